Source: an optimization exercise on an open RTL-to-GDS flow (aim: small area, a short achievable clock period and few clock cycles). Production flows keep margins and buffers that such runs may drop.
At most, simulation tests tie the RTL to the original design; equivalence was not proved.
Runs are listed by start time; runs that overlapped did not see each other's results, and the first one shown may already differ from the original design.
Not every run is shown, and edits may drop behaviour that the tests do not exercise.
No functional check of the RTL was part of runs 4, 5, 10, 13 and 19.
Power is estimated from default activity; no workload was simulated.

==> design/flow/design.v <==
`timescale 1ns/1ps
module rdma_hdr_validator #(
    parameter [47:0] LOCAL_MAC  = 48'h000A35010203,
    parameter [15:0] LOCAL_PORT = 16'd5005
)(
    input  wire        clk,
    input  wire        rst_n,       
    input  wire [47:0] i_dst_mac,
    input  wire [47:0] i_src_mac,
    input  wire [15:0] i_ethertype,
    input  wire [3:0]  i_ip_version,
    input  wire [3:0]  i_ip_ihl,
    input  wire [7:0]  i_ip_protocol,
    input  wire [15:0] i_ip_total_len,
    input  wire [15:0] i_ip_checksum,
    input  wire [31:0] i_src_ip,
    input  wire [31:0] i_dst_ip,
    input  wire [15:0] i_src_port,
    input  wire [15:0] i_dst_port,
    input  wire [15:0] i_udp_len,
    input  wire [31:0] i_checksum_accum,   
    input  wire        i_hdr_valid,        
    output reg         o_hdr_ready,        
    output reg  [31:0] o_src_ip,
    output reg  [31:0] o_dst_ip,
    output reg  [15:0] o_src_port,
    output reg  [15:0] o_dst_port,
    output reg  [15:0] o_payload_len,
    output reg         o_valid,            
    input  wire        i_ready,            
    output reg         o_error,
    output reg  [3:0]  o_error_code
);
    wire rst = ~rst_n;
    localparam [3:0] ERR_NONE           = 4'd0,
                     ERR_MAC_MISMATCH   = 4'd1,
                     ERR_NOT_IPV4       = 4'd2,
                     ERR_IP_VERSION     = 4'd3,
                     ERR_IP_OPTIONS     = 4'd4,
                     ERR_IP_CHECKSUM    = 4'd5,
                     ERR_NOT_UDP        = 4'd6,
                     ERR_PORT_MISMATCH  = 4'd7,
                     ERR_LENGTH         = 4'd8,
                     ERR_FRAME_ERROR    = 4'd9;
    localparam [1:0] IDLE     = 2'b00,
                     VALIDATE = 2'b01,
                     FORWARD  = 2'b10,
                     ERROR_ST = 2'b11;
    reg [1:0] state;
    reg [47:0] lat_dst_mac;
    reg [47:0] lat_src_mac;
    reg [15:0] lat_ethertype;
    reg [3:0]  lat_ip_version;
    reg [3:0]  lat_ip_ihl;
    reg [7:0]  lat_ip_protocol;
    reg [15:0] lat_ip_total_len;
    reg [31:0] lat_checksum_accum;
    reg [31:0] lat_src_ip;
    reg [31:0] lat_dst_ip;
    reg [15:0] lat_src_port;
    reg [15:0] lat_dst_port;
    reg [15:0] lat_udp_len;
    wire mac_match      = (lat_dst_mac == LOCAL_MAC) || (lat_dst_mac == 48'hFFFFFFFFFFFF);
    wire ethertype_ok   = (lat_ethertype == 16'h0800);
    wire ip_version_ok  = (lat_ip_version == 4'd4);
    wire ip_ihl_ok      = (lat_ip_ihl == 4'd5);
    wire ip_protocol_ok = (lat_ip_protocol == 8'h11);   
    wire udp_port_ok    = (lat_dst_port == LOCAL_PORT);
    wire length_ok      = (lat_ip_total_len >= 16'd28);   
    wire [31:0] cksum_fold1 = lat_checksum_accum[15:0] + lat_checksum_accum[31:16];
    wire [15:0] cksum_final = cksum_fold1[15:0] + cksum_fold1[16];
    wire cksum_valid = (cksum_final == 16'hFFFF);
    wire all_valid = mac_match && ethertype_ok && ip_version_ok && ip_ihl_ok &&
                     ip_protocol_ok && cksum_valid && udp_port_ok && length_ok;
    wire [15:0] payload_len = lat_udp_len - 16'd8;
    function [3:0] get_error_code;
        input mac_ok, etype_ok, ipver_ok, ihl_ok, proto_ok, cksum_ok, port_ok, len_ok;
        begin
            if (!mac_ok)        get_error_code = ERR_MAC_MISMATCH;
            else if (!etype_ok) get_error_code = ERR_NOT_IPV4;
            else if (!ipver_ok) get_error_code = ERR_IP_VERSION;
            else if (!ihl_ok)   get_error_code = ERR_IP_OPTIONS;
            else if (!cksum_ok) get_error_code = ERR_IP_CHECKSUM;
            else if (!proto_ok) get_error_code = ERR_NOT_UDP;
            else if (!port_ok)  get_error_code = ERR_PORT_MISMATCH;
            else if (!len_ok)   get_error_code = ERR_LENGTH;
            else                get_error_code = ERR_NONE;
        end
    endfunction
    always @(posedge clk) begin
        if (rst) begin
            state           <= IDLE;
            o_hdr_ready     <= 1'b0;
            o_valid         <= 1'b0;
            o_error         <= 1'b0;
            o_error_code    <= ERR_NONE;
            o_src_ip        <= 32'd0;
            o_dst_ip        <= 32'd0;
            o_src_port      <= 16'd0;
            o_dst_port      <= 16'd0;
            o_payload_len   <= 16'd0;
            lat_dst_mac     <= 48'd0;
            lat_src_mac     <= 48'd0;
            lat_ethertype   <= 16'd0;
            lat_ip_version  <= 4'd0;
            lat_ip_ihl      <= 4'd0;
            lat_ip_protocol <= 8'd0;
            lat_ip_total_len <= 16'd0;
            lat_checksum_accum <= 32'd0;
            lat_src_ip      <= 32'd0;
            lat_dst_ip      <= 32'd0;
            lat_src_port    <= 16'd0;
            lat_dst_port    <= 16'd0;
            lat_udp_len     <= 16'd0;
        end else begin
            case (state)
                IDLE: begin
                    o_hdr_ready  <= 1'b1;
                    o_valid      <= 1'b0;
                    o_error      <= 1'b0;
                    o_error_code <= ERR_NONE;
                    if (i_hdr_valid && o_hdr_ready) begin
                        lat_dst_mac     <= i_dst_mac;
                        lat_src_mac     <= i_src_mac;
                        lat_ethertype   <= i_ethertype;
                        lat_ip_version  <= i_ip_version;
                        lat_ip_ihl      <= i_ip_ihl;
                        lat_ip_protocol <= i_ip_protocol;
                        lat_ip_total_len <= i_ip_total_len;
                        lat_checksum_accum <= i_checksum_accum;
                        lat_src_ip      <= i_src_ip;
                        lat_dst_ip      <= i_dst_ip;
                        lat_src_port    <= i_src_port;
                        lat_dst_port    <= i_dst_port;
                        lat_udp_len     <= i_udp_len;
                        o_hdr_ready <= 1'b0;
                        state <= VALIDATE;
                    end
                end
                VALIDATE: begin
                    if (all_valid) begin
                        o_src_ip      <= lat_src_ip;
                        o_dst_ip      <= lat_dst_ip;
                        o_src_port    <= lat_src_port;
                        o_dst_port    <= lat_dst_port;
                        o_payload_len <= payload_len;
                        o_valid       <= 1'b1;
                        state         <= FORWARD;
                    end else begin
                        o_error      <= 1'b1;
                        o_error_code <= get_error_code(mac_match, ethertype_ok, ip_version_ok,
                                                       ip_ihl_ok, ip_protocol_ok, cksum_valid,
                                                       udp_port_ok, length_ok);
                        state        <= ERROR_ST;
                    end
                end
                FORWARD: begin
                    if (i_ready && o_valid) begin
                        o_valid <= 1'b0;
                        state   <= IDLE;
                    end
                end
                ERROR_ST: begin
                    o_error <= 1'b0;
                    state   <= IDLE;
                end
                default: state <= IDLE;
            endcase
        end
    end
endmodule
`timescale 1ns/1ps
module ip_eth_rx_64_rdma (
    input  wire        iClk,
    input  wire        iRst,         
    input  wire [31:0] s_eth_tdata,
    input  wire [3:0]  s_eth_tkeep,
    input  wire        s_eth_tvalid,
    output wire        s_eth_tready,
    input  wire        s_eth_tlast,
    input  wire        s_eth_tuser,   
    output wire [31:0] m_payload_tdata,
    output wire [3:0]  m_payload_tkeep,
    output wire        m_payload_tvalid,
    input  wire        m_payload_tready,
    output wire        m_payload_tlast,
    output wire        m_payload_tuser,   
    output wire [47:0] m_hdr_dst_mac,
    output wire [47:0] m_hdr_src_mac,
    output wire [15:0] m_hdr_ethertype,
    output wire [3:0]  m_hdr_ip_version,
    output wire [3:0]  m_hdr_ip_ihl,
    output wire [7:0]  m_hdr_ip_protocol,
    output wire [15:0] m_hdr_ip_total_len,
    output wire [31:0] m_hdr_src_ip,
    output wire [31:0] m_hdr_dst_ip,
    output wire [15:0] m_hdr_src_port,
    output wire [15:0] m_hdr_dst_port,
    output wire [15:0] m_hdr_udp_len,
    output wire [31:0] m_hdr_checksum_accum,   
    output wire [15:0] m_hdr_payload_len,
    output wire        m_hdr_valid,            
    input  wire        m_hdr_ready,            
    input  wire        i_packet_accept,   
    input  wire        i_packet_drop,     
    output wire        busy,
    output wire [2:0]  o_debug_state,
    output wire        stat_pkt_received,    
    output wire        stat_pkt_dropped      
);
localparam [3:0]
    ST_IDLE       = 4'd0,    
    ST_HDR_0      = 4'd1,    
    ST_HDR_1      = 4'd2,    
    ST_HDR_2      = 4'd3,    
    ST_HDR_3      = 4'd4,    
    ST_HDR_4      = 4'd5,    
    ST_HDR_5      = 4'd6,    
    ST_HDR_6      = 4'd7,    
    ST_HDR_7      = 4'd8,    
    ST_HDR_8      = 4'd9,    
    ST_HDR_9      = 4'd10,   
    ST_TRANSITION = 4'd11,   
    ST_PAYLOAD    = 4'd12;   
reg [3:0] state_reg;
reg drop_mode;
reg waiting_validator;   
reg [31:0] hdr_beat0, hdr_beat1, hdr_beat2, hdr_beat3, hdr_beat4;
reg [31:0] hdr_beat5, hdr_beat6, hdr_beat7, hdr_beat8, hdr_beat9;
wire [47:0] rx_dst_mac_w = {hdr_beat0[7:0],   hdr_beat0[15:8],  hdr_beat0[23:16],
                            hdr_beat0[31:24], hdr_beat1[7:0],   hdr_beat1[15:8]};
wire [47:0] rx_src_mac_w = {hdr_beat1[23:16], hdr_beat1[31:24], hdr_beat2[7:0],
                            hdr_beat2[15:8],  hdr_beat2[23:16], hdr_beat2[31:24]};
wire [15:0] rx_ethertype = {hdr_beat3[7:0], hdr_beat3[15:8]};
wire [7:0]  rx_ip_ver_ihl = hdr_beat3[23:16];
wire [3:0]  rx_ip_version = rx_ip_ver_ihl[7:4];
wire [3:0]  rx_ip_ihl     = rx_ip_ver_ihl[3:0];
wire [7:0]  rx_ip_dscp_ecn = hdr_beat3[31:24];
wire [15:0] rx_ip_total_len = {hdr_beat4[7:0], hdr_beat4[15:8]};
wire [15:0] rx_ip_id = {hdr_beat4[23:16], hdr_beat4[31:24]};
wire [15:0] rx_ip_flags_frag = {hdr_beat5[7:0], hdr_beat5[15:8]};
wire [7:0]  rx_ip_ttl = hdr_beat5[23:16];
wire [7:0]  rx_ip_protocol = hdr_beat5[31:24];
wire [15:0] rx_ip_checksum = {hdr_beat6[7:0], hdr_beat6[15:8]};
wire [31:0] rx_src_ip = {hdr_beat6[23:16], hdr_beat6[31:24],
                         hdr_beat7[7:0],   hdr_beat7[15:8]};
wire [31:0] rx_dst_ip = {hdr_beat7[23:16], hdr_beat7[31:24],
                         hdr_beat8[7:0],   hdr_beat8[15:8]};
wire [15:0] rx_udp_src_port = {hdr_beat8[23:16], hdr_beat8[31:24]};
wire [15:0] rx_udp_dst_port = {hdr_beat9[7:0], hdr_beat9[15:8]};
wire [15:0] rx_udp_len = {hdr_beat9[23:16], hdr_beat9[31:24]};
wire [15:0] rx_payload_len = rx_udp_len - 16'd8;   
wire [31:0] checksum_accum =
    {rx_ip_ver_ihl, rx_ip_dscp_ecn} +      
    rx_ip_total_len +                       
    rx_ip_id +                              
    rx_ip_flags_frag +                      
    {rx_ip_ttl, rx_ip_protocol} +           
    rx_ip_checksum +                        
    rx_src_ip[31:16] + rx_src_ip[15:0] +    
    rx_dst_ip[31:16] + rx_dst_ip[15:0];     
reg [15:0] shift_reg;        
reg [2:0]  shift_count;      
reg        last_pending;     
reg        last_tuser;       
reg [31:0] m_payload_tdata_reg;
reg [3:0]  m_payload_tkeep_reg;
reg        m_payload_tvalid_reg;
reg        m_payload_tlast_reg;
reg        m_payload_tuser_reg;
reg        s_eth_tready_reg;
reg        busy_reg;
reg [47:0] hdr_dst_mac_reg;
reg [47:0] hdr_src_mac_reg;
reg [15:0] hdr_ethertype_reg;
reg [3:0]  hdr_ip_version_reg;
reg [3:0]  hdr_ip_ihl_reg;
reg [7:0]  hdr_ip_protocol_reg;
reg [15:0] hdr_ip_total_len_reg;
reg [31:0] hdr_src_ip_reg;
reg [31:0] hdr_dst_ip_reg;
reg [15:0] hdr_src_port_reg;
reg [15:0] hdr_dst_port_reg;
reg [15:0] hdr_udp_len_reg;
reg [31:0] hdr_checksum_accum_reg;
reg [15:0] hdr_payload_len_reg;
reg        hdr_valid_reg;
reg        stat_received_reg;
reg        stat_dropped_reg;
assign m_payload_tdata  = m_payload_tdata_reg;
assign m_payload_tkeep  = m_payload_tkeep_reg;
assign m_payload_tvalid = m_payload_tvalid_reg;
assign m_payload_tlast  = m_payload_tlast_reg;
assign m_payload_tuser  = m_payload_tuser_reg;
assign s_eth_tready = (state_reg == ST_PAYLOAD && !drop_mode && !last_pending) ?
                      (!m_payload_tvalid_reg || m_payload_tready) : s_eth_tready_reg;
assign busy         = busy_reg;
assign m_hdr_dst_mac        = hdr_dst_mac_reg;
assign m_hdr_src_mac        = hdr_src_mac_reg;
assign m_hdr_ethertype      = hdr_ethertype_reg;
assign m_hdr_ip_version     = hdr_ip_version_reg;
assign m_hdr_ip_ihl         = hdr_ip_ihl_reg;
assign m_hdr_ip_protocol    = hdr_ip_protocol_reg;
assign m_hdr_ip_total_len   = hdr_ip_total_len_reg;
assign m_hdr_src_ip         = hdr_src_ip_reg;
assign m_hdr_dst_ip         = hdr_dst_ip_reg;
assign m_hdr_src_port       = hdr_src_port_reg;
assign m_hdr_dst_port       = hdr_dst_port_reg;
assign m_hdr_udp_len        = hdr_udp_len_reg;
assign m_hdr_checksum_accum = hdr_checksum_accum_reg;
assign m_hdr_payload_len    = hdr_payload_len_reg;
assign m_hdr_valid          = hdr_valid_reg;
assign o_debug_state     = state_reg[2:0];   
assign stat_pkt_received = stat_received_reg;
assign stat_pkt_dropped  = stat_dropped_reg;
function [2:0] count_ones;
    input [3:0] keep;
    begin
        count_ones = keep[0] + keep[1] + keep[2] + keep[3];
    end
endfunction
always @(posedge iClk) begin
    if (!iRst) begin
        state_reg <= ST_IDLE;
        drop_mode <= 1'b0;
        waiting_validator <= 1'b0;
        hdr_beat0 <= 32'd0;
        hdr_beat1 <= 32'd0;
        hdr_beat2 <= 32'd0;
        hdr_beat3 <= 32'd0;
        hdr_beat4 <= 32'd0;
        hdr_beat5 <= 32'd0;
        hdr_beat6 <= 32'd0;
        hdr_beat7 <= 32'd0;
        hdr_beat8 <= 32'd0;
        hdr_beat9 <= 32'd0;
        m_payload_tdata_reg  <= 32'd0;
        m_payload_tkeep_reg  <= 4'd0;
        m_payload_tvalid_reg <= 1'b0;
        m_payload_tlast_reg  <= 1'b0;
        m_payload_tuser_reg  <= 1'b0;
        s_eth_tready_reg <= 1'b0;
        busy_reg         <= 1'b0;
        hdr_dst_mac_reg        <= 48'd0;
        hdr_src_mac_reg        <= 48'd0;
        hdr_ethertype_reg      <= 16'd0;
        hdr_ip_version_reg     <= 4'd0;
        hdr_ip_ihl_reg         <= 4'd0;
        hdr_ip_protocol_reg    <= 8'd0;
        hdr_ip_total_len_reg   <= 16'd0;
        hdr_src_ip_reg         <= 32'd0;
        hdr_dst_ip_reg         <= 32'd0;
        hdr_src_port_reg       <= 16'd0;
        hdr_dst_port_reg       <= 16'd0;
        hdr_udp_len_reg        <= 16'd0;
        hdr_checksum_accum_reg <= 32'd0;
        hdr_payload_len_reg    <= 16'd0;
        hdr_valid_reg          <= 1'b0;
        stat_received_reg <= 1'b0;
        stat_dropped_reg  <= 1'b0;
        shift_reg    <= 16'd0;
        shift_count  <= 3'd0;
        last_pending <= 1'b0;
        last_tuser   <= 1'b0;
    end else begin
        hdr_valid_reg     <= 1'b0;
        stat_received_reg <= 1'b0;
        stat_dropped_reg  <= 1'b0;
        if (m_payload_tvalid_reg && m_payload_tready) begin
            m_payload_tvalid_reg <= 1'b0;
            m_payload_tlast_reg  <= 1'b0;
        end
        case (state_reg)
            ST_IDLE: begin
                s_eth_tready_reg <= 1'b1;
                busy_reg         <= 1'b0;
                drop_mode        <= 1'b0;
                last_pending     <= 1'b0;
                waiting_validator <= 1'b0;
                if (s_eth_tvalid && s_eth_tready_reg) begin
                    busy_reg <= 1'b1;
                    if (s_eth_tuser) begin
                        stat_dropped_reg <= 1'b1;
                        if (s_eth_tlast) begin
                            state_reg <= ST_IDLE;
                        end else begin
                            drop_mode <= 1'b1;
                            state_reg <= ST_PAYLOAD;
                        end
                    end else if (s_eth_tlast) begin
                        stat_dropped_reg <= 1'b1;
                        state_reg        <= ST_IDLE;
                    end else begin
                        hdr_beat0 <= s_eth_tdata;
                        state_reg <= ST_HDR_0;
                    end
                end
            end
            ST_HDR_0: begin
                if (s_eth_tvalid && s_eth_tready_reg) begin
                    hdr_beat1 <= s_eth_tdata;
                    if (s_eth_tlast || s_eth_tuser) begin
                        stat_dropped_reg <= 1'b1;
                        if (s_eth_tlast) begin
                            state_reg <= ST_IDLE;
                        end else begin
                            drop_mode <= 1'b1;
                            state_reg <= ST_PAYLOAD;
                        end
                    end else begin
                        state_reg <= ST_HDR_1;
                    end
                end
            end
            ST_HDR_1: begin
                if (s_eth_tvalid && s_eth_tready_reg) begin
                    hdr_beat2 <= s_eth_tdata;
                    if (s_eth_tlast || s_eth_tuser) begin
                        stat_dropped_reg <= 1'b1;
                        if (s_eth_tlast) begin
                            state_reg <= ST_IDLE;
                        end else begin
                            drop_mode <= 1'b1;
                            state_reg <= ST_PAYLOAD;
                        end
                    end else begin
                        state_reg <= ST_HDR_2;
                    end
                end
            end
            ST_HDR_2: begin
                if (s_eth_tvalid && s_eth_tready_reg) begin
                    hdr_beat3 <= s_eth_tdata;
                    if (s_eth_tlast || s_eth_tuser) begin
                        stat_dropped_reg <= 1'b1;
                        if (s_eth_tlast) begin
                            state_reg <= ST_IDLE;
                        end else begin
                            drop_mode <= 1'b1;
                            state_reg <= ST_PAYLOAD;
                        end
                    end else begin
                        state_reg <= ST_HDR_3;
                    end
                end
            end
            ST_HDR_3: begin
                if (s_eth_tvalid && s_eth_tready_reg) begin
                    hdr_beat4 <= s_eth_tdata;
                    if (s_eth_tlast || s_eth_tuser) begin
                        stat_dropped_reg <= 1'b1;
                        if (s_eth_tlast) begin
                            state_reg <= ST_IDLE;
                        end else begin
                            drop_mode <= 1'b1;
                            state_reg <= ST_PAYLOAD;
                        end
                    end else begin
                        state_reg <= ST_HDR_4;
                    end
                end
            end
            ST_HDR_4: begin
                if (s_eth_tvalid && s_eth_tready_reg) begin
                    hdr_beat5 <= s_eth_tdata;
                    if (s_eth_tlast || s_eth_tuser) begin
                        stat_dropped_reg <= 1'b1;
                        if (s_eth_tlast) begin
                            state_reg <= ST_IDLE;
                        end else begin
                            drop_mode <= 1'b1;
                            state_reg <= ST_PAYLOAD;
                        end
                    end else begin
                        state_reg <= ST_HDR_5;
                    end
                end
            end
            ST_HDR_5: begin
                if (s_eth_tvalid && s_eth_tready_reg) begin
                    hdr_beat6 <= s_eth_tdata;
                    if (s_eth_tlast || s_eth_tuser) begin
                        stat_dropped_reg <= 1'b1;
                        if (s_eth_tlast) begin
                            state_reg <= ST_IDLE;
                        end else begin
                            drop_mode <= 1'b1;
                            state_reg <= ST_PAYLOAD;
                        end
                    end else begin
                        state_reg <= ST_HDR_6;
                    end
                end
            end
            ST_HDR_6: begin
                if (s_eth_tvalid && s_eth_tready_reg) begin
                    hdr_beat7 <= s_eth_tdata;
                    if (s_eth_tlast || s_eth_tuser) begin
                        stat_dropped_reg <= 1'b1;
                        if (s_eth_tlast) begin
                            state_reg <= ST_IDLE;
                        end else begin
                            drop_mode <= 1'b1;
                            state_reg <= ST_PAYLOAD;
                        end
                    end else begin
                        state_reg <= ST_HDR_7;
                    end
                end
            end
            ST_HDR_7: begin
                if (s_eth_tvalid && s_eth_tready_reg) begin
                    hdr_beat8 <= s_eth_tdata;
                    if (s_eth_tlast || s_eth_tuser) begin
                        stat_dropped_reg <= 1'b1;
                        if (s_eth_tlast) begin
                            state_reg <= ST_IDLE;
                        end else begin
                            drop_mode <= 1'b1;
                            state_reg <= ST_PAYLOAD;
                        end
                    end else begin
                        state_reg <= ST_HDR_8;
                    end
                end
            end
            ST_HDR_8: begin
                if (s_eth_tvalid && s_eth_tready_reg) begin
                    hdr_beat9 <= s_eth_tdata;
                    if (s_eth_tlast || s_eth_tuser) begin
                        stat_dropped_reg <= 1'b1;
                        if (s_eth_tlast) begin
                            state_reg <= ST_IDLE;
                        end else begin
                            drop_mode <= 1'b1;
                            state_reg <= ST_PAYLOAD;
                        end
                    end else begin
                        s_eth_tready_reg <= 1'b0;
                        state_reg <= ST_HDR_9;
                    end
                end
            end
            ST_HDR_9: begin
                if (!waiting_validator) begin
                    hdr_dst_mac_reg        <= rx_dst_mac_w;
                    hdr_src_mac_reg        <= rx_src_mac_w;
                    hdr_ethertype_reg      <= rx_ethertype;
                    hdr_ip_version_reg     <= rx_ip_version;
                    hdr_ip_ihl_reg         <= rx_ip_ihl;
                    hdr_ip_protocol_reg    <= rx_ip_protocol;
                    hdr_ip_total_len_reg   <= rx_ip_total_len;
                    hdr_src_ip_reg         <= rx_src_ip;
                    hdr_dst_ip_reg         <= rx_dst_ip;
                    hdr_src_port_reg       <= rx_udp_src_port;
                    hdr_dst_port_reg       <= rx_udp_dst_port;
                    hdr_udp_len_reg        <= rx_udp_len;
                    hdr_checksum_accum_reg <= checksum_accum;
                    hdr_payload_len_reg    <= rx_payload_len;
                    hdr_valid_reg          <= 1'b1;
                    waiting_validator      <= 1'b1;
                end else begin
                    if (i_packet_accept) begin
                        s_eth_tready_reg  <= 1'b1;
                        drop_mode         <= 1'b0;
                        waiting_validator <= 1'b0;
                        state_reg         <= ST_TRANSITION;
                    end else if (i_packet_drop) begin
                        s_eth_tready_reg  <= 1'b1;
                        drop_mode         <= 1'b1;
                        waiting_validator <= 1'b0;
                        stat_dropped_reg  <= 1'b1;
                        state_reg         <= ST_TRANSITION;
                    end
                end
            end
            ST_TRANSITION: begin
                if (s_eth_tvalid && s_eth_tready_reg) begin
                    if (drop_mode) begin
                        if (s_eth_tlast) begin
                            drop_mode <= 1'b0;
                            state_reg <= ST_IDLE;
                        end else begin
                            state_reg <= ST_PAYLOAD;
                        end
                    end else begin
                        shift_reg <= s_eth_tdata[31:16];
                        if (s_eth_tlast) begin
                            s_eth_tready_reg <= 1'b0;   
                            if (!m_payload_tvalid_reg || m_payload_tready) begin
                                m_payload_tdata_reg  <= {16'd0, s_eth_tdata[31:16]};
                                m_payload_tkeep_reg  <= {2'b00, s_eth_tkeep[3:2]};
                                m_payload_tvalid_reg <= (s_eth_tkeep[3:2] != 2'd0);
                                m_payload_tlast_reg  <= 1'b1;
                                m_payload_tuser_reg  <= s_eth_tuser;
                                stat_received_reg    <= 1'b1;
                                state_reg            <= ST_IDLE;
                            end else begin
                                last_pending <= 1'b1;
                                last_tuser   <= s_eth_tuser;
                                shift_count  <= {2'b00, s_eth_tkeep[3]} + {2'b00, s_eth_tkeep[2]};
                                state_reg    <= ST_PAYLOAD;
                            end
                        end else begin
                            state_reg <= ST_PAYLOAD;
                        end
                    end
                end
            end
            ST_PAYLOAD: begin
                if (drop_mode) begin
                    s_eth_tready_reg <= 1'b1;   
                    if (s_eth_tvalid && s_eth_tready_reg) begin
                        if (s_eth_tlast) begin
                            drop_mode <= 1'b0;
                            state_reg <= ST_IDLE;
                        end
                    end
                end else begin
                    s_eth_tready_reg <= !m_payload_tvalid_reg || m_payload_tready;
                    if (!m_payload_tvalid_reg || m_payload_tready) begin
                        if (last_pending) begin
                            if (shift_count > 3'd0) begin
                                m_payload_tdata_reg  <= {16'd0, shift_reg};
                                m_payload_tkeep_reg  <= (4'hF >> (3'd4 - shift_count));
                                m_payload_tvalid_reg <= 1'b1;
                                m_payload_tlast_reg  <= 1'b1;
                                m_payload_tuser_reg  <= last_tuser;
                            end
                            stat_received_reg    <= 1'b1;
                            last_pending         <= 1'b0;
                            state_reg            <= ST_IDLE;
                        end else if (s_eth_tvalid) begin
                            m_payload_tdata_reg  <= {s_eth_tdata[15:0], shift_reg};
                            m_payload_tkeep_reg  <= 4'hF;
                            m_payload_tvalid_reg <= 1'b1;
                            m_payload_tlast_reg  <= 1'b0;
                            shift_reg <= s_eth_tdata[31:16];
                            if (s_eth_tlast) begin
                                s_eth_tready_reg <= 1'b0;
                                if (count_ones(s_eth_tkeep) <= 3'd2) begin
                                    m_payload_tkeep_reg <= {s_eth_tkeep[1:0], 2'b11};
                                    m_payload_tlast_reg <= 1'b1;
                                    m_payload_tuser_reg <= s_eth_tuser;
                                    stat_received_reg   <= 1'b1;
                                    state_reg           <= ST_IDLE;
                                end else begin
                                    last_pending <= 1'b1;
                                    last_tuser   <= s_eth_tuser;
                                    shift_count  <= count_ones(s_eth_tkeep) - 3'd2;
                                end
                            end
                        end
                    end   
                end   
            end   
            default: state_reg <= ST_IDLE;
        endcase
    end
end
endmodule
`timescale 1ns/1ps
module rdma_ip_decap_integrated #(
    parameter [47:0] LOCAL_MAC  = 48'h000A35010203,
    parameter [15:0] LOCAL_PORT = 16'd5005
)(
    input  wire        iClk,
    input  wire        iRst,         
    input  wire [31:0] i_eth_axis_tdata,
    input  wire [3:0]  i_eth_axis_tkeep,
    input  wire        i_eth_axis_tvalid,
    output wire        o_eth_axis_tready,
    input  wire        i_eth_axis_tlast,
    input  wire        i_eth_axis_tuser,
    output wire [31:0] o_payload_axis_tdata,
    output wire [3:0]  o_payload_axis_tkeep,
    output wire        o_payload_axis_tvalid,
    input  wire        i_payload_axis_tready,
    output wire        o_payload_axis_tlast,
    output wire        o_payload_axis_tuser,
    output wire [31:0] o_hdr_src_ip,
    output wire [31:0] o_hdr_dst_ip,
    output wire [15:0] o_hdr_src_port,
    output wire [15:0] o_hdr_dst_port,
    output wire [15:0] o_hdr_payload_len,
    output wire        o_hdr_valid,
    output wire        o_busy,
    output wire        o_error,
    output wire [3:0]  o_error_code,
    output wire        o_stat_pkt_received,
    output wire        o_stat_pkt_dropped,
    output wire [2:0]  o_debug_state
);
wire [47:0] w_raw_dst_mac;
wire [47:0] w_raw_src_mac;
wire [15:0] w_raw_ethertype;
wire [3:0]  w_raw_ip_version;
wire [3:0]  w_raw_ip_ihl;
wire [7:0]  w_raw_ip_protocol;
wire [15:0] w_raw_ip_total_len;
wire [31:0] w_raw_src_ip;
wire [31:0] w_raw_dst_ip;
wire [15:0] w_raw_src_port;
wire [15:0] w_raw_dst_port;
wire [15:0] w_raw_udp_len;
wire [31:0] w_raw_checksum_accum;
wire [15:0] w_raw_payload_len;
wire        w_raw_hdr_valid;
wire        w_raw_hdr_ready;
wire        w_packet_accept;
wire        w_packet_drop;
wire [31:0] w_val_src_ip;
wire [31:0] w_val_dst_ip;
wire [15:0] w_val_src_port;
wire [15:0] w_val_dst_port;
wire [15:0] w_val_payload_len;
wire        w_val_valid;
wire        w_val_error;
wire [3:0]  w_val_error_code;
ip_eth_rx_64_rdma u_streaming_rx (
    .iClk(iClk),
    .iRst(iRst),
    .s_eth_tdata(i_eth_axis_tdata),
    .s_eth_tkeep(i_eth_axis_tkeep),
    .s_eth_tvalid(i_eth_axis_tvalid),
    .s_eth_tready(o_eth_axis_tready),
    .s_eth_tlast(i_eth_axis_tlast),
    .s_eth_tuser(i_eth_axis_tuser),
    .m_payload_tdata(o_payload_axis_tdata),
    .m_payload_tkeep(o_payload_axis_tkeep),
    .m_payload_tvalid(o_payload_axis_tvalid),
    .m_payload_tready(i_payload_axis_tready),
    .m_payload_tlast(o_payload_axis_tlast),
    .m_payload_tuser(o_payload_axis_tuser),
    .m_hdr_dst_mac(w_raw_dst_mac),
    .m_hdr_src_mac(w_raw_src_mac),
    .m_hdr_ethertype(w_raw_ethertype),
    .m_hdr_ip_version(w_raw_ip_version),
    .m_hdr_ip_ihl(w_raw_ip_ihl),
    .m_hdr_ip_protocol(w_raw_ip_protocol),
    .m_hdr_ip_total_len(w_raw_ip_total_len),
    .m_hdr_src_ip(w_raw_src_ip),
    .m_hdr_dst_ip(w_raw_dst_ip),
    .m_hdr_src_port(w_raw_src_port),
    .m_hdr_dst_port(w_raw_dst_port),
    .m_hdr_udp_len(w_raw_udp_len),
    .m_hdr_checksum_accum(w_raw_checksum_accum),
    .m_hdr_payload_len(w_raw_payload_len),
    .m_hdr_valid(w_raw_hdr_valid),
    .m_hdr_ready(w_raw_hdr_ready),
    .i_packet_accept(w_packet_accept),
    .i_packet_drop(w_packet_drop),
    .busy(o_busy),
    .o_debug_state(),
    .stat_pkt_received(o_stat_pkt_received),
    .stat_pkt_dropped(o_stat_pkt_dropped)
);
rdma_hdr_validator #(
    .LOCAL_MAC(LOCAL_MAC),
    .LOCAL_PORT(LOCAL_PORT)
) u_validator (
    .clk(iClk),
    .rst_n(iRst),
    .i_dst_mac(w_raw_dst_mac),
    .i_src_mac(w_raw_src_mac),
    .i_ethertype(w_raw_ethertype),
    .i_ip_version(w_raw_ip_version),
    .i_ip_ihl(w_raw_ip_ihl),
    .i_ip_protocol(w_raw_ip_protocol),
    .i_ip_total_len(w_raw_ip_total_len),
    .i_ip_checksum(16'd0),   
    .i_src_ip(w_raw_src_ip),
    .i_dst_ip(w_raw_dst_ip),
    .i_src_port(w_raw_src_port),
    .i_dst_port(w_raw_dst_port),
    .i_udp_len(w_raw_udp_len),
    .i_checksum_accum(w_raw_checksum_accum),
    .i_hdr_valid(w_raw_hdr_valid),
    .o_hdr_ready(w_raw_hdr_ready),
    .o_src_ip(w_val_src_ip),
    .o_dst_ip(w_val_dst_ip),
    .o_src_port(w_val_src_port),
    .o_dst_port(w_val_dst_port),
    .o_payload_len(w_val_payload_len),
    .o_valid(w_val_valid),
    .i_ready(1'b1),   
    .o_error(w_val_error),
    .o_error_code(w_val_error_code)
);
assign w_packet_accept = w_val_valid;
assign w_packet_drop   = w_val_error;
assign o_debug_state = 3'b000;
assign o_hdr_src_ip      = w_val_src_ip;
assign o_hdr_dst_ip      = w_val_dst_ip;
assign o_hdr_src_port    = w_val_src_port;
assign o_hdr_dst_port    = w_val_dst_port;
assign o_hdr_payload_len = w_val_payload_len;
assign o_hdr_valid       = w_val_valid;
assign o_error      = w_val_error;
assign o_error_code = w_val_error_code;
endmodule
==> design/flow/run.sh <==
#!/bin/bash
# synth_recipe.tcl (not shown) runs the flow's synth.tcl, then flattens the netlist and writes it again
# the make line also repeats each setting of config.mk as NAME=value (left out here)
make -C /OpenROAD-flow-scripts/flow DESIGN_CONFIG=/design/flow/config.mk WORK_HOME=/design/flow/orfs CLKGATE_MAP_FILE= SYNTH_SCRIPT=/design/flow/synth_recipe.tcl finish
==> design/flow/config.mk <==
export PLATFORM = sky130hd
export DESIGN_NAME = rdma_ip_decap_integrated
export DESIGN_NICKNAME = rdma_ip_decap_integrated
export VERILOG_FILES = /design/flow/design.v
export SDC_FILE = /design/flow/constraint.sdc
export NUM_CORES = 4
export LEC_CHECK = 0
export CAP_MARGIN = 20
export CORE_MARGIN = 2
export CORE_UTILIZATION = 40
export SLEW_MARGIN = 20
==> design/flow/constraint.sdc <==
create_clock -name core_clock -period 9.0 [get_ports {iClk}]
set_input_delay 1.8000 -clock core_clock [delete_from_list [all_inputs] [get_ports {iClk}]]
set_output_delay 1.8000 -clock core_clock [all_outputs]
set_load 0.01 [all_outputs]
==> impl_metrics.prom, run 1 <==
# TYPE chip_impl_metric gauge
chip_impl_info{name="run_status",value="complete, no violations"} 1
chip_impl_metric{name="clock_tree.htree_level_count",unit=""} 3
chip_impl_info{name="family_with_the_most_delay_on_the_worst_path",value="adder cells"} 1
chip_impl_metric{name="cts_max_path_buffers",unit=""} 3
chip_impl_metric{name="finalClockSkew",unit="ns"} 0.0408
chip_impl_metric{name="synth_cell_type_count",unit=""} 73
chip_impl_metric{name="globalRouteOverflowTotal",unit=""} 0
chip_impl_metric{name="synthesis.area",unit="sq mm"} 0.0381
chip_impl_info{name="path_class",value="reg2reg"} 1
chip_impl_metric{name="critical_path_peak_fanout",unit=""} 5
chip_impl_info{name="start_kind",value="flip-flop"} 1
chip_impl_metric{name="clkSinkCount",unit=""} 916
chip_impl_metric{name="sequential_fraction_of_the_synthesis_area",unit="%"} 48.1
chip_impl_info{name="most_common_cell_after_layout_fill_and_taps_aside",value="sky130_fd_sc_hd__nand2_1"} 1
chip_impl_metric{name="globalRouteTotalUtil",unit="%"} 22.4
chip_impl_metric{name="number_of_enable_flip_flop_cells_after_synthesis",unit=""} 0
chip_impl_metric{name="grt_max_degree",unit=""} 206
chip_impl_metric{name="placeableCoreArea",unit="sq mm"} 0.0947
chip_impl_metric{name="post-cts-setup-buffers",unit=""} 0
chip_impl_metric{name="critPathArrivalTime",unit="ns"} 6.89
chip_impl_metric{name="die_area",unit="sq mm"} 0.0977
chip_impl_metric{name="num_antenna_cells",unit=""} 0
chip_impl_metric{name="setup_violations",unit=""} 0
chip_impl_metric{name="cts_bufs_inserted",unit=""} 98
chip_impl_info{name="setup.worst_path.end_class",value="flip-flop"} 1
chip_impl_metric{name="design.portCount",unit=""} 206
chip_impl_metric{name="synth.ff_latch_count",unit=""} 916
chip_impl_metric{name="drt-pass1-iter-count",unit=""} 5
chip_impl_metric{name="grt_first_pass_wirelength",unit="um"} 173000
chip_impl_metric{name="final.min_clock_period",unit="ns"} 6.31
chip_impl_metric{name="post_cts.resized_instances",unit=""} 0
chip_impl_metric{name="share_of_flip_flops_with_an_asynchronous_set_or_reset",unit="%"} 0
chip_impl_metric{name="fillers",unit=""} 9473
chip_impl_info{name="synth_area_leader_cell",value="sky130_fd_sc_hd__dfxtp_1"} 1
chip_impl_metric{name="antenna_found_initial",unit=""} 2
chip_impl_info{name="dominantRegCellSynth",value="sky130_fd_sc_hd__dfxtp_1"} 1
chip_impl_metric{name="synthToLayoutAreaGrowth",unit="%"} 15.7
chip_impl_metric{name="slew-limit-headroom",unit="%"} 17.4
chip_impl_info{name="layout_common_cells",value="1713 x sky130_fd_sc_hd__nand2_1, 916 x sky130_fd_sc_hd__dfxtp_1, 825 x sky130_fd_sc_hd__a21oi_1, 201 x sky130_fd_sc_hd__clkdlybuf4s50_1, 143 x sky130_fd_sc_hd__inv_1"} 1
chip_impl_metric{name="totalNegativeSetupSlack",unit="ns"} 0
chip_impl_info{name="min-delay-path-class",value="reg2reg"} 1
chip_impl_metric{name="die_x",unit="um"} 313
chip_impl_metric{name="footprint_of_the_multi_input_gates",unit="sq mm"} 0.0179
chip_impl_metric{name="io_buffer_count",unit=""} 202
chip_impl_metric{name="peakVddDrop",unit="mV"} 0.164
chip_impl_metric{name="timing_worst_slew_pin_value",unit="ns"} 1.23
chip_impl_info{name="netlist_top_cells_area",value="sky130_fd_sc_hd__dfxtp_1 48%, sky130_fd_sc_hd__nand2_1 17%, sky130_fd_sc_hd__a21oi_1 11%"} 1
chip_impl_metric{name="clkSlewWorstSetupHoldPaths",unit="ns"} 0.06
chip_impl_metric{name="max_freq",unit="MHz"} 159
chip_impl_metric{name="synthesis.instances",unit=""} 4774
chip_impl_metric{name="synth_largest_type_area_fraction",unit="%"} 48.1
chip_impl_info{name="crit_path_top_delay_cell",value="sky130_fd_sc_hd__fa_1"} 1
chip_impl_metric{name="final-seq-area",unit="sq mm"} 0.0183
chip_impl_metric{name="drc",unit=""} 0
chip_impl_metric{name="routedWlPerCell",unit="um"} 18.2
chip_impl_metric{name="gpl.final_weighted_congestion",unit=""} 0.906
chip_impl_metric{name="cts.hold.buffers_added",unit=""} 0
chip_impl_metric{name="antenna_violating_nets_post_route",unit=""} 0
chip_impl_metric{name="final_core_utilization",unit="%"} 46.5
chip_impl_metric{name="number_of_design_rule_violations_left_by_the_first_detailed_router_iteration",unit=""} 2722
chip_impl_info{name="critPathMostFrequentCell",value="sky130_fd_sc_hd__o21ai_0"} 1
chip_impl_metric{name="post_route_cells_drive_above_1_share",unit="%"} 5.71
chip_impl_metric{name="cp.required",unit="ns"} 9.59
chip_impl_metric{name="crit_buf_inv",unit=""} 3
chip_impl_metric{name="worst_r2r_path_depth",unit=""} 24
chip_impl_metric{name="num_rows",unit=""} 113
chip_impl_metric{name="starting_density_of_the_core",unit="%"} 40.2
chip_impl_metric{name="worst_path_largest_cell_delay",unit="ns"} 0.54
chip_impl_metric{name="avgSynthCellArea",unit="sq um"} 7.98
chip_impl_metric{name="die_h",unit="um"} 313
chip_impl_metric{name="post_drt_via_cell_ratio",unit=""} 5.15
chip_impl_metric{name="cap_viol_max_count",unit=""} 0
chip_impl_metric{name="post-route-period-util",unit="%"} 70.1
chip_impl_metric{name="finish.net_count",unit=""} 4979
chip_impl_metric{name="power",unit="mW"} 8.47
chip_impl_metric{name="dp_slack",unit="ns"} 2.67
chip_impl_metric{name="hold_viol",unit=""} 0
chip_impl_metric{name="drt_wl_total",unit="um"} 111000
chip_impl_metric{name="cp.depth",unit=""} 24
chip_impl_metric{name="dr_total_vias",unit=""} 31432
chip_impl_metric{name="power.density_cell_area",unit="mW/mm^2"} 192
chip_impl_info{name="tritoncts",value="built"} 1
chip_impl_metric{name="setup_slack",unit="ns"} 2.69
chip_impl_metric{name="clk-insertion-delay-late",unit="ns"} 0.68
chip_impl_info{name="worstPathCellList",value="ha_1, inv_1, fa_1, nor2b_1, o21ai_0, a21oi_1, o21ai_0, a211oi_1, nor3_1, xnor2_1, fa_1, inv_1, fa_1, fa_1, fa_1, inv_1, ha_1, o21ai_0, o21ai_0, o41ai_1, o21a_1, o21ai_0, xnor2_1, o21ai_0"} 1
chip_impl_metric{name="min_delay_path_depth",unit=""} 2
chip_impl_metric{name="vias_in_the_first_global_route",unit=""} 29335
chip_impl_metric{name="yosysWarningCount",unit=""} 2
chip_impl_metric{name="p_leak",unit="nW"} 14.8
chip_impl_info{name="ctsRootBufferMaster",value="sky130_fd_sc_hd__clkbuf_16"} 1
chip_impl_metric{name="hpwl",unit="um"} 70600
chip_impl_metric{name="finalMaxSlewViolations",unit=""} 0
chip_impl_info{name="rsz_0062_raised_after_global_routing",value="false"} 1
[where the power goes]
group | internal (mW) | leakage [nW] | switching, mW
registers | 4.07 | 7.38 | 0.0185
logic | 0.0730 | 5.84 | 0.212
clock network | 2.40 | 1.60 | 1.69
[routing by layer]
metal	up-vias	GRT usage, %	wire length, um
li1	15543	-	-
met1	14920	32.9	53700
met2	842	33.7	47600
met3	127	3.84	7270
met4	0	6.13	2610
met5	-	0	0
[path summary, 6_finish.rpt]
check | from | to | slack (ns)
setup reg to reg | u_streaming_rx.hdr_beat3[24] | u_streaming_rx.hdr_checksum_accum_reg[17] | 2.69
hold reg to reg | u_streaming_rx.hdr_dst_port_reg[9] | u_validator.lat_dst_port[9] | 0.44
setup / recovery | u_streaming_rx.hdr_beat3[24] | u_streaming_rx.hdr_checksum_accum_reg[17] | 2.69
hold / removal | u_streaming_rx.hdr_dst_port_reg[9] | u_validator.lat_dst_port[9] | 0.44
[synth_stat cells (all sizes together), types with 10 or more instances]
library cell	number
a211oi	23
a21oi	875
a311oi	18
a31oi	17
and2	10
and3	20
buf	29
clkbuf	328
dfxtp	916
fa	114
ha	58
inv	144
mux2i	22
nand2	1715
nand3	45
nand4	21
nor2	132
nor2b	11
nor3	37
nor4	24
o21ai	42
or3	20
xnor2	35
xor2	15
[tightest hold or removal path, cell delays in order (launching register included)]
cell	delay, ns
sky130_fd_sc_hd__dfxtp_1	0.31
sky130_fd_sc_hd__nand2_1	0.05
sky130_fd_sc_hd__a21oi_1	0.05
[through the flow]
stage               area (sq um)  cells  hold WS, ns
CTS                        44100   6102        0.431
finish                     44100   6102        0.436
global route               44100   6102        0.443
global placement           40800   5930        0.436
floorplan                  38100   4776        0.431
detailed placement         40800   5930        0.441
[cell type report]
cell class | instances | area share [%]
clock buffers | 136 | 6.32
clock inverters | 36 | 1.10
inverters | 144 | 1.24
multi-input cells | 3359 | 40.6
flip-flops and latches | 916 | 41.6
well taps | 1265 | 3.59
repair buffers | 246 | 5.50
[cell families after synthesis]
logic type	synth area share, %
adder cells (fa/ha/maj)	7.90
multiplexers	0.578
flip-flops	48.1
XOR/XNOR	1.15
other	0.00984
AO/OA/AOI/OAI	15.3
AND/OR/NAND/NOR	21.8
buffers and inverters	5.16
Testbench counts, summed over its fixed seeds: cycles 49,527.
==> run 2, diff against run 1 <==
==> design/flow/design.v (replaced) <==
`timescale 1ns/1ps
module rdma_ip_decap_integrated #(
    parameter [47:0] LOCAL_MAC  = 48'h000A35010203,
    parameter [15:0] LOCAL_PORT = 16'd5005
)(
    input  wire        iClk,
    input  wire        iRst,
    input  wire [31:0] i_eth_axis_tdata,
    input  wire [3:0]  i_eth_axis_tkeep,
    input  wire        i_eth_axis_tvalid,
    output wire        o_eth_axis_tready,
    input  wire        i_eth_axis_tlast,
    input  wire        i_eth_axis_tuser,
    output wire [31:0] o_payload_axis_tdata,
    output wire [3:0]  o_payload_axis_tkeep,
    output wire        o_payload_axis_tvalid,
    input  wire        i_payload_axis_tready,
    output wire        o_payload_axis_tlast,
    output wire        o_payload_axis_tuser,
    output wire [31:0] o_hdr_src_ip,
    output wire [31:0] o_hdr_dst_ip,
    output wire [15:0] o_hdr_src_port,
    output wire [15:0] o_hdr_dst_port,
    output wire [15:0] o_hdr_payload_len,
    output wire        o_hdr_valid,
    output wire        o_busy,
    output wire        o_error,
    output wire [3:0]  o_error_code,
    output wire        o_stat_pkt_received,
    output wire        o_stat_pkt_dropped,
    output wire [2:0]  o_debug_state
);
wire [31:0] d    = i_eth_axis_tdata;
wire [3:0]  k    = i_eth_axis_tkeep;
wire        tl   = i_eth_axis_tlast;
wire        tu   = i_eth_axis_tuser;
reg  [3:0] bc;       
reg        drop;     
reg        pay;      
reg        v1;       
reg        pend;     
reg        pk3;      
reg        pu;       
wire hdr_mode = !drop && !pay;
wire b10      = hdr_mode && (bc == 4'd10);
reg [31:0] o_data; reg [3:0] o_keep; reg o_last, o_user, o_valid;
reg [31:0] q_data; reg [3:0] q_keep; reg q_last, q_user, q_valid;
wire tready = (hdr_mode && bc != 4'd10) || drop || (!pend && !q_valid);
wire hs     = i_eth_axis_tvalid && tready;
reg        ml, mb;           
reg        mac_bad, et_bad, ver_bad, ihl_bad, len_bad, pr_bad, port_bad;
reg [15:0] ca, cb;           
reg [31:0] src_ip, dst_ip;
reg [15:0] src_port, plen;
reg [15:0] s_reg;            
reg        hv_r, er_r, rc_r, dr_r;
reg [3:0]  code_r;
wire [15:0] cx = (bc == 4'd3) ? 16'd0 : d[15:0];
wire [15:0] ya = (bc == 4'd3) ? 16'd0 : ca;
wire [15:0] yb = (bc == 4'd3) ? 16'd0 : cb;
wire [15:0] cw2 = (bc == 4'd8) ? 16'd0 : d[31:16];
wire [15:0] s1 = ya ^ yb ^ cx;
wire [15:0] c1 = (ya & yb) | (ya & cx) | (yb & cx);
wire [15:0] c1r = {c1[14:0], c1[15]};
wire [15:0] s2 = s1 ^ c1r ^ cw2;
wire [15:0] c2 = (s1 & c1r) | (s1 & cw2) | (c1r & cw2);
wire [15:0] c2r = {c2[14:0], c2[15]};
wire ck_ok = (ca == ~cb) || ((ca == 16'h0000) && (cb == 16'h0000)) ||
             ((ca == 16'hFFFF) && (cb == 16'hFFFF));
wire good  = !mac_bad && !et_bad && !ver_bad && !ihl_bad && ck_ok &&
             !pr_bad && !port_bad && !len_bad;
wire [3:0] code = mac_bad  ? 4'd1 : et_bad ? 4'd2 : ver_bad ? 4'd3 :
                  ihl_bad  ? 4'd4 : !ck_ok ? 4'd5 : pr_bad  ? 4'd6 :
                  port_bad ? 4'd7 : 4'd8;
wire drop_eff = drop || (v1 && !good);
wire [15:0] w_lo = {d[7:0],   d[15:8]};     
wire [15:0] w_hi = {d[23:16], d[31:24]};    
always @(posedge iClk) begin
    if (hdr_mode) begin
        case (bc)
            4'd0: begin
                ml <= (d == {LOCAL_MAC[23:16], LOCAL_MAC[31:24], LOCAL_MAC[39:32], LOCAL_MAC[47:40]});
                mb <= (d == 32'hFFFFFFFF);
            end
            4'd1: mac_bad <= !((ml && w_lo == LOCAL_MAC[15:0]) || (mb && w_lo == 16'hFFFF));
            4'd3: begin
                et_bad  <= (w_lo != 16'h0800);
                ver_bad <= (d[23:20] != 4'd4);
                ihl_bad <= (d[19:16] != 4'd5);
            end
            4'd4: len_bad  <= (w_lo < 16'd28);
            4'd5: pr_bad   <= (d[31:24] != 8'h11);
            4'd6: src_ip[31:16] <= w_hi;
            4'd7: begin
                src_ip[15:0]   <= w_lo;
                dst_ip[31:16]  <= w_hi;
            end
            4'd8: begin
                dst_ip[15:0] <= w_lo;
                src_port     <= w_hi;
            end
            4'd9: begin
                port_bad <= (w_lo != LOCAL_PORT);
            end
            default: ;
        endcase
    end
    if (hdr_mode && bc == 4'd9)
        plen <= w_hi;
    else if (v1)
        plen <= plen - 16'd8;
    if (hs && hdr_mode && bc >= 4'd3 && bc <= 4'd8) begin
        ca <= s2;
        cb <= c2r;
    end
    if (hs && (pay || (b10 && !drop_eff)))
        s_reg <= d[31:16];
end
wire push_in = hs && pay;
wire push_fl = pend && !q_valid;
wire push    = push_in || push_fl;
wire pop     = o_valid && i_payload_axis_tready;
wire [31:0] w_data = push_in ? {d[15:0], s_reg} : {16'd0, s_reg};
wire        w_last = push_in ? (tl && !k[2]) : 1'b1;
wire [3:0]  w_keep = push_in ? (w_last ? {k[1:0], 2'b11} : 4'hF) : {2'b00, pk3, 1'b1};
wire        w_user = push_in ? tu : pu;
always @(posedge iClk) begin
    if (!iRst) begin
        bc <= 4'd0; drop <= 1'b0; pay <= 1'b0; v1 <= 1'b0;
        pend <= 1'b0; o_valid <= 1'b0; q_valid <= 1'b0;
        hv_r <= 1'b0; er_r <= 1'b0; rc_r <= 1'b0; dr_r <= 1'b0;
    end else begin
        hv_r <= 1'b0; er_r <= 1'b0; rc_r <= 1'b0; dr_r <= 1'b0;
        v1 <= 1'b0;
        if (v1) begin
            if (good) begin
                hv_r <= 1'b1;
            end else begin
                er_r <= 1'b1;
                dr_r <= 1'b1;
                drop <= 1'b1;
                bc   <= 4'd0;
            end
        end
        if (push_fl) pend <= 1'b0;
        if (hs) begin
            if (drop_eff) begin
                if (tl) begin drop <= 1'b0; bc <= 4'd0; end
            end else if (pay) begin
                if (tl) begin
                    pay  <= 1'b0;
                    rc_r <= 1'b1;
                    if (k[2]) begin pend <= 1'b1; pk3 <= k[3]; pu <= tu; end
                end
            end else if (bc == 4'd10) begin
                bc <= 4'd0;
                if (tl) begin
                    rc_r <= 1'b1;
                    if (k[2]) begin pend <= 1'b1; pk3 <= k[3]; pu <= tu; end
                end else begin
                    pay <= 1'b1;
                end
            end else if (tl || tu) begin
                dr_r <= 1'b1;
                bc   <= 4'd0;
                if (!tl) drop <= 1'b1;
            end else begin
                bc <= bc + 4'd1;
                if (bc == 4'd9) v1 <= 1'b1;
            end
        end
        if (q_valid) begin
            if (pop) begin
                o_valid <= 1'b1;
                q_valid <= 1'b0;
            end
        end else if (push) begin
            if (!o_valid || pop) o_valid <= 1'b1;
            else                 q_valid <= 1'b1;
        end else if (pop) begin
            o_valid <= 1'b0;
        end
    end
end
always @(posedge iClk) begin
    if (v1) code_r <= code;
    if (q_valid) begin
        if (pop) begin
            o_data <= q_data; o_keep <= q_keep; o_last <= q_last; o_user <= q_user;
        end
    end else if (push) begin
        if (!o_valid || pop) begin
            o_data <= w_data; o_keep <= w_keep; o_last <= w_last; o_user <= w_user;
        end else begin
            q_data <= w_data; q_keep <= w_keep; q_last <= w_last; q_user <= w_user;
        end
    end
end
assign o_eth_axis_tready     = tready;
assign o_payload_axis_tdata  = o_data;
assign o_payload_axis_tkeep  = o_keep;
assign o_payload_axis_tvalid = o_valid;
assign o_payload_axis_tlast  = o_last;
assign o_payload_axis_tuser  = o_user;
assign o_hdr_src_ip      = src_ip;
assign o_hdr_dst_ip      = dst_ip;
assign o_hdr_src_port    = src_port;
assign o_hdr_dst_port    = LOCAL_PORT;    
assign o_hdr_payload_len = plen;
assign o_hdr_valid       = hv_r;
assign o_busy       = drop || pay || (bc != 4'd0);
assign o_error      = er_r;
assign o_error_code = code_r;
assign o_stat_pkt_received = rc_r;
assign o_stat_pkt_dropped  = dr_r;
assign o_debug_state       = 3'b000;
endmodule
==> run 2 against run 1 <==
Still clean on timing, DRC and antenna. Highest routed layer unchanged. Global-route usage is 3.6 points lower. Setup slack improved by 2.0 ns. Via count fell by 79%. Clock skew fell by 0.020 ns. Critical endpoint is now q_data[5]. Maximum frequency increased by 45%.
==> impl_metrics.prom, run 2 <==
# TYPE chip_impl_metric gauge
chip_impl_metric{name="post_route_cells_drive_above_1_share",unit="%"} 10.0
chip_impl_metric{name="max_freq",unit="MHz"} 230
chip_impl_metric{name="vias_in_the_first_global_route",unit=""} 6425
chip_impl_metric{name="grt_first_pass_wirelength",unit="um"} 40100
chip_impl_metric{name="cts_max_path_buffers",unit=""} 3
chip_impl_metric{name="routedWlPerCell",unit="um"} 21.1
chip_impl_info{name="r2r_end",value="q_data[5]"} 1
chip_impl_metric{name="setup_slack",unit="ns"} 4.66
chip_impl_metric{name="cap_viol_max_count",unit=""} 0
chip_impl_metric{name="totalNegativeSetupSlack",unit="ns"} 0
chip_impl_metric{name="design.portCount",unit=""} 206
chip_impl_info{name="layout_common_cells",value="233 x sky130_fd_sc_hd__edfxtp_1, 185 x sky130_fd_sc_hd__clkdlybuf4s50_1, 68 x sky130_fd_sc_hd__and2_1, 38 x sky130_fd_sc_hd__nand2_1, 36 x sky130_fd_sc_hd__mux2_2"} 1
chip_impl_metric{name="post-cts-setup-buffers",unit=""} 0
chip_impl_info{name="ctsRootBufferMaster",value="sky130_fd_sc_hd__clkbuf_16"} 1
chip_impl_metric{name="globalRouteOverflowTotal",unit=""} 0
chip_impl_metric{name="die_area",unit="sq mm"} 0.0279
chip_impl_metric{name="worst_r2r_path_depth",unit=""} 8
chip_impl_metric{name="die_x",unit="um"} 167
chip_impl_metric{name="antenna_found_initial",unit=""} 1
chip_impl_metric{name="drc",unit=""} 0
chip_impl_info{name="most_used_standard_cells_in_the_synthesized_netlist",value="233 x sky130_fd_sc_hd__edfxtp_1, 69 x sky130_fd_sc_hd__and2_1, 39 x sky130_fd_sc_hd__nand2_1"} 1
chip_impl_metric{name="yosysWarningCount",unit=""} 1
chip_impl_metric{name="number_of_design_rule_violations_left_by_the_first_detailed_router_iteration",unit=""} 442
chip_impl_info{name="setup.worst_path.end_class",value="flip-flop"} 1
chip_impl_metric{name="post_drt_via_cell_ratio",unit=""} 5.24
chip_impl_metric{name="dr_total_vias",unit=""} 6566
chip_impl_info{name="path_class",value="in2reg"} 1
chip_impl_metric{name="final.min_clock_period",unit="ns"} 4.34
chip_impl_metric{name="finalMaxSlewViolations",unit=""} 0
chip_impl_metric{name="globalRouteTotalUtil",unit="%"} 18.7
chip_impl_info{name="synth_area_leader_cell",value="sky130_fd_sc_hd__edfxtp_1"} 1
chip_impl_metric{name="post_cts.resized_instances",unit=""} 0
chip_impl_metric{name="clk-insertion-delay-late",unit="ns"} 0.53
chip_impl_metric{name="num_rows",unit=""} 59
chip_impl_metric{name="critPathArrivalTime",unit="ns"} 4.53
chip_impl_metric{name="dp_slack",unit="ns"} 4.11
chip_impl_metric{name="num_antenna_cells",unit=""} 0
chip_impl_metric{name="share_of_flip_flops_with_an_asynchronous_set_or_reset",unit="%"} 0
chip_impl_info{name="tritoncts",value="built"} 1
chip_impl_metric{name="synthToLayoutAreaGrowth",unit="%"} 28.2
chip_impl_metric{name="cp.required",unit="ns"} 9.19
chip_impl_metric{name="sequential_fraction_of_the_synthesis_area",unit="%"} 68.4
chip_impl_metric{name="avgSynthCellArea",unit="sq um"} 15.1
chip_impl_info{name="ff_to_ff_start",value="bc[0]"} 1
chip_impl_metric{name="power.density_cell_area",unit="mW/mm^2"} 175
chip_impl_metric{name="timing.reg2reg.setup_slack",unit="ns"} 5.42
chip_impl_metric{name="timing_worst_slew_pin_value",unit="ns"} 0.952
chip_impl_metric{name="placeableCoreArea",unit="sq mm"} 0.0261
chip_impl_info{name="synth.most_common_cell",value="sky130_fd_sc_hd__edfxtp_1"} 1
chip_impl_metric{name="die_h",unit="um"} 167
chip_impl_metric{name="antenna_violating_nets_post_route",unit=""} 0
chip_impl_metric{name="cts.hold.buffers_added",unit=""} 0
chip_impl_info{name="most_common_cell_after_layout_fill_and_taps_aside",value="sky130_fd_sc_hd__edfxtp_1"} 1
chip_impl_metric{name="setup_violations",unit=""} 0
chip_impl_metric{name="synth_largest_type_area_fraction",unit="%"} 65.7
chip_impl_metric{name="gpl.final_weighted_congestion",unit=""} 0.865
chip_impl_metric{name="finish.net_count",unit=""} 978
chip_impl_metric{name="clock_tree.htree_level_count",unit=""} 1
chip_impl_metric{name="hpwl",unit="um"} 18300
chip_impl_info{name="min-delay-path-class",value="reg2reg"} 1
chip_impl_metric{name="io_buffer_count",unit=""} 185
chip_impl_metric{name="p_leak",unit="nW"} 4.72
chip_impl_metric{name="post-route-period-util",unit="%"} 48.2
chip_impl_metric{name="drt-pass1-iter-count",unit=""} 5
chip_impl_metric{name="synth.ff_latch_count",unit=""} 247
chip_impl_metric{name="drt_wl_total",unit="um"} 26400
chip_impl_metric{name="synthesis.instances",unit=""} 704
chip_impl_metric{name="min_delay_path_depth",unit=""} 0
chip_impl_metric{name="starting_density_of_the_core",unit="%"} 40.8
chip_impl_metric{name="clkSinkCount",unit=""} 247
chip_impl_info{name="dominantRegCellSynth",value="sky130_fd_sc_hd__edfxtp_1"} 1
chip_impl_metric{name="synth_cell_type_count",unit=""} 52
chip_impl_metric{name="final_core_utilization",unit="%"} 52.4
chip_impl_metric{name="cts_bufs_inserted",unit=""} 26
chip_impl_metric{name="synthesis.area",unit="sq mm"} 0.0106
chip_impl_metric{name="number_of_enable_flip_flop_cells_after_synthesis",unit=""} 233
chip_impl_metric{name="peakVddDrop",unit="mV"} 0.134
chip_impl_info{name="whs_endpoint",value="q_data[4]"} 1
chip_impl_metric{name="critical_path_peak_fanout",unit=""} 21
chip_impl_info{name="run_status",value="complete, no violations"} 1
chip_impl_metric{name="slew-limit-headroom",unit="%"} 36.6
chip_impl_metric{name="clkSlewWorstSetupHoldPaths",unit="ns"} 0.06
chip_impl_metric{name="grt_max_degree",unit=""} 50
chip_impl_metric{name="finalClockSkew",unit="ns"} 0.0213
chip_impl_metric{name="hold_viol",unit=""} 0
chip_impl_metric{name="power",unit="mW"} 2.38
chip_impl_info{name="rsz_0062_raised_after_global_routing",value="false"} 1
chip_impl_info{name="start_kind",value="primary input"} 1
chip_impl_info{name="netlist_top_cells_area",value="sky130_fd_sc_hd__edfxtp_1 66%, sky130_fd_sc_hd__fa_1 6.0%, sky130_fd_sc_hd__and2_1 4.1%"} 1
chip_impl_info{name="worstHoldStart",value="s_reg[4]"} 1
==> run 2: changes by cell type in the layout (fill, tap and decap cells not counted), sizes merged, moves of 116 or more <==
cell / change
nor2: -116
inv: -133
a21oi: -862
nand2: -1676
edfxtp: +233
dfxtp: -902
==> run 2: power by group <==
| part | leakage, nW | total (mW) | internal (mW) | switching (mW) |
|---|---|---|---|---|
| sequential | 2.31 | 1.25 | 1.25 | 0.00171 |
| combinational | 2.01 | 0.0868 | 0.0327 | 0.0541 |
| clock | 0.391 | 1.04 | 0.616 | 0.428 |
| total | 4.72 | 2.38 | 1.90 | 0.484 |
==> run 2: layout make-up <==
class,instances,area (sq um)
Inverter,15,56.3
Timing Repair Buffer,192,1900
Sequential cell,247,7280
Clock inverter,15,164
Fill cell,2171,12400
Tap cell,335,419
Multi-Input combinational cell,417,3160
Clock buffer,31,669
==> run 2: how the worst max path moves through the flow <==
stage / cells past startpoint / startpoint / endpoint
3_5_place_dp: 6 / i_eth_axis_tvalid / q_data[2]
3_3_place_gp: 6 / i_eth_axis_tvalid / q_data[2]
6_report: 6 / i_eth_axis_tvalid / q_data[5]
4_1_cts: 6 / i_eth_axis_tvalid / q_data[3]
5_1_grt: 6 / i_eth_axis_tvalid / q_data[5]
2_1_floorplan: 5 / i_eth_axis_tvalid / q_data[0]
==> run 2: logic make-up (layout without fill, tap and decap cells) <==
logic type	after synthesis	count (layout)	share of synthesized area, %
AND/OR/NAND/NOR	241	241	12.9
other	2	20	0.0706
multiplexers	39	39	4.19
buffers and inverters	58	253	2.86
XOR/XNOR	15	15	1.23
AO/OA/AOI/OAI	65	65	3.80
flip-flops	247	247	68.4
adder cells (fa/ha/maj)	37	37	6.61
==> run 2: critical path, cell delays in order <==
cell and delay (ns):
sky130_fd_sc_hd__clkdlybuf4s50_1 0.50, sky130_fd_sc_hd__o31a_1 0.58, sky130_fd_sc_hd__and2_1 0.37, sky130_fd_sc_hd__o21ai_0 0.22, sky130_fd_sc_hd__nor3b_2 0.64, sky130_fd_sc_hd__buf_4 0.41
==> run 2: per-layer routing <==
layer  up-vias  track usage, %  part of all wire, %
met5         -               0                    0
met4         0            4.80                  1.9
met3        38            2.69                  6.0
met2       249            30.9                   49
met1      3304            26.3                   43
li1       2975               -                    -
==> run 2: through the flow <==
| step | cells | area [sq um] | hold slack (ns) |
|---|---|---|---|
| floorplan | 722 | 10700 | 0.417 |
| global placement | 1206 | 12800 | 0.434 |
| detailed placement | 1206 | 12800 | 0.437 |
| CTS | 1252 | 13600 | 0.451 |
| global route | 1252 | 13600 | 0.466 |
| finish | 1252 | 13600 | 0.448 |
Testbench counts for the RTL of run 2, summed over its fixed seeds: cycles 43,647.
==> run 3, diff against run 2 <==
==> design/flow/design.v (replaced) <==
`timescale 1ns/1ps
module rdma_ip_decap_integrated #(
    parameter [47:0] LOCAL_MAC  = 48'h000A35010203,
    parameter [15:0] LOCAL_PORT = 16'd5005
)(
    input  wire        iClk,
    input  wire        iRst,
    input  wire [31:0] i_eth_axis_tdata,
    input  wire [3:0]  i_eth_axis_tkeep,
    input  wire        i_eth_axis_tvalid,
    output wire        o_eth_axis_tready,
    input  wire        i_eth_axis_tlast,
    input  wire        i_eth_axis_tuser,
    output wire [31:0] o_payload_axis_tdata,
    output wire [3:0]  o_payload_axis_tkeep,
    output wire        o_payload_axis_tvalid,
    input  wire        i_payload_axis_tready,
    output wire        o_payload_axis_tlast,
    output wire        o_payload_axis_tuser,
    output wire [31:0] o_hdr_src_ip,
    output wire [31:0] o_hdr_dst_ip,
    output wire [15:0] o_hdr_src_port,
    output wire [15:0] o_hdr_dst_port,
    output wire [15:0] o_hdr_payload_len,
    output wire        o_hdr_valid,
    output wire        o_busy,
    output wire        o_error,
    output wire [3:0]  o_error_code,
    output wire        o_stat_pkt_received,
    output wire        o_stat_pkt_dropped,
    output wire [2:0]  o_debug_state
);
wire [31:0] d    = i_eth_axis_tdata;
wire [3:0]  k    = i_eth_axis_tkeep;
wire        tl   = i_eth_axis_tlast;
wire        tu   = i_eth_axis_tuser;
reg  [3:0] bc;       
reg        drop;     
reg        pay;      
reg        pend;     
reg        pk3;      
reg        pu;       
wire hdr_mode = !drop && !pay;
reg [31:0] o_data; reg [3:0] o_keep; reg o_last, o_user, o_valid;
reg [31:0] q_data; reg [3:0] q_keep; reg q_last, q_user, q_valid;
wire out_idle = !pend && !o_valid && !q_valid;
wire tready = drop || (pay ? !q_valid : (!(bc == 4'd6 || bc == 4'd7) || out_idle));
wire hs     = i_eth_axis_tvalid && tready;
wire hh     = hs && hdr_mode;      
reg [3:0]  ec;               
reg [15:0] ca, cb;           
reg [15:0] s_reg;            
reg        hv_r, er_r, rc_r, dr_r;
wire [15:0] cw2 = (bc == 4'd8) ? 16'd0 : d[31:16];
wire [15:0] s1  = ca ^ cb ^ d[15:0];
wire [15:0] c1  = (ca & cb) | (ca & d[15:0]) | (cb & d[15:0]);
wire [15:0] c1r = {c1[14:0], c1[15]};
wire [15:0] s2  = s1 ^ c1r ^ cw2;
wire [15:0] c2  = (s1 & c1r) | (s1 & cw2) | (c1r & cw2);
wire [15:0] c2r = {c2[14:0], c2[15]};
wire ck_ok = (ca == ~cb) || ((ca == 16'h0000) && (cb == 16'h0000)) ||
             ((ca == 16'hFFFF) && (cb == 16'hFFFF));
wire [15:0] w_lo = {d[7:0],   d[15:8]};     
wire [15:0] w_hi = {d[23:16], d[31:24]};    
wire mac_ok = (ec[1] && w_lo == LOCAL_MAC[15:0]) || (ec[0] && w_lo == 16'hFFFF);
wire [3:0] ec3 = (w_lo != 16'h0800)  ? 4'd2 : (d[23:20] != 4'd4) ? 4'd3 :
                 (d[19:16] != 4'd5)  ? 4'd4 : 4'd0;
wire [3:0] ec9 = (ec != 4'd0 && ec < 4'd5) ? ec :
                 !ck_ok               ? 4'd5 :
                 (ec == 4'd6)         ? 4'd6 :
                 (w_lo != LOCAL_PORT) ? 4'd7 : ec;
wire       good9 = (ec9 == 4'd0);
wire       hfail = tl || tu;            
always @(posedge iClk) begin
    if (hh) begin
        case (bc)
            4'd0: ec <= {2'b00,
                         d == {LOCAL_MAC[23:16], LOCAL_MAC[31:24], LOCAL_MAC[39:32], LOCAL_MAC[47:40]},
                         d == 32'hFFFFFFFF};
            4'd1: ec <= mac_ok ? 4'd0 : 4'd1;
            4'd3: if (ec == 4'd0) ec <= ec3;
            4'd4: if (ec == 4'd0 && w_lo < 16'd28) ec <= 4'd8;
            4'd5: if ((ec == 4'd0 || ec == 4'd8) && d[31:24] != 8'h11) ec <= 4'd6;
            4'd9: ec <= ec9;
            default: ;
        endcase
        if (bc == 4'd3) begin
            ca <= d[31:16];
            cb <= 16'd0;
        end else if (bc >= 4'd4 && bc <= 4'd8) begin
            ca <= s2;
            cb <= c2r;
        end else if (bc == 4'd9) begin
            ca <= {w_hi[15:3] - 13'd1, w_hi[2:0]};
        end
    end
    if (hs && (pay || (hdr_mode && (bc == 4'd6 || bc == 4'd7 || bc == 4'd8 || bc == 4'd10))))
        s_reg <= d[31:16];
end
wire push_in = hs && pay;
wire push_fl = pend && !q_valid;
wire push    = push_in || push_fl;
wire pop     = o_valid && i_payload_axis_tready;
wire [31:0] w_data = {d[15:0], s_reg};
wire        w_last = push_in ? (tl && !k[2]) : 1'b1;
wire [3:0]  w_keep = push_in ? (w_last ? {k[1:0], 2'b11} : 4'hF) : {2'b00, pk3, 1'b1};
wire        w_user = push_in ? tu : pu;
always @(posedge iClk) begin
    if (!iRst) begin
        bc <= 4'd0; drop <= 1'b0; pay <= 1'b0;
        pend <= 1'b0; o_valid <= 1'b0; q_valid <= 1'b0;
        hv_r <= 1'b0; er_r <= 1'b0; rc_r <= 1'b0; dr_r <= 1'b0;
    end else begin
        hv_r <= 1'b0; er_r <= 1'b0; rc_r <= 1'b0; dr_r <= 1'b0;
        if (push_fl) pend <= 1'b0;
        if (hs) begin
            if (drop) begin
                if (tl) drop <= 1'b0;
            end else if (pay) begin
                if (tl) begin
                    pay  <= 1'b0;
                    rc_r <= 1'b1;
                    if (k[2]) begin pend <= 1'b1; pk3 <= k[3]; pu <= tu; end
                end
            end else if (bc == 4'd10) begin
                bc <= 4'd0;
                if (tl) begin
                    rc_r <= 1'b1;
                    if (k[2]) begin pend <= 1'b1; pk3 <= k[3]; pu <= tu; end
                end else begin
                    pay <= 1'b1;
                end
            end else if (hfail) begin
                dr_r <= 1'b1;
                bc   <= 4'd0;
                if (!tl) drop <= 1'b1;
            end else if (bc == 4'd9) begin
                if (good9) begin
                    hv_r <= 1'b1;
                    bc   <= 4'd10;
                end else begin
                    er_r <= 1'b1;
                    dr_r <= 1'b1;
                    drop <= 1'b1;
                    bc   <= 4'd0;
                end
            end else begin
                bc <= bc + 4'd1;
            end
        end
        if (q_valid) begin
            if (pop) begin
                o_valid <= 1'b1;
                q_valid <= 1'b0;
            end
        end else if (push) begin
            if (!o_valid || pop) o_valid <= 1'b1;
            else                 q_valid <= 1'b1;
        end else if (pop) begin
            o_valid <= 1'b0;
        end
    end
end
wire hdr7 = hh && bc == 4'd7;
wire hdr8 = hh && bc == 4'd8;
always @(posedge iClk) begin
    if (q_valid) begin
        if (pop) begin
            o_data <= q_data; o_keep <= q_keep; o_last <= q_last; o_user <= q_user;
        end
    end else if (push) begin
        if (!o_valid || pop) begin
            o_data <= w_data; o_keep <= w_keep; o_last <= w_last; o_user <= w_user;
        end else begin
            q_data <= w_data; q_keep <= w_keep; q_last <= w_last; q_user <= w_user;
        end
    end else begin
        if (hdr7) o_data <= w_data;
        if (hdr8) q_data <= w_data;
    end
end
assign o_eth_axis_tready     = tready;
assign o_payload_axis_tdata  = o_data;
assign o_payload_axis_tkeep  = o_keep;
assign o_payload_axis_tvalid = o_valid;
assign o_payload_axis_tlast  = o_last;
assign o_payload_axis_tuser  = o_user;
assign o_hdr_src_ip      = {o_data[7:0], o_data[15:8], o_data[23:16], o_data[31:24]};
assign o_hdr_dst_ip      = {q_data[7:0], q_data[15:8], q_data[23:16], q_data[31:24]};
assign o_hdr_src_port    = {s_reg[7:0], s_reg[15:8]};
assign o_hdr_dst_port    = LOCAL_PORT;    
assign o_hdr_payload_len = ca;
assign o_hdr_valid       = hv_r;
assign o_busy       = drop || pay || (bc != 4'd0);
assign o_error      = er_r;
assign o_error_code = ec;
assign o_stat_pkt_received = rc_r;
assign o_stat_pkt_dropped  = dr_r;
assign o_debug_state       = 3'b000;
endmodule
==> run 3 against run 2 <==
Setup slack better by 0.19 ns. Worst hold slack improved by 0.041 ns. Synthesized area decreased by 27%. Utilization rose by 0.71 points. Combinational power is 23% higher. Via count fell by 11%. Critical path depth rose by 1. Clock skew down 0.012 ns. Non-clock buffer count shrank 5.
==> impl_metrics.prom, run 3 <==
# TYPE chip_impl_metric gauge
chip_impl_info{name="run_status",value="complete, no violations"} 1
chip_impl_metric{name="globalRouteOverflowTotal",unit=""} 0
chip_impl_metric{name="cap_viol_max_count",unit=""} 0
chip_impl_metric{name="min_delay_path_depth",unit=""} 0
chip_impl_metric{name="critical_path_peak_fanout",unit=""} 4
chip_impl_metric{name="clkSinkCount",unit=""} 141
chip_impl_metric{name="post_drt_via_cell_ratio",unit=""} 5.38
chip_impl_metric{name="clock_tree.htree_level_count",unit=""} 4
chip_impl_metric{name="hpwl",unit="um"} 16900
chip_impl_info{name="layout_common_cells",value="185 x sky130_fd_sc_hd__clkdlybuf4s50_1, 128 x sky130_fd_sc_hd__edfxtp_1, 44 x sky130_fd_sc_hd__nand2_1, 36 x sky130_fd_sc_hd__inv_1, 36 x sky130_fd_sc_hd__and2_1"} 1
chip_impl_info{name="rsz_0062_raised_after_global_routing",value="false"} 1
chip_impl_metric{name="yosysWarningCount",unit=""} 1
chip_impl_metric{name="fillers",unit=""} 1687
chip_impl_metric{name="design.portCount",unit=""} 206
chip_impl_metric{name="power_switching",unit="uW"} 358
chip_impl_metric{name="post-route-period-util",unit="%"} 46.1
chip_impl_metric{name="power.switching_fraction",unit="%"} 23.4
chip_impl_metric{name="post_route_cells_drive_above_1_share",unit="%"} 9.67
chip_impl_info{name="path_class",value="reg2out"} 1
chip_impl_info{name="setup.worst_path.end_class",value="output pin"} 1
chip_impl_metric{name="finish.net_count",unit=""} 899
chip_impl_metric{name="cts_max_path_buffers",unit=""} 2
chip_impl_metric{name="hold_viol",unit=""} 0
chip_impl_metric{name="synthesis.instances",unit=""} 652
chip_impl_metric{name="dr_total_vias",unit=""} 5830
chip_impl_metric{name="dpl-instance-area",unit="sq mm"} 0.00963
chip_impl_metric{name="avgSynthCellArea",unit="sq um"} 12.0
chip_impl_metric{name="peakVddDrop",unit="mV"} 0.131
chip_impl_metric{name="clk-insertion-delay-late",unit="ns"} 0.43
chip_impl_metric{name="placeableCoreArea",unit="sq mm"} 0.0193
chip_impl_info{name="dominantRegCellSynth",value="sky130_fd_sc_hd__edfxtp_1"} 1
chip_impl_metric{name="drc",unit=""} 0
chip_impl_metric{name="timing_worst_slew_pin_value",unit="ns"} 1.09
chip_impl_metric{name="share_of_flip_flops_with_an_asynchronous_set_or_reset",unit="%"} 0
chip_impl_metric{name="critPathArrivalTime",unit="ns"} 2.35
chip_impl_metric{name="slew-limit-headroom",unit="%"} 27.2
chip_impl_metric{name="synth.ff_latch_count",unit=""} 141
chip_impl_metric{name="worst_r2r_path_depth",unit=""} 5
chip_impl_metric{name="finalMaxSlewViolations",unit=""} 0
chip_impl_metric{name="internal_power",unit="mW"} 1.17
chip_impl_metric{name="post-cts-setup-buffers",unit=""} 0
chip_impl_metric{name="cts_bufs_inserted",unit=""} 17
chip_impl_metric{name="finalClockSkew",unit="ns"} 0.00901
chip_impl_metric{name="sequential_fraction_of_the_synthesis_area",unit="%"} 52.6
chip_impl_metric{name="cts.hold.buffers_added",unit=""} 0
chip_impl_metric{name="p_leak",unit="nW"} 3.60
chip_impl_info{name="synth.most_common_cell",value="sky130_fd_sc_hd__edfxtp_1"} 1
chip_impl_metric{name="number_of_enable_flip_flop_cells_after_synthesis",unit=""} 128
chip_impl_metric{name="cp.required",unit="ns"} 7.20
chip_impl_info{name="most_used_standard_cells_in_the_synthesized_netlist",value="128 x sky130_fd_sc_hd__edfxtp_1, 52 x sky130_fd_sc_hd__buf_4, 44 x sky130_fd_sc_hd__nand2_1"} 1
chip_impl_metric{name="post_cts.resized_instances",unit=""} 0
chip_impl_metric{name="totalNegativeSetupSlack",unit="ns"} 0
chip_impl_metric{name="routedWlPerCell",unit="um"} 20.9
chip_impl_metric{name="final.min_clock_period",unit="ns"} 4.15
chip_impl_metric{name="synthToLayoutAreaGrowth",unit="%"} 31.1
chip_impl_info{name="most_common_cell_after_layout_fill_and_taps_aside",value="sky130_fd_sc_hd__clkdlybuf4s50_1"} 1
chip_impl_metric{name="starting_density_of_the_core",unit="%"} 40.5
chip_impl_metric{name="setup_violations",unit=""} 0
chip_impl_metric{name="drt_wl_total",unit="um"} 22600
chip_impl_metric{name="synthesis.area",unit="sq mm"} 0.00780
chip_impl_metric{name="die_x",unit="um"} 144
chip_impl_metric{name="synth_largest_type_area_fraction",unit="%"} 49.3
chip_impl_metric{name="drt-pass1-iter-count",unit=""} 5
chip_impl_metric{name="combinationalPowerShare",unit="%"} 7.0
chip_impl_metric{name="max_freq",unit="MHz"} 241
chip_impl_info{name="min-delay-path-class",value="reg2reg"} 1
chip_impl_metric{name="power.density_cell_area",unit="mW/mm^2"} 149
chip_impl_metric{name="final_cell_area",unit="sq mm"} 0.0102
chip_impl_metric{name="antenna_violating_nets_post_route",unit=""} 0
chip_impl_metric{name="globalRouteTotalUtil",unit="%"} 22.3
chip_impl_info{name="start_kind",value="flip-flop"} 1
chip_impl_metric{name="vias_in_the_first_global_route",unit=""} 5566
chip_impl_metric{name="io_buffer_count",unit=""} 185
chip_impl_metric{name="die_area",unit="sq mm"} 0.0206
chip_impl_metric{name="grt_max_degree",unit=""} 53
chip_impl_info{name="synth_area_leader_cell",value="sky130_fd_sc_hd__edfxtp_1"} 1
chip_impl_metric{name="sequentialPowerShare",unit="%"} 46.8
chip_impl_info{name="ctsRootBufferMaster",value="sky130_fd_sc_hd__clkbuf_16"} 1
chip_impl_metric{name="synth_cell_type_count",unit=""} 59
chip_impl_info{name="netlist_top_cells_area",value="sky130_fd_sc_hd__edfxtp_1 49%, sky130_fd_sc_hd__fa_1 8.2%, sky130_fd_sc_hd__buf_4 5.0%"} 1
chip_impl_metric{name="die_h",unit="um"} 144
chip_impl_metric{name="clkSlewWorstSetupHoldPaths",unit="ns"} 0.06
chip_impl_metric{name="num_rows",unit=""} 51
chip_impl_metric{name="antenna_found_initial",unit=""} 0
chip_impl_metric{name="power_frac_clock",unit="%"} 46.2
chip_impl_info{name="tritoncts",value="built"} 1
chip_impl_metric{name="number_of_design_rule_violations_left_by_the_first_detailed_router_iteration",unit=""} 528
chip_impl_metric{name="grt_first_pass_wirelength",unit="um"} 34100
chip_impl_metric{name="gpl.final_weighted_congestion",unit=""} 0.970
## run 3: worst max-delay path, stage by stage, from the launching register on
cell and delay, ns:
sky130_fd_sc_hd__dfxtp_1 0.38, sky130_fd_sc_hd__inv_1 0.10, sky130_fd_sc_hd__ha_1 0.25, sky130_fd_sc_hd__nor2_1 0.22
sky130_fd_sc_hd__nor2_1 0.10, sky130_fd_sc_hd__o22ai_1 0.21, sky130_fd_sc_hd__nand2b_1 0.14, sky130_fd_sc_hd__clkdlybuf4s50_1 0.54
## run 3: cell families (layout without fill, tap and decap cells)
logic type      after synthesis  after routing  share of synthesized area (%)
simple gates                210            210                           14.3
flops                       141            141                           52.6
buf+inv                     108            255                           7.70
compound gates               93             93                           7.65
fa+ha+maj                    53             53                           11.6
mux                          34             34                           4.84
xor+xnor                     11             11                           1.23
other cells                   2             21                         0.0963
## run 3: power by group through the flow
stage	registers [mW]	clock network, mW	logic [mW]
global placement	0.729	0	0.103
floorplan	0.729	0	0.0560
CTS	0.715	0.714	0.106
finish	0.715	0.706	0.107
global route	0.715	0.749	0.117
detailed placement	0.729	0	0.105
## run 3: cell type report
class | count | area [sq um] | share of cell area (%)
Antenna cell | 1 | 2.50 | 0.0245
Clock buffer | 17 | 425 | 4.16
Clock inverter | 15 | 164 | 1.60
Inverter | 36 | 135 | 1.32
Multi-Input combinational cell | 421 | 3200 | 31.2
Sequential cell | 141 | 4110 | 40.2
Tap cell | 265 | 332 | 3.24
Timing Repair Buffer | 187 | 1870 | 18.3
## run 3: per-stage QoR
step	utilization (%)	cells	total power, mW	setup WS (ns)	hold slack (ns)
3_3_place_gp	50.0	1050	0.833	4.75	0.468
6_report	53.1	1083	1.53	4.85	0.489
2_1_floorplan	-	670	0.785	4.66	0.496
3_5_place_dp	50.0	1050	0.834	4.65	0.475
4_1_cts	53.1	1082	1.54	4.81	0.491
5_1_grt	53.1	1082	1.58	4.67	0.514
## run 3: path summary, 6_finish.rpt
check | from | end | slack, ns
min | s_reg[7] | q_data[7] | 0.49
min reg2reg | s_reg[7] | q_data[7] | 0.49
max | bc[0] | o_eth_axis_tready | 4.85
max reg2reg | bc[3] | q_data[22] | 5.78
## run 3: routing by layer
metal	vias to the layer above	GRT usage [%]	share of wire (%)
met5	-	0	0
met4	0	6.97	2.0
met3	35	5.00	7.6
met2	342	36.0	47
met1	2858	30.2	43
li1	2595	-	-
Testbench counts for the RTL of run 3, summed over its fixed seeds: cycles 43,647.
==> run 4, diff against run 3 <==
--- a/design/flow/design.v
+++ b/design/flow/design.v
@@ -42,8 +42,8 @@
 reg        pu;       
 wire hdr_mode = !drop && !pay;
-reg [31:0] o_data; reg [3:0] o_keep; reg o_last, o_user, o_valid;
-reg [31:0] q_data; reg [3:0] q_keep; reg q_last, q_user, q_valid;
-wire out_idle = !pend && !o_valid && !q_valid;
-wire tready = drop || (pay ? !q_valid : (!(bc == 4'd6 || bc == 4'd7) || out_idle));
+reg [31:0] o_data; reg [3:1] o_keep; reg o_last, o_user, o_valid;
+reg [31:0] q_data; reg [3:1] q_keep; reg q_last, q_user, q_valid;
+reg  tready;          
+reg  busy_r;
 wire hs     = i_eth_axis_tvalid && tready;
 wire hh     = hs && hdr_mode;      
@@ -104,6 +104,61 @@
 wire [31:0] w_data = {d[15:0], s_reg};
 wire        w_last = push_in ? (tl && !k[2]) : 1'b1;
-wire [3:0]  w_keep = push_in ? (w_last ? {k[1:0], 2'b11} : 4'hF) : {2'b00, pk3, 1'b1};
+wire [3:1]  w_keep = push_in ? (w_last ? {k[1], 2'b11} : 3'b111) : {2'b00, pk3};
 wire        w_user = push_in ? tu : pu;
+reg  [3:0] bc_n;
+reg        drop_n, pay_n, pend_n, o_valid_n, q_valid_n;
+reg        hv_n, er_n, rc_n, dr_n, set_pend;
+always @* begin
+    bc_n = bc; drop_n = drop; pay_n = pay;
+    hv_n = 1'b0; er_n = 1'b0; rc_n = 1'b0; dr_n = 1'b0; set_pend = 1'b0;
+    if (hs) begin
+        if (drop) begin
+            if (tl) drop_n = 1'b0;
+        end else if (pay) begin
+            if (tl) begin
+                pay_n    = 1'b0;
+                rc_n     = 1'b1;
+                set_pend = k[2];
+            end
+        end else if (bc == 4'd10) begin
+            bc_n = 4'd0;
+            if (tl) begin
+                rc_n     = 1'b1;
+                set_pend = k[2];
+            end else begin
+                pay_n = 1'b1;
+            end
+        end else if (hfail) begin
+            dr_n = 1'b1;
+            bc_n = 4'd0;
+            if (!tl) drop_n = 1'b1;
+        end else if (bc == 4'd9) begin
+            if (good9) begin
+                hv_n = 1'b1;
+                bc_n = 4'd10;
+            end else begin
+                er_n   = 1'b1;
+                dr_n   = 1'b1;
+                drop_n = 1'b1;
+                bc_n   = 4'd0;
+            end
+        end else begin
+            bc_n = bc + 4'd1;
+        end
+    end
+    pend_n = set_pend || (pend && !push_fl);
+    o_valid_n = o_valid; q_valid_n = q_valid;
+    if (q_valid) begin
+        if (pop) q_valid_n = 1'b0;
+    end else if (push) begin
+        if (!o_valid || pop) o_valid_n = 1'b1;
+        else                 q_valid_n = 1'b1;
+    end else if (pop) begin
+        o_valid_n = 1'b0;
+    end
+end
+wire tready_n = drop_n ||
+                (pay_n ? !q_valid_n
+                       : !(bc_n == 4'd6 && (pend_n || o_valid_n || q_valid_n)));
 always @(posedge iClk) begin
     if (!iRst) begin
@@ -111,53 +166,17 @@
         pend <= 1'b0; o_valid <= 1'b0; q_valid <= 1'b0;
         hv_r <= 1'b0; er_r <= 1'b0; rc_r <= 1'b0; dr_r <= 1'b0;
+        tready <= 1'b1; busy_r <= 1'b0;
     end else begin
-        hv_r <= 1'b0; er_r <= 1'b0; rc_r <= 1'b0; dr_r <= 1'b0;
-        if (push_fl) pend <= 1'b0;
-        if (hs) begin
-            if (drop) begin
-                if (tl) drop <= 1'b0;
-            end else if (pay) begin
-                if (tl) begin
-                    pay  <= 1'b0;
-                    rc_r <= 1'b1;
-                    if (k[2]) begin pend <= 1'b1; pk3 <= k[3]; pu <= tu; end
-                end
-            end else if (bc == 4'd10) begin
-                bc <= 4'd0;
-                if (tl) begin
-                    rc_r <= 1'b1;
-                    if (k[2]) begin pend <= 1'b1; pk3 <= k[3]; pu <= tu; end
-                end else begin
-                    pay <= 1'b1;
-                end
-            end else if (hfail) begin
-                dr_r <= 1'b1;
-                bc   <= 4'd0;
-                if (!tl) drop <= 1'b1;
-            end else if (bc == 4'd9) begin
-                if (good9) begin
-                    hv_r <= 1'b1;
-                    bc   <= 4'd10;
-                end else begin
-                    er_r <= 1'b1;
-                    dr_r <= 1'b1;
-                    drop <= 1'b1;
-                    bc   <= 4'd0;
-                end
-            end else begin
-                bc <= bc + 4'd1;
-            end
-        end
-        if (q_valid) begin
-            if (pop) begin
-                o_valid <= 1'b1;
-                q_valid <= 1'b0;
-            end
-        end else if (push) begin
-            if (!o_valid || pop) o_valid <= 1'b1;
-            else                 q_valid <= 1'b1;
-        end else if (pop) begin
-            o_valid <= 1'b0;
-        end
+        bc <= bc_n; drop <= drop_n; pay <= pay_n;
+        pend <= pend_n; o_valid <= o_valid_n; q_valid <= q_valid_n;
+        hv_r <= hv_n; er_r <= er_n; rc_r <= rc_n; dr_r <= dr_n;
+        tready <= tready_n;
+        busy_r <= drop_n || pay_n || (bc_n != 4'd0);
+    end
+end
+always @(posedge iClk) begin
+    if (set_pend) begin
+        pk3 <= k[3];
+        pu  <= tu;
     end
 end
@@ -182,5 +201,5 @@
 assign o_eth_axis_tready     = tready;
 assign o_payload_axis_tdata  = o_data;
-assign o_payload_axis_tkeep  = o_keep;
+assign o_payload_axis_tkeep  = {o_keep, 1'b1};    
 assign o_payload_axis_tvalid = o_valid;
 assign o_payload_axis_tlast  = o_last;
@@ -192,5 +211,5 @@
 assign o_hdr_payload_len = ca;
 assign o_hdr_valid       = hv_r;
-assign o_busy       = drop || pay || (bc != 4'd0);
+assign o_busy       = busy_r;
 assign o_error      = er_r;
 assign o_error_code = ec;
==> design/flow/flow/run.sh (new file) <==
#!/bin/bash
# The standard layout, except that the port buffers inserted before global
# placement are plain buf_1 cells instead of the default delay-cell choice.
set -euo pipefail
export BUFFER_PORTS_ARGS="-buffer_cell sky130_fd_sc_hd__buf_1"
bash standard.sh > standard_flow.log 2>&1
==> design/flow/standard.sh (new file) <==
#!/bin/bash
# synth_recipe.tcl (not shown) runs the flow's synth.tcl, then flattens the netlist and writes it again
# the make line also repeats each setting of config.mk as NAME=value (left out here)
make -C /OpenROAD-flow-scripts/flow DESIGN_CONFIG=/design/flow/config.mk WORK_HOME=/design/flow/orfs CLKGATE_MAP_FILE= SYNTH_SCRIPT=/design/flow/synth_recipe.tcl "${@:-finish}"
--- a/design/flow/config.mk
+++ b/design/flow/config.mk
@@ -6,6 +6,8 @@
 export NUM_CORES = 4
 export LEC_CHECK = 0
+export ABC_CLOCK_PERIOD_IN_PS = 2500
 export CAP_MARGIN = 20
 export CORE_MARGIN = 2
 export CORE_UTILIZATION = 40
+export SETUP_SLACK_MARGIN = 5
 export SLEW_MARGIN = 20
removed: design/flow/run.sh
==> run 4 against run 3 <==
Die area rose by 1.1%. Routed wire length fell by 6.8%. Critical endpoint is now o_data[26]. First-iteration DRC count fell by 34%. Still clean on timing, DRC and antenna.
==> impl_metrics.prom, run 4 <==
# TYPE chip_impl_metric gauge
chip_impl_metric{name="finalMaxSlewViolations",unit=""} 0
chip_impl_metric{name="gpl.final_weighted_congestion",unit=""} 0.887
chip_impl_info{name="netlist_top_cells_area",value="sky130_fd_sc_hd__edfxtp_1 49%, sky130_fd_sc_hd__fa_1 8.1%, sky130_fd_sc_hd__buf_4 4.9%"} 1
chip_impl_metric{name="post_drt_via_cell_ratio",unit=""} 5.18
chip_impl_metric{name="synth_cell_type_count",unit=""} 58
chip_impl_metric{name="routedWlPerCell",unit="um"} 19.3
chip_impl_info{name="run_status",value="complete, no violations"} 1
chip_impl_metric{name="placeableCoreArea",unit="sq mm"} 0.0194
chip_impl_metric{name="synthesis.area",unit="sq mm"} 0.00789
chip_impl_metric{name="setup_violations",unit=""} 0
chip_impl_info{name="min-delay-path-class",value="reg2reg"} 1
chip_impl_info{name="dominantRegCellSynth",value="sky130_fd_sc_hd__edfxtp_1"} 1
chip_impl_info{name="start_kind",value="primary input"} 1
chip_impl_info{name="most_common_cell_after_layout_fill_and_taps_aside",value="sky130_fd_sc_hd__buf_1"} 1
chip_impl_metric{name="p_leak",unit="nW"} 3.12
chip_impl_metric{name="power.density_cell_area",unit="mW/mm^2"} 168
chip_impl_info{name="r2r_end",value="cb[0]"} 1
chip_impl_metric{name="globalRouteTotalUtil",unit="%"} 20.4
chip_impl_metric{name="post-cts-setup-buffers",unit=""} 0
chip_impl_info{name="synth.most_common_cell",value="sky130_fd_sc_hd__edfxtp_1"} 1
chip_impl_metric{name="timing.reg2reg.setup_slack",unit="ns"} 6.20
chip_impl_metric{name="sequential_fraction_of_the_synthesis_area",unit="%"} 52.5
chip_impl_metric{name="totalNegativeSetupSlack",unit="ns"} 0
chip_impl_metric{name="final_cell_area",unit="sq mm"} 0.00922
chip_impl_metric{name="synthesis.instances",unit=""} 658
chip_impl_metric{name="die_area",unit="sq mm"} 0.0209
chip_impl_metric{name="die_x",unit="um"} 144
chip_impl_metric{name="final_core_utilization",unit="%"} 47.5
chip_impl_metric{name="grt_max_degree",unit=""} 52
chip_impl_metric{name="timing_worst_slew_pin_value",unit="ns"} 1.05
chip_impl_metric{name="critical_path_peak_fanout",unit=""} 16
chip_impl_info{name="ctsRootBufferMaster",value="sky130_fd_sc_hd__clkbuf_16"} 1
chip_impl_metric{name="antenna_violating_nets_post_route",unit=""} 0
chip_impl_metric{name="final.min_clock_period",unit="ns"} 3.85
chip_impl_metric{name="starting_density_of_the_core",unit="%"} 40.7
chip_impl_metric{name="hpwl",unit="um"} 15500
chip_impl_metric{name="fillers",unit=""} 1807
chip_impl_metric{name="final-seq-area",unit="sq mm"} 0.00415
chip_impl_metric{name="io_buffer_count",unit=""} 184
chip_impl_metric{name="grt_first_pass_wirelength",unit="um"} 31200
chip_impl_metric{name="design.portCount",unit=""} 206
chip_impl_metric{name="globalRouteOverflowTotal",unit=""} 0
chip_impl_metric{name="clkSinkCount",unit=""} 143
chip_impl_metric{name="worst_r2r_path_depth",unit=""} 3
chip_impl_metric{name="post_route_cells_drive_above_1_share",unit="%"} 10.4
chip_impl_metric{name="num_antenna_cells",unit=""} 0
chip_impl_metric{name="vias_in_the_first_global_route",unit=""} 5332
chip_impl_metric{name="clkSlewWorstSetupHoldPaths",unit="ns"} 0.06
chip_impl_metric{name="cts_bufs_inserted",unit=""} 17
chip_impl_metric{name="drc",unit=""} 0
chip_impl_metric{name="number_of_enable_flip_flop_cells_after_synthesis",unit=""} 128
chip_impl_metric{name="antenna_found_initial",unit=""} 0
chip_impl_metric{name="dpl-instance-area",unit="sq mm"} 0.00856
chip_impl_metric{name="avgSynthCellArea",unit="sq um"} 12.0
chip_impl_metric{name="min_delay_path_depth",unit=""} 0
chip_impl_metric{name="non_filler_instances",unit=""} 1091
chip_impl_info{name="path_class",value="in2reg"} 1
chip_impl_metric{name="synthToLayoutAreaGrowth",unit="%"} 16.8
chip_impl_metric{name="cts_max_path_buffers",unit=""} 2
chip_impl_metric{name="number_of_design_rule_violations_left_by_the_first_detailed_router_iteration",unit=""} 350
chip_impl_info{name="tritoncts",value="built"} 1
chip_impl_metric{name="critPathArrivalTime",unit="ns"} 3.90
chip_impl_metric{name="synth_largest_type_area_fraction",unit="%"} 48.7
chip_impl_metric{name="cp.required",unit="ns"} 9.05
chip_impl_metric{name="share_of_flip_flops_with_an_asynchronous_set_or_reset",unit="%"} 0
chip_impl_info{name="rsz_0062_raised_after_global_routing",value="true"} 1
chip_impl_metric{name="clk-insertion-delay-late",unit="ns"} 0.43
chip_impl_info{name="layout_common_cells",value="184 x sky130_fd_sc_hd__buf_1, 128 x sky130_fd_sc_hd__edfxtp_1, 57 x sky130_fd_sc_hd__nand2_1, 35 x sky130_fd_sc_hd__nor2_1, 34 x sky130_fd_sc_hd__and2_1"} 1
chip_impl_metric{name="max_freq",unit="MHz"} 260
chip_impl_metric{name="finish.net_count",unit=""} 908
chip_impl_metric{name="drt_wl_total",unit="um"} 21100
chip_impl_metric{name="hold_viol",unit=""} 0
chip_impl_metric{name="synth.ff_latch_count",unit=""} 143
chip_impl_info{name="most_used_standard_cells_in_the_synthesized_netlist",value="128 x sky130_fd_sc_hd__edfxtp_1, 57 x sky130_fd_sc_hd__nand2_1, 52 x sky130_fd_sc_hd__buf_4"} 1
chip_impl_info{name="synth_area_leader_cell",value="sky130_fd_sc_hd__edfxtp_1"} 1
chip_impl_metric{name="num_rows",unit=""} 51
chip_impl_metric{name="die_h",unit="um"} 144
chip_impl_metric{name="dr_total_vias",unit=""} 5656
chip_impl_info{name="ff_to_ff_start",value="bc[0]"} 1
chip_impl_info{name="setup.worst_path.start",value="i_eth_axis_tvalid"} 1
chip_impl_metric{name="cap_viol_max_count",unit=""} 0
chip_impl_metric{name="post-route-period-util",unit="%"} 42.7
chip_impl_metric{name="drt-pass1-iter-count",unit=""} 5
chip_impl_metric{name="clock_tree.htree_level_count",unit=""} 4
chip_impl_metric{name="peakVddDrop",unit="mV"} 0.104
chip_impl_metric{name="finalClockSkew",unit="ns"} 0.0104
chip_impl_metric{name="yosysWarningCount",unit=""} 1
chip_impl_metric{name="slew-limit-headroom",unit="%"} 30.1
chip_impl_info{name="setup.worst_path.end_class",value="flip-flop"} 1
chip_impl_metric{name="placed_cells",unit=""} 1057
chip_impl_info{name="worst_setup_path_endpoint",value="o_data[26]"} 1
chip_impl_metric{name="footprint_of_the_multi_input_gates",unit="sq mm"} 0.00328
run 4: changes by cell type in the layout (fill, tap and decap cells not counted), moves of 4 or more:
cell                              previous run  this run
sky130_fd_sc_hd__inv_1                      36        27
sky130_fd_sc_hd__nor3_1                     18        10
sky130_fd_sc_hd__o21ai_1                     1        11
sky130_fd_sc_hd__o21ai_0                    35        30
sky130_fd_sc_hd__nand4_1                    20        24
sky130_fd_sc_hd__buf_1                       0       184
sky130_fd_sc_hd__a21oi_1                    17        11
sky130_fd_sc_hd__nand2_1                    44        57
sky130_fd_sc_hd__clkdlybuf4s50_1           185         0
run 4: area by class of cell:
| class | instances | share of cell area, % |
|---|---|---|
| clock buffer | 17 | 4.61 |
| clock inverter | 15 | 2.01 |
| inverter | 29 | 1.18 |
| multi-input combinational | 434 | 35.6 |
| sequential | 143 | 45.0 |
| tap | 265 | 3.60 |
| timing repair buffer | 188 | 8.03 |
run 4: logic make-up after synthesis:
family / synth area share [%]
other: 0.0952
AND/OR/NAND/NOR: 15.8
adder cells (fa/ha/maj): 11.4
buffers and inverters: 7.43
flip-flops: 52.5
AO/OA/AOI/OAI: 6.72
XOR/XNOR: 1.11
multiplexers: 4.93
run 4: through the flow:
stage | worst slack, ns | power, mW | hold WS, ns
after global placement | 4.61 | 0.828 | 0.465
after floorplan | 5.08 | 0.795 | 0.490
final | 5.15 | 1.55 | 0.483
after CTS | 5.06 | 1.56 | 0.481
after detailed placement | 4.60 | 0.829 | 0.465
after global routing | 4.97 | 1.59 | 0.504
run 4: worst max-delay path, cell delays in order:
cell                      delay, ns
sky130_fd_sc_hd__buf_1         0.11
sky130_fd_sc_hd__nand2_1       0.22
sky130_fd_sc_hd__nor3_1        0.63
sky130_fd_sc_hd__nand3_1       0.44
sky130_fd_sc_hd__a21oi_4       0.67
run 4: worst min-delay path by stage:
stage | startpoint | end | slack (ns)
after floorplan | pend | pend | 0.49
after global placement | s_reg[8] | q_data[8] | 0.46
after detailed placement | s_reg[8] | q_data[8] | 0.46
after CTS | s_reg[8] | q_data[8] | 0.48
after global routing | s_reg[13] | q_data[13] | 0.50
final | s_reg[8] | q_data[8] | 0.48
run 4: power breakdown:
group          switching, mW  internal (mW)  leakage, nW
logic                 0.0603         0.0305         1.55
clock network          0.290          0.440        0.297
registers            0.00278          0.722         1.28
run 4: timing repair:
action,in CTS,in global routing
resized for setup,0,1
endpoints found under the setup margin,0,32
hold buffers,0,0
run 4: layer usage:
metal	global-route usage (%)	wire [um]	vias to the layer above
li1	-	-	2633
met4	7.20	358	0
met3	3.34	1400	25
met5	0	0	-
met2	33.0	10100	252
met1	28.0	9220	2746
==> run 5, diff against run 4 <==
==> design/flow/run.sh (new file) <==
#!/bin/bash
# synth_recipe.tcl (not shown) runs the flow's synth.tcl, then flattens the netlist and writes it again
# the make line also repeats each setting of config.mk as NAME=value (left out here)
make -C /OpenROAD-flow-scripts/flow DESIGN_CONFIG=/design/flow/config.mk WORK_HOME=/design/flow/orfs CLKGATE_MAP_FILE= SYNTH_SCRIPT=/design/flow/synth_recipe.tcl finish
removed: design/flow/flow/run.sh
removed: design/flow/standard.sh
==> run 5 against run 4 <==
Clock-buffer cell count up 1. Synthesized cell count is the same. Sequential power about the same. Total power rose by 3.2%. Global-route usage is 1.6 points higher. Sequential share of layout area fell by 5.6 points. Still clean. Combinational power grew 17%. Final area is 14% higher. Highest routed layer unchanged. Critical path type unchanged. Non-clock buffer count rose by 6. Worst hold slack about the same. Maximum frequency decreased by 1.2%.
==> impl_metrics.prom, run 5 <==
# TYPE chip_impl_metric gauge
chip_impl_info{name="dominantRegCellSynth",value="sky130_fd_sc_hd__edfxtp_1"} 1
chip_impl_metric{name="clock_tree.htree_level_count",unit=""} 4
chip_impl_metric{name="clkSinkCount",unit=""} 143
chip_impl_info{name="start_kind",value="primary input"} 1
chip_impl_metric{name="peakVddDrop",unit="mV"} 0.128
chip_impl_metric{name="cp.required",unit="ns"} 9.30
chip_impl_metric{name="finalClockSkew",unit="ns"} 0.0132
chip_impl_metric{name="grt_first_pass_wirelength",unit="um"} 34000
chip_impl_info{name="ctsRootBufferMaster",value="sky130_fd_sc_hd__clkbuf_16"} 1
chip_impl_metric{name="die_area",unit="sq mm"} 0.0209
chip_impl_metric{name="post-route-period-util",unit="%"} 43.3
chip_impl_info{name="setup.worst_path.end_class",value="flip-flop"} 1
chip_impl_metric{name="yosysWarningCount",unit=""} 1
chip_impl_metric{name="drt-pass1-iter-count",unit=""} 5
chip_impl_metric{name="timing_worst_slew_pin_value",unit="ns"} 1.08
chip_impl_metric{name="design.portCount",unit=""} 206
chip_impl_metric{name="synth_largest_type_area_fraction",unit="%"} 48.7
chip_impl_metric{name="totalNegativeSetupSlack",unit="ns"} 0
chip_impl_metric{name="synthToLayoutAreaGrowth",unit="%"} 33.5
chip_impl_info{name="synth.most_common_cell",value="sky130_fd_sc_hd__edfxtp_1"} 1
chip_impl_metric{name="die_x",unit="um"} 144
chip_impl_info{name="crit_path_top_delay_cell",value="sky130_fd_sc_hd__clkdlybuf4s50_1"} 1
chip_impl_metric{name="synthesis.instances",unit=""} 658
chip_impl_metric{name="drc",unit=""} 0
chip_impl_metric{name="hpwl",unit="um"} 16500
chip_impl_metric{name="finalMaxSlewViolations",unit=""} 0
chip_impl_info{name="synth_area_leader_cell",value="sky130_fd_sc_hd__edfxtp_1"} 1
chip_impl_metric{name="clkSlewWorstSetupHoldPaths",unit="ns"} 0.06
chip_impl_info{name="run_status",value="complete, no violations"} 1
chip_impl_metric{name="power.density_cell_area",unit="mW/mm^2"} 151
chip_impl_info{name="critPathMostFrequentCell",value="sky130_fd_sc_hd__a2111o_1"} 1
chip_impl_metric{name="vias_in_the_first_global_route",unit=""} 5656
chip_impl_metric{name="setup_slack",unit="ns"} 5.11
chip_impl_info{name="min-delay-path-class",value="reg2reg"} 1
chip_impl_info{name="path_class",value="in2reg"} 1
chip_impl_metric{name="cts_max_path_buffers",unit=""} 2
chip_impl_metric{name="final.min_clock_period",unit="ns"} 3.89
chip_impl_metric{name="setup_violations",unit=""} 0
chip_impl_metric{name="routedWlPerCell",unit="um"} 20.7
chip_impl_metric{name="number_of_enable_flip_flop_cells_after_synthesis",unit=""} 128
chip_impl_info{name="tritoncts",value="built"} 1
chip_impl_metric{name="dpl-instance-area",unit="sq mm"} 0.00970
chip_impl_metric{name="share_of_flip_flops_with_an_asynchronous_set_or_reset",unit="%"} 0
chip_impl_metric{name="sequential_fraction_of_the_synthesis_area",unit="%"} 52.5
chip_impl_metric{name="critical_path_peak_fanout",unit=""} 5
chip_impl_metric{name="antenna_found_initial",unit=""} 0
chip_impl_metric{name="max_freq",unit="MHz"} 257
chip_impl_metric{name="hold_viol",unit=""} 0
chip_impl_metric{name="cap_viol_max_count",unit=""} 0
chip_impl_metric{name="number_of_design_rule_violations_left_by_the_first_detailed_router_iteration",unit=""} 478
chip_impl_metric{name="io_buffer_count",unit=""} 184
chip_impl_metric{name="globalRouteTotalUtil",unit="%"} 22.1
chip_impl_metric{name="globalRouteOverflowTotal",unit=""} 0
chip_impl_metric{name="antenna_violating_nets_post_route",unit=""} 0
chip_impl_metric{name="synth.ff_latch_count",unit=""} 143
chip_impl_metric{name="num_rows",unit=""} 51
chip_impl_metric{name="die_h",unit="um"} 144
chip_impl_metric{name="cts_bufs_inserted",unit=""} 17
chip_impl_metric{name="fillers",unit=""} 1708
chip_impl_metric{name="p_leak",unit="nW"} 3.78
chip_impl_info{name="worstPathCellList",value="clkdlybuf4s50_1, and3_1, nand3_1, nor3_4, and4_1, a211oi_1, a2111o_1, a2111o_1"} 1
chip_impl_metric{name="synthesis.area",unit="sq mm"} 0.00789
chip_impl_metric{name="cts.hold.buffers_added",unit=""} 0
chip_impl_metric{name="synth_cell_type_count",unit=""} 58
chip_impl_metric{name="drt_wl_total",unit="um"} 22700
chip_impl_info{name="most_common_cell_after_layout_fill_and_taps_aside",value="sky130_fd_sc_hd__clkdlybuf4s50_1"} 1
chip_impl_info{name="rsz_0062_raised_after_global_routing",value="false"} 1
chip_impl_metric{name="num_antenna_cells",unit=""} 0
chip_impl_metric{name="clk-insertion-delay-late",unit="ns"} 0.43
chip_impl_metric{name="slew-limit-headroom",unit="%"} 28.1
chip_impl_metric{name="dr_total_vias",unit=""} 5843
chip_impl_metric{name="critPathArrivalTime",unit="ns"} 4.20
chip_impl_info{name="layout_common_cells",value="174 x sky130_fd_sc_hd__clkdlybuf4s50_1, 128 x sky130_fd_sc_hd__edfxtp_1, 57 x sky130_fd_sc_hd__nand2_1, 35 x sky130_fd_sc_hd__nor2_1, 34 x sky130_fd_sc_hd__and2_1"} 1
chip_impl_metric{name="gpl.final_weighted_congestion",unit=""} 0.913
chip_impl_info{name="netlist_top_cells_area",value="sky130_fd_sc_hd__edfxtp_1 49%, sky130_fd_sc_hd__fa_1 8.1%, sky130_fd_sc_hd__buf_4 4.9%"} 1
chip_impl_metric{name="post_route_cells_drive_above_1_share",unit="%"} 11.9
chip_impl_metric{name="avgSynthCellArea",unit="sq um"} 12.0
chip_impl_metric{name="finish.net_count",unit=""} 915
chip_impl_metric{name="post_drt_via_cell_ratio",unit=""} 5.32
chip_impl_info{name="most_used_standard_cells_in_the_synthesized_netlist",value="128 x sky130_fd_sc_hd__edfxtp_1, 57 x sky130_fd_sc_hd__nand2_1, 52 x sky130_fd_sc_hd__buf_4"} 1
chip_impl_metric{name="placeableCoreArea",unit="sq mm"} 0.0194
chip_impl_metric{name="dp_slack",unit="ns"} 4.20
chip_impl_metric{name="grt_max_degree",unit=""} 53
chip_impl_metric{name="worst_path_largest_cell_delay",unit="ns"} 0.62
chip_impl_metric{name="final_cell_area",unit="sq mm"} 0.0105
chip_impl_metric{name="starting_density_of_the_core",unit="%"} 40.7
-- run 5: cell counts after synthesis --
No cell type changed its count.
-- run 5: layout make-up --
class / count / area, sq um / area share (%)
clock buffer: 18 / 429 / 4.07
clock inverter: 14 / 208 / 1.97
inverter: 29 / 109 / 1.03
multi-input combinational: 435 / 3330 / 31.6
sequential: 143 / 4150 / 39.4
tap: 265 / 332 / 3.15
timing repair buffer: 194 / 1980 / 18.8
-- run 5: worst paths after layout --
path	depth (start not counted)	slack (ns)	to	from
max	8	5.11	tready	i_eth_axis_tdata[0]
min	0	0.48	q_data[7]	s_reg[7]
max reg2reg	3	6.22	cb[11]	bc[0]
min reg2reg	0	0.48	q_data[7]	s_reg[7]
-- run 5: report_power, final --
part	leakage, nW	total [mW]	internal, mW	switching (mW)
logic	2.20	0.106	0.0441	0.0620
registers	1.28	0.724	0.721	0.00288
clock network	0.311	0.765	0.471	0.295
-- run 5: stage by stage --
step,cells,utilization (%),hold slack [ns],total power [mW]
floorplan,676,-,0.490,0.795
detailed placement,1056,50.0,0.471,0.842
CTS,1097,54.0,0.484,1.60
global route,1098,54.3,0.505,1.64
finish,1098,54.3,0.483,1.60
global placement,1056,50.0,0.471,0.841
-- run 5: cell families (layout without fill, tap and decap cells) --
group	after synthesis	in the layout	synth area share [%]
XOR/XNOR	10	10	1.11
other	2	20	0.0952
multiplexers	35	35	4.93
AO/OA/AOI/OAI	87	89	6.72
AND/OR/NAND/NOR	228	228	15.8
adder cells (fa/ha/maj)	53	53	11.4
buffers and inverters	100	255	7.43
flip-flops	143	143	52.5
-- run 5: layer usage --
| metal | vias up | wire [um] | global-route usage [%] |
|---|---|---|---|
| li1 | 2641 | - | - |
| met5 | - | 0 | 0 |
| met1 | 2869 | 9440 | 28.9 |
| met4 | 0 | 401 | 6.90 |
| met3 | 29 | 1820 | 4.97 |
| met2 | 304 | 11100 | 36.6 |
-- run 5: worst max-delay path, delay by kind of cell --
kind	cells	cell delay [ns]
AOI/OAI and AO/OA	3	0.82
and+or+nand+nor	4	0.95
buffers and inverters	1	0.62
-- run 5: timing repair --
| action | CTS | global route |
|---|---|---|
| pin swaps | 3 | 2 |
| endpoints found under the setup margin | 71 | 22 |
| buffers inserted | 7 | 1 |
| cloned | 2 | 0 |
| gates resized for setup | 7 | 12 |
==> run 6, diff against run 5 <==
--- a/design/flow/design.v
+++ b/design/flow/design.v
@@ -52,7 +52,10 @@
 reg [15:0] s_reg;            
 reg        hv_r, er_r, rc_r, dr_r;
+wire        b3  = (bc == 4'd3);
+wire [15:0] ya  = b3 ? 16'hFFF7 : ca;
+wire [15:0] yb  = b3 ? 16'h0000 : cb;
 wire [15:0] cw2 = (bc == 4'd8) ? 16'd0 : d[31:16];
-wire [15:0] s1  = ca ^ cb ^ d[15:0];
-wire [15:0] c1  = (ca & cb) | (ca & d[15:0]) | (cb & d[15:0]);
+wire [15:0] s1  = ya ^ yb ^ d[15:0];
+wire [15:0] c1  = (ya & yb) | (ya & d[15:0]) | (yb & d[15:0]);
 wire [15:0] c1r = {c1[14:0], c1[15]};
 wire [15:0] s2  = s1 ^ c1r ^ cw2;
@@ -85,8 +88,5 @@
             default: ;
         endcase
-        if (bc == 4'd3) begin
-            ca <= d[31:16];
-            cb <= 16'd0;
-        end else if (bc >= 4'd4 && bc <= 4'd8) begin
+        if (bc >= 4'd3 && bc <= 4'd8) begin
             ca <= s2;
             cb <= c2r;
@@ -181,20 +181,17 @@
     end
 end
-wire hdr7 = hh && bc == 4'd7;
-wire hdr8 = hh && bc == 4'd8;
-always @(posedge iClk) begin
-    if (q_valid) begin
-        if (pop) begin
+wire hold_o = hdr_mode && (bc == 4'd8 || bc == 4'd9 || bc == 4'd10);
+wire o_load = q_valid ? pop : ((!o_valid || pop) && !hold_o);
+wire q_load = !q_valid && ((o_valid && !pop) || (hdr_mode && bc == 4'd8));
+always @(posedge iClk) begin
+    if (o_load) begin
+        if (q_valid) begin
             o_data <= q_data; o_keep <= q_keep; o_last <= q_last; o_user <= q_user;
+        end else begin
+            o_data <= w_data; o_keep <= w_keep; o_last <= w_last; o_user <= w_user;
         end
-    end else if (push) begin
-        if (!o_valid || pop) begin
-            o_data <= w_data; o_keep <= w_keep; o_last <= w_last; o_user <= w_user;
-        end else begin
-            q_data <= w_data; q_keep <= w_keep; q_last <= w_last; q_user <= w_user;
-        end
-    end else begin
-        if (hdr7) o_data <= w_data;
-        if (hdr8) q_data <= w_data;
+    end
+    if (q_load) begin
+        q_data <= w_data; q_keep <= w_keep; q_last <= w_last; q_user <= w_user;
     end
 end
==> design/flow/flow/run.sh (new file) <==
#!/bin/bash
# The standard layout (standard.sh), with two changes: the port buffers
# inserted before global placement are plain buf_1 cells instead of the
# default delay-cell choice, and timing repair aims for a setup slack of
# 6.0 ns at the 9 ns clock, i.e. a period well under the constraint.
set -euo pipefail
export BUFFER_PORTS_ARGS="-buffer_cell sky130_fd_sc_hd__buf_1"
bash standard.sh SETUP_SLACK_MARGIN=6.0 finish > standard_flow.log 2>&1
==> design/flow/standard.sh (new file) <==
#!/bin/bash
# synth_recipe.tcl (not shown) runs the flow's synth.tcl, then flattens the netlist and writes it again
# the make line also repeats each setting of config.mk as NAME=value (left out here)
make -C /OpenROAD-flow-scripts/flow DESIGN_CONFIG=/design/flow/config.mk WORK_HOME=/design/flow/orfs CLKGATE_MAP_FILE= SYNTH_SCRIPT=/design/flow/synth_recipe.tcl "${@:-finish}"
--- a/design/flow/config.mk
+++ b/design/flow/config.mk
@@ -10,4 +10,3 @@
 export CORE_MARGIN = 2
 export CORE_UTILIZATION = 40
-export SETUP_SLACK_MARGIN = 5
 export SLEW_MARGIN = 20
removed: design/flow/run.sh
==> run 6 against run 5 <==
Still clean. Register-to-register slack worse by 0.04 ns. Setup slack improved by 0.87 ns. Clock-buffer cell count is 1 lower. Utilization fell by 4.7 points. Total power increased by 2.5%. Critical path type unchanged.
==> impl_metrics.prom, run 6 <==
# TYPE chip_impl_metric gauge
chip_impl_info{name="netlist_top_cells_area",value="sky130_fd_sc_hd__edfxtp_1 49%, sky130_fd_sc_hd__fa_1 8.1%, sky130_fd_sc_hd__buf_4 5.0%"} 1
chip_impl_metric{name="vias_in_the_first_global_route",unit=""} 5546
chip_impl_info{name="rsz_0062_raised_after_global_routing",value="true"} 1
chip_impl_metric{name="number_of_design_rule_violations_left_by_the_first_detailed_router_iteration",unit=""} 384
chip_impl_metric{name="synth-compound-area-share",unit="%"} 7.13
chip_impl_metric{name="finish.net_count",unit=""} 933
chip_impl_info{name="path_class",value="in2reg"} 1
chip_impl_metric{name="timing_worst_slew_pin_value",unit="ns"} 0.757
chip_impl_metric{name="avgSynthCellArea",unit="sq um"} 11.4
chip_impl_metric{name="drt_wl_total",unit="um"} 21600
chip_impl_metric{name="cts_bufs_inserted",unit=""} 17
chip_impl_info{name="synth_area_leader_cell",value="sky130_fd_sc_hd__edfxtp_1"} 1
chip_impl_metric{name="post_route_cells_drive_above_1_share",unit="%"} 17.6
chip_impl_metric{name="design.portCount",unit=""} 206
chip_impl_metric{name="worst_path_largest_cell_delay",unit="ns"} 0.57
chip_impl_metric{name="crit_buf_inv",unit=""} 1
chip_impl_metric{name="cts_max_path_buffers",unit=""} 2
chip_impl_metric{name="io_buffer_count",unit=""} 184
chip_impl_metric{name="cap_viol_max_count",unit=""} 0
chip_impl_metric{name="hold_viol",unit=""} 0
chip_impl_metric{name="num_antenna_cells",unit=""} 0
chip_impl_info{name="ctsRootBufferMaster",value="sky130_fd_sc_hd__clkbuf_16"} 1
chip_impl_metric{name="synth_cell_type_count",unit=""} 60
chip_impl_metric{name="num_rows",unit=""} 51
chip_impl_metric{name="dr_total_vias",unit=""} 5852
chip_impl_metric{name="placeableCoreArea",unit="sq mm"} 0.0194
chip_impl_metric{name="antenna_violating_nets_post_route",unit=""} 0
chip_impl_metric{name="gpl.final_weighted_congestion",unit=""} 0.919
chip_impl_info{name="highest_layer",value="met4"} 1
chip_impl_metric{name="synth_simple_gate_area_share",unit="%"} 16.1
chip_impl_info{name="worstPathCellList",value="buf_1, or4bb_4, a32oi_1, o31ai_2, a211o_1, o31a_1"} 1
chip_impl_metric{name="globalRouteOverflowTotal",unit=""} 0
chip_impl_metric{name="yosysWarningCount",unit=""} 1
chip_impl_metric{name="clk-insertion-delay-late",unit="ns"} 0.43
chip_impl_metric{name="critical_path_peak_fanout",unit=""} 7
chip_impl_info{name="synth_top_family_by_area",value="simple AND/OR/NAND/NOR gates"} 1
chip_impl_metric{name="antenna_found_initial",unit=""} 0
chip_impl_metric{name="grt_first_pass_wirelength",unit="um"} 32500
chip_impl_metric{name="synth_fa_ha_area_share",unit="%"} 8.92
chip_impl_metric{name="die_x",unit="um"} 144
chip_impl_info{name="tritoncts",value="built"} 1
chip_impl_metric{name="synthesis.area",unit="sq mm"} 0.00788
chip_impl_metric{name="globalRouteTotalUtil",unit="%"} 21.1
chip_impl_metric{name="finalClockSkew",unit="ns"} 0.0139
chip_impl_metric{name="clkSlewWorstSetupHoldPaths",unit="ns"} 0.07
chip_impl_metric{name="clock_tree.htree_level_count",unit=""} 4
chip_impl_metric{name="routedWlPerCell",unit="um"} 19.1
chip_impl_metric{name="power.density_cell_area",unit="mW/mm^2"} 170
chip_impl_info{name="family_with_the_most_delay_on_the_worst_path",value="compound AO/OA/AOI/OAI gates"} 1
chip_impl_info{name="setup.worst_path.start",value="i_eth_axis_tvalid"} 1
chip_impl_metric{name="timing.reg2reg.setup_slack",unit="ns"} 6.18
chip_impl_metric{name="final_core_utilization",unit="%"} 49.6
chip_impl_info{name="start_kind",value="primary input"} 1
chip_impl_metric{name="finalMaxSlewViolations",unit=""} 0
chip_impl_metric{name="share_of_flip_flops_with_an_asynchronous_set_or_reset",unit="%"} 0
chip_impl_metric{name="synth.ff_latch_count",unit=""} 143
chip_impl_info{name="layout_common_cells",value="159 x sky130_fd_sc_hd__buf_1, 128 x sky130_fd_sc_hd__edfxtp_1, 74 x sky130_fd_sc_hd__nand2_1, 40 x sky130_fd_sc_hd__nor2_1, 33 x sky130_fd_sc_hd__inv_1"} 1
chip_impl_metric{name="peakVddDrop",unit="mV"} 0.130
chip_impl_metric{name="grt_max_degree",unit=""} 53
chip_impl_metric{name="critPathArrivalTime",unit="ns"} 3.33
chip_impl_metric{name="synth_mux_area_share",unit="%"} 3.41
chip_impl_metric{name="fillers",unit=""} 1782
chip_impl_metric{name="synthToLayoutAreaGrowth",unit="%"} 22.2
chip_impl_info{name="ff_to_ff_start",value="bc[0]"} 1
chip_impl_metric{name="post-route-period-util",unit="%"} 33.5
chip_impl_metric{name="post_drt_via_cell_ratio",unit=""} 5.17
chip_impl_info{name="min-delay-path-class",value="reg2reg"} 1
chip_impl_metric{name="cts.hold.buffers_added",unit=""} 0
chip_impl_metric{name="sequential_fraction_of_the_synthesis_area",unit="%"} 52.6
chip_impl_info{name="dominantRegCellSynth",value="sky130_fd_sc_hd__edfxtp_1"} 1
chip_impl_metric{name="synthesis.instances",unit=""} 693
chip_impl_metric{name="dr_wl_met3",unit="um"} 1590
chip_impl_info{name="setup.worst_path.end_class",value="flip-flop"} 1
chip_impl_metric{name="m1WireLength",unit="um"} 9620
chip_impl_metric{name="die_h",unit="um"} 144
chip_impl_metric{name="drc",unit=""} 0
chip_impl_metric{name="final.min_clock_period",unit="ns"} 3.02
chip_impl_info{name="run_status",value="complete, no violations"} 1
chip_impl_metric{name="hpwl",unit="um"} 16100
chip_impl_metric{name="max_freq",unit="MHz"} 331
chip_impl_metric{name="slew-limit-headroom",unit="%"} 49.4
chip_impl_metric{name="clkSinkCount",unit=""} 143
chip_impl_metric{name="drt-pass1-iter-count",unit=""} 5
chip_impl_metric{name="setup_violations",unit=""} 0
chip_impl_info{name="crit_path_top_delay_cell",value="sky130_fd_sc_hd__or4bb_4"} 1
chip_impl_metric{name="synth_largest_type_area_fraction",unit="%"} 48.8
chip_impl_metric{name="synthXorXnorAreaFrac",unit="%"} 3.33
chip_impl_metric{name="number_of_enable_flip_flop_cells_after_synthesis",unit=""} 128
chip_impl_info{name="most_common_cell_after_layout_fill_and_taps_aside",value="sky130_fd_sc_hd__buf_1"} 1
chip_impl_metric{name="die_area",unit="sq mm"} 0.0208
chip_impl_metric{name="p_leak",unit="nW"} 3.43
chip_impl_metric{name="cp.required",unit="ns"} 9.31
chip_impl_metric{name="totalNegativeSetupSlack",unit="ns"} 0
chip_impl_info{name="worstHoldStart",value="s_reg[14]"} 1
chip_impl_metric{name="starting_density_of_the_core",unit="%"} 40.6
chip_impl_info{name="synth.most_common_cell",value="sky130_fd_sc_hd__edfxtp_1"} 1
chip_impl_metric{name="power",unit="mW"} 1.64
chip_impl_info{name="most_used_standard_cells_in_the_synthesized_netlist",value="128 x sky130_fd_sc_hd__edfxtp_1, 76 x sky130_fd_sc_hd__nand2_1, 52 x sky130_fd_sc_hd__buf_4"} 1
chip_impl_metric{name="wl_met2",unit="um"} 10100
## run 6: cell type report
| cell class | count | area, sq um | area share, % |
|---|---|---|---|
| Clock buffer | 17 | 425 | 4.42 |
| Timing Repair Buffer | 202 | 900 | 9.35 |
| Clock inverter | 15 | 234 | 2.43 |
| Tap cell | 265 | 332 | 3.44 |
| Sequential cell | 143 | 4150 | 43.1 |
| Inverter | 46 | 248 | 2.57 |
| Multi-Input combinational cell | 444 | 3340 | 34.7 |
## run 6: final timing paths
check	cells past startpoint	to
worst max-delay path	6	busy_r
worst min register to register	0	q_data[14]
worst max register to register	7	ca[15]
worst min-delay path	0	q_data[14]
## run 6: report_power, final
group / internal [mW] / switching, mW
Sequential: 0.725 / 0.00477
Combinational: 0.0396 / 0.0713
Clock: 0.480 / 0.315
## run 6: logic make-up after synthesis
group,Yosys count
and+or+nand+nor,245
DFF,143
buffers and inverters,124
AOI/OAI and AO/OA,88
adders and majority gates,37
xor gates and xnor gates,30
muxes,24
other,2
## run 6: routing by layer
layer  vias up  track usage [%]
met5         -                0
li1       2730                -
met4         0             5.47
met3        26             4.87
met1      2830             29.6
met2       266             33.3
## run 6: timing repair
item / 4_1_cts / 5_1_grt
pin swaps: 5 / 11
resized for setup: 27 / 38
buffers inserted: 10 / 4
endpoints found under the setup margin: 63 / 27
## run 6: worst register-to-register path, stage by stage (launching register included)
cell and delay (ns):
sky130_fd_sc_hd__dfxtp_1 0.43, sky130_fd_sc_hd__ha_1 0.34, sky130_fd_sc_hd__nand2_2 0.32, sky130_fd_sc_hd__and2_1 0.31, sky130_fd_sc_hd__fa_1 0.57, sky130_fd_sc_hd__fa_1 0.43
sky130_fd_sc_hd__nand2_1 0.06, sky130_fd_sc_hd__o21ai_0 0.09
## run 6: per-stage QoR
stage | instances | area (sq um) | worst slack [ns] | hold slack [ns]
5_1_grt | 1132 | 9630 | 5.91 | 0.502
3_5_place_dp | 1086 | 8720 | 5.21 | 0.468
4_1_cts | 1128 | 9500 | 5.90 | 0.484
3_3_place_gp | 1086 | 8720 | 5.25 | 0.463
6_report | 1132 | 9630 | 5.98 | 0.490
2_1_floorplan | 711 | 8170 | 5.80 | 0.477
Testbench counts for the RTL of run 6, summed over its fixed seeds: cycles 43,647.
==> run 7, diff against run 6 <==
==> design/flow/flow/run.sh (replaced) <==
#!/bin/bash
# The standard layout (standard.sh), with two changes: the port buffers
# inserted before global placement are plain buf_1 cells instead of the
# default delay-cell choice, and timing repair aims for a setup slack of
# 6.5 ns at the 9 ns clock, i.e. a period well under the constraint.
set -euo pipefail
export BUFFER_PORTS_ARGS="-buffer_cell sky130_fd_sc_hd__buf_1"
bash standard.sh SETUP_SLACK_MARGIN=6.5 finish > standard_flow.log 2>&1
==> run 7 against run 6 <==
Final area is 15% higher. Utilization increased by 7.3 points. Synthesized area unchanged. Via count up 7.8%. Flip-flop and latch count is the same. Clock power shrank 3.3%. Register-to-register slack improved by 0.13 ns. Maximum frequency up 0.86%. Routed wire length rose by 13%. Total power up 0.72%. Die area is the same. Non-clock buffer count is 71 higher. Critical path type unchanged. Critical endpoint is now ca[9]. Largest power group unchanged.
==> impl_metrics.prom, run 7 <==
# TYPE chip_impl_metric gauge
chip_impl_metric{name="setup_violations",unit=""} 0
chip_impl_metric{name="clkSinkCount",unit=""} 143
chip_impl_metric{name="cts_bufs_inserted",unit=""} 17
chip_impl_info{name="tritoncts",value="built"} 1
chip_impl_metric{name="routedWlPerCell",unit="um"} 20.2
chip_impl_metric{name="globalRouteTotalUtil",unit="%"} 23.2
chip_impl_metric{name="finish.net_count",unit=""} 1004
chip_impl_metric{name="share_of_flip_flops_with_an_asynchronous_set_or_reset",unit="%"} 0
chip_impl_metric{name="finalClockSkew",unit="ns"} 0.0175
chip_impl_metric{name="min_delay_path_depth",unit=""} 0
chip_impl_metric{name="number_of_design_rule_violations_left_by_the_first_detailed_router_iteration",unit=""} 400
chip_impl_metric{name="grt_first_pass_wirelength",unit="um"} 35300
chip_impl_metric{name="final_core_utilization",unit="%"} 57.0
chip_impl_metric{name="drt-pass1-iter-count",unit=""} 6
chip_impl_metric{name="hold_viol",unit=""} 0
chip_impl_info{name="worstHoldStart",value="s_reg[13]"} 1
chip_impl_info{name="dominantRegCellSynth",value="sky130_fd_sc_hd__edfxtp_1"} 1
chip_impl_metric{name="max_freq",unit="MHz"} 334
chip_impl_metric{name="num_antenna_cells",unit=""} 0
chip_impl_info{name="path_class",value="in2reg"} 1
chip_impl_metric{name="finalMaxSlewViolations",unit=""} 0
chip_impl_metric{name="vias_in_the_first_global_route",unit=""} 6005
chip_impl_metric{name="sequential_fraction_of_the_synthesis_area",unit="%"} 52.6
chip_impl_metric{name="post_drt_via_cell_ratio",unit=""} 5.24
chip_impl_metric{name="slew-limit-headroom",unit="%"} 47.4
chip_impl_info{name="whs_endpoint",value="q_data[13]"} 1
chip_impl_metric{name="synth.ff_latch_count",unit=""} 143
chip_impl_metric{name="antenna_found_initial",unit=""} 0
chip_impl_info{name="netlist_top_cells_area",value="sky130_fd_sc_hd__edfxtp_1 49%, sky130_fd_sc_hd__fa_1 8.1%, sky130_fd_sc_hd__buf_4 5.0%"} 1
chip_impl_metric{name="gpl.final_weighted_congestion",unit=""} 0.886
chip_impl_info{name="ctsRootBufferMaster",value="sky130_fd_sc_hd__clkbuf_16"} 1
chip_impl_info{name="ff_to_ff_start",value="bc[0]"} 1
chip_impl_info{name="rsz_0062_raised_after_global_routing",value="true"} 1
chip_impl_metric{name="clkSlewWorstSetupHoldPaths",unit="ns"} 0.07
chip_impl_metric{name="synth_largest_type_area_fraction",unit="%"} 48.8
chip_impl_metric{name="die_area",unit="sq mm"} 0.0208
chip_impl_info{name="start_kind",value="primary input"} 1
chip_impl_metric{name="drt_wl_total",unit="um"} 24300
chip_impl_metric{name="totalNegativeSetupSlack",unit="ns"} 0
chip_impl_metric{name="die_x",unit="um"} 144
chip_impl_metric{name="design.portCount",unit=""} 206
chip_impl_metric{name="cp.required",unit="ns"} 9.18
chip_impl_metric{name="synthToLayoutAreaGrowth",unit="%"} 40.2
chip_impl_metric{name="dr_total_vias",unit=""} 6309
chip_impl_metric{name="timing.reg2reg.setup_slack",unit="ns"} 6.31
chip_impl_metric{name="power.density_cell_area",unit="mW/mm^2"} 149
chip_impl_metric{name="io_buffer_count",unit=""} 184
chip_impl_metric{name="critPathArrivalTime",unit="ns"} 3.17
chip_impl_info{name="r2r_end",value="ca[3]"} 1
chip_impl_info{name="run_status",value="complete, no violations"} 1
chip_impl_metric{name="synth_cell_type_count",unit=""} 60
chip_impl_metric{name="worst_r2r_path_depth",unit=""} 7
chip_impl_metric{name="starting_density_of_the_core",unit="%"} 40.6
chip_impl_metric{name="die_h",unit="um"} 144
chip_impl_metric{name="p_leak",unit="nW"} 4.35
chip_impl_metric{name="drc",unit=""} 0
chip_impl_info{name="most_used_standard_cells_in_the_synthesized_netlist",value="128 x sky130_fd_sc_hd__edfxtp_1, 76 x sky130_fd_sc_hd__nand2_1, 52 x sky130_fd_sc_hd__buf_4"} 1
chip_impl_info{name="synth_area_leader_cell",value="sky130_fd_sc_hd__edfxtp_1"} 1
chip_impl_metric{name="globalRouteOverflowTotal",unit=""} 0
chip_impl_metric{name="peakVddDrop",unit="mV"} 0.121
chip_impl_info{name="most_common_cell_after_layout_fill_and_taps_aside",value="sky130_fd_sc_hd__edfxtp_1"} 1
chip_impl_metric{name="hpwl",unit="um"} 16300
chip_impl_info{name="min-delay-path-class",value="reg2reg"} 1
chip_impl_info{name="synth.most_common_cell",value="sky130_fd_sc_hd__edfxtp_1"} 1
chip_impl_metric{name="avgSynthCellArea",unit="sq um"} 11.4
chip_impl_info{name="setup.worst_path.end_class",value="flip-flop"} 1
chip_impl_metric{name="num_rows",unit=""} 51
chip_impl_metric{name="synthesis.instances",unit=""} 693
chip_impl_metric{name="post_route_cells_drive_above_1_share",unit="%"} 44.8
chip_impl_metric{name="timing_worst_slew_pin_value",unit="ns"} 0.783
chip_impl_metric{name="grt_max_degree",unit=""} 53
chip_impl_metric{name="number_of_enable_flip_flop_cells_after_synthesis",unit=""} 128
chip_impl_metric{name="clock_tree.htree_level_count",unit=""} 4
chip_impl_metric{name="placeableCoreArea",unit="sq mm"} 0.0194
chip_impl_metric{name="critical_path_peak_fanout",unit=""} 3
chip_impl_metric{name="antenna_violating_nets_post_route",unit=""} 0
chip_impl_metric{name="synthesis.area",unit="sq mm"} 0.00788
chip_impl_metric{name="cts.hold.buffers_added",unit=""} 0
chip_impl_metric{name="post-route-period-util",unit="%"} 33.3
chip_impl_metric{name="final.min_clock_period",unit="ns"} 2.99
chip_impl_metric{name="cts_max_path_buffers",unit=""} 2
chip_impl_metric{name="clk-insertion-delay-late",unit="ns"} 0.43
chip_impl_info{name="layout_common_cells",value="128 x sky130_fd_sc_hd__edfxtp_1, 105 x sky130_fd_sc_hd__clkbuf_2, 77 x sky130_fd_sc_hd__buf_4, 70 x sky130_fd_sc_hd__nand2_1, 38 x sky130_fd_sc_hd__nor2_1"} 1
chip_impl_metric{name="cap_viol_max_count",unit=""} 0
chip_impl_metric{name="yosysWarningCount",unit=""} 1
[run 7: cell count changes in the layout (fill, tap and decap cells not counted), sizes merged]
cell / change
buf: -26
bufinv: -1
inv: -3
clkinv: +4
clkbuf: +97
[run 7: logic make-up after synthesis]
kind of cell	Yosys count	synth area share, %
simple gates	245	16.1
compound gates	88	7.13
mux	24	3.41
buf+inv	124	8.38
other cells	2	0.0953
flops	143	52.6
fa+ha+maj	37	8.92
xor+xnor	30	3.34
[run 7: what timing repair did]
| item | in CTS | in global routing |
|---|---|---|
| setup buffers | 63 | 21 |
| pin swaps | 27 | 13 |
| endpoints found under the setup margin | 319 | 268 |
| gates cloned | 1 | 0 |
| gates resized for setup | 196 | 145 |
[run 7: final cells by class]
type	count	area, sq um
fillers	1634	8350
flip-flops and latches	143	4150
multi-input cells	444	3610
repair buffers	273	2060
clock buffers	17	425
well taps	265	332
inverters	46	255
clock inverters	15	219
[run 7: worst max-delay path by stage]
stage | from | to | depth (start not counted)
floorplan | i_eth_axis_tdata[11] | ca[11] | 6
global placement | i_eth_axis_tdata[0] | busy_r | 7
detailed placement | i_eth_axis_tvalid | ca[8] | 3
CTS | i_eth_axis_tdata[2] | busy_r | 8
global route | i_eth_axis_tdata[9] | ca[9] | 7
finish | i_eth_axis_tdata[9] | ca[9] | 7
[run 7: metal layers]
layer / share of wire (%) / track usage, % / up-vias
li1: - / - / 2868
met1: 43 / 31.9 / 3109
met2: 48 / 37.2 / 306
met3: 7.4 / 5.40 / 26
met4: 1.5 / 6.29 / 0
met5: 0 / 0 / -
[run 7: worst max-delay path: stages]
cell and delay [ns]:
sky130_fd_sc_hd__buf_8 0.09, sky130_fd_sc_hd__clkinvlp_4 0.15, sky130_fd_sc_hd__fa_2 0.57, sky130_fd_sc_hd__inv_2 0.04, sky130_fd_sc_hd__fa_2 0.41, sky130_fd_sc_hd__nand2_1 0.06
sky130_fd_sc_hd__o21ai_1 0.06
[run 7: power breakdown]
group          switching [mW]  internal [mW]
clock network           0.318          0.451
logic                  0.0823         0.0665
registers             0.00465          0.725
total                   0.405           1.24
[run 7: through the flow]
stage                     worst slack [ns]  power (mW)  hold WS, ns  std cells  area, sq um
after floorplan                       5.80       0.817        0.477        711         8310
after global placement                5.23       0.850        0.462       1086         8840
after detailed placement              5.24       0.850        0.467       1086         8840
after CTS                             5.99        1.65        0.480       1182        10600
after global routing                  5.98        1.70        0.504       1203        11000
final                                 6.01        1.65        0.482       1203        11000
==> run 8, diff against run 7 <==
==> design/flow/flow/run.sh (replaced) <==
#!/bin/bash
# The standard layout (standard.sh) with these changes: the port buffers
# inserted before global placement are plain buf_1 cells instead of the
# default delay-cell choice, and timing repair aims for a setup slack of
# 6.0 ns at the 9 ns clock, i.e. a period well under the constraint.
set -euo pipefail
export BUFFER_PORTS_ARGS="-buffer_cell sky130_fd_sc_hd__buf_1"
# Clock tree without dummy balancing loads.
export CTS_ARGS="-sink_clustering_enable -repair_clock_nets -dont_use_dummy_load"
bash standard.sh SETUP_SLACK_MARGIN=6.0 finish > standard_flow.log 2>&1
==> run 8 against run 7 <==
Clock skew grew 0.015 ns. Final area fell by 15%. Register-to-register slack worse by 0.08 ns. Global-route usage is 2.2 points lower. Sequential power barely moved. Still clean. Synthesized cell count did not move. Routed wire length is 11% lower. Total power is 15% lower. Critical path type unchanged. Critical path depth grew 1. Setup slack got worse by 0.059 ns. Via count fell by 8.0%.
==> impl_metrics.prom, run 8 <==
# TYPE chip_impl_metric gauge
chip_impl_metric{name="power_frac_clock",unit="%"} 40.0
chip_impl_metric{name="antenna_violating_nets_post_route",unit=""} 0
chip_impl_metric{name="footprint_of_the_multi_input_gates",unit="sq mm"} 0.00335
chip_impl_metric{name="post_route_cells_drive_above_1_share",unit="%"} 15.8
chip_impl_info{name="worstHoldStart",value="s_reg[8]"} 1
chip_impl_info{name="path_class",value="in2reg"} 1
chip_impl_metric{name="io_buffer_count",unit=""} 184
chip_impl_metric{name="setup_violations",unit=""} 0
chip_impl_metric{name="totalNegativeSetupSlack",unit="ns"} 0
chip_impl_metric{name="timing_worst_slew_pin_value",unit="ns"} 0.748
chip_impl_metric{name="slew-limit-headroom",unit="%"} 50.0
chip_impl_metric{name="cts_max_path_buffers",unit=""} 2
chip_impl_info{name="synth_area_leader_cell",value="sky130_fd_sc_hd__edfxtp_1"} 1
chip_impl_metric{name="design.portCount",unit=""} 206
chip_impl_info{name="whs_endpoint",value="q_data[8]"} 1
chip_impl_metric{name="num_rows",unit=""} 51
chip_impl_metric{name="synth_cell_type_count",unit=""} 60
chip_impl_metric{name="starting_density_of_the_core",unit="%"} 40.6
chip_impl_metric{name="finalClockSkew",unit="ns"} 0.0328
chip_impl_metric{name="synth.ff_latch_count",unit=""} 143
chip_impl_metric{name="finalMaxSlewViolations",unit=""} 0
chip_impl_metric{name="gpl.final_weighted_congestion",unit=""} 0.919
chip_impl_info{name="netlist_top_cells_area",value="sky130_fd_sc_hd__edfxtp_1 49%, sky130_fd_sc_hd__fa_1 8.1%, sky130_fd_sc_hd__buf_4 5.0%"} 1
chip_impl_metric{name="hold_viol",unit=""} 0
chip_impl_info{name="dominantRegCellSynth",value="sky130_fd_sc_hd__edfxtp_1"} 1
chip_impl_metric{name="clk-insertion-delay-late",unit="ns"} 0.42
chip_impl_info{name="r2r_end",value="ca[15]"} 1
chip_impl_info{name="min-delay-path-class",value="reg2reg"} 1
chip_impl_metric{name="power.switching_fraction",unit="%"} 22.2
chip_impl_metric{name="synthToLayoutAreaGrowth",unit="%"} 19.3
chip_impl_metric{name="cp.required",unit="ns"} 9.29
chip_impl_info{name="setup.worst_path.end_class",value="flip-flop"} 1
chip_impl_info{name="synth.most_common_cell",value="sky130_fd_sc_hd__edfxtp_1"} 1
chip_impl_metric{name="peakVddDrop",unit="mV"} 0.128
chip_impl_info{name="family_with_the_most_delay_on_the_worst_path",value="compound AO/OA/AOI/OAI gates"} 1
chip_impl_metric{name="worst_path_largest_cell_delay",unit="ns"} 0.28
chip_impl_info{name="ctsRootBufferMaster",value="sky130_fd_sc_hd__clkbuf_16"} 1
chip_impl_metric{name="synth_largest_type_area_fraction",unit="%"} 48.8
chip_impl_metric{name="worst_r2r_path_depth",unit=""} 7
chip_impl_info{name="most_common_cell_after_layout_fill_and_taps_aside",value="sky130_fd_sc_hd__buf_1"} 1
chip_impl_metric{name="timing.reg2reg.setup_slack",unit="ns"} 6.23
chip_impl_metric{name="die_h",unit="um"} 144
chip_impl_info{name="run_status",value="complete, no violations"} 1
chip_impl_metric{name="clock_tree.htree_level_count",unit=""} 4
chip_impl_metric{name="vias_in_the_first_global_route",unit=""} 5519
chip_impl_info{name="tritoncts",value="built"} 1
chip_impl_metric{name="placeableCoreArea",unit="sq mm"} 0.0194
chip_impl_metric{name="fillers",unit=""} 1805
chip_impl_info{name="ff_to_ff_start",value="bc[0]"} 1
chip_impl_info{name="rsz_0062_raised_after_global_routing",value="true"} 1
chip_impl_metric{name="critical_path_peak_fanout",unit=""} 5
chip_impl_metric{name="post-route-period-util",unit="%"} 33.9
chip_impl_metric{name="routedWlPerCell",unit="um"} 19.3
chip_impl_metric{name="cts_bufs_inserted",unit=""} 17
chip_impl_metric{name="share_of_flip_flops_with_an_asynchronous_set_or_reset",unit="%"} 0
chip_impl_metric{name="critPathArrivalTime",unit="ns"} 3.34
chip_impl_metric{name="num_antenna_cells",unit=""} 0
chip_impl_metric{name="final-seq-area",unit="sq mm"} 0.00415
chip_impl_metric{name="number_of_enable_flip_flop_cells_after_synthesis",unit=""} 128
chip_impl_metric{name="avgSynthCellArea",unit="sq um"} 11.4
chip_impl_metric{name="drc",unit=""} 0
chip_impl_metric{name="globalRouteTotalUtil",unit="%"} 21.0
chip_impl_metric{name="crit_buf_inv",unit=""} 2
chip_impl_metric{name="p_leak",unit="nW"} 3.30
chip_impl_metric{name="combinationalPowerShare",unit="%"} 7.9
chip_impl_metric{name="power.density_cell_area",unit="mW/mm^2"} 149
chip_impl_metric{name="synthesis.area",unit="sq mm"} 0.00788
chip_impl_metric{name="clkSlewWorstSetupHoldPaths",unit="ns"} 0.06
chip_impl_metric{name="synthesis.instances",unit=""} 693
chip_impl_metric{name="min_delay_path_depth",unit=""} 0
chip_impl_metric{name="max_freq",unit="MHz"} 328
chip_impl_metric{name="sequentialPowerShare",unit="%"} 52.1
chip_impl_metric{name="power_switching",unit="uW"} 312
chip_impl_metric{name="cap_viol_max_count",unit=""} 0
chip_impl_info{name="most_used_standard_cells_in_the_synthesized_netlist",value="128 x sky130_fd_sc_hd__edfxtp_1, 76 x sky130_fd_sc_hd__nand2_1, 52 x sky130_fd_sc_hd__buf_4"} 1
chip_impl_metric{name="dr_total_vias",unit=""} 5805
chip_impl_metric{name="final.min_clock_period",unit="ns"} 3.05
chip_impl_metric{name="die_area",unit="sq mm"} 0.0208
chip_impl_metric{name="drt_wl_total",unit="um"} 21500
chip_impl_info{name="layout_common_cells",value="159 x sky130_fd_sc_hd__buf_1, 128 x sky130_fd_sc_hd__edfxtp_1, 74 x sky130_fd_sc_hd__nand2_1, 40 x sky130_fd_sc_hd__nor2_1, 33 x sky130_fd_sc_hd__inv_1"} 1
chip_impl_metric{name="yosysWarningCount",unit=""} 1
chip_impl_metric{name="globalRouteOverflowTotal",unit=""} 0
chip_impl_metric{name="die_x",unit="um"} 144
chip_impl_info{name="worstPathCellList",value="buf_2, and3_1, nand3_1, nor3_4, buf_6, o311ai_4, a211o_1, o31a_1"} 1
chip_impl_metric{name="grt_first_pass_wirelength",unit="um"} 32400
chip_impl_metric{name="antenna_found_initial",unit=""} 0
chip_impl_metric{name="internal_power",unit="mW"} 1.09
chip_impl_info{name="crit_path_top_delay_cell",value="sky130_fd_sc_hd__a211o_1"} 1
chip_impl_metric{name="grt_max_degree",unit=""} 53
chip_impl_metric{name="clkSinkCount",unit=""} 143
chip_impl_metric{name="sequential_fraction_of_the_synthesis_area",unit="%"} 52.6
chip_impl_info{name="start_kind",value="primary input"} 1
chip_impl_metric{name="drt-pass1-iter-count",unit=""} 5
chip_impl_metric{name="post_drt_via_cell_ratio",unit=""} 5.22
chip_impl_metric{name="number_of_design_rule_violations_left_by_the_first_detailed_router_iteration",unit=""} 350
chip_impl_metric{name="finish.net_count",unit=""} 929
chip_impl_metric{name="hpwl",unit="um"} 16100
chip_impl_metric{name="power",unit="mW"} 1.40
==> run 8: cell count changes in the layout (fill, tap and decap cells not counted), moves of 7 or more <==
cell	previous run	this run
sky130_fd_sc_hd__fa_1	13	30
sky130_fd_sc_hd__clkbuf_2	105	5
sky130_fd_sc_hd__buf_6	25	4
sky130_fd_sc_hd__fa_2	19	2
sky130_fd_sc_hd__buf_4	77	17
sky130_fd_sc_hd__inv_1	20	33
sky130_fd_sc_hd__buf_12	20	2
sky130_fd_sc_hd__inv_2	14	2
sky130_fd_sc_hd__buf_1	25	159
sky130_fd_sc_hd__buf_2	15	8
==> run 8: power groups by stage <==
stage	logic (mW)	clock network [mW]	registers (mW)
floorplan	0.0654	0	0.747
global placement	0.0994	0	0.745
detailed placement	0.100	0	0.745
CTS	0.106	0.574	0.731
global route	0.124	0.598	0.732
finish	0.111	0.562	0.731
==> run 8: what timing repair did <==
item	4_1_cts	5_1_grt
gates resized for setup	31	36
hold buffers	0	0
endpoints found under the setup margin	63	27
buffers inserted	8	2
pin swaps	5	11
hold endpoints to repair	0	0
==> run 8: worst register-to-register path, delay by kind of cell (launching register included) <==
kind,cells,cell delay [ns]
adders and majority gates,3,1.31
and+or+nand+nor,3,0.67
DFF,1,0.42
AOI/OAI and AO/OA,1,0.09
==> run 8: how the worst max path moves through the flow <==
stage,startpoint,to,slack [ns],cells after the start
after global placement,i_eth_axis_tdata[4],busy_r,5.25,7
after detailed placement,i_eth_axis_tdata[4],busy_r,5.21,7
after floorplan,i_eth_axis_tdata[11],ca[11],5.80,6
after CTS,i_eth_axis_tvalid,busy_r,5.85,6
after global routing,i_eth_axis_tdata[7],busy_r,5.90,8
final,i_eth_axis_tdata[15],busy_r,5.95,8
==> run 8: logic make-up after synthesis <==
kind of cell             synth area share, %
multiplexers                            3.41
AO/OA/AOI/OAI                           7.13
other                                 0.0953
AND/OR/NAND/NOR                         16.1
buffers and inverters                   8.38
XOR/XNOR                                3.34
flip-flops                              52.6
adder cells (fa/ha/maj)                 8.92
==> run 8: area by class of cell <==
type | count | share of cell area, %
tap | 265 | 3.53
inverter | 46 | 2.64
timing repair buffer | 198 | 9.55
multi-input combinational | 444 | 35.7
clock buffer | 17 | 4.53
sequential | 143 | 44.1
==> run 8: stage by stage <==
stage / instances / instance area, sq um / setup slack (ns) / hold slack [ns] / util, %
3_5_place_dp: 1086 / 8720 / 5.21 / 0.468 / 44.9
4_1_cts: 1111 / 9290 / 5.85 / 0.479 / 47.9
2_1_floorplan: 711 / 8170 / 5.80 / 0.477 / -
3_3_place_gp: 1086 / 8720 / 5.25 / 0.463 / 44.9
6_report: 1113 / 9400 / 5.95 / 0.482 / 48.4
5_1_grt: 1113 / 9400 / 5.90 / 0.495 / 48.4
==> run 8: per-layer routing <==
| layer | routed length, um | vias to the layer above | track usage [%] |
|---|---|---|---|
| li1 | - | 2711 | - |
| met1 | 9870 | 2809 | 29.6 |
| met2 | 9930 | 260 | 33.0 |
| met3 | 1420 | 25 | 4.80 |
| met4 | 287 | 0 | 5.62 |
| met5 | 0 | - | 0 |
==> run 9, diff against run 8 <==
--- a/design/flow/flow/run.sh
+++ b/design/flow/flow/run.sh
@@ -6,5 +6,4 @@
 set -euo pipefail
 export BUFFER_PORTS_ARGS="-buffer_cell sky130_fd_sc_hd__buf_1"
-# Clock tree without dummy balancing loads.
-export CTS_ARGS="-sink_clustering_enable -repair_clock_nets -dont_use_dummy_load"
+
 bash standard.sh SETUP_SLACK_MARGIN=6.0 finish > standard_flow.log 2>&1
--- a/design/flow/config.mk
+++ b/design/flow/config.mk
@@ -6,5 +6,5 @@
 export NUM_CORES = 4
 export LEC_CHECK = 0
-export ABC_CLOCK_PERIOD_IN_PS = 2500
+export ABC_AREA = 1
 export CAP_MARGIN = 20
 export CORE_MARGIN = 2
==> run 9 against run 8 <==
Utilization is 2.9 points higher. Critical path type unchanged. Total power is 11% higher. Setup slack better by 0.067 ns. Still clean.
==> impl_metrics.prom, run 9 <==
# TYPE chip_impl_metric gauge
chip_impl_info{name="run_status",value="complete, no violations"} 1
chip_impl_metric{name="finalClockSkew",unit="ns"} 0.0145
chip_impl_metric{name="setup_violations",unit=""} 0
chip_impl_metric{name="slew-limit-headroom",unit="%"} 41.4
chip_impl_info{name="crit_path_top_delay_cell",value="sky130_fd_sc_hd__fa_1"} 1
chip_impl_info{name="worstPathCellList",value="buf_12, buf_4, inv_8, fa_1, inv_1, fa_1, nand2_1, o21ai_1"} 1
chip_impl_metric{name="internal_power",unit="mW"} 1.16
chip_impl_metric{name="vias_in_the_first_global_route",unit=""} 6300
chip_impl_metric{name="die_h",unit="um"} 146
chip_impl_metric{name="grt_first_pass_wirelength",unit="um"} 36500
chip_impl_metric{name="non_filler_instances",unit=""} 1339
chip_impl_info{name="start_kind",value="primary input"} 1
chip_impl_metric{name="finish.net_count",unit=""} 1141
chip_impl_metric{name="share_of_flip_flops_with_an_asynchronous_set_or_reset",unit="%"} 0
chip_impl_metric{name="hold_viol",unit=""} 0
chip_impl_metric{name="number_of_design_rule_violations_left_by_the_first_detailed_router_iteration",unit=""} 450
chip_impl_info{name="most_common_cell_after_layout_fill_and_taps_aside",value="sky130_fd_sc_hd__nand2_1"} 1
chip_impl_info{name="path_class",value="in2reg"} 1
chip_impl_metric{name="cts_bufs_inserted",unit=""} 17
chip_impl_metric{name="totalNegativeSetupSlack",unit="ns"} 0
chip_impl_metric{name="clkSlewWorstSetupHoldPaths",unit="ns"} 0.06
chip_impl_info{name="dominantRegCellSynth",value="sky130_fd_sc_hd__edfxtp_1"} 1
chip_impl_metric{name="drt_wl_total",unit="um"} 24100
chip_impl_metric{name="dr_total_vias",unit=""} 6643
chip_impl_metric{name="hold_slack",unit="ns"} 0.477
chip_impl_info{name="netlist_top_cells_area",value="sky130_fd_sc_hd__edfxtp_1 48%, sky130_fd_sc_hd__nand2_1 10%, sky130_fd_sc_hd__fa_1 8.0%"} 1
chip_impl_metric{name="die_x",unit="um"} 146
chip_impl_metric{name="grt_max_degree",unit=""} 56
chip_impl_metric{name="power_switching",unit="uW"} 400
chip_impl_info{name="most_used_standard_cells_in_the_synthesized_netlist",value="221 x sky130_fd_sc_hd__nand2_1, 128 x sky130_fd_sc_hd__edfxtp_1, 124 x sky130_fd_sc_hd__inv_1"} 1
chip_impl_metric{name="placed_cells",unit=""} 1284
chip_impl_metric{name="avgSynthCellArea",unit="sq um"} 9.09
chip_impl_metric{name="cts_max_path_buffers",unit=""} 2
chip_impl_metric{name="synth_cell_type_count",unit=""} 35
chip_impl_metric{name="drc",unit=""} 0
chip_impl_metric{name="power.density_cell_area",unit="mW/mm^2"} 155
chip_impl_metric{name="critical_path_peak_fanout",unit=""} 4
chip_impl_metric{name="p_leak",unit="nW"} 4.04
chip_impl_metric{name="synth_largest_type_area_fraction",unit="%"} 47.9
chip_impl_metric{name="antenna_found_initial",unit=""} 0
chip_impl_info{name="tritoncts",value="built"} 1
chip_impl_metric{name="dpl-instance-area",unit="sq mm"} 0.00889
chip_impl_info{name="ctsRootBufferMaster",value="sky130_fd_sc_hd__clkbuf_16"} 1
chip_impl_metric{name="post_route_cells_drive_above_1_share",unit="%"} 16.7
chip_impl_metric{name="number_of_enable_flip_flop_cells_after_synthesis",unit=""} 128
chip_impl_info{name="synth.most_common_cell",value="sky130_fd_sc_hd__nand2_1"} 1
chip_impl_metric{name="globalRouteOverflowTotal",unit=""} 0
chip_impl_metric{name="cp.required",unit="ns"} 9.15
chip_impl_metric{name="clock_tree.htree_level_count",unit=""} 4
chip_impl_metric{name="cts.hold.buffers_added",unit=""} 0
chip_impl_metric{name="num_antenna_cells",unit=""} 0
chip_impl_info{name="critPathMostFrequentCell",value="sky130_fd_sc_hd__fa_1"} 1
chip_impl_metric{name="sequential_fraction_of_the_synthesis_area",unit="%"} 51.7
chip_impl_metric{name="final_cell_area",unit="sq mm"} 0.0101
chip_impl_metric{name="power_frac_clock",unit="%"} 44.8
chip_impl_metric{name="placeableCoreArea",unit="sq mm"} 0.0196
chip_impl_metric{name="num_rows",unit=""} 51
chip_impl_metric{name="gpl.final_weighted_congestion",unit=""} 0.939
chip_impl_metric{name="routedWlPerCell",unit="um"} 18.0
chip_impl_metric{name="cap_viol_max_count",unit=""} 0
chip_impl_metric{name="synthesis.area",unit="sq mm"} 0.00802
chip_impl_metric{name="post_drt_via_cell_ratio",unit=""} 4.96
chip_impl_metric{name="io_buffer_count",unit=""} 184
chip_impl_metric{name="clk-insertion-delay-late",unit="ns"} 0.43
chip_impl_metric{name="hpwl",unit="um"} 17600
chip_impl_metric{name="drt-pass1-iter-count",unit=""} 7
chip_impl_metric{name="critPathArrivalTime",unit="ns"} 3.13
chip_impl_metric{name="finalMaxSlewViolations",unit=""} 0
chip_impl_metric{name="sequentialPowerShare",unit="%"} 46.9
chip_impl_metric{name="synth.ff_latch_count",unit=""} 143
chip_impl_info{name="rsz_0062_raised_after_global_routing",value="true"} 1
chip_impl_metric{name="starting_density_of_the_core",unit="%"} 40.9
chip_impl_metric{name="clkSinkCount",unit=""} 143
chip_impl_metric{name="globalRouteTotalUtil",unit="%"} 22.7
chip_impl_metric{name="yosysWarningCount",unit=""} 1
chip_impl_metric{name="post-route-period-util",unit="%"} 33.2
chip_impl_metric{name="final_core_utilization",unit="%"} 51.4
chip_impl_metric{name="max_freq",unit="MHz"} 335
chip_impl_metric{name="synthToLayoutAreaGrowth",unit="%"} 25.5
chip_impl_metric{name="worst_path_largest_cell_delay",unit="ns"} 0.47
chip_impl_metric{name="power.switching_fraction",unit="%"} 25.6
chip_impl_info{name="layout_common_cells",value="213 x sky130_fd_sc_hd__nand2_1, 162 x sky130_fd_sc_hd__buf_1, 128 x sky130_fd_sc_hd__edfxtp_1, 106 x sky130_fd_sc_hd__inv_1, 99 x sky130_fd_sc_hd__nor2_1"} 1
chip_impl_metric{name="combinationalPowerShare",unit="%"} 8.4
chip_impl_metric{name="antenna_violating_nets_post_route",unit=""} 0
chip_impl_metric{name="timing_worst_slew_pin_value",unit="ns"} 0.878
chip_impl_info{name="min-delay-path-class",value="reg2reg"} 1
chip_impl_metric{name="synthesis.instances",unit=""} 882
chip_impl_metric{name="design.portCount",unit=""} 206
chip_impl_metric{name="peakVddDrop",unit="mV"} 0.126
chip_impl_metric{name="final.min_clock_period",unit="ns"} 2.99
chip_impl_metric{name="die_area",unit="sq mm"} 0.0212
chip_impl_info{name="setup.worst_path.end_class",value="flip-flop"} 1
chip_impl_info{name="synth_area_leader_cell",value="sky130_fd_sc_hd__edfxtp_1"} 1
## run 9: through the flow
stage	power (mW)	setup WS [ns]
2_1_floorplan	0.815	5.84
3_3_place_gp	0.853	5.17
3_5_place_dp	0.854	5.13
4_1_cts	1.55	5.92
5_1_grt	1.61	5.94
6_report	1.56	6.01
## run 9: kinds of logic after synthesis
kind of cell | after synthesis | synth area share [%]
and+or+nand+nor | 421 | 22.1
buffers and inverters | 202 | 11.9
DFF | 143 | 51.7
AOI/OAI and AO/OA | 71 | 4.79
adders and majority gates | 37 | 8.77
xor gates and xnor gates | 6 | 0.655
other | 2 | 0.0936
## run 9: final cells by class
type                            count  area (sq um)
Clock buffer                       17           425
Timing Repair Buffer              211          1080
Tap cell                          265           332
Inverter                          133           618
Multi-Input combinational cell    556          3320
Sequential cell                   143          4150
Fill cell                        1842          9520
Clock inverter                     14           145
## run 9: what timing repair did
action	in CTS	in global routing
cloned	1	0
resized for setup	42	91
endpoints found under the setup margin	79	43
buffers inserted	10	13
pin swaps	6	34
## run 9: per-layer routing
layer | vias to the layer above | global-route usage [%] | wire length, um
met1 | 3143 | 30.4 | 10000
met4 | 0 | 6.96 | 517
met5 | - | 0 | 0
li1 | 3124 | - | -
met2 | 321 | 37.5 | 11600
met3 | 55 | 4.39 | 1910
## run 9: final timing paths
path | startpoint | endpoint | slack (ns) | depth (start not counted)
setup / recovery | i_eth_axis_tdata[6] | ca[6] | 6.01 | 8
hold / removal | s_reg[8] | q_data[8] | 0.48 | 0
setup reg to reg | bc[0] | ca[5] | 6.16 | 11
hold reg to reg | s_reg[8] | q_data[8] | 0.48 | 0
## run 9: power by group through the flow
stage / combinational [mW] / sequential (mW) / clock (mW)
6_report: 0.131 / 0.731 / 0.698
5_1_grt: 0.142 / 0.732 / 0.735
4_1_cts: 0.113 / 0.731 / 0.709
3_5_place_dp: 0.108 / 0.746 / 0
3_3_place_gp: 0.107 / 0.746 / 0
2_1_floorplan: 0.0675 / 0.747 / 0
## run 9: worst max-delay path, delay by kind of cell
family / cells / cell delay (ns)
AND/OR/NAND/NOR: 1 / 0.07
AO/OA/AOI/OAI: 1 / 0.08
buffers and inverters: 4 / 0.30
adder cells (fa/ha/maj): 2 / 0.89
==> run 10, diff against run 9 <==
--- a/design/flow/design.v
+++ b/design/flow/design.v
@@ -49,19 +49,18 @@
 wire hh     = hs && hdr_mode;      
 reg [3:0]  ec;               
-reg [15:0] ca, cb;           
+reg [15:0] acc;              
+reg [1:0]  cd;               
+reg        fresh;            
+reg        ck_r;             
 reg [15:0] s_reg;            
 reg        hv_r, er_r, rc_r, dr_r;
-wire        b3  = (bc == 4'd3);
-wire [15:0] ya  = b3 ? 16'hFFF7 : ca;
-wire [15:0] yb  = b3 ? 16'h0000 : cb;
-wire [15:0] cw2 = (bc == 4'd8) ? 16'd0 : d[31:16];
-wire [15:0] s1  = ya ^ yb ^ d[15:0];
-wire [15:0] c1  = (ya & yb) | (ya & d[15:0]) | (yb & d[15:0]);
-wire [15:0] c1r = {c1[14:0], c1[15]};
-wire [15:0] s2  = s1 ^ c1r ^ cw2;
-wire [15:0] c2  = (s1 & c1r) | (s1 & cw2) | (c1r & cw2);
-wire [15:0] c2r = {c2[14:0], c2[15]};
-wire ck_ok = (ca == ~cb) || ((ca == 16'h0000) && (cb == 16'h0000)) ||
-             ((ca == 16'hFFFF) && (cb == 16'hFFFF));
+wire        first = (bc == 4'd5);
+wire [15:0] acc_in = first ? 16'd0 : acc;
+wire [1:0]  cd_in  = first ? 2'd0 : cd;
+wire [17:0] sum = {2'b00, acc_in} + {2'b00, q_data[15:0]} + {2'b00, q_data[31:16]} + {16'd0, cd_in};
+wire ck_sum = (sum[15:2] == 14'h3FFF) &&
+              ({sum[17:16], sum[1:0]} == 4'b0011 || {sum[17:16], sum[1:0]} == 4'b0110 ||
+               {sum[17:16], sum[1:0]} == 4'b1001);
+wire ck_ok  = fresh ? ck_sum : ck_r;
 wire [15:0] w_lo = {d[7:0],   d[15:8]};     
 wire [15:0] w_hi = {d[23:16], d[31:24]};    
@@ -88,12 +87,13 @@
             default: ;
         endcase
-        if (bc >= 4'd3 && bc <= 4'd8) begin
-            ca <= s2;
-            cb <= c2r;
-        end else if (bc == 4'd9) begin
-            ca <= {w_hi[15:3] - 13'd1, w_hi[2:0]};
-        end
-    end
-    if (hs && (pay || (hdr_mode && (bc == 4'd6 || bc == 4'd7 || bc == 4'd8 || bc == 4'd10))))
+        if (bc == 4'd9) acc <= {w_hi[15:3] - 13'd1, w_hi[2:0]};
+    end
+    if (fresh && !(hh && bc == 4'd9)) begin
+        acc <= sum[15:0];
+        cd  <= sum[17:16];
+    end
+    if (fresh) ck_r <= ck_sum;
+    fresh <= hh && !hfail && bc >= 4'd4 && bc <= 4'd8;
+    if (hs && (pay || (hdr_mode && ((bc >= 4'd3 && bc <= 4'd8) || bc == 4'd10))))
         s_reg <= d[31:16];
 end
@@ -160,5 +160,5 @@
 wire tready_n = drop_n ||
                 (pay_n ? !q_valid_n
-                       : !(bc_n == 4'd6 && (pend_n || o_valid_n || q_valid_n)));
+                       : !(bc_n == 4'd3 && (pend_n || o_valid_n || q_valid_n)));
 always @(posedge iClk) begin
     if (!iRst) begin
@@ -183,5 +183,5 @@
 wire hold_o = hdr_mode && (bc == 4'd8 || bc == 4'd9 || bc == 4'd10);
 wire o_load = q_valid ? pop : ((!o_valid || pop) && !hold_o);
-wire q_load = !q_valid && ((o_valid && !pop) || (hdr_mode && bc == 4'd8));
+wire q_load = !q_valid && ((o_valid && !pop) || (hdr_mode && bc >= 4'd4 && bc <= 4'd8));
 always @(posedge iClk) begin
     if (o_load) begin
@@ -206,5 +206,5 @@
 assign o_hdr_src_port    = {s_reg[7:0], s_reg[15:8]};
 assign o_hdr_dst_port    = LOCAL_PORT;    
-assign o_hdr_payload_len = ca;
+assign o_hdr_payload_len = acc;
 assign o_hdr_valid       = hv_r;
 assign o_busy       = busy_r;
==> design/flow/flow/run.sh (replaced) <==
#!/bin/bash
# The standard layout (standard.sh) with these changes:
# - the port buffers inserted before global placement are plain buf_1 cells
#   instead of the default delay-cell choice;
# - clock tree synthesis adds no dummy balancing loads;
# - timing repair aims for a setup slack of 6.0 ns at the 9 ns clock, i.e. a
#   shorter achieved period than the constraint asks for.
# The whole make output goes to standard_flow.log; each step's own log is
# under orfs/logs.
set -euo pipefail
export BUFFER_PORTS_ARGS="-buffer_cell sky130_fd_sc_hd__buf_1"
export CTS_ARGS="-sink_clustering_enable -repair_clock_nets -dont_use_dummy_load"
bash standard.sh SETUP_SLACK_MARGIN=6.0 finish > standard_flow.log 2>&1
--- a/design/flow/config.mk
+++ b/design/flow/config.mk
@@ -6,5 +6,5 @@
 export NUM_CORES = 4
 export LEC_CHECK = 0
-export ABC_AREA = 1
+export ABC_CLOCK_PERIOD_IN_PS = 2500
 export CAP_MARGIN = 20
 export CORE_MARGIN = 2
==> run 10 against run 9 <==
Still clean on timing, DRC and antenna. Clock-buffer cell count stayed put. Routed wire length is 1.4% higher. Sequential power is 8.8% lower. Maximum frequency is 32% lower. Die area is 0.69% lower. Flip-flop and latch count is 12 lower. Combinational power is about 40% lower. Sequential share of layout area is 4.6 points lower. First-iteration DRC count is 39% higher. Critical path depth is 12 higher. Synthesized cell count is 16% lower. Clock power is 21% lower. Critical endpoint is now tready.
==> impl_metrics.prom, run 10 <==
# TYPE chip_impl_metric gauge
chip_impl_info{name="min-delay-path-class",value="reg2reg"} 1
chip_impl_metric{name="die_h",unit="um"} 145
chip_impl_metric{name="hold_viol",unit=""} 0
chip_impl_metric{name="grt_first_pass_wirelength",unit="um"} 35800
chip_impl_metric{name="timing_worst_slew_pin_value",unit="ns"} 0.718
chip_impl_info{name="run_status",value="complete, no violations"} 1
chip_impl_metric{name="grt_max_degree",unit=""} 38
chip_impl_metric{name="worst_path_largest_cell_delay",unit="ns"} 0.55
chip_impl_metric{name="cp.required",unit="ns"} 9.34
chip_impl_metric{name="globalRouteOverflowTotal",unit=""} 0
chip_impl_info{name="most_used_standard_cells_in_the_synthesized_netlist",value="114 x sky130_fd_sc_hd__edfxtp_1, 70 x sky130_fd_sc_hd__inv_1, 69 x sky130_fd_sc_hd__nand2_1"} 1
chip_impl_info{name="r2r_end",value="tready"} 1
chip_impl_metric{name="m1WireLength",unit="um"} 10500
chip_impl_metric{name="hpwl",unit="um"} 17600
chip_impl_metric{name="globalRouteTotalUtil",unit="%"} 22.3
chip_impl_metric{name="power.density_cell_area",unit="mW/mm^2"} 125
chip_impl_metric{name="finalMaxSlewViolations",unit=""} 0
chip_impl_info{name="family_with_the_most_delay_on_the_worst_path",value="adder cells"} 1
chip_impl_metric{name="sequentialPowerShare",unit="%"} 51.5
chip_impl_metric{name="synthesis.area",unit="sq mm"} 0.00797
chip_impl_metric{name="starting_density_of_the_core",unit="%"} 40.8
chip_impl_metric{name="final.min_clock_period",unit="ns"} 4.41
chip_impl_metric{name="power.switching_fraction",unit="%"} 21.6
chip_impl_metric{name="timing.reg2reg.setup_slack",unit="ns"} 4.59
chip_impl_metric{name="die_x",unit="um"} 145
chip_impl_metric{name="power_switching",unit="uW"} 280
chip_impl_metric{name="synth_largest_type_area_fraction",unit="%"} 43.0
chip_impl_info{name="ctsRootBufferMaster",value="sky130_fd_sc_hd__clkbuf_16"} 1
chip_impl_metric{name="dr_total_vias",unit=""} 6461
chip_impl_metric{name="drc",unit=""} 0
chip_impl_metric{name="dr_wl_met3",unit="um"} 2110
chip_impl_metric{name="drt-pass1-iter-count",unit=""} 5
chip_impl_info{name="path_class",value="reg2reg"} 1
chip_impl_metric{name="power_frac_clock",unit="%"} 42.4
chip_impl_metric{name="antenna_found_initial",unit=""} 0
chip_impl_metric{name="fillers",unit=""} 1710
chip_impl_metric{name="slew-limit-headroom",unit="%"} 51.5
chip_impl_metric{name="vias_in_the_first_global_route",unit=""} 5984
chip_impl_info{name="setup.worst_path.start",value="bc[1]"} 1
chip_impl_info{name="ff_to_ff_start",value="bc[1]"} 1
chip_impl_metric{name="number_of_design_rule_violations_left_by_the_first_detailed_router_iteration",unit=""} 626
chip_impl_info{name="start_kind",value="flip-flop"} 1
chip_impl_info{name="dominantRegCellSynth",value="sky130_fd_sc_hd__edfxtp_1"} 1
chip_impl_info{name="worstPathCellList",value="inv_4, ha_4, nand2_8, nand2_2, fa_1, inv_2, fa_2, ha_4, inv_2, fa_2, nor2b_4, o31a_4, o21a_4, a211oi_2, nor4_1, and4_4, a32oi_4, o221a_1, nor2b_4, o211ai_2"} 1
chip_impl_metric{name="synthesis.instances",unit=""} 742
chip_impl_metric{name="non_filler_instances",unit=""} 1205
chip_impl_metric{name="antenna_violating_nets_post_route",unit=""} 0
chip_impl_metric{name="die_area",unit="sq mm"} 0.0211
chip_impl_metric{name="finalClockSkew",unit="ns"} 0.0308
chip_impl_metric{name="routedWlPerCell",unit="um"} 20.3
chip_impl_info{name="worstHoldStart",value="s_reg[1]"} 1
chip_impl_info{name="setup.worst_path.end_class",value="flip-flop"} 1
chip_impl_info{name="most_common_cell_after_layout_fill_and_taps_aside",value="sky130_fd_sc_hd__buf_1"} 1
chip_impl_metric{name="cts_bufs_inserted",unit=""} 17
chip_impl_metric{name="gpl.final_weighted_congestion",unit=""} 0.909
chip_impl_info{name="tritoncts",value="built"} 1
chip_impl_metric{name="synth.ff_latch_count",unit=""} 131
chip_impl_metric{name="peakVddDrop",unit="mV"} 0.0913
chip_impl_metric{name="clkSlewWorstSetupHoldPaths",unit="ns"} 0.06
chip_impl_metric{name="avgSynthCellArea",unit="sq um"} 10.7
chip_impl_info{name="highest_layer",value="met4"} 1
chip_impl_metric{name="number_of_enable_flip_flop_cells_after_synthesis",unit=""} 114
chip_impl_metric{name="worst_r2r_path_depth",unit=""} 20
chip_impl_metric{name="placeableCoreArea",unit="sq mm"} 0.0195
chip_impl_metric{name="internal_power",unit="mW"} 1.02
chip_impl_info{name="synth.most_common_cell",value="sky130_fd_sc_hd__edfxtp_1"} 1
chip_impl_metric{name="share_of_flip_flops_with_an_asynchronous_set_or_reset",unit="%"} 0
chip_impl_metric{name="clock_tree.htree_level_count",unit=""} 4
chip_impl_metric{name="sequential_fraction_of_the_synthesis_area",unit="%"} 47.3
chip_impl_metric{name="post_drt_via_cell_ratio",unit=""} 5.36
chip_impl_metric{name="design.portCount",unit=""} 206
chip_impl_metric{name="totalNegativeSetupSlack",unit="ns"} 0
chip_impl_metric{name="finish.net_count",unit=""} 1038
chip_impl_metric{name="io_buffer_count",unit=""} 184
chip_impl_info{name="crit_path_top_delay_cell",value="sky130_fd_sc_hd__fa_2"} 1
chip_impl_info{name="worst_setup_path_endpoint",value="tready"} 1
chip_impl_metric{name="placed_cells",unit=""} 1142
chip_impl_metric{name="critPathArrivalTime",unit="ns"} 4.76
chip_impl_metric{name="synthToLayoutAreaGrowth",unit="%"} 29.7
chip_impl_metric{name="yosysWarningCount",unit=""} 1
chip_impl_metric{name="crit_buf_inv",unit=""} 3
chip_impl_info{name="netlist_top_cells_area",value="sky130_fd_sc_hd__edfxtp_1 43%, sky130_fd_sc_hd__ha_1 5.7%, sky130_fd_sc_hd__mux2_2 5.1%"} 1
chip_impl_info{name="rsz_0062_raised_after_global_routing",value="true"} 1
chip_impl_metric{name="p_leak",unit="nW"} 3.86
chip_impl_metric{name="clkSinkCount",unit=""} 131
chip_impl_metric{name="synth_cell_type_count",unit=""} 72
chip_impl_metric{name="post-route-period-util",unit="%"} 49.0
chip_impl_metric{name="cts_max_path_buffers",unit=""} 2
chip_impl_metric{name="clk-insertion-delay-late",unit="ns"} 0.42
chip_impl_metric{name="drt_wl_total",unit="um"} 24400
chip_impl_metric{name="wl_met2",unit="um"} 11300
chip_impl_metric{name="combinationalPowerShare",unit="%"} 6.1
chip_impl_metric{name="cap_viol_max_count",unit=""} 0
chip_impl_info{name="synth_area_leader_cell",value="sky130_fd_sc_hd__edfxtp_1"} 1
chip_impl_metric{name="post_route_cells_drive_above_1_share",unit="%"} 25.3
chip_impl_metric{name="num_rows",unit=""} 51
chip_impl_metric{name="cp.depth",unit=""} 20
chip_impl_info{name="layout_common_cells",value="178 x sky130_fd_sc_hd__buf_1, 114 x sky130_fd_sc_hd__edfxtp_1, 62 x sky130_fd_sc_hd__inv_1, 58 x sky130_fd_sc_hd__nand2_1, 36 x sky130_fd_sc_hd__buf_4"} 1
chip_impl_metric{name="num_antenna_cells",unit=""} 0
chip_impl_metric{name="critical_path_peak_fanout",unit=""} 5
chip_impl_metric{name="max_freq",unit="MHz"} 227
chip_impl_metric{name="setup_violations",unit=""} 0
## run 10: cell count changes after synthesis, moves of 14 or more
cell / change
sky130_fd_sc_hd__nand2_1: -152
sky130_fd_sc_hd__nor2_1: -73
sky130_fd_sc_hd__inv_1: -54
sky130_fd_sc_hd__mux2_2: +36
sky130_fd_sc_hd__ha_1: +31
sky130_fd_sc_hd__a21oi_1: +22
sky130_fd_sc_hd__edfxtp_1: -14
sky130_fd_sc_hd__fa_1: -14
## run 10: power by group through the flow
stage	combinational [mW]	sequential (mW)	clock [mW]
2_1_floorplan	0.0447	0.682	0
3_3_place_gp	0.0688	0.680	0
3_5_place_dp	0.0687	0.680	0
4_1_cts	0.0740	0.667	0.559
5_1_grt	0.0846	0.668	0.581
6_report	0.0787	0.667	0.549
## run 10: cell families after synthesis
logic type                 synth area share, %
buffers and inverters                     9.17
xor gates and xnor gates                  1.76
DFF                                       47.3
other                                   0.0943
adders and majority gates                 10.2
and+or+nand+nor                           14.4
muxes                                     5.22
AOI/OAI and AO/OA                         12.0
## run 10: per-stage QoR
stage	utilization [%]	hold slack, ns	instance area (sq um)	worst slack [ns]	power (mW)
3_3_place_gp	45.0	0.457	8790	4.19	0.749
3_5_place_dp	45.0	0.461	8790	4.16	0.749
6_report	52.9	0.468	10300	4.59	1.30
5_1_grt	52.9	0.469	10300	4.45	1.33
2_1_floorplan	-	0.470	8260	4.60	0.727
4_1_cts	50.5	0.465	9860	4.64	1.30
## run 10: area by class of cell
cell class / instances / area [sq um] / area share (%)
Clock buffer: 17 / 425 / 4.12
Inverter: 72 / 274 / 2.65
Tap cell: 265 / 332 / 3.21
Timing Repair Buffer: 230 / 1120 / 10.8
Multi-Input combinational cell: 490 / 4400 / 42.6
Sequential cell: 131 / 3780 / 36.6
## run 10: worst min-delay path by stage
stage / end / slack (ns) / cells after the start
5_1_grt: q_data[13] / 0.47 / 0
4_1_cts: q_data[13] / 0.47 / 0
2_1_floorplan: pend / 0.47 / 2
3_5_place_dp: q_data[0] / 0.46 / 0
6_report: q_data[1] / 0.47 / 0
3_3_place_gp: q_data[1] / 0.46 / 0
## run 10: repair_timing
action                                  CTS  global route
resized for setup                        83            59
endpoints found under the setup margin   69            51
setup buffers                            25            19
gates cloned                              1             1
pin swaps                                39            33
hold buffers                              0             0
## run 10: layer usage
metal  up-vias  GRT usage (%)
li1       3011              -
met2       336           35.0
met3        31           4.69
met4         0           6.62
met1      3083           31.1
met5         -              0
## run 10: worst register-to-register path: cells and delay by family (launching register included)
kind / cells / cell delay (ns)
AOI/OAI and AO/OA: 6 / 1.00
adders and majority gates: 5 / 1.75
buffers and inverters: 3 / 0.11
DFF: 1 / 0.36
and+or+nand+nor: 6 / 1.13
==> run 11, diff against run 10 <==
==> design/flow/design.v: back to that of run 6 <==
==> run 11 against run 10 <==
Still clean. Routed wire length shrank 12%. Register-to-register slack gained 1.6 ns. Die area shrank 1.1%. Utilization shrank 4.5 points. Worst hold slack gained 0.014 ns. Combinational power grew 41%. Final area shrank 9.0%. Clock skew grew 0.0021 ns. Critical path type is now in2reg. Critical endpoint is now busy_r. Largest cell class is now registers. Largest power group unchanged.
==> impl_metrics.prom, run 11 <==
# TYPE chip_impl_metric gauge
chip_impl_info{name="run_status",value="complete, no violations"} 1
chip_impl_info{name="synth_area_leader_cell",value="sky130_fd_sc_hd__edfxtp_1"} 1
chip_impl_info{name="netlist_top_cells_area",value="sky130_fd_sc_hd__edfxtp_1 49%, sky130_fd_sc_hd__fa_1 8.1%, sky130_fd_sc_hd__buf_4 5.0%"} 1
chip_impl_metric{name="cts_bufs_inserted",unit=""} 17
chip_impl_metric{name="vias_in_the_first_global_route",unit=""} 5519
chip_impl_metric{name="fillers",unit=""} 1805
chip_impl_info{name="tritoncts",value="built"} 1
chip_impl_metric{name="synth_fa_ha_area_share",unit="%"} 8.92
chip_impl_info{name="path_class",value="in2reg"} 1
chip_impl_metric{name="num_rows",unit=""} 51
chip_impl_metric{name="finalMaxSlewViolations",unit=""} 0
chip_impl_metric{name="antenna_violating_nets_post_route",unit=""} 0
chip_impl_metric{name="power_frac_clock",unit="%"} 40.0
chip_impl_metric{name="post_route_cells_drive_above_1_share",unit="%"} 15.8
chip_impl_metric{name="gpl.final_weighted_congestion",unit=""} 0.919
chip_impl_metric{name="placeableCoreArea",unit="sq mm"} 0.0194
chip_impl_info{name="synth_top_family_by_area",value="simple AND/OR/NAND/NOR gates"} 1
chip_impl_info{name="layout_common_cells",value="159 x sky130_fd_sc_hd__buf_1, 128 x sky130_fd_sc_hd__edfxtp_1, 74 x sky130_fd_sc_hd__nand2_1, 40 x sky130_fd_sc_hd__nor2_1, 33 x sky130_fd_sc_hd__inv_1"} 1
chip_impl_metric{name="clkSlewWorstSetupHoldPaths",unit="ns"} 0.06
chip_impl_metric{name="max_freq",unit="MHz"} 328
chip_impl_info{name="start_kind",value="primary input"} 1
chip_impl_metric{name="drc",unit=""} 0
chip_impl_info{name="ctsRootBufferMaster",value="sky130_fd_sc_hd__clkbuf_16"} 1
chip_impl_metric{name="synthToLayoutAreaGrowth",unit="%"} 19.3
chip_impl_metric{name="number_of_design_rule_violations_left_by_the_first_detailed_router_iteration",unit=""} 350
chip_impl_metric{name="drt_wl_total",unit="um"} 21500
chip_impl_info{name="dominantRegCellSynth",value="sky130_fd_sc_hd__edfxtp_1"} 1
chip_impl_metric{name="globalRouteOverflowTotal",unit=""} 0
chip_impl_metric{name="cts_max_path_buffers",unit=""} 2
chip_impl_metric{name="cp.required",unit="ns"} 9.29
chip_impl_metric{name="synthesis.area",unit="sq mm"} 0.00788
chip_impl_metric{name="clk-insertion-delay-late",unit="ns"} 0.42
chip_impl_metric{name="antenna_found_initial",unit=""} 0
chip_impl_metric{name="synthXorXnorAreaFrac",unit="%"} 3.33
chip_impl_metric{name="synth_cell_type_count",unit=""} 60
chip_impl_metric{name="hold_slack",unit="ns"} 0.482
chip_impl_info{name="synth.most_common_cell",value="sky130_fd_sc_hd__edfxtp_1"} 1
chip_impl_metric{name="num_antenna_cells",unit=""} 0
chip_impl_metric{name="internal_power",unit="mW"} 1.09
chip_impl_info{name="crit_path_top_delay_cell",value="sky130_fd_sc_hd__a211o_1"} 1
chip_impl_info{name="worstPathCellList",value="buf_2, and3_1, nand3_1, nor3_4, buf_6, o311ai_4, a211o_1, o31a_1"} 1
chip_impl_metric{name="crit_buf_inv",unit=""} 2
chip_impl_metric{name="yosysWarningCount",unit=""} 1
chip_impl_metric{name="die_x",unit="um"} 144
chip_impl_metric{name="cap_viol_max_count",unit=""} 0
chip_impl_metric{name="die_h",unit="um"} 144
chip_impl_metric{name="setup_slack",unit="ns"} 5.95
chip_impl_metric{name="sequential_fraction_of_the_synthesis_area",unit="%"} 52.6
chip_impl_metric{name="synth_simple_gate_area_share",unit="%"} 16.1
chip_impl_metric{name="die_area",unit="sq mm"} 0.0208
chip_impl_metric{name="synth.ff_latch_count",unit=""} 143
chip_impl_metric{name="final.min_clock_period",unit="ns"} 3.05
chip_impl_metric{name="power_switching",unit="uW"} 312
chip_impl_metric{name="power.density_cell_area",unit="mW/mm^2"} 149
chip_impl_metric{name="design.portCount",unit=""} 206
chip_impl_metric{name="cts.hold.buffers_added",unit=""} 0
chip_impl_metric{name="critPathArrivalTime",unit="ns"} 3.34
chip_impl_metric{name="p_leak",unit="nW"} 3.30
chip_impl_info{name="setup.worst_path.end_class",value="flip-flop"} 1
chip_impl_metric{name="power.switching_fraction",unit="%"} 22.2
chip_impl_metric{name="synth_largest_type_area_fraction",unit="%"} 48.8
chip_impl_metric{name="dp_slack",unit="ns"} 5.21
chip_impl_metric{name="hpwl",unit="um"} 16100
chip_impl_info{name="rsz_0062_raised_after_global_routing",value="true"} 1
chip_impl_metric{name="globalRouteTotalUtil",unit="%"} 21.0
chip_impl_metric{name="drt-pass1-iter-count",unit=""} 5
chip_impl_metric{name="synth_mux_area_share",unit="%"} 3.41
chip_impl_metric{name="synthesis.instances",unit=""} 693
chip_impl_metric{name="critical_path_peak_fanout",unit=""} 5
chip_impl_metric{name="synth-compound-area-share",unit="%"} 7.13
chip_impl_metric{name="hold_viol",unit=""} 0
chip_impl_metric{name="finish.net_count",unit=""} 929
chip_impl_info{name="most_used_standard_cells_in_the_synthesized_netlist",value="128 x sky130_fd_sc_hd__edfxtp_1, 76 x sky130_fd_sc_hd__nand2_1, 52 x sky130_fd_sc_hd__buf_4"} 1
chip_impl_info{name="family_with_the_most_delay_on_the_worst_path",value="compound AO/OA/AOI/OAI gates"} 1
chip_impl_metric{name="finalClockSkew",unit="ns"} 0.0328
chip_impl_metric{name="share_of_flip_flops_with_an_asynchronous_set_or_reset",unit="%"} 0
chip_impl_metric{name="timing_worst_slew_pin_value",unit="ns"} 0.748
chip_impl_info{name="min-delay-path-class",value="reg2reg"} 1
chip_impl_metric{name="clkSinkCount",unit=""} 143
chip_impl_metric{name="clock_tree.htree_level_count",unit=""} 4
chip_impl_metric{name="post_drt_via_cell_ratio",unit=""} 5.22
chip_impl_metric{name="grt_first_pass_wirelength",unit="um"} 32400
chip_impl_info{name="most_common_cell_after_layout_fill_and_taps_aside",value="sky130_fd_sc_hd__buf_1"} 1
chip_impl_metric{name="avgSynthCellArea",unit="sq um"} 11.4
chip_impl_metric{name="slew-limit-headroom",unit="%"} 50.0
chip_impl_metric{name="power",unit="mW"} 1.40
chip_impl_metric{name="worst_path_largest_cell_delay",unit="ns"} 0.28
chip_impl_metric{name="starting_density_of_the_core",unit="%"} 40.6
chip_impl_metric{name="setup_violations",unit=""} 0
chip_impl_metric{name="routedWlPerCell",unit="um"} 19.3
chip_impl_metric{name="io_buffer_count",unit=""} 184
chip_impl_metric{name="totalNegativeSetupSlack",unit="ns"} 0
chip_impl_metric{name="dr_total_vias",unit=""} 5805
chip_impl_metric{name="combinationalPowerShare",unit="%"} 7.9
chip_impl_metric{name="peakVddDrop",unit="mV"} 0.128
chip_impl_metric{name="post-route-period-util",unit="%"} 33.9
chip_impl_metric{name="grt_max_degree",unit=""} 53
chip_impl_metric{name="number_of_enable_flip_flop_cells_after_synthesis",unit=""} 128
chip_impl_metric{name="sequentialPowerShare",unit="%"} 52.1
[run 11: worst paths after layout]
kind	start	endpoint	slack, ns	cells after the start
worst max-delay path	i_eth_axis_tdata[15]	busy_r	5.95	8
worst min-delay path	s_reg[8]	q_data[8]	0.48	0
worst max register to register	bc[0]	ca[15]	6.23	7
worst min register to register	s_reg[8]	q_data[8]	0.48	0
[run 11: power groups by stage]
stage | Clock, mW | Combinational (mW) | Sequential [mW]
2_1_floorplan | 0 | 0.0654 | 0.747
3_3_place_gp | 0 | 0.0994 | 0.745
3_5_place_dp | 0 | 0.100 | 0.745
4_1_cts | 0.574 | 0.106 | 0.731
5_1_grt | 0.598 | 0.124 | 0.732
6_report | 0.562 | 0.111 | 0.731
[run 11: through the flow]
stage	utilization (%)	area, sq um	cells
after floorplan	-	8170	711
after global placement	44.9	8720	1086
after detailed placement	44.9	8720	1086
after CTS	47.9	9290	1111
after global routing	48.4	9400	1113
final	48.4	9400	1113
[run 11: kinds of logic (layout without fill, tap and decap cells)]
group / after synthesis / count (layout)
buffers and inverters: 124 / 261
DFF: 143 / 143
adders and majority gates: 37 / 37
AOI/OAI and AO/OA: 88 / 88
other: 2 / 20
and+or+nand+nor: 245 / 245
xor gates and xnor gates: 30 / 30
muxes: 24 / 24
[run 11: layout make-up]
type	instances	area (sq um)	area share, %
Timing Repair Buffer	198	897	9.55
Clock buffer	17	425	4.53
Multi-Input combinational cell	444	3350	35.7
Inverter	46	248	2.64
Tap cell	265	332	3.53
Sequential cell	143	4150	44.1
[run 11: timing repair]
action / CTS / global route
setup endpoints to repair: 63 / 27
hold endpoints to repair: 0 / 0
resized for setup: 31 / 36
buffers inserted: 8 / 2
pin swaps: 5 / 11
[run 11: layer usage]
layer  vias to the layer above  share of wire, %  global-route usage (%)
met3                        25               6.6                    4.80
met4                         0               1.3                    5.62
met2                       260                46                    33.0
met1                      2809                46                    29.6
met5                         -                 0                       0
li1                       2711                 -                       -
Testbench counts for the RTL of run 11, summed over its fixed seeds: cycles 43,647.
==> run 12, diff against run 11 <==
--- a/design/flow/config.mk
+++ b/design/flow/config.mk
@@ -10,3 +10,4 @@
 export CORE_MARGIN = 2
 export CORE_UTILIZATION = 40
+export CTS_BUF_LIST = sky130_fd_sc_hd__clkbuf_8
 export SLEW_MARGIN = 20
==> run 12 against run 11 <==
Worst hold slack unchanged. Still clean on timing, DRC and antenna. Via count unchanged. Sequential share of layout area unchanged. Largest cell class unchanged.
==> impl_metrics.prom, run 12 <==
# TYPE chip_impl_metric gauge
chip_impl_metric{name="slew-limit-headroom",unit="%"} 50.0
chip_impl_metric{name="number_of_design_rule_violations_left_by_the_first_detailed_router_iteration",unit=""} 350
chip_impl_metric{name="worst_path_largest_cell_delay",unit="ns"} 0.28
chip_impl_metric{name="cts_max_path_buffers",unit=""} 2
chip_impl_metric{name="cts_bufs_inserted",unit=""} 17
chip_impl_metric{name="synth_cell_type_count",unit=""} 60
chip_impl_metric{name="dp_slack",unit="ns"} 5.21
chip_impl_metric{name="synth_largest_type_area_fraction",unit="%"} 48.8
chip_impl_metric{name="num_rows",unit=""} 51
chip_impl_metric{name="sequential_fraction_of_the_synthesis_area",unit="%"} 52.6
chip_impl_metric{name="power_frac_clock",unit="%"} 40.0
chip_impl_metric{name="gpl.final_weighted_congestion",unit=""} 0.919
chip_impl_info{name="rsz_0062_raised_after_global_routing",value="true"} 1
chip_impl_metric{name="cp.required",unit="ns"} 9.29
chip_impl_info{name="setup.worst_path.end_class",value="flip-flop"} 1
chip_impl_metric{name="dr_total_vias",unit=""} 5805
chip_impl_metric{name="timing_worst_slew_pin_value",unit="ns"} 0.748
chip_impl_metric{name="io_buffer_count",unit=""} 184
chip_impl_metric{name="routedWlPerCell",unit="um"} 19.3
chip_impl_info{name="most_used_standard_cells_in_the_synthesized_netlist",value="128 x sky130_fd_sc_hd__edfxtp_1, 76 x sky130_fd_sc_hd__nand2_1, 52 x sky130_fd_sc_hd__buf_4"} 1
chip_impl_metric{name="timing.reg2reg.setup_slack",unit="ns"} 6.23
chip_impl_info{name="worstHoldStart",value="s_reg[8]"} 1
chip_impl_metric{name="critPathArrivalTime",unit="ns"} 3.34
chip_impl_metric{name="min_delay_path_depth",unit=""} 0
chip_impl_metric{name="critical_path_peak_fanout",unit=""} 5
chip_impl_info{name="ctsRootBufferMaster",value="sky130_fd_sc_hd__clkbuf_16"} 1
chip_impl_metric{name="hpwl",unit="um"} 16100
chip_impl_info{name="synth_area_leader_cell",value="sky130_fd_sc_hd__edfxtp_1"} 1
chip_impl_metric{name="num_antenna_cells",unit=""} 0
chip_impl_metric{name="design.portCount",unit=""} 206
chip_impl_metric{name="setup_slack",unit="ns"} 5.95
chip_impl_metric{name="die_x",unit="um"} 144
chip_impl_metric{name="power.density_cell_area",unit="mW/mm^2"} 149
chip_impl_info{name="most_common_cell_after_layout_fill_and_taps_aside",value="sky130_fd_sc_hd__buf_1"} 1
chip_impl_info{name="r2r_end",value="ca[15]"} 1
chip_impl_metric{name="finalClockSkew",unit="ns"} 0.0328
chip_impl_metric{name="drt-pass1-iter-count",unit=""} 5
chip_impl_info{name="ff_to_ff_start",value="bc[0]"} 1
chip_impl_metric{name="clk-insertion-delay-late",unit="ns"} 0.42
chip_impl_metric{name="grt_max_degree",unit=""} 53
chip_impl_metric{name="post_route_cells_drive_above_1_share",unit="%"} 15.8
chip_impl_info{name="crit_path_top_delay_cell",value="sky130_fd_sc_hd__a211o_1"} 1
chip_impl_metric{name="footprint_of_the_multi_input_gates",unit="sq mm"} 0.00335
chip_impl_metric{name="worst_r2r_path_depth",unit=""} 7
chip_impl_metric{name="vias_in_the_first_global_route",unit=""} 5519
chip_impl_metric{name="antenna_violating_nets_post_route",unit=""} 0
chip_impl_metric{name="final_cell_area",unit="sq mm"} 0.00940
chip_impl_metric{name="finish.net_count",unit=""} 929
chip_impl_metric{name="drt_wl_total",unit="um"} 21500
chip_impl_metric{name="placeableCoreArea",unit="sq mm"} 0.0194
chip_impl_metric{name="internal_power",unit="mW"} 1.09
chip_impl_metric{name="post_drt_via_cell_ratio",unit=""} 5.22
chip_impl_metric{name="combinationalPowerShare",unit="%"} 7.9
chip_impl_info{name="run_status",value="complete, no violations"} 1
chip_impl_metric{name="finalMaxSlewViolations",unit=""} 0
chip_impl_metric{name="power.switching_fraction",unit="%"} 22.2
chip_impl_metric{name="synthToLayoutAreaGrowth",unit="%"} 19.3
chip_impl_metric{name="grt_first_pass_wirelength",unit="um"} 32400
chip_impl_metric{name="die_area",unit="sq mm"} 0.0208
chip_impl_info{name="netlist_top_cells_area",value="sky130_fd_sc_hd__edfxtp_1 49%, sky130_fd_sc_hd__fa_1 8.1%, sky130_fd_sc_hd__buf_4 5.0%"} 1
chip_impl_metric{name="number_of_enable_flip_flop_cells_after_synthesis",unit=""} 128
chip_impl_metric{name="drc",unit=""} 0
chip_impl_metric{name="clkSlewWorstSetupHoldPaths",unit="ns"} 0.06
chip_impl_metric{name="share_of_flip_flops_with_an_asynchronous_set_or_reset",unit="%"} 0
chip_impl_info{name="dominantRegCellSynth",value="sky130_fd_sc_hd__edfxtp_1"} 1
chip_impl_metric{name="final-seq-area",unit="sq mm"} 0.00415
chip_impl_metric{name="final.min_clock_period",unit="ns"} 3.05
chip_impl_metric{name="yosysWarningCount",unit=""} 1
chip_impl_metric{name="synthesis.area",unit="sq mm"} 0.00788
chip_impl_info{name="synth.most_common_cell",value="sky130_fd_sc_hd__edfxtp_1"} 1
chip_impl_metric{name="setup_violations",unit=""} 0
chip_impl_info{name="worstPathCellList",value="buf_2, and3_1, nand3_1, nor3_4, buf_6, o311ai_4, a211o_1, o31a_1"} 1
chip_impl_metric{name="antenna_found_initial",unit=""} 0
chip_impl_info{name="start_kind",value="primary input"} 1
chip_impl_metric{name="peakVddDrop",unit="mV"} 0.128
chip_impl_metric{name="dpl-instance-area",unit="sq mm"} 0.00872
chip_impl_info{name="whs_endpoint",value="q_data[8]"} 1
chip_impl_metric{name="placed_cells",unit=""} 1086
chip_impl_metric{name="fillers",unit=""} 1805
chip_impl_metric{name="power",unit="mW"} 1.40
chip_impl_metric{name="max_freq",unit="MHz"} 328
chip_impl_metric{name="totalNegativeSetupSlack",unit="ns"} 0
chip_impl_metric{name="p_leak",unit="nW"} 3.30
chip_impl_metric{name="synth.ff_latch_count",unit=""} 143
chip_impl_metric{name="globalRouteTotalUtil",unit="%"} 21.0
chip_impl_info{name="layout_common_cells",value="159 x sky130_fd_sc_hd__buf_1, 128 x sky130_fd_sc_hd__edfxtp_1, 74 x sky130_fd_sc_hd__nand2_1, 40 x sky130_fd_sc_hd__nor2_1, 33 x sky130_fd_sc_hd__inv_1"} 1
chip_impl_metric{name="power_switching",unit="uW"} 312
chip_impl_metric{name="sequentialPowerShare",unit="%"} 52.1
chip_impl_metric{name="globalRouteOverflowTotal",unit=""} 0
chip_impl_metric{name="non_filler_instances",unit=""} 1113
chip_impl_metric{name="clkSinkCount",unit=""} 143
chip_impl_metric{name="avgSynthCellArea",unit="sq um"} 11.4
chip_impl_metric{name="synthesis.instances",unit=""} 693
chip_impl_metric{name="cap_viol_max_count",unit=""} 0
chip_impl_metric{name="hold_viol",unit=""} 0
chip_impl_metric{name="die_h",unit="um"} 144
chip_impl_info{name="min-delay-path-class",value="reg2reg"} 1
chip_impl_info{name="path_class",value="in2reg"} 1
chip_impl_info{name="tritoncts",value="built"} 1
chip_impl_metric{name="clock_tree.htree_level_count",unit=""} 4
chip_impl_metric{name="post-route-period-util",unit="%"} 33.9
chip_impl_metric{name="starting_density_of_the_core",unit="%"} 40.6
-- run 12: cell counts after synthesis --
No cell type changed its count.
-- run 12: worst max path at each step --
stage                               from      to  slack [ns]  depth (start not counted)
detailed placement   i_eth_axis_tdata[4]  busy_r        5.21                          7
CTS                    i_eth_axis_tvalid  busy_r        5.85                          6
global placement     i_eth_axis_tdata[4]  busy_r        5.25                          7
floorplan           i_eth_axis_tdata[11]  ca[11]        5.80                          6
global route         i_eth_axis_tdata[7]  busy_r        5.90                          8
finish              i_eth_axis_tdata[15]  busy_r        5.95                          8
-- run 12: logic make-up (layout without fill, tap and decap cells) --
group / Yosys count / after routing / share of synthesized area (%)
and+or+nand+nor: 245 / 245 / 16.1
DFF: 143 / 143 / 52.6
buffers and inverters: 124 / 261 / 8.38
AOI/OAI and AO/OA: 88 / 88 / 7.13
adders and majority gates: 37 / 37 / 8.92
xor gates and xnor gates: 30 / 30 / 3.34
muxes: 24 / 24 / 3.41
other: 2 / 20 / 0.0953
-- run 12: routing by layer --
layer  wire (um)  part of all wire [%]  global-route usage (%)  vias to the layer above
li1            -                     -                       -                     2711
met1        9870                    46                    29.6                     2809
met2        9930                    46                    33.0                      260
met3        1420                   6.6                    4.80                       25
met4         287                   1.3                    5.62                        0
met5           0                     0                       0                        -
-- run 12: repair_timing --
action / CTS / global route
endpoints found under the setup margin: 63 / 27
gates resized for setup: 31 / 36
buffers inserted: 8 / 2
pin swaps: 5 / 11
hold buffers: 0 / 0
-- run 12: power by group through the flow --
| stage | combinational [mW] | sequential (mW) | clock [mW] |
|---|---|---|---|
| after floorplan | 0.0654 | 0.747 | 0 |
| after global placement | 0.0994 | 0.745 | 0 |
| after detailed placement | 0.100 | 0.745 | 0 |
| after CTS | 0.106 | 0.731 | 0.574 |
| after global routing | 0.124 | 0.732 | 0.598 |
| final | 0.111 | 0.731 | 0.562 |
-- run 12: cell type report --
type / count / share of cell area [%]
multi-input combinational: 444 / 35.7
sequential: 143 / 44.1
timing repair buffer: 198 / 9.55
clock buffer: 17 / 4.53
inverter: 46 / 2.64
tap: 265 / 3.53
-- run 12: critical path: cells and delay by family --
family | cells | cell delay, ns
buffers and inverters | 2 | 0.34
and+or+nand+nor | 3 | 0.55
AOI/OAI and AO/OA | 3 | 0.63
-- run 12: through the flow --
| step | util (%) | hold slack [ns] |
|---|---|---|
| 6_report | 48.4 | 0.482 |
| 3_3_place_gp | 44.9 | 0.463 |
| 4_1_cts | 47.9 | 0.479 |
| 5_1_grt | 48.4 | 0.495 |
| 2_1_floorplan | - | 0.477 |
| 3_5_place_dp | 44.9 | 0.468 |
==> run 13, diff against run 12 <==
--- a/design/flow/design.v
+++ b/design/flow/design.v
@@ -43,5 +43,5 @@
 wire hdr_mode = !drop && !pay;
 reg [31:0] o_data; reg [3:1] o_keep; reg o_last, o_user, o_valid;
-reg [31:0] q_data; reg [3:1] q_keep; reg q_last, q_user, q_valid;
+reg [3:1] q_keep; reg q_last, q_user, q_valid;    
 reg  tready;          
 reg  busy_r;
@@ -50,4 +50,6 @@
 reg [3:0]  ec;               
 reg [15:0] ca, cb;           
+reg [15:0] plen;             
+reg        ck_r;             
 reg [15:0] s_reg;            
 reg        hv_r, er_r, rc_r, dr_r;
@@ -55,13 +57,13 @@
 wire [15:0] ya  = b3 ? 16'hFFF7 : ca;
 wire [15:0] yb  = b3 ? 16'h0000 : cb;
-wire [15:0] cw2 = (bc == 4'd8) ? 16'd0 : d[31:16];
 wire [15:0] s1  = ya ^ yb ^ d[15:0];
 wire [15:0] c1  = (ya & yb) | (ya & d[15:0]) | (yb & d[15:0]);
 wire [15:0] c1r = {c1[14:0], c1[15]};
-wire [15:0] s2  = s1 ^ c1r ^ cw2;
-wire [15:0] c2  = (s1 & c1r) | (s1 & cw2) | (c1r & cw2);
+wire [15:0] s2  = s1 ^ c1r ^ d[31:16];
+wire [15:0] c2  = (s1 & c1r) | (s1 & d[31:16]) | (c1r & d[31:16]);
 wire [15:0] c2r = {c2[14:0], c2[15]};
-wire ck_ok = (ca == ~cb) || ((ca == 16'h0000) && (cb == 16'h0000)) ||
-             ((ca == 16'hFFFF) && (cb == 16'hFFFF));
+wire ck8 = (s1 == ~c1r) || ((s1 == 16'h0000) && (c1r == 16'h0000)) ||
+           ((s1 == 16'hFFFF) && (c1r == 16'hFFFF));
+wire ck_ok = ck_r;
 wire [15:0] w_lo = {d[7:0],   d[15:8]};     
 wire [15:0] w_hi = {d[23:16], d[31:24]};    
@@ -88,10 +90,6 @@
             default: ;
         endcase
-        if (bc >= 4'd3 && bc <= 4'd8) begin
-            ca <= s2;
-            cb <= c2r;
-        end else if (bc == 4'd9) begin
-            ca <= {w_hi[15:3] - 13'd1, w_hi[2:0]};
-        end
+        if (bc == 4'd8) ck_r <= ck8;
+        if (bc == 4'd9) plen <= {w_hi[15:3] - 13'd1, w_hi[2:0]};
     end
     if (hs && (pay || (hdr_mode && (bc == 4'd6 || bc == 4'd7 || bc == 4'd8 || bc == 4'd10))))
@@ -160,5 +158,5 @@
 wire tready_n = drop_n ||
                 (pay_n ? !q_valid_n
-                       : !(bc_n == 4'd6 && (pend_n || o_valid_n || q_valid_n)));
+                       : !(bc_n == 4'd3 && (pend_n || o_valid_n || q_valid_n)));
 always @(posedge iClk) begin
     if (!iRst) begin
@@ -183,15 +181,23 @@
 wire hold_o = hdr_mode && (bc == 4'd8 || bc == 4'd9 || bc == 4'd10);
 wire o_load = q_valid ? pop : ((!o_valid || pop) && !hold_o);
-wire q_load = !q_valid && ((o_valid && !pop) || (hdr_mode && bc == 4'd8));
+wire q_load = !q_valid && o_valid && !pop;
+wire ck_acc = hh && bc >= 4'd3 && bc <= 4'd7;      
+wire ck_end = hh && bc == 4'd8;                    
 always @(posedge iClk) begin
     if (o_load) begin
         if (q_valid) begin
-            o_data <= q_data; o_keep <= q_keep; o_last <= q_last; o_user <= q_user;
+            o_data <= {cb, ca}; o_keep <= q_keep; o_last <= q_last; o_user <= q_user;
         end else begin
             o_data <= w_data; o_keep <= w_keep; o_last <= w_last; o_user <= w_user;
         end
     end
+    if (ck_acc) begin
+        ca <= s2;
+        cb <= c2r;
+    end else if (ck_end || q_load) begin
+        {cb, ca} <= w_data;
+    end
     if (q_load) begin
-        q_data <= w_data; q_keep <= w_keep; q_last <= w_last; q_user <= w_user;
+        q_keep <= w_keep; q_last <= w_last; q_user <= w_user;
     end
 end
@@ -203,8 +209,8 @@
 assign o_payload_axis_tuser  = o_user;
 assign o_hdr_src_ip      = {o_data[7:0], o_data[15:8], o_data[23:16], o_data[31:24]};
-assign o_hdr_dst_ip      = {q_data[7:0], q_data[15:8], q_data[23:16], q_data[31:24]};
+assign o_hdr_dst_ip      = {ca[7:0], ca[15:8], cb[7:0], cb[15:8]};
 assign o_hdr_src_port    = {s_reg[7:0], s_reg[15:8]};
 assign o_hdr_dst_port    = LOCAL_PORT;    
-assign o_hdr_payload_len = ca;
+assign o_hdr_payload_len = plen;
 assign o_hdr_valid       = hv_r;
 assign o_busy       = busy_r;
--- a/design/flow/config.mk
+++ b/design/flow/config.mk
@@ -10,4 +10,3 @@
 export CORE_MARGIN = 2
 export CORE_UTILIZATION = 40
-export CTS_BUF_LIST = sky130_fd_sc_hd__clkbuf_8
 export SLEW_MARGIN = 20
==> run 13 against run 12 <==
Utilization rose by 5.8 points. Routed wire length rose by 2.4%. Combinational power grew 41%. Critical path depth decreased by 1. Final area is 4.0% higher. Sequential power is about 10% lower. Cell count down 0.63%. Still clean. Register-to-register slack worse by 0.26 ns. Via count is 2.3% higher. Critical endpoint is now ec[0]. Largest power group unchanged. Synthesized cell count down 3.0%. Setup slack worse by 0.35 ns.
==> impl_metrics.prom, run 13 <==
# TYPE chip_impl_metric gauge
chip_impl_info{name="busiest_layer",value="met2"} 1
chip_impl_metric{name="largest_register_ffs",unit=""} 32
chip_impl_metric{name="power.switching_fraction",unit="%"} 22.9
chip_impl_metric{name="dpl-instance-area",unit="sq mm"} 0.00834
chip_impl_info{name="rsz_0062_raised_after_global_routing",value="true"} 1
chip_impl_metric{name="grt_util_met2",unit="%"} 36.9
chip_impl_metric{name="footprint_of_the_multi_input_gates",unit="sq mm"} 0.00359
chip_impl_metric{name="post_route_cells_drive_above_1_share",unit="%"} 27.1
chip_impl_metric{name="max_freq",unit="MHz"} 294
chip_impl_metric{name="combinationalPowerShare",unit="%"} 11.6
chip_impl_metric{name="sequential_fraction_of_the_synthesis_area",unit="%"} 50.0
chip_impl_metric{name="number_of_enable_flip_flop_cells_after_synthesis",unit=""} 113
chip_impl_metric{name="num_rows",unit=""} 49
chip_impl_metric{name="power.density_cell_area",unit="mW/mm^2"} 139
chip_impl_metric{name="finalClockSkew",unit="ns"} 0.0172
chip_impl_info{name="min-delay-path-class",value="reg2reg"} 1
chip_impl_metric{name="share_of_flip_flops_with_an_asynchronous_set_or_reset",unit="%"} 0
chip_impl_metric{name="avgSynthCellArea",unit="sq um"} 11.0
chip_impl_info{name="path_class",value="in2reg"} 1
chip_impl_metric{name="die_area",unit="sq mm"} 0.0196
chip_impl_metric{name="slew-limit-headroom",unit="%"} 42.3
chip_impl_metric{name="global_route.usage.met1",unit="%"} 29.3
chip_impl_metric{name="power_switching",unit="uW"} 311
chip_impl_metric{name="die_h",unit="um"} 140
chip_impl_metric{name="dr_total_vias",unit=""} 5940
chip_impl_metric{name="io_buffer_count",unit=""} 184
chip_impl_metric{name="starting_density_of_the_core",unit="%"} 41.0
chip_impl_info{name="tritoncts",value="built"} 1
chip_impl_metric{name="clk-insertion-delay-late",unit="ns"} 0.41
chip_impl_metric{name="hold_viol",unit=""} 0
chip_impl_metric{name="antenna_violating_nets_post_route",unit=""} 0
chip_impl_metric{name="power",unit="mW"} 1.35
chip_impl_info{name="netlist_top_cells_area",value="sky130_fd_sc_hd__edfxtp_1 46%, sky130_fd_sc_hd__fa_1 8.7%, sky130_fd_sc_hd__mux2_2 5.3%"} 1
chip_impl_info{name="start_kind",value="primary input"} 1
chip_impl_metric{name="internal_power",unit="mW"} 1.04
chip_impl_metric{name="clkSlewWorstSetupHoldPaths",unit="ns"} 0.06
chip_impl_info{name="most_common_cell_after_layout_fill_and_taps_aside",value="sky130_fd_sc_hd__buf_1"} 1
chip_impl_metric{name="fillers",unit=""} 1614
chip_impl_info{name="top_register",value="o_data"} 1
chip_impl_metric{name="routedWlPerCell",unit="um"} 19.9
chip_impl_metric{name="drt-pass1-iter-count",unit=""} 4
chip_impl_metric{name="peakVddDrop",unit="mV"} 0.126
chip_impl_metric{name="final.min_clock_period",unit="ns"} 3.41
chip_impl_metric{name="final-seq-area",unit="sq mm"} 0.00369
chip_impl_metric{name="cap_viol_max_count",unit=""} 0
chip_impl_metric{name="clkSinkCount",unit=""} 128
chip_impl_metric{name="grt_max_degree",unit=""} 56
chip_impl_metric{name="clock_tree.htree_level_count",unit=""} 4
chip_impl_metric{name="globalRouteTotalUtil",unit="%"} 22.3
chip_impl_metric{name="vias_in_the_first_global_route",unit=""} 5712
chip_impl_info{name="setup.worst_path.end_class",value="flip-flop"} 1
chip_impl_metric{name="post_drt_via_cell_ratio",unit=""} 5.37
chip_impl_metric{name="antenna_found_initial",unit=""} 1
chip_impl_metric{name="synth_largest_type_area_fraction",unit="%"} 45.9
chip_impl_metric{name="power_frac_clock",unit="%"} 40.0
chip_impl_metric{name="synthesis.area",unit="sq mm"} 0.00739
chip_impl_metric{name="hold_slack",unit="ns"} 0.490
chip_impl_metric{name="critPathArrivalTime",unit="ns"} 3.53
chip_impl_metric{name="cts_max_path_buffers",unit=""} 2
chip_impl_info{name="synth.most_common_cell",value="sky130_fd_sc_hd__edfxtp_1"} 1
chip_impl_info{name="ctsRootBufferMaster",value="sky130_fd_sc_hd__clkbuf_16"} 1
chip_impl_metric{name="synthesis.instances",unit=""} 672
chip_impl_metric{name="setup_violations",unit=""} 0
chip_impl_metric{name="finish.net_count",unit=""} 974
chip_impl_metric{name="synth.ff_latch_count",unit=""} 128
chip_impl_metric{name="hpwl",unit="um"} 15300
chip_impl_metric{name="synthToLayoutAreaGrowth",unit="%"} 32.2
chip_impl_metric{name="critical_path_peak_fanout",unit=""} 2
chip_impl_info{name="layout_common_cells",value="163 x sky130_fd_sc_hd__buf_1, 113 x sky130_fd_sc_hd__edfxtp_1, 85 x sky130_fd_sc_hd__nand2_1, 48 x sky130_fd_sc_hd__buf_4, 39 x sky130_fd_sc_hd__nor2_1"} 1
chip_impl_info{name="synth_area_leader_cell",value="sky130_fd_sc_hd__edfxtp_1"} 1
chip_impl_metric{name="p_leak",unit="nW"} 3.55
chip_impl_metric{name="placeableCoreArea",unit="sq mm"} 0.0180
chip_impl_metric{name="drc",unit=""} 0
chip_impl_metric{name="cp.required",unit="ns"} 9.13
chip_impl_metric{name="finalMaxSlewViolations",unit=""} 0
chip_impl_metric{name="timing_worst_slew_pin_value",unit="ns"} 0.865
chip_impl_metric{name="gpl.final_weighted_congestion",unit=""} 0.910
chip_impl_info{name="run_status",value="complete, no violations"} 1
chip_impl_metric{name="yosysWarningCount",unit=""} 1
chip_impl_metric{name="synth_cell_type_count",unit=""} 51
chip_impl_metric{name="sequentialPowerShare",unit="%"} 48.4
chip_impl_metric{name="cts_bufs_inserted",unit=""} 17
chip_impl_info{name="most_used_standard_cells_in_the_synthesized_netlist",value="113 x sky130_fd_sc_hd__edfxtp_1, 88 x sky130_fd_sc_hd__nand2_1, 56 x sky130_fd_sc_hd__inv_1"} 1
chip_impl_metric{name="final_cell_area",unit="sq mm"} 0.00977
chip_impl_metric{name="totalNegativeSetupSlack",unit="ns"} 0
chip_impl_metric{name="die_x",unit="um"} 140
chip_impl_metric{name="number_of_design_rule_violations_left_by_the_first_detailed_router_iteration",unit=""} 338
chip_impl_metric{name="grt_first_pass_wirelength",unit="um"} 32900
chip_impl_metric{name="post-route-period-util",unit="%"} 37.8
chip_impl_metric{name="num_antenna_cells",unit=""} 0
chip_impl_metric{name="globalRouteOverflowTotal",unit=""} 0
chip_impl_metric{name="cts.hold.buffers_added",unit=""} 0
chip_impl_metric{name="drt_wl_total",unit="um"} 22000
chip_impl_info{name="dominantRegCellSynth",value="sky130_fd_sc_hd__edfxtp_1"} 1
chip_impl_metric{name="design.portCount",unit=""} 206
chip_impl_metric{name="use_met3",unit="%"} 5.88
-- run 13: layout make-up --
cell class | count | share of cell area, %
clock buffer | 17 | 4.35
inverter | 59 | 3.93
multi-input combinational | 437 | 36.8
sequential | 128 | 37.8
tap | 229 | 2.93
timing repair buffer | 236 | 14.2
-- run 13: final timing paths --
path	cells after the start	to	startpoint	slack [ns]
max	7	ec[0]	i_eth_axis_tdata[0]	5.59
min reg2reg	2	pend	pend	0.49
min	2	pend	pend	0.49
max reg2reg	10	ck_r	bc[3]	5.97
-- run 13: worst max-delay path, stage by stage --
cell and delay [ns]:
sky130_fd_sc_hd__buf_12 0.11, sky130_fd_sc_hd__or3_4 0.40, sky130_fd_sc_hd__or4b_1 0.49, sky130_fd_sc_hd__o311ai_2 0.28
sky130_fd_sc_hd__a21oi_1 0.08, sky130_fd_sc_hd__a31oi_1 0.21, sky130_fd_sc_hd__o221ai_1 0.16
-- run 13: power by group through the flow --
| stage | Combinational [mW] | Clock [mW] | Sequential [mW] |
|---|---|---|---|
| CTS | 0.151 | 0.554 | 0.655 |
| global route | 0.169 | 0.574 | 0.656 |
| floorplan | 0.0724 | 0 | 0.669 |
| detailed placement | 0.118 | 0 | 0.667 |
| finish | 0.157 | 0.542 | 0.655 |
| global placement | 0.117 | 0 | 0.667 |
-- run 13: cells by family after synthesis --
kind of cell | after synthesis | share of synthesized area [%]
adder cells (fa/ha/maj) | 53 | 12.2
multiplexers | 35 | 5.33
buffers and inverters | 128 | 9.17
XOR/XNOR | 10 | 1.18
AO/OA/AOI/OAI | 84 | 6.62
AND/OR/NAND/NOR | 232 | 15.4
other | 2 | 0.102
flip-flops | 128 | 50.0
-- run 13: through the flow --
| step | instances | worst slack (ns) | util (%) |
|---|---|---|---|
| after floorplan | 690 | 5.48 | - |
| after global placement | 1038 | 4.87 | 46.3 |
| after detailed placement | 1038 | 4.88 | 46.3 |
| after CTS | 1101 | 5.74 | 53.4 |
| after global routing | 1106 | 5.58 | 54.2 |
| final | 1106 | 5.59 | 54.2 |
-- run 13: layer usage --
metal,part of all wire [%],vias up,routed length [um]
li1,-,2711,-
met1,42,2938,9220
met2,49,266,10800
met3,7.6,25,1670
met4,1.3,0,286
met5,0,-,0
-- run 13: repair_timing --
action / 4_1_cts / 5_1_grt
pin swaps: 53 / 28
buffers inserted: 42 / 5
gates resized for setup: 133 / 25
endpoints found under the setup margin: 111 / 58
gates cloned: 4 / 0
hold endpoints to repair: 0 / 0
==> run 14, diff against run 13 <==
==> design/flow/design.v: back to that of run 6 <==
--- a/design/flow/flow/run.sh
+++ b/design/flow/flow/run.sh
@@ -10,4 +10,4 @@
 set -euo pipefail
 export BUFFER_PORTS_ARGS="-buffer_cell sky130_fd_sc_hd__buf_1"
-export CTS_ARGS="-sink_clustering_enable -repair_clock_nets -dont_use_dummy_load"
+export CTS_ARGS="-sink_clustering_enable -repair_clock_nets -dont_use_dummy_load -buf_list sky130_fd_sc_hd__clkbuf_8"
 bash standard.sh SETUP_SLACK_MARGIN=6.0 finish > standard_flow.log 2>&1
==> run 14 against run 13 <==
Synthesized area rose by 6.6%. Global-route usage fell by 1.3 points. Setup slack improved by 0.40 ns. Sequential power rose by 11%. Cell count rose by 1.2%. Maximum frequency rose by 13%. Utilization fell by 6.7 points. Combinational power fell by 29%. Critical path type unchanged. Highest routed layer unchanged.
==> impl_metrics.prom, run 14 <==
# TYPE chip_impl_metric gauge
chip_impl_info{name="run_status",value="complete, no violations"} 1
chip_impl_metric{name="slew-limit-headroom",unit="%"} 49.2
chip_impl_metric{name="clkSinkCount",unit=""} 143
chip_impl_metric{name="sequential_fraction_of_the_synthesis_area",unit="%"} 52.6
chip_impl_metric{name="cap_viol_max_count",unit=""} 0
chip_impl_metric{name="die_h",unit="um"} 144
chip_impl_metric{name="clock_tree.htree_level_count",unit=""} 4
chip_impl_metric{name="clk-insertion-delay-late",unit="ns"} 0.46
chip_impl_metric{name="vias_in_the_first_global_route",unit=""} 5515
chip_impl_metric{name="routedWlPerCell",unit="um"} 19.3
chip_impl_metric{name="cts_max_path_buffers",unit=""} 2
chip_impl_metric{name="synthesis.area",unit="sq mm"} 0.00788
chip_impl_info{name="min-delay-path-class",value="reg2reg"} 1
chip_impl_metric{name="io_buffer_count",unit=""} 184
chip_impl_metric{name="antenna_violating_nets_post_route",unit=""} 0
chip_impl_info{name="most_used_standard_cells_in_the_synthesized_netlist",value="128 x sky130_fd_sc_hd__edfxtp_1, 76 x sky130_fd_sc_hd__nand2_1, 52 x sky130_fd_sc_hd__buf_4"} 1
chip_impl_metric{name="finalClockSkew",unit="ns"} 0.0467
chip_impl_metric{name="max_freq",unit="MHz"} 332
chip_impl_metric{name="design.portCount",unit=""} 206
chip_impl_metric{name="die_area",unit="sq mm"} 0.0208
chip_impl_metric{name="avgSynthCellArea",unit="sq um"} 11.4
chip_impl_info{name="netlist_top_cells_area",value="sky130_fd_sc_hd__edfxtp_1 49%, sky130_fd_sc_hd__fa_1 8.1%, sky130_fd_sc_hd__buf_4 5.0%"} 1
chip_impl_info{name="rsz_0062_raised_after_global_routing",value="true"} 1
chip_impl_metric{name="final.min_clock_period",unit="ns"} 3.01
chip_impl_metric{name="fillers",unit=""} 1837
chip_impl_metric{name="dr_total_vias",unit=""} 5823
chip_impl_metric{name="totalNegativeSetupSlack",unit="ns"} 0
chip_impl_metric{name="placeableCoreArea",unit="sq mm"} 0.0194
chip_impl_info{name="dominantRegCellSynth",value="sky130_fd_sc_hd__edfxtp_1"} 1
chip_impl_metric{name="internal_power",unit="uW"} 931
chip_impl_metric{name="post-route-period-util",unit="%"} 33.4
chip_impl_metric{name="post_drt_via_cell_ratio",unit=""} 5.20
chip_impl_metric{name="drt-pass1-iter-count",unit=""} 4
chip_impl_metric{name="power_frac_clock",unit="%"} 31.2
chip_impl_metric{name="globalRouteOverflowTotal",unit=""} 0
chip_impl_metric{name="peakVddDrop",unit="mV"} 0.0831
chip_impl_metric{name="critPathArrivalTime",unit="ns"} 3.32
chip_impl_metric{name="cp.required",unit="ns"} 9.31
chip_impl_metric{name="grt_first_pass_wirelength",unit="um"} 32300
chip_impl_info{name="start_kind",value="primary input"} 1
chip_impl_metric{name="synth_cell_type_count",unit=""} 60
chip_impl_metric{name="synthToLayoutAreaGrowth",unit="%"} 17.1
chip_impl_metric{name="critical_path_peak_fanout",unit=""} 5
chip_impl_metric{name="synth_largest_type_area_fraction",unit="%"} 48.8
chip_impl_metric{name="number_of_enable_flip_flop_cells_after_synthesis",unit=""} 128
chip_impl_metric{name="share_of_flip_flops_with_an_asynchronous_set_or_reset",unit="%"} 0
chip_impl_metric{name="final_core_utilization",unit="%"} 47.6
chip_impl_metric{name="grt_max_degree",unit=""} 53
chip_impl_info{name="ctsRootBufferMaster",value="sky130_fd_sc_hd__clkbuf_8"} 1
chip_impl_metric{name="clkSlewWorstSetupHoldPaths",unit="ns"} 0.08
chip_impl_metric{name="synth.ff_latch_count",unit=""} 143
chip_impl_metric{name="cts_bufs_inserted",unit=""} 17
chip_impl_metric{name="globalRouteTotalUtil",unit="%"} 21.0
chip_impl_metric{name="placed_cells",unit=""} 1086
chip_impl_metric{name="number_of_design_rule_violations_left_by_the_first_detailed_router_iteration",unit=""} 400
chip_impl_metric{name="timing_worst_slew_pin_value",unit="ns"} 0.760
chip_impl_metric{name="synthesis.instances",unit=""} 693
chip_impl_info{name="most_common_cell_after_layout_fill_and_taps_aside",value="sky130_fd_sc_hd__buf_1"} 1
chip_impl_metric{name="p_leak",unit="nW"} 3.24
chip_impl_info{name="synth_area_leader_cell",value="sky130_fd_sc_hd__edfxtp_1"} 1
chip_impl_metric{name="gpl.final_weighted_congestion",unit=""} 0.919
chip_impl_metric{name="sequentialPowerShare",unit="%"} 59.8
chip_impl_metric{name="num_antenna_cells",unit=""} 0
chip_impl_metric{name="yosysWarningCount",unit=""} 1
chip_impl_metric{name="combinationalPowerShare",unit="%"} 9.1
chip_impl_metric{name="drc",unit=""} 0
chip_impl_metric{name="starting_density_of_the_core",unit="%"} 40.6
chip_impl_metric{name="hpwl",unit="um"} 16100
chip_impl_metric{name="finalMaxSlewViolations",unit=""} 0
chip_impl_metric{name="drt_wl_total",unit="um"} 21600
chip_impl_info{name="layout_common_cells",value="159 x sky130_fd_sc_hd__buf_1, 128 x sky130_fd_sc_hd__edfxtp_1, 74 x sky130_fd_sc_hd__nand2_1, 40 x sky130_fd_sc_hd__nor2_1, 33 x sky130_fd_sc_hd__inv_1"} 1
chip_impl_metric{name="setup_violations",unit=""} 0
chip_impl_info{name="tritoncts",value="built"} 1
chip_impl_info{name="synth.most_common_cell",value="sky130_fd_sc_hd__edfxtp_1"} 1
chip_impl_metric{name="finish.net_count",unit=""} 935
chip_impl_metric{name="post_route_cells_drive_above_1_share",unit="%"} 16.4
chip_impl_metric{name="antenna_found_initial",unit=""} 0
chip_impl_info{name="path_class",value="in2reg"} 1
chip_impl_metric{name="num_rows",unit=""} 51
chip_impl_metric{name="power_switching",unit="uW"} 291
chip_impl_metric{name="power.density_cell_area",unit="mW/mm^2"} 132
chip_impl_metric{name="hold_viol",unit=""} 0
chip_impl_metric{name="die_x",unit="um"} 144
chip_impl_info{name="setup.worst_path.end_class",value="flip-flop"} 1
chip_impl_metric{name="non_filler_instances",unit=""} 1119
chip_impl_metric{name="power.switching_fraction",unit="%"} 23.8
==> run 14: cell types whose count changed after synthesis, moves of 6 or more <==
cell                       before  now
sky130_fd_sc_hd__o21ai_0       44   37
sky130_fd_sc_hd__nor4_1        21   15
sky130_fd_sc_hd__mux2_2        35   23
sky130_fd_sc_hd__xor2_1         6   21
sky130_fd_sc_hd__nand2_1       88   76
sky130_fd_sc_hd__ha_1          21    5
sky130_fd_sc_hd__edfxtp_1     113  128
sky130_fd_sc_hd__clkbuf_1      12   26
sky130_fd_sc_hd__and2_1         5   23
sky130_fd_sc_hd__inv_1         56   46
==> run 14: routing by layer <==
layer	part of all wire, %	global-route usage, %	up-vias
li1	-	-	2721
met1	46	29.7	2839
met2	47	33.3	243
met3	6.6	4.60	20
met4	1.2	4.85	0
met5	0	0	-
==> run 14: kinds of logic (layout without fill, tap and decap cells) <==
kind of cell / Yosys count / in the layout / share of synthesized area, %
compound gates: 88 / 88 / 7.13
xor+xnor: 30 / 30 / 3.34
fa+ha+maj: 37 / 37 / 8.92
buf+inv: 124 / 267 / 8.38
flops: 143 / 143 / 52.6
mux: 24 / 24 / 3.41
other cells: 2 / 20 / 0.0953
simple gates: 245 / 245 / 16.1
==> run 14: final timing paths <==
path | endpoint | cells after the start | slack (ns) | start
max | busy_r | 8 | 5.99 | i_eth_axis_tdata[15]
min | q_data[8] | 0 | 0.48 | s_reg[8]
max reg2reg | ca[15] | 7 | 6.23 | bc[0]
min reg2reg | q_data[8] | 0 | 0.48 | s_reg[8]
==> run 14: area by class of cell <==
class | count | area, sq um | share of cell area [%]
Clock buffer | 17 | 234 | 2.54
Inverter | 46 | 248 | 2.68
Multi-Input combinational cell | 444 | 3340 | 36.2
Sequential cell | 143 | 4150 | 44.9
Tap cell | 265 | 332 | 3.59
Timing Repair Buffer | 204 | 928 | 10.1
==> run 14: metrics by stage <==
step | hold WS (ns) | power (mW) | area [sq um] | setup slack, ns
6_report | 0.476 | 1.22 | 9230 | 5.99
5_1_grt | 0.486 | 1.27 | 9230 | 5.94
4_1_cts | 0.481 | 1.22 | 9080 | 5.88
3_5_place_dp | 0.468 | 0.846 | 8720 | 5.21
3_3_place_gp | 0.463 | 0.845 | 8720 | 5.25
2_1_floorplan | 0.477 | 0.812 | 8170 | 5.80
==> run 14: timing repair <==
item / 4_1_cts / 5_1_grt
pin swaps: 5 / 9
gates resized for setup: 26 / 33
setup endpoints to repair: 53 / 28
setup buffers: 7 / 9
hold buffers: 0 / 0
==> run 14: critical path: stages <==
cell and delay, ns:
sky130_fd_sc_hd__buf_2 0.18, sky130_fd_sc_hd__and3_1 0.19, sky130_fd_sc_hd__nand3_1 0.15, sky130_fd_sc_hd__nor3_4 0.22, sky130_fd_sc_hd__buf_6 0.15, sky130_fd_sc_hd__o311ai_4 0.11
sky130_fd_sc_hd__a211o_1 0.28, sky130_fd_sc_hd__o31a_1 0.24
==> run 14: power by group through the flow <==
stage	combinational, mW	sequential, mW	clock, mW
4_1_cts	0.105	0.730	0.390
5_1_grt	0.124	0.731	0.414
3_3_place_gp	0.0994	0.745	0
2_1_floorplan	0.0654	0.747	0
6_report	0.111	0.730	0.381
3_5_place_dp	0.100	0.745	0
Testbench counts for the RTL of run 14, summed over its fixed seeds: cycles 43,647.
==> run 15, diff against run 14 <==
--- a/design/flow/config.mk
+++ b/design/flow/config.mk
@@ -9,4 +9,4 @@
 export CAP_MARGIN = 20
 export CORE_MARGIN = 2
-export CORE_UTILIZATION = 40
+export CORE_UTILIZATION = 65
 export SLEW_MARGIN = 20
==> run 15 against run 14 <==
Still clean on timing, DRC and antenna. Routed wire length fell by 0.96%. Clock-buffer cell count did not move. Combinational power barely moved. Setup slack got worse by 0.025 ns. Largest cell class unchanged. Highest routed layer unchanged.
==> impl_metrics.prom, run 15 <==
# TYPE chip_impl_metric gauge
chip_impl_info{name="run_status",value="complete, no violations"} 1
chip_impl_metric{name="setup_slack",unit="ns"} 5.97
chip_impl_metric{name="antenna_found_initial",unit=""} 0
chip_impl_metric{name="critPathArrivalTime",unit="ns"} 3.18
chip_impl_metric{name="clk-insertion-delay-late",unit="ns"} 0.44
chip_impl_info{name="worstPathCellList",value="buf_4, clkinvlp_4, fa_1, inv_1, fa_2, nand2_1, o21ai_1"} 1
chip_impl_metric{name="yosysWarningCount",unit=""} 1
chip_impl_metric{name="hpwl",unit="um"} 15900
chip_impl_metric{name="cts_max_path_buffers",unit=""} 2
chip_impl_metric{name="dp_slack",unit="ns"} 5.24
chip_impl_metric{name="sequentialPowerShare",unit="%"} 60.0
chip_impl_metric{name="cts.hold.buffers_added",unit=""} 0
chip_impl_metric{name="power.switching_fraction",unit="%"} 23.6
chip_impl_metric{name="cts_bufs_inserted",unit=""} 17
chip_impl_metric{name="clock_tree.htree_level_count",unit=""} 4
chip_impl_info{name="min-delay-path-class",value="reg2reg"} 1
chip_impl_metric{name="non_filler_instances",unit=""} 995
chip_impl_metric{name="setup_violations",unit=""} 0
chip_impl_info{name="tritoncts",value="built"} 1
chip_impl_metric{name="grt_util_met2",unit="%"} 54.0
chip_impl_info{name="netlist_top_cells_area",value="sky130_fd_sc_hd__edfxtp_1 49%, sky130_fd_sc_hd__fa_1 8.1%, sky130_fd_sc_hd__buf_4 5.0%"} 1
chip_impl_metric{name="synth.ff_latch_count",unit=""} 143
chip_impl_metric{name="combinationalPowerShare",unit="%"} 9.1
chip_impl_metric{name="use_met3",unit="%"} 6.83
chip_impl_metric{name="grt_first_pass_wirelength",unit="um"} 32800
chip_impl_metric{name="final.min_clock_period",unit="ns"} 3.03
chip_impl_metric{name="timing_worst_slew_pin_value",unit="ns"} 1.10
chip_impl_metric{name="sequential_fraction_of_the_synthesis_area",unit="%"} 52.6
chip_impl_metric{name="global_route.usage.met1",unit="%"} 47.1
chip_impl_metric{name="synthToLayoutAreaGrowth",unit="%"} 14.9
chip_impl_metric{name="synth_cell_type_count",unit=""} 60
chip_impl_metric{name="synth_largest_type_area_fraction",unit="%"} 48.8
chip_impl_metric{name="peakVddDrop",unit="mV"} 0.0645
chip_impl_metric{name="placed_cells",unit=""} 966
chip_impl_metric{name="gpl.final_weighted_congestion",unit=""} 0.958
chip_impl_metric{name="synthesis.instances",unit=""} 693
chip_impl_metric{name="finalMaxSlewViolations",unit=""} 0
chip_impl_metric{name="power",unit="mW"} 1.22
chip_impl_info{name="crit_path_top_delay_cell",value="sky130_fd_sc_hd__fa_1"} 1
chip_impl_metric{name="number_of_design_rule_violations_left_by_the_first_detailed_router_iteration",unit=""} 630
chip_impl_metric{name="cp.required",unit="ns"} 9.14
chip_impl_metric{name="antenna_violating_nets_post_route",unit=""} 0
chip_impl_metric{name="die_h",unit="um"} 114
chip_impl_info{name="path_class",value="in2reg"} 1
chip_impl_metric{name="power_switching",unit="uW"} 287
chip_impl_metric{name="clkSlewWorstSetupHoldPaths",unit="ns"} 0.06
chip_impl_info{name="setup.worst_path.end_class",value="flip-flop"} 1
chip_impl_metric{name="design.portCount",unit=""} 206
chip_impl_info{name="busiest_layer",value="met2"} 1
chip_impl_metric{name="drt_wl_total",unit="um"} 21400
chip_impl_metric{name="post-route-period-util",unit="%"} 33.7
chip_impl_metric{name="post_route_cells_drive_above_1_share",unit="%"} 15.9
chip_impl_metric{name="avgSynthCellArea",unit="sq um"} 11.4
chip_impl_info{name="layout_common_cells",value="158 x sky130_fd_sc_hd__buf_1, 128 x sky130_fd_sc_hd__edfxtp_1, 74 x sky130_fd_sc_hd__nand2_1, 40 x sky130_fd_sc_hd__nor2_1, 34 x sky130_fd_sc_hd__inv_1"} 1
chip_impl_metric{name="fillers",unit=""} 816
chip_impl_metric{name="min_delay_path_depth",unit=""} 0
chip_impl_metric{name="drt-pass1-iter-count",unit=""} 6
chip_impl_metric{name="die_area",unit="sq mm"} 0.0130
chip_impl_info{name="rsz_0062_raised_after_global_routing",value="true"} 1
chip_impl_metric{name="number_of_enable_flip_flop_cells_after_synthesis",unit=""} 128
chip_impl_metric{name="die_x",unit="um"} 114
chip_impl_metric{name="io_buffer_count",unit=""} 184
chip_impl_metric{name="synthesis.area",unit="sq mm"} 0.00788
chip_impl_metric{name="hold_viol",unit=""} 0
chip_impl_metric{name="num_antenna_cells",unit=""} 0
chip_impl_info{name="most_used_standard_cells_in_the_synthesized_netlist",value="128 x sky130_fd_sc_hd__edfxtp_1, 76 x sky130_fd_sc_hd__nand2_1, 52 x sky130_fd_sc_hd__buf_4"} 1
chip_impl_metric{name="routedWlPerCell",unit="um"} 21.5
chip_impl_metric{name="slew-limit-headroom",unit="%"} 26.8
chip_impl_metric{name="hold_slack",unit="ns"} 0.487
chip_impl_metric{name="critical_path_peak_fanout",unit=""} 4
chip_impl_metric{name="globalRouteTotalUtil",unit="%"} 33.7
chip_impl_metric{name="placeableCoreArea",unit="sq mm"} 0.0119
chip_impl_metric{name="power_frac_clock",unit="%"} 30.9
chip_impl_metric{name="power.density_cell_area",unit="mW/mm^2"} 135
chip_impl_metric{name="share_of_flip_flops_with_an_asynchronous_set_or_reset",unit="%"} 0
chip_impl_metric{name="totalNegativeSetupSlack",unit="ns"} 0
chip_impl_metric{name="clkSinkCount",unit=""} 143
chip_impl_info{name="start_kind",value="primary input"} 1
chip_impl_info{name="dominantRegCellSynth",value="sky130_fd_sc_hd__edfxtp_1"} 1
chip_impl_metric{name="drc",unit=""} 0
chip_impl_metric{name="finish.net_count",unit=""} 929
chip_impl_metric{name="finalClockSkew",unit="ns"} 0.0180
chip_impl_metric{name="post_drt_via_cell_ratio",unit=""} 6.05
chip_impl_metric{name="cap_viol_max_count",unit=""} 0
chip_impl_info{name="most_common_cell_after_layout_fill_and_taps_aside",value="sky130_fd_sc_hd__buf_1"} 1
chip_impl_metric{name="internal_power",unit="uW"} 931
chip_impl_metric{name="worst_path_largest_cell_delay",unit="ns"} 0.49
chip_impl_metric{name="grt_max_degree",unit=""} 54
chip_impl_metric{name="starting_density_of_the_core",unit="%"} 66.1
chip_impl_metric{name="globalRouteOverflowTotal",unit=""} 0
chip_impl_metric{name="worst_r2r_path_depth",unit=""} 7
chip_impl_info{name="synth_area_leader_cell",value="sky130_fd_sc_hd__edfxtp_1"} 1
chip_impl_metric{name="dr_total_vias",unit=""} 6015
chip_impl_metric{name="max_freq",unit="MHz"} 330
chip_impl_metric{name="num_rows",unit=""} 40
chip_impl_metric{name="p_leak",unit="nW"} 3.22
chip_impl_info{name="synth.most_common_cell",value="sky130_fd_sc_hd__edfxtp_1"} 1
chip_impl_metric{name="vias_in_the_first_global_route",unit=""} 5818
chip_impl_info{name="ctsRootBufferMaster",value="sky130_fd_sc_hd__clkbuf_8"} 1
run 15: cell counts after synthesis:
No cell type changed its count.
run 15: power by group through the flow:
stage	sequential (mW)	combinational [mW]	clock, mW
2_1_floorplan	0.747	0.0654	0
3_3_place_gp	0.746	0.0964	0
3_5_place_dp	0.746	0.0996	0
4_1_cts	0.731	0.104	0.382
5_1_grt	0.731	0.121	0.405
6_report	0.730	0.111	0.376
run 15: logic make-up after synthesis:
family,synth area share (%)
AO/OA/AOI/OAI,7.13
AND/OR/NAND/NOR,16.1
buffers and inverters,8.38
adder cells (fa/ha/maj),8.92
XOR/XNOR,3.34
flip-flops,52.6
other,0.0953
multiplexers,3.41
run 15: worst max-delay path, delay by kind of cell:
kind | cells | cell delay (ns)
compound gates | 1 | 0.07
simple gates | 1 | 0.07
buf+inv | 3 | 0.29
fa+ha+maj | 2 | 0.94
run 15: cell type report:
class	count	area (sq um)	area share [%]
sequential	143	4150	45.8
inverter	46	248	2.74
clock buffer	17	234	2.59
tap	147	184	2.03
multi-input combinational	444	3330	36.8
timing repair buffer	198	911	10.1
run 15: worst paths after layout:
check | slack, ns | start | end
min | 0.49 | s_reg[12] | q_data[12]
max reg2reg | 6.17 | bc[0] | ca[12]
min reg2reg | 0.49 | s_reg[12] | q_data[12]
max | 5.97 | i_eth_axis_tdata[11] | ca[11]
run 15: per-layer routing:
metal  routed length [um]  up-vias  part of all wire, %
met5                    0        -                    0
met4                  432        0                  2.0
met3                 1840       41                  8.6
met2                10400      337                   48
met1                 8780     2945                   41
li1                     -     2692                    -
run 15: timing repair:
action / in CTS / in global routing
endpoints found under the setup margin: 61 / 44
buffers inserted: 5 / 7
cloned: 0 / 0
resized for setup: 29 / 30
pin swaps: 7 / 6
run 15: per-stage QoR:
step / area, sq um / utilization, %
6_report: 9050 / 76.0
3_3_place_gp: 8560 / 71.8
4_1_cts: 8910 / 74.8
5_1_grt: 9050 / 76.0
2_1_floorplan: 8170 / -
3_5_place_dp: 8560 / 71.8
==> run 16, diff against run 15 <==
--- a/design/flow/flow/run.sh
+++ b/design/flow/flow/run.sh
@@ -10,4 +10,4 @@
 set -euo pipefail
 export BUFFER_PORTS_ARGS="-buffer_cell sky130_fd_sc_hd__buf_1"
-export CTS_ARGS="-sink_clustering_enable -repair_clock_nets -dont_use_dummy_load -buf_list sky130_fd_sc_hd__clkbuf_8"
+export CTS_ARGS="-sink_clustering_enable -repair_clock_nets -dont_use_dummy_load -buf_list sky130_fd_sc_hd__clkbuf_8 -sink_clustering_size 25 -sink_clustering_max_diameter 80"
 bash standard.sh SETUP_SLACK_MARGIN=6.0 finish > standard_flow.log 2>&1
--- a/design/flow/config.mk
+++ b/design/flow/config.mk
@@ -9,4 +9,4 @@
 export CAP_MARGIN = 20
 export CORE_MARGIN = 2
-export CORE_UTILIZATION = 65
+export CORE_UTILIZATION = 40
 export SLEW_MARGIN = 20
==> run 16 against run 15 <==
Maximum frequency rose by 0.84%. Utilization fell by 28 points. Still clean on timing, DRC and antenna. Routed wire length rose by 0.97%. Die area rose by 60%. Non-clock buffer count rose by 6. Combinational power barely moved. Sequential share of layout area fell by 0.88 points. Register-to-register slack improved by 0.06 ns. Global-route usage fell by 13 points. Clock power rose by 1%. Largest power group unchanged. Flip-flop and latch count did not move.
==> impl_metrics.prom, run 16 <==
# TYPE chip_impl_metric gauge
chip_impl_info{name="most_common_cell_after_layout_fill_and_taps_aside",value="sky130_fd_sc_hd__buf_1"} 1
chip_impl_info{name="most_used_standard_cells_in_the_synthesized_netlist",value="128 x sky130_fd_sc_hd__edfxtp_1, 76 x sky130_fd_sc_hd__nand2_1, 52 x sky130_fd_sc_hd__buf_4"} 1
chip_impl_metric{name="die_h",unit="um"} 144
chip_impl_metric{name="die_x",unit="um"} 144
chip_impl_metric{name="totalNegativeSetupSlack",unit="ns"} 0
chip_impl_metric{name="synthToLayoutAreaGrowth",unit="%"} 17.1
chip_impl_metric{name="avgSynthCellArea",unit="sq um"} 11.4
chip_impl_metric{name="cts.hold.buffers_added",unit=""} 0
chip_impl_metric{name="yosysWarningCount",unit=""} 1
chip_impl_metric{name="synthesis.instances",unit=""} 693
chip_impl_metric{name="setup_violations",unit=""} 0
chip_impl_metric{name="synth_cell_type_count",unit=""} 60
chip_impl_metric{name="final.min_clock_period",unit="ns"} 3.01
chip_impl_info{name="worst_setup_path_endpoint",value="busy_r"} 1
chip_impl_metric{name="critPathArrivalTime",unit="ns"} 3.32
chip_impl_metric{name="synth.ff_latch_count",unit=""} 143
chip_impl_metric{name="post_drt_via_cell_ratio",unit=""} 5.20
chip_impl_metric{name="setup_slack",unit="ns"} 5.99
chip_impl_metric{name="drt-pass1-iter-count",unit=""} 4
chip_impl_metric{name="cap_viol_max_count",unit=""} 0
chip_impl_metric{name="grt_max_degree",unit=""} 53
chip_impl_metric{name="clkSlewWorstSetupHoldPaths",unit="ns"} 0.08
chip_impl_info{name="r2r_end",value="ca[15]"} 1
chip_impl_metric{name="min_delay_path_depth",unit=""} 0
chip_impl_metric{name="routedWlPerCell",unit="um"} 19.3
chip_impl_metric{name="globalRouteTotalUtil",unit="%"} 21.0
chip_impl_metric{name="cts_bufs_inserted",unit=""} 17
chip_impl_metric{name="post-route-period-util",unit="%"} 33.4
chip_impl_metric{name="clock_tree.htree_level_count",unit=""} 4
chip_impl_metric{name="grt_first_pass_wirelength",unit="um"} 32300
chip_impl_metric{name="cts_max_path_buffers",unit=""} 2
chip_impl_info{name="tritoncts",value="built"} 1
chip_impl_metric{name="design.portCount",unit=""} 206
chip_impl_info{name="dominantRegCellSynth",value="sky130_fd_sc_hd__edfxtp_1"} 1
chip_impl_metric{name="finalMaxSlewViolations",unit=""} 0
chip_impl_metric{name="sequential_fraction_of_the_synthesis_area",unit="%"} 52.6
chip_impl_info{name="layout_common_cells",value="159 x sky130_fd_sc_hd__buf_1, 128 x sky130_fd_sc_hd__edfxtp_1, 74 x sky130_fd_sc_hd__nand2_1, 40 x sky130_fd_sc_hd__nor2_1, 33 x sky130_fd_sc_hd__inv_1"} 1
chip_impl_info{name="setup.worst_path.end_class",value="flip-flop"} 1
chip_impl_metric{name="gpl.final_weighted_congestion",unit=""} 0.919
chip_impl_info{name="ff_to_ff_start",value="bc[0]"} 1
chip_impl_metric{name="peakVddDrop",unit="mV"} 0.0831
chip_impl_metric{name="dr_total_vias",unit=""} 5823
chip_impl_metric{name="power.density_cell_area",unit="mW/mm^2"} 132
chip_impl_metric{name="max_freq",unit="MHz"} 332
chip_impl_info{name="min-delay-path-class",value="reg2reg"} 1
chip_impl_metric{name="synth_largest_type_area_fraction",unit="%"} 48.8
chip_impl_metric{name="num_rows",unit=""} 51
chip_impl_metric{name="post_route_cells_drive_above_1_share",unit="%"} 16.4
chip_impl_metric{name="finish.net_count",unit=""} 935
chip_impl_metric{name="antenna_found_initial",unit=""} 0
chip_impl_metric{name="number_of_design_rule_violations_left_by_the_first_detailed_router_iteration",unit=""} 400
chip_impl_metric{name="drt_wl_total",unit="um"} 21600
chip_impl_info{name="start_kind",value="primary input"} 1
chip_impl_metric{name="finalClockSkew",unit="ns"} 0.0467
chip_impl_metric{name="p_leak",unit="nW"} 3.24
chip_impl_metric{name="worst_r2r_path_depth",unit=""} 7
chip_impl_info{name="synth.most_common_cell",value="sky130_fd_sc_hd__edfxtp_1"} 1
chip_impl_metric{name="cp.required",unit="ns"} 9.31
chip_impl_info{name="rsz_0062_raised_after_global_routing",value="true"} 1
chip_impl_metric{name="antenna_violating_nets_post_route",unit=""} 0
chip_impl_metric{name="io_buffer_count",unit=""} 184
chip_impl_metric{name="die_area",unit="sq mm"} 0.0208
chip_impl_metric{name="num_antenna_cells",unit=""} 0
chip_impl_metric{name="synthesis.area",unit="sq mm"} 0.00788
chip_impl_metric{name="clkSinkCount",unit=""} 143
chip_impl_info{name="synth_area_leader_cell",value="sky130_fd_sc_hd__edfxtp_1"} 1
chip_impl_metric{name="slew-limit-headroom",unit="%"} 49.2
chip_impl_metric{name="critical_path_peak_fanout",unit=""} 5
chip_impl_metric{name="wl_met2",unit="um"} 10100
chip_impl_metric{name="m1WireLength",unit="um"} 9900
chip_impl_metric{name="globalRouteOverflowTotal",unit=""} 0
chip_impl_info{name="highest_layer",value="met4"} 1
chip_impl_info{name="ctsRootBufferMaster",value="sky130_fd_sc_hd__clkbuf_8"} 1
chip_impl_info{name="run_status",value="complete, no violations"} 1
chip_impl_metric{name="share_of_flip_flops_with_an_asynchronous_set_or_reset",unit="%"} 0
chip_impl_metric{name="clk-insertion-delay-late",unit="ns"} 0.46
chip_impl_metric{name="dr_wl_met3",unit="um"} 1420
chip_impl_metric{name="timing.reg2reg.setup_slack",unit="ns"} 6.23
chip_impl_metric{name="dp_slack",unit="ns"} 5.21
chip_impl_metric{name="hpwl",unit="um"} 16100
chip_impl_metric{name="drc",unit=""} 0
chip_impl_info{name="setup.worst_path.start",value="i_eth_axis_tdata[15]"} 1
chip_impl_metric{name="placeableCoreArea",unit="sq mm"} 0.0194
chip_impl_metric{name="timing_worst_slew_pin_value",unit="ns"} 0.760
chip_impl_metric{name="hold_viol",unit=""} 0
chip_impl_metric{name="vias_in_the_first_global_route",unit=""} 5515
chip_impl_metric{name="number_of_enable_flip_flop_cells_after_synthesis",unit=""} 128
chip_impl_metric{name="starting_density_of_the_core",unit="%"} 40.6
chip_impl_info{name="netlist_top_cells_area",value="sky130_fd_sc_hd__edfxtp_1 49%, sky130_fd_sc_hd__fa_1 8.1%, sky130_fd_sc_hd__buf_4 5.0%"} 1
chip_impl_info{name="path_class",value="in2reg"} 1
run 16: cell counts after synthesis:
No cell type changed its count.
run 16: timing repair:
action,4_1_cts,5_1_grt
endpoints found under the hold margin,0,0
endpoints found under the setup margin,53,28
pin swaps,5,9
gates resized for setup,26,33
buffers inserted,7,9
run 16: area by class of cell:
class | count | area (sq um)
clock buffers | 17 | 234
fillers | 1837 | 10200
inverters | 46 | 248
multi-input cells | 444 | 3340
flip-flops and latches | 143 | 4150
well taps | 265 | 332
repair buffers | 204 | 928
run 16: report_power, final:
group | switching, mW | internal, mW
clock | 0.214 | 0.166
combinational | 0.0715 | 0.0395
sequential | 0.00483 | 0.725
total | 0.291 | 0.931
run 16: logic make-up (layout without fill, tap and decap cells):
group	Yosys count	in the layout	share of synthesized area, %
multiplexers	24	24	3.41
adder cells (fa/ha/maj)	37	37	8.92
AO/OA/AOI/OAI	88	88	7.13
AND/OR/NAND/NOR	245	245	16.1
XOR/XNOR	30	30	3.34
flip-flops	143	143	52.6
buffers and inverters	124	267	8.38
other	2	20	0.0953
run 16: per-layer routing:
metal | vias to the layer above | global-route usage [%]
li1 | 2721 | -
met1 | 2839 | 29.7
met2 | 243 | 33.3
met3 | 20 | 4.60
met4 | 0 | 4.85
met5 | - | 0
run 16: how the worst min path moves through the flow:
stage | startpoint | end | slack [ns]
floorplan | pend | pend | 0.48
global placement | s_reg[9] | q_data[9] | 0.46
detailed placement | s_reg[9] | q_data[9] | 0.47
CTS | s_reg[8] | q_data[8] | 0.48
global route | s_reg[8] | q_data[8] | 0.49
finish | s_reg[8] | q_data[8] | 0.48
run 16: metrics by stage:
stage | instances | hold slack [ns] | cell area (sq um) | power, mW | utilization, %
after floorplan | 711 | 0.477 | 8170 | 0.812 | -
after global placement | 1086 | 0.463 | 8720 | 0.845 | 44.9
after detailed placement | 1086 | 0.468 | 8720 | 0.846 | 44.9
after CTS | 1110 | 0.481 | 9080 | 1.22 | 46.8
after global routing | 1119 | 0.486 | 9230 | 1.27 | 47.6
final | 1119 | 0.476 | 9230 | 1.22 | 47.6
run 16: critical path: stages:
cell and delay, ns:
sky130_fd_sc_hd__buf_2 0.18, sky130_fd_sc_hd__and3_1 0.19, sky130_fd_sc_hd__nand3_1 0.15, sky130_fd_sc_hd__nor3_4 0.22
sky130_fd_sc_hd__buf_6 0.15, sky130_fd_sc_hd__o311ai_4 0.11, sky130_fd_sc_hd__a211o_1 0.28, sky130_fd_sc_hd__o31a_1 0.24
==> run 17, diff against run 16 <==
==> design/flow/flow/run.sh (replaced) <==
#!/bin/bash
# The standard layout (standard.sh) with these changes:
# - the port buffers inserted before global placement are plain buf_1 cells
#   instead of the default delay-cell choice;
# - clock tree synthesis adds no dummy balancing loads;
# - timing repair aims for a setup slack of 6.2 ns at the 9 ns clock, i.e. a
#   shorter achieved period than the constraint asks for.
# The whole make output goes to standard_flow.log; each step's own log is
# under orfs/logs.
set -euo pipefail
export BUFFER_PORTS_ARGS="-buffer_cell sky130_fd_sc_hd__buf_1"
export CTS_ARGS="-sink_clustering_enable -repair_clock_nets -dont_use_dummy_load -buf_list sky130_fd_sc_hd__clkbuf_8"
bash standard.sh SETUP_SLACK_MARGIN=6.2 finish > standard_flow.log 2>&1
==> run 17 against run 16 <==
Combinational power is 25% higher. Worst hold slack better by 0.012 ns. Largest power group unchanged. Register-to-register slack worse by 0.04 ns. Clock skew is 0.015 ns lower. Maximum frequency is 0.74% higher. Setup slack improved by 0.022 ns. Total power grew 2.6%. Clock-buffer cell count unchanged. Critical path depth decreased by 1. Sequential power about the same. Final area grew 12%. Cell count grew 4.7%.
==> impl_metrics.prom, run 17 <==
# TYPE chip_impl_metric gauge
chip_impl_metric{name="setup_violations",unit=""} 0
chip_impl_info{name="tritoncts",value="built"} 1
chip_impl_info{name="dominantRegCellSynth",value="sky130_fd_sc_hd__edfxtp_1"} 1
chip_impl_metric{name="number_of_design_rule_violations_left_by_the_first_detailed_router_iteration",unit=""} 454
chip_impl_metric{name="avgSynthCellArea",unit="sq um"} 11.4
chip_impl_metric{name="antenna_found_initial",unit=""} 0
chip_impl_metric{name="drt_wl_total",unit="um"} 23000
chip_impl_info{name="min-delay-path-class",value="reg2reg"} 1
chip_impl_metric{name="synth_cell_type_count",unit=""} 60
chip_impl_metric{name="cts.hold.buffers_added",unit=""} 0
chip_impl_metric{name="post-route-period-util",unit="%"} 33.2
chip_impl_metric{name="post_route_cells_drive_above_1_share",unit="%"} 39.9
chip_impl_metric{name="yosysWarningCount",unit=""} 1
chip_impl_metric{name="grt_first_pass_wirelength",unit="um"} 33800
chip_impl_info{name="worstPathCellList",value="buf_6, clkinvlp_4, fa_2, inv_1, fa_2, nand2_1, o21ai_1"} 1
chip_impl_info{name="layout_common_cells",value="128 x sky130_fd_sc_hd__edfxtp_1, 95 x sky130_fd_sc_hd__clkbuf_2, 70 x sky130_fd_sc_hd__nand2_1, 63 x sky130_fd_sc_hd__buf_4, 42 x sky130_fd_sc_hd__buf_1"} 1
chip_impl_metric{name="combinationalPowerShare",unit="%"} 11.1
chip_impl_info{name="path_class",value="in2reg"} 1
chip_impl_metric{name="synthToLayoutAreaGrowth",unit="%"} 31.5
chip_impl_metric{name="power_switching",unit="uW"} 303
chip_impl_metric{name="synth_mux_area_share",unit="%"} 3.41
chip_impl_metric{name="drt-pass1-iter-count",unit=""} 5
chip_impl_metric{name="num_antenna_cells",unit=""} 0
chip_impl_metric{name="critical_path_peak_fanout",unit=""} 4
chip_impl_metric{name="dr_total_vias",unit=""} 6181
chip_impl_metric{name="antenna_violating_nets_post_route",unit=""} 0
chip_impl_info{name="ctsRootBufferMaster",value="sky130_fd_sc_hd__clkbuf_8"} 1
chip_impl_metric{name="finalClockSkew",unit="ns"} 0.0314
chip_impl_info{name="synth.most_common_cell",value="sky130_fd_sc_hd__edfxtp_1"} 1
chip_impl_metric{name="finalMaxSlewViolations",unit=""} 0
chip_impl_metric{name="critPathArrivalTime",unit="ns"} 3.15
chip_impl_metric{name="starting_density_of_the_core",unit="%"} 40.6
chip_impl_metric{name="globalRouteOverflowTotal",unit=""} 0
chip_impl_info{name="most_common_cell_after_layout_fill_and_taps_aside",value="sky130_fd_sc_hd__edfxtp_1"} 1
chip_impl_info{name="run_status",value="complete, no violations"} 1
chip_impl_metric{name="internal_power",unit="uW"} 951
chip_impl_metric{name="clock_tree.htree_level_count",unit=""} 4
chip_impl_metric{name="max_freq",unit="MHz"} 335
chip_impl_metric{name="synth_largest_type_area_fraction",unit="%"} 48.8
chip_impl_metric{name="number_of_enable_flip_flop_cells_after_synthesis",unit=""} 128
chip_impl_metric{name="routedWlPerCell",unit="um"} 19.6
chip_impl_metric{name="crit_buf_inv",unit=""} 3
chip_impl_metric{name="sequential_fraction_of_the_synthesis_area",unit="%"} 52.6
chip_impl_metric{name="totalNegativeSetupSlack",unit="ns"} 0
chip_impl_metric{name="power.switching_fraction",unit="%"} 24.2
chip_impl_metric{name="setup_slack",unit="ns"} 6.01
chip_impl_metric{name="clk-insertion-delay-late",unit="ns"} 0.45
chip_impl_metric{name="synth_fa_ha_area_share",unit="%"} 8.92
chip_impl_metric{name="timing_worst_slew_pin_value",unit="ns"} 0.978
chip_impl_metric{name="cap_viol_max_count",unit=""} 0
chip_impl_info{name="family_with_the_most_delay_on_the_worst_path",value="adder cells"} 1
chip_impl_metric{name="power.density_cell_area",unit="mW/mm^2"} 121
chip_impl_metric{name="gpl.final_weighted_congestion",unit=""} 0.906
chip_impl_metric{name="num_rows",unit=""} 51
chip_impl_metric{name="slew-limit-headroom",unit="%"} 34.5
chip_impl_info{name="synth_area_leader_cell",value="sky130_fd_sc_hd__edfxtp_1"} 1
chip_impl_metric{name="worst_path_largest_cell_delay",unit="ns"} 0.54
chip_impl_metric{name="synth_simple_gate_area_share",unit="%"} 16.1
chip_impl_metric{name="hpwl",unit="um"} 16000
chip_impl_metric{name="hold_viol",unit=""} 0
chip_impl_metric{name="fillers",unit=""} 1732
chip_impl_metric{name="post_drt_via_cell_ratio",unit=""} 5.27
chip_impl_metric{name="cp.required",unit="ns"} 9.17
chip_impl_metric{name="p_leak",unit="nW"} 3.96
chip_impl_metric{name="globalRouteTotalUtil",unit="%"} 22.0
chip_impl_metric{name="peakVddDrop",unit="mV"} 0.0814
chip_impl_info{name="most_used_standard_cells_in_the_synthesized_netlist",value="128 x sky130_fd_sc_hd__edfxtp_1, 76 x sky130_fd_sc_hd__nand2_1, 52 x sky130_fd_sc_hd__buf_4"} 1
chip_impl_metric{name="clkSinkCount",unit=""} 143
chip_impl_metric{name="clkSlewWorstSetupHoldPaths",unit="ns"} 0.06
chip_impl_info{name="start_kind",value="primary input"} 1
chip_impl_info{name="critPathMostFrequentCell",value="sky130_fd_sc_hd__fa_2"} 1
chip_impl_metric{name="synthesis.area",unit="sq mm"} 0.00788
chip_impl_metric{name="placeableCoreArea",unit="sq mm"} 0.0194
chip_impl_metric{name="io_buffer_count",unit=""} 184
chip_impl_info{name="netlist_top_cells_area",value="sky130_fd_sc_hd__edfxtp_1 49%, sky130_fd_sc_hd__fa_1 8.1%, sky130_fd_sc_hd__buf_4 5.0%"} 1
chip_impl_info{name="rsz_0062_raised_after_global_routing",value="true"} 1
chip_impl_metric{name="die_x",unit="um"} 144
chip_impl_metric{name="sequentialPowerShare",unit="%"} 58.2
chip_impl_metric{name="final-seq-area",unit="sq mm"} 0.00415
chip_impl_metric{name="share_of_flip_flops_with_an_asynchronous_set_or_reset",unit="%"} 0
chip_impl_metric{name="synthesis.instances",unit=""} 693
chip_impl_metric{name="die_h",unit="um"} 144
chip_impl_metric{name="grt_max_degree",unit=""} 53
chip_impl_info{name="setup.worst_path.end_class",value="flip-flop"} 1
chip_impl_metric{name="die_area",unit="sq mm"} 0.0208
chip_impl_metric{name="footprint_of_the_multi_input_gates",unit="sq mm"} 0.00358
chip_impl_metric{name="design.portCount",unit=""} 206
chip_impl_metric{name="cts_max_path_buffers",unit=""} 2
chip_impl_metric{name="synth-compound-area-share",unit="%"} 7.13
chip_impl_metric{name="cts_bufs_inserted",unit=""} 17
chip_impl_metric{name="dp_slack",unit="ns"} 5.24
chip_impl_metric{name="finish.net_count",unit=""} 988
chip_impl_info{name="synth_top_family_by_area",value="simple AND/OR/NAND/NOR gates"} 1
chip_impl_metric{name="drc",unit=""} 0
chip_impl_metric{name="vias_in_the_first_global_route",unit=""} 5783
chip_impl_metric{name="synthXorXnorAreaFrac",unit="%"} 3.33
chip_impl_info{name="crit_path_top_delay_cell",value="sky130_fd_sc_hd__fa_2"} 1
chip_impl_metric{name="synth.ff_latch_count",unit=""} 143
chip_impl_metric{name="power_frac_clock",unit="%"} 30.7
chip_impl_metric{name="final.min_clock_period",unit="ns"} 2.99
==> run 17: what timing repair did <==
item | in CTS | in global routing
resized for setup | 120 | 184
gates cloned | 1 | 0
pin swaps | 24 | 21
setup buffers | 51 | 17
setup endpoints to repair | 170 | 171
==> run 17: worst reg2reg max path: stages (launching register included) <==
cell and delay (ns):
sky130_fd_sc_hd__dfxtp_1 0.43, sky130_fd_sc_hd__ha_1 0.37, sky130_fd_sc_hd__and2_2 0.47, sky130_fd_sc_hd__nor2_1 0.13, sky130_fd_sc_hd__fa_2 0.54, sky130_fd_sc_hd__inv_1 0.05
sky130_fd_sc_hd__fa_2 0.43, sky130_fd_sc_hd__nand2_1 0.07, sky130_fd_sc_hd__o21ai_1 0.06
==> run 17: stage by stage <==
stage | util (%) | total power, mW | cell area (sq um) | instances | hold slack, ns
floorplan | - | 0.815 | 8250 | 711 | 0.477
global placement | 45.3 | 0.848 | 8780 | 1086 | 0.461
detailed placement | 45.3 | 0.849 | 8780 | 1086 | 0.475
finish | 53.4 | 1.25 | 10400 | 1172 | 0.488
CTS | 50.5 | 1.25 | 9790 | 1155 | 0.492
global route | 53.4 | 1.29 | 10400 | 1172 | 0.504
==> run 17: power groups by stage <==
stage,Sequential [mW],Clock [mW],Combinational (mW)
after floorplan,0.747,0,0.0686
after global placement,0.745,0,0.103
after detailed placement,0.745,0,0.103
after CTS,0.729,0.392,0.124
after global routing,0.730,0.412,0.152
final,0.729,0.385,0.139
==> run 17: worst paths after layout <==
kind	start	end	slack (ns)	cells after the start
setup / recovery	i_eth_axis_tdata[11]	ca[11]	6.01	7
hold / removal	s_reg[5]	q_data[5]	0.49	0
setup reg to reg	bc[0]	ca[11]	6.19	8
hold reg to reg	s_reg[5]	q_data[5]	0.49	0
==> run 17: cell type report <==
class | count | area share [%]
Tap cell | 265 | 3.20
Timing Repair Buffer | 257 | 17.5
Inverter | 46 | 2.46
Clock buffer | 17 | 2.26
Sequential cell | 143 | 40.1
Multi-Input combinational cell | 444 | 34.6
==> run 17: cells by family (layout without fill, tap and decap cells) <==
family                     count (synthesis)  count (layout)
AOI/OAI and AO/OA                         88              88
xor gates and xnor gates                  30              30
adders and majority gates                 37              37
buffers and inverters                    124             320
DFF                                      143             143
muxes                                     24              24
other                                      2              20
and+or+nand+nor                          245             245
==> run 17: layer usage <==
layer	vias to the layer above	wire length, um	global-route usage [%]
met4	0	286	6.13
li1	2811	-	-
met5	-	0	0
met1	3045	9770	30.0
met2	305	10900	34.8
met3	20	2090	5.99
==> run 18, diff against run 17 <==
==> design/flow/flow/run.sh (replaced) <==
#!/bin/bash
# The standard layout (standard.sh) with these changes:
# - the port buffers inserted before global placement are plain buf_1 cells
#   instead of the default delay-cell choice;
# - clock tree synthesis adds no dummy balancing loads;
# - timing repair aims for a setup slack of 5.8 ns at the 9 ns clock, i.e. a
#   shorter achieved period than the constraint asks for.
# The whole make output goes to standard_flow.log; each step's own log is
# under orfs/logs.
set -euo pipefail
export BUFFER_PORTS_ARGS="-buffer_cell sky130_fd_sc_hd__buf_1"
export CTS_ARGS="-sink_clustering_enable -repair_clock_nets -dont_use_dummy_load -buf_list sky130_fd_sc_hd__clkbuf_8"
bash standard.sh SETUP_SLACK_MARGIN=5.8 finish > standard_flow.log 2>&1
==> run 18 against run 17 <==
Die area unchanged. Non-clock buffer count decreased by 66. Maximum frequency decreased by 5.2%. Flip-flop and latch count unchanged. Via count decreased by 7.7%. Synthesized cell count unchanged. Sequential power about the same. Total power decreased by 3.5%. Critical endpoint is now ec[2]. Largest power group unchanged.
==> impl_metrics.prom, run 18 <==
# TYPE chip_impl_metric gauge
chip_impl_metric{name="clkSlewWorstSetupHoldPaths",unit="ns"} 0.07
chip_impl_metric{name="synthToLayoutAreaGrowth",unit="%"} 12.9
chip_impl_metric{name="number_of_design_rule_violations_left_by_the_first_detailed_router_iteration",unit=""} 370
chip_impl_metric{name="die_area",unit="sq mm"} 0.0208
chip_impl_metric{name="dr_wl_met3",unit="um"} 1520
chip_impl_metric{name="synthesis.area",unit="sq mm"} 0.00788
chip_impl_metric{name="p_leak",unit="nW"} 3.11
chip_impl_metric{name="io_buffer_count",unit=""} 184
chip_impl_metric{name="design.portCount",unit=""} 206
chip_impl_info{name="most_common_cell_after_layout_fill_and_taps_aside",value="sky130_fd_sc_hd__buf_1"} 1
chip_impl_info{name="run_status",value="complete, no violations"} 1
chip_impl_metric{name="power.density_cell_area",unit="mW/mm^2"} 136
chip_impl_metric{name="grt_max_degree",unit=""} 53
chip_impl_info{name="tritoncts",value="built"} 1
chip_impl_metric{name="dr_total_vias",unit=""} 5706
chip_impl_metric{name="avgSynthCellArea",unit="sq um"} 11.4
chip_impl_metric{name="max_freq",unit="MHz"} 317
chip_impl_info{name="min-delay-path-class",value="reg2reg"} 1
chip_impl_metric{name="routedWlPerCell",unit="um"} 19.0
chip_impl_metric{name="globalRouteTotalUtil",unit="%"} 20.8
chip_impl_metric{name="num_antenna_cells",unit=""} 0
chip_impl_metric{name="final-seq-area",unit="sq mm"} 0.00415
chip_impl_info{name="dominantRegCellSynth",value="sky130_fd_sc_hd__edfxtp_1"} 1
chip_impl_metric{name="gpl.final_weighted_congestion",unit=""} 0.919
chip_impl_metric{name="totalNegativeSetupSlack",unit="ns"} 0
chip_impl_metric{name="wl_met2",unit="um"} 9420
chip_impl_metric{name="starting_density_of_the_core",unit="%"} 40.6
chip_impl_metric{name="worst_r2r_path_depth",unit=""} 8
chip_impl_info{name="most_used_standard_cells_in_the_synthesized_netlist",value="128 x sky130_fd_sc_hd__edfxtp_1, 76 x sky130_fd_sc_hd__nand2_1, 52 x sky130_fd_sc_hd__buf_4"} 1
chip_impl_info{name="path_class",value="in2reg"} 1
chip_impl_info{name="ff_to_ff_start",value="bc[0]"} 1
chip_impl_metric{name="post-route-period-util",unit="%"} 35.0
chip_impl_info{name="synth.most_common_cell",value="sky130_fd_sc_hd__edfxtp_1"} 1
chip_impl_metric{name="timing_worst_slew_pin_value",unit="ns"} 0.985
chip_impl_metric{name="share_of_flip_flops_with_an_asynchronous_set_or_reset",unit="%"} 0
chip_impl_metric{name="timing.reg2reg.setup_slack",unit="ns"} 5.97
chip_impl_metric{name="synth_cell_type_count",unit=""} 60
chip_impl_metric{name="peakVddDrop",unit="mV"} 0.0899
chip_impl_metric{name="number_of_enable_flip_flop_cells_after_synthesis",unit=""} 128
chip_impl_metric{name="finish.net_count",unit=""} 922
chip_impl_metric{name="synthesis.instances",unit=""} 693
chip_impl_metric{name="post_drt_via_cell_ratio",unit=""} 5.16
chip_impl_metric{name="grt_first_pass_wirelength",unit="um"} 31900
chip_impl_metric{name="critical_path_peak_fanout",unit=""} 6
chip_impl_metric{name="num_rows",unit=""} 51
chip_impl_metric{name="vias_in_the_first_global_route",unit=""} 5453
chip_impl_metric{name="clkSinkCount",unit=""} 143
chip_impl_info{name="layout_common_cells",value="171 x sky130_fd_sc_hd__buf_1, 128 x sky130_fd_sc_hd__edfxtp_1, 75 x sky130_fd_sc_hd__nand2_1, 42 x sky130_fd_sc_hd__inv_1, 42 x sky130_fd_sc_hd__nor2_1"} 1
chip_impl_metric{name="non_filler_instances",unit=""} 1106
chip_impl_info{name="worst_setup_path_endpoint",value="ec[2]"} 1
chip_impl_metric{name="cts_max_path_buffers",unit=""} 2
chip_impl_metric{name="drc",unit=""} 0
chip_impl_metric{name="antenna_found_initial",unit=""} 0
chip_impl_metric{name="setup_violations",unit=""} 0
chip_impl_metric{name="post_route_cells_drive_above_1_share",unit="%"} 10.3
chip_impl_metric{name="synth.ff_latch_count",unit=""} 143
chip_impl_info{name="rsz_0062_raised_after_global_routing",value="true"} 1
chip_impl_metric{name="cap_viol_max_count",unit=""} 0
chip_impl_metric{name="yosysWarningCount",unit=""} 1
chip_impl_metric{name="clk-insertion-delay-late",unit="ns"} 0.47
chip_impl_metric{name="slew-limit-headroom",unit="%"} 34.3
chip_impl_metric{name="placed_cells",unit=""} 1085
chip_impl_metric{name="fillers",unit=""} 1842
chip_impl_metric{name="final.min_clock_period",unit="ns"} 3.15
chip_impl_info{name="start_kind",value="primary input"} 1
chip_impl_info{name="setup.worst_path.end_class",value="flip-flop"} 1
chip_impl_metric{name="placeableCoreArea",unit="sq mm"} 0.0194
chip_impl_metric{name="worst_path_largest_cell_delay",unit="ns"} 0.42
chip_impl_metric{name="finalMaxSlewViolations",unit=""} 0
chip_impl_metric{name="footprint_of_the_multi_input_gates",unit="sq mm"} 0.00323
chip_impl_metric{name="finalClockSkew",unit="ns"} 0.0507
chip_impl_metric{name="m1WireLength",unit="um"} 9660
chip_impl_info{name="crit_path_top_delay_cell",value="sky130_fd_sc_hd__a2111oi_0"} 1
chip_impl_metric{name="drt-pass1-iter-count",unit=""} 4
chip_impl_info{name="worstPathCellList",value="buf_1, inv_1, and4_1, a2111oi_0, o211ai_1, nor2_2"} 1
chip_impl_metric{name="sequential_fraction_of_the_synthesis_area",unit="%"} 52.6
chip_impl_metric{name="die_h",unit="um"} 144
chip_impl_metric{name="globalRouteOverflowTotal",unit=""} 0
chip_impl_metric{name="die_x",unit="um"} 144
chip_impl_info{name="ctsRootBufferMaster",value="sky130_fd_sc_hd__clkbuf_8"} 1
chip_impl_metric{name="synth_largest_type_area_fraction",unit="%"} 48.8
chip_impl_metric{name="clock_tree.htree_level_count",unit=""} 4
chip_impl_metric{name="critPathArrivalTime",unit="ns"} 3.27
chip_impl_info{name="netlist_top_cells_area",value="sky130_fd_sc_hd__edfxtp_1 49%, sky130_fd_sc_hd__fa_1 8.1%, sky130_fd_sc_hd__buf_4 5.0%"} 1
chip_impl_metric{name="drt_wl_total",unit="um"} 21000
chip_impl_metric{name="cts_bufs_inserted",unit=""} 17
chip_impl_info{name="synth_area_leader_cell",value="sky130_fd_sc_hd__edfxtp_1"} 1
chip_impl_metric{name="hpwl",unit="um"} 15800
chip_impl_metric{name="cp.required",unit="ns"} 9.12
chip_impl_info{name="setup.worst_path.start",value="i_eth_axis_tdata[27]"} 1
chip_impl_info{name="r2r_end",value="ca[5]"} 1
chip_impl_metric{name="hold_viol",unit=""} 0
chip_impl_metric{name="antenna_violating_nets_post_route",unit=""} 0
chip_impl_info{name="highest_layer",value="met4"} 1
## run 18: changes by cell type in the layout (fill, tap and decap cells not counted), sizes merged
cell	delta
buf	+19
clkbuf	-85
## run 18: power breakdown
group          internal [mW]  leakage (nW)  switching, mW
clock network          0.166         0.122          0.214
registers              0.725          1.33        0.00550
logic                 0.0320          1.66         0.0666
total                  0.924          3.11          0.286
## run 18: cell families (layout without fill, tap and decap cells)
kind of cell,Yosys count,after routing,share of synthesized area (%)
compound gates,88,88,7.13
xor+xnor,30,30,3.34
fa+ha+maj,37,37,8.92
buf+inv,124,254,8.38
flops,143,143,52.6
mux,24,24,3.41
other cells,2,20,0.0953
simple gates,245,245,16.1
## run 18: layer usage
metal | track usage (%) | up-vias
met5 | 0 | -
met4 | 6.75 | 0
met3 | 4.30 | 29
met2 | 31.8 | 263
met1 | 29.8 | 2742
li1 | - | 2672
## run 18: what timing repair did
action | CTS | global route
pin swaps | 2 | 3
endpoints found under the hold margin | 0 | 0
hold buffers | 0 | 0
gates resized for setup | 5 | 18
setup endpoints to repair | 40 | 37
buffers inserted | 2 | 2
## run 18: through the flow
| step | hold WS [ns] | instance area (sq um) | utilization (%) | worst slack (ns) | power [mW] |
|---|---|---|---|---|---|
| final | 0.483 | 8890 | 45.8 | 5.85 | 1.21 |
| after global routing | 0.504 | 8890 | 45.8 | 5.74 | 1.26 |
| after CTS | 0.487 | 8820 | 45.5 | 5.81 | 1.22 |
| after detailed placement | 0.470 | 8560 | 44.1 | 5.13 | 0.839 |
| after global placement | 0.471 | 8560 | 44.1 | 5.15 | 0.838 |
| after floorplan | 0.477 | 8000 | - | 5.77 | 0.808 |
## run 18: worst max-delay path: cells and delay by family
family | cells | cell delay [ns]
AOI/OAI and AO/OA | 2 | 0.59
buffers and inverters | 2 | 0.45
and+or+nand+nor | 2 | 0.43
## run 18: layout make-up
class / count / area share [%]
well taps: 265 / 3.73
inverters: 46 / 2.03
repair buffers: 191 / 8.68
multi-input cells: 444 / 36.3
clock buffers: 17 / 2.63
flip-flops and latches: 143 / 46.6
## run 18: worst min-delay path by stage
stage,startpoint,end,depth (start not counted)
3_5_place_dp,s_reg[5],q_data[5],0
3_3_place_gp,s_reg[5],q_data[5],0
6_report,s_reg[5],q_data[5],0
5_1_grt,s_reg[5],q_data[5],0
2_1_floorplan,pend,pend,2
4_1_cts,s_reg[5],q_data[5],0
==> run 19, diff against run 18 <==
--- a/design/flow/design.v
+++ b/design/flow/design.v
@@ -62,6 +62,5 @@
 wire [15:0] c2  = (s1 & c1r) | (s1 & cw2) | (c1r & cw2);
 wire [15:0] c2r = {c2[14:0], c2[15]};
-wire ck_ok = (ca == ~cb) || ((ca == 16'h0000) && (cb == 16'h0000)) ||
-             ((ca == 16'hFFFF) && (cb == 16'hFFFF));
+wire ck_ok = &(ca ^ cb);
 wire [15:0] w_lo = {d[7:0],   d[15:8]};     
 wire [15:0] w_hi = {d[23:16], d[31:24]};    
==> design/flow/flow/run.sh (replaced) <==
#!/bin/bash
# The standard layout (standard.sh) with these changes:
# - the port buffers inserted before global placement are plain buf_1 cells
#   instead of the default delay-cell choice;
# - clock tree synthesis adds no dummy balancing loads;
# - timing repair aims for a setup slack of 6.0 ns at the 9 ns clock, i.e. a
#   shorter achieved period than the constraint asks for.
# The whole make output goes to standard_flow.log; each step's own log is
# under orfs/logs.
set -euo pipefail
export BUFFER_PORTS_ARGS="-buffer_cell sky130_fd_sc_hd__buf_1"
export CTS_ARGS="-sink_clustering_enable -repair_clock_nets -dont_use_dummy_load -buf_list sky130_fd_sc_hd__clkbuf_8"
bash standard.sh SETUP_SLACK_MARGIN=6.0 finish > standard_flow.log 2>&1
==> run 19 against run 18 <==
Still clean on timing, DRC and antenna. Synthesized cell count shrank 4.2%. Maximum frequency fell by 1.1%. First-iteration DRC count is 18% higher. Global-route usage shrank 0.18 points. Final area is 2.7% higher. Clock-buffer cell count is the same. Cell count decreased by 4.0%. Sequential share of layout area decreased by 1.2 points. Clock skew down 0.0027 ns. Critical endpoint is now tready. Largest cell class unchanged.
==> impl_metrics.prom, run 19 <==
# TYPE chip_impl_metric gauge
chip_impl_metric{name="synth_simple_gate_area_share",unit="%"} 15.0
chip_impl_metric{name="synthXorXnorAreaFrac",unit="%"} 2.98
chip_impl_metric{name="grt_max_degree",unit=""} 50
chip_impl_metric{name="dr_total_vias",unit=""} 5571
chip_impl_metric{name="non_filler_instances",unit=""} 1062
chip_impl_metric{name="clk-insertion-delay-late",unit="ns"} 0.46
chip_impl_info{name="netlist_top_cells_area",value="sky130_fd_sc_hd__edfxtp_1 50%, sky130_fd_sc_hd__fa_1 8.4%, sky130_fd_sc_hd__buf_4 5.1%"} 1
chip_impl_metric{name="critPathArrivalTime",unit="ns"} 3.48
chip_impl_metric{name="die_x",unit="um"} 142
chip_impl_metric{name="global_route.usage.met1",unit="%"} 28.2
chip_impl_metric{name="grt_util_met2",unit="%"} 33.0
chip_impl_metric{name="cts.hold.buffers_added",unit=""} 0
chip_impl_metric{name="synth_cell_type_count",unit=""} 56
chip_impl_metric{name="placed_cells",unit=""} 1034
chip_impl_metric{name="die_area",unit="sq mm"} 0.0202
chip_impl_metric{name="power",unit="mW"} 1.23
chip_impl_metric{name="power.density_cell_area",unit="mW/mm^2"} 134
chip_impl_metric{name="timing_worst_slew_pin_value",unit="ns"} 0.675
chip_impl_metric{name="num_rows",unit=""} 50
chip_impl_metric{name="grt_first_pass_wirelength",unit="um"} 30500
chip_impl_info{name="most_used_standard_cells_in_the_synthesized_netlist",value="128 x sky130_fd_sc_hd__edfxtp_1, 68 x sky130_fd_sc_hd__nand2_1, 54 x sky130_fd_sc_hd__inv_1"} 1
chip_impl_metric{name="final.min_clock_period",unit="ns"} 3.19
chip_impl_metric{name="setup_slack",unit="ns"} 5.81
chip_impl_info{name="synth_top_family_by_area",value="simple AND/OR/NAND/NOR gates"} 1
chip_impl_metric{name="clock_tree.htree_level_count",unit=""} 4
chip_impl_metric{name="vias_in_the_first_global_route",unit=""} 5175
chip_impl_info{name="busiest_layer",value="met2"} 1
chip_impl_metric{name="routedWlPerCell",unit="um"} 19.6
chip_impl_metric{name="synth_fa_ha_area_share",unit="%"} 9.20
chip_impl_metric{name="drt-pass1-iter-count",unit=""} 5
chip_impl_metric{name="hold_viol",unit=""} 0
chip_impl_metric{name="setup_violations",unit=""} 0
chip_impl_info{name="tritoncts",value="built"} 1
chip_impl_metric{name="antenna_found_initial",unit=""} 0
chip_impl_metric{name="synth_largest_type_area_fraction",unit="%"} 50.3
chip_impl_metric{name="combinationalPowerShare",unit="%"} 9.7
chip_impl_metric{name="finalMaxSlewViolations",unit=""} 0
chip_impl_metric{name="synth-compound-area-share",unit="%"} 6.28
chip_impl_metric{name="power_switching",unit="uW"} 289
chip_impl_info{name="path_class",value="in2reg"} 1
chip_impl_metric{name="synthesis.area",unit="sq mm"} 0.00764
chip_impl_info{name="rsz_0062_raised_after_global_routing",value="true"} 1
chip_impl_metric{name="post-route-period-util",unit="%"} 35.4
chip_impl_metric{name="fillers",unit=""} 1716
chip_impl_metric{name="synth.ff_latch_count",unit=""} 143
chip_impl_metric{name="cts_max_path_buffers",unit=""} 2
chip_impl_metric{name="critical_path_peak_fanout",unit=""} 3
chip_impl_info{name="dominantRegCellSynth",value="sky130_fd_sc_hd__edfxtp_1"} 1
chip_impl_info{name="ctsRootBufferMaster",value="sky130_fd_sc_hd__clkbuf_8"} 1
chip_impl_metric{name="finish.net_count",unit=""} 909
chip_impl_metric{name="num_antenna_cells",unit=""} 0
chip_impl_metric{name="finalClockSkew",unit="ns"} 0.0480
chip_impl_metric{name="hpwl",unit="um"} 15400
chip_impl_metric{name="share_of_flip_flops_with_an_asynchronous_set_or_reset",unit="%"} 0
chip_impl_metric{name="power.switching_fraction",unit="%"} 23.6
chip_impl_metric{name="starting_density_of_the_core",unit="%"} 40.9
chip_impl_metric{name="sequentialPowerShare",unit="%"} 59.6
chip_impl_info{name="start_kind",value="primary input"} 1
chip_impl_info{name="run_status",value="complete, no violations"} 1
chip_impl_metric{name="dp_slack",unit="ns"} 4.73
chip_impl_metric{name="gpl.final_weighted_congestion",unit=""} 0.885
chip_impl_metric{name="p_leak",unit="nW"} 3.20
chip_impl_metric{name="post_route_cells_drive_above_1_share",unit="%"} 17.8
chip_impl_metric{name="totalNegativeSetupSlack",unit="ns"} 0
chip_impl_info{name="most_common_cell_after_layout_fill_and_taps_aside",value="sky130_fd_sc_hd__buf_1"} 1
chip_impl_metric{name="globalRouteTotalUtil",unit="%"} 20.6
chip_impl_metric{name="io_buffer_count",unit=""} 184
chip_impl_metric{name="design.portCount",unit=""} 206
chip_impl_metric{name="synthesis.instances",unit=""} 664
chip_impl_metric{name="synthToLayoutAreaGrowth",unit="%"} 19.5
chip_impl_metric{name="clkSinkCount",unit=""} 143
chip_impl_metric{name="clkSlewWorstSetupHoldPaths",unit="ns"} 0.10
chip_impl_info{name="synth.most_common_cell",value="sky130_fd_sc_hd__edfxtp_1"} 1
chip_impl_metric{name="power_frac_clock",unit="%"} 30.8
chip_impl_metric{name="number_of_design_rule_violations_left_by_the_first_detailed_router_iteration",unit=""} 437
chip_impl_metric{name="synth_mux_area_share",unit="%"} 3.54
chip_impl_metric{name="peakVddDrop",unit="mV"} 0.0845
chip_impl_metric{name="sequential_fraction_of_the_synthesis_area",unit="%"} 54.2
chip_impl_metric{name="use_met3",unit="%"} 5.45
chip_impl_info{name="setup.worst_path.end_class",value="flip-flop"} 1
chip_impl_metric{name="drt_wl_total",unit="um"} 20800
chip_impl_metric{name="post_drt_via_cell_ratio",unit=""} 5.25
chip_impl_metric{name="globalRouteOverflowTotal",unit=""} 0
chip_impl_metric{name="internal_power",unit="uW"} 936
chip_impl_metric{name="drc",unit=""} 0
chip_impl_metric{name="yosysWarningCount",unit=""} 1
chip_impl_metric{name="number_of_enable_flip_flop_cells_after_synthesis",unit=""} 128
chip_impl_info{name="synth_area_leader_cell",value="sky130_fd_sc_hd__edfxtp_1"} 1
chip_impl_metric{name="die_h",unit="um"} 142
chip_impl_metric{name="max_freq",unit="MHz"} 314
chip_impl_metric{name="avgSynthCellArea",unit="sq um"} 11.5
chip_impl_info{name="min-delay-path-class",value="reg2reg"} 1
chip_impl_metric{name="cp.required",unit="ns"} 9.30
chip_impl_info{name="layout_common_cells",value="155 x sky130_fd_sc_hd__buf_1, 128 x sky130_fd_sc_hd__edfxtp_1, 67 x sky130_fd_sc_hd__nand2_1, 39 x sky130_fd_sc_hd__nor2_1, 39 x sky130_fd_sc_hd__inv_1"} 1
chip_impl_metric{name="cap_viol_max_count",unit=""} 0
chip_impl_metric{name="antenna_violating_nets_post_route",unit=""} 0
chip_impl_metric{name="hold_slack",unit="ns"} 0.467
chip_impl_metric{name="cts_bufs_inserted",unit=""} 17
chip_impl_metric{name="placeableCoreArea",unit="sq mm"} 0.0187
chip_impl_metric{name="slew-limit-headroom",unit="%"} 54.9
-- run 19: cell types whose count changed after synthesis, moves of 4 or more --
| cell | delta |
|---|---|
| sky130_fd_sc_hd__xnor2_1 | +15 |
| sky130_fd_sc_hd__xor2_1 | -19 |
| sky130_fd_sc_hd__clkbuf_1 | -9 |
| sky130_fd_sc_hd__or2_2 | +4 |
| sky130_fd_sc_hd__nor3_1 | -5 |
| sky130_fd_sc_hd__inv_1 | +8 |
| sky130_fd_sc_hd__nand2_1 | -8 |
| sky130_fd_sc_hd__nand4_1 | -9 |
-- run 19: repair_timing --
| item | in CTS | in global routing |
|---|---|---|
| setup buffers | 6 | 4 |
| setup endpoints to repair | 104 | 98 |
| gates resized for setup | 69 | 26 |
| pin swaps | 11 | 8 |
| cloned | 1 | 0 |
-- run 19: power groups by stage --
stage / Combinational, mW / Clock [mW] / Sequential [mW]
global placement: 0.102 / 0 / 0.744
CTS: 0.114 / 0.386 / 0.730
global route: 0.130 / 0.410 / 0.731
floorplan: 0.0621 / 0 / 0.746
finish: 0.118 / 0.377 / 0.730
detailed placement: 0.102 / 0 / 0.744
-- run 19: cells by family (layout without fill, tap and decap cells) --
group / count (synthesis) / in the layout
AND/OR/NAND/NOR: 224 / 225
flip-flops: 143 / 143
buffers and inverters: 125 / 270
AO/OA/AOI/OAI: 83 / 83
adder cells (fa/ha/maj): 37 / 37
XOR/XNOR: 26 / 26
multiplexers: 24 / 24
other: 2 / 20
-- run 19: metal layers --
metal | up-vias | wire length [um]
met2 | 269 | 9780
met4 | 0 | 201
met5 | - | 0
met3 | 13 | 1760
met1 | 2700 | 9090
li1 | 2589 | -
-- run 19: cell type report --
cell class	count	area, sq um	area share [%]
Inverter	55	312	3.41
Multi-Input combinational cell	415	3190	34.9
Timing Repair Buffer	198	962	10.5
Tap cell	234	293	3.21
Sequential cell	143	4150	45.4
Clock buffer	17	234	2.56
-- run 19: worst paths after layout --
kind / start / end / slack [ns] / cells past startpoint
max reg2reg: bc[3] / q_data[20] / 5.93 / 5
min reg2reg: s_reg[10] / q_data[10] / 0.47 / 0
min: s_reg[10] / q_data[10] / 0.47 / 0
max: i_eth_axis_tdata[7] / tready / 5.81 / 7
-- run 19: worst max-delay path: stages --
cell                      delay (ns)
sky130_fd_sc_hd__buf_12         0.11
sky130_fd_sc_hd__nor4_4         0.30
sky130_fd_sc_hd__nand4_2        0.16
sky130_fd_sc_hd__or3_4          0.41
sky130_fd_sc_hd__o31ai_4        0.21
sky130_fd_sc_hd__a31oi_1        0.11
sky130_fd_sc_hd__or4_1          0.39
-- run 19: stage by stage --
| step | instance area (sq um) | util [%] |
|---|---|---|
| after global placement | 8490 | 45.4 |
| after floorplan | 7940 | - |
| after global routing | 9130 | 48.8 |
| final | 9130 | 48.8 |
| after CTS | 9010 | 48.2 |
| after detailed placement | 8500 | 45.4 |

[re-timing with driven ports]
The flow's constraints put no driver on any port. The routed layouts listed below were extracted and timed again, unchanged, in two steps.
Step 1: set_driving_cell puts a clkbuf_16 on iClk and a buf_2 on each other input, an assumption about the parent block.
Step 2 also shifts input and output timing later by t, the mid clock arrival at the registers, as if the neighbouring blocks saw the same clock.
Slacks: ideal / step 1 / step 2; pairs: ideal / step 1.
run | shift t [ns] | setup slack, ns | worst register clock-pin slew, ns
run 1 | 0.734 | 2.695 / 2.695 / 2.695 | 0.07 / 0.07
run 2 | 0.570 | 4.660 / 4.661 / 4.105 | 0.07 / 0.07
run 3 | 0.468 | 4.851 / 4.805 / 4.524 | 0.06 / 0.06
run 4 | 0.467 | 5.154 / 5.175 / 4.709 | 0.07 / 0.07
run 5 | 0.466 | 5.107 / 5.120 / 4.654 | 0.07 / 0.07
run 6 | 0.465 | 5.981 / 5.990 / 5.525 | 0.07 / 0.07
run 7 | 0.465 | 6.006 / 5.971 / 5.506 | 0.07 / 0.07
run 8 | 0.448 | 5.947 / 5.961 / 5.513 | 0.07 / 0.07
run 9 | 0.466 | 6.014 / 5.965 / 5.499 | 0.07 / 0.07
run 10 | 0.447 | 4.586 / 4.586 / 4.586 | 0.06 / 0.06
run 11 | 0.448 | 5.947 / 5.961 / 5.513 | 0.07 / 0.07
run 12 | 0.448 | 5.947 / 5.961 / 5.513 | 0.07 / 0.07
run 13 | 0.451 | 5.595 / 5.576 / 5.125 | 0.06 / 0.06
run 14 | 0.474 | 5.991 / 5.988 / 5.514 | 0.09 / 0.09
run 15 | 0.472 | 5.966 / 5.972 / 5.501 | 0.08 / 0.08
run 16 | 0.474 | 5.991 / 5.988 / 5.514 | 0.09 / 0.09
run 17 | 0.475 | 6.013 / 5.996 / 5.522 | 0.09 / 0.09
run 18 | 0.481 | 5.849 / 5.866 / 5.386 | 0.10 / 0.10
run 19 | 0.472 | 5.814 / 5.799 / 5.327 | 0.10 / 0.10
After both steps every run listed still meets setup and hold. The setup slack of run 2, which loses most, moves by +0.001 ns with the drivers and by -0.555 ns with both steps.
